Context: an optimization exercise on an open-source flow, tuned for small area, a short achievable clock period and few clock cycles. The choices shown serve that exercise and are no tape-out recipe.
RTL that was checked went through simulation tests only; none was proved equivalent to the original.
The runs stand in the order in which they began. Some may have run side by side, so a run need not build on the results above it, and the first need not be the original design.
Some runs may be left out. An edit can pass the tests and still lose a function that they never use.
No functional check of the RTL was part of runs 2 to 6 and 14.
Power and IR drop assume default switching activity.

===== flow/run.sh =====
#!/bin/bash
# synth_recipe.tcl (not shown) runs the flow's synth.tcl, then flattens the netlist and writes it again
# the make line also repeats each setting of config.mk as NAME=value (left out here)
make -C /OpenROAD-flow-scripts/flow DESIGN_CONFIG=/design/flow/config.mk WORK_HOME=/design/flow/orfs CLKGATE_MAP_FILE= SYNTH_SCRIPT=/design/flow/synth_recipe.tcl finish

===== flow/config.mk =====
export PLATFORM = sky130hd
export DESIGN_NAME = engine
export DESIGN_NICKNAME = engine
export VERILOG_FILES = /design/flow/design.v
export SDC_FILE = /design/flow/constraint.sdc
export NUM_CORES = 4
export LEC_CHECK = 0
export CAP_MARGIN = 20
export CORE_MARGIN = 2
export CORE_UTILIZATION = 40
export SLEW_MARGIN = 20

===== flow/constraint.sdc =====
create_clock -name core_clock -period 11.0 [get_ports {clk}]
set_input_delay 2.2000 -clock core_clock [delete_from_list [all_inputs] [get_ports {clk}]]
set_output_delay 2.2000 -clock core_clock [all_outputs]
set_load 0.01 [all_outputs]

===== flow/design.v =====
`timescale 1 ns / 1 ps
module generic_register_chain #(
   parameter                  DATA_WIDTH     = 32,
   parameter                  CHAIN_LENGTH   = 1
) (
   input                      clk,
   input                      rst,
   input    [DATA_WIDTH-1:0]  data_in,
   output   [DATA_WIDTH-1:0]  data_out
);
   wire  [DATA_WIDTH-1:0]     chain [0:CHAIN_LENGTH];
   assign chain[CHAIN_LENGTH] = data_in;
   genvar i;
   generate
      for (i = CHAIN_LENGTH-1; i >= 0; i = i - 1) begin : REGS
         generic_register #(
            .DATA_WIDTH       (DATA_WIDTH)
         ) REG_I (
            .clk              (clk),
            .rst              (rst),
            .data_in          (chain[i+1]),
            .data_out         (chain[i])
         );
      end
   endgenerate
   assign data_out = chain[0];
endmodule
module generic_register #(
   parameter                  DATA_WIDTH     = 32
) (
   input                      clk,
   input                      rst,
   input    [DATA_WIDTH-1:0]  data_in,
   output   [DATA_WIDTH-1:0]  data_out
);
   reg   [DATA_WIDTH-1:0]     data_s;
   always @(posedge clk)
   begin
      if (rst == 1'd1)
         data_s <= {DATA_WIDTH{1'b0}};
      else
         data_s <= data_in;
   end
   assign data_out = data_s;
endmodule
`timescale 1 ns / 1 ps
module generic_fifo #(
   parameter                  DATA_WIDTH  = 8,
   parameter                  DATA_DEPTH  = 32,
   parameter                  AFULL_POS   = 24
) (
   input                      clk,
   input                      rst,
   output                     afull_out,
   input                      write_en_in,
   input    [DATA_WIDTH-1:0]  data_in,
   output                     empty_out,
   input                      read_en_in,
   output   [DATA_WIDTH-1:0]  data_out
);
   localparam                 PW = $clog2(DATA_DEPTH);
   reg   [DATA_WIDTH-1:0]     memory_s [0:DATA_DEPTH-1];
   reg   [PW-1:0]             push_pointer_s;
   reg   [PW-1:0]             pop_pointer_s;
   wire                       empty_s;
   wire                       afull_s;
   always @(posedge clk)
   begin
      if (rst == 1'd1) begin
         push_pointer_s <= {PW{1'b0}};
      end else if (write_en_in == 1'd1) begin
         memory_s[push_pointer_s] <= data_in;
         if (push_pointer_s >= DATA_DEPTH-1)
            push_pointer_s <= {PW{1'b0}};
         else
            push_pointer_s <= push_pointer_s + 1'd1;
      end
   end
   always @(posedge clk)
   begin
      if (rst == 1'd1) begin
         pop_pointer_s <= {PW{1'b0}};
      end else if (read_en_in == 1'd1 && empty_s == 1'd0) begin
         if (pop_pointer_s >= DATA_DEPTH-1)
            pop_pointer_s <= {PW{1'b0}};
         else
            pop_pointer_s <= pop_pointer_s + 1'd1;
      end
   end
   assign empty_s = (push_pointer_s == pop_pointer_s);
   assign afull_s = ((push_pointer_s > pop_pointer_s) &&
                     ({1'b0, push_pointer_s} - {1'b0, pop_pointer_s} > AFULL_POS)) ||
                    ((push_pointer_s < pop_pointer_s) &&
                     (DATA_DEPTH - 1 - pop_pointer_s + push_pointer_s > AFULL_POS));
   assign empty_out  = empty_s;
   assign afull_out  = afull_s;
   assign data_out   = memory_s[pop_pointer_s];
endmodule
`timescale 1 ns / 1 ps
module fifo_64x512 (
   input                      clk,
   input                      rst,
   input    [63:0]            din,
   input                      wr_en,
   input                      rd_en,
   output   [63:0]            dout,
   output                     full,
   output                     empty,
   output                     prog_full
);
   localparam                 DEPTH       = 8;
   localparam                 PROG_FULL   = 6;
   reg   [63:0]               memory_s [0:DEPTH-1];
   reg   [2:0]                push_pointer_s;
   reg   [2:0]                pop_pointer_s;
   reg   [3:0]                count_s;
   wire                       push_s = wr_en && !full;
   wire                       pop_s  = rd_en && !empty;
   always @(posedge clk)
   begin
      if (push_s)
         memory_s[push_pointer_s] <= din;
   end
   always @(posedge clk)
   begin
      if (rst == 1'd1) begin
         push_pointer_s <= 3'd0;
         pop_pointer_s  <= 3'd0;
         count_s        <= 4'd0;
      end else begin
         if (push_s)
            push_pointer_s <= push_pointer_s + 3'd1;
         if (pop_s)
            pop_pointer_s  <= pop_pointer_s + 3'd1;
         count_s <= count_s + {3'd0, push_s} - {3'd0, pop_s};
      end
   end
   assign dout       = memory_s[pop_pointer_s];
   assign full       = (count_s == DEPTH);
   assign empty      = (count_s == 4'd0);
   assign prog_full  = (count_s >= PROG_FULL);
endmodule
`timescale 1 ns / 1 ps
module mul_48 (
   input                      clk,
   input    [47:0]            a,
   input    [47:0]            b,
   output   [47:0]            p
);
   reg   [47:0]               p_s;
   always @(posedge clk)
   begin
      p_s <= a * b;
   end
   assign p = p_s;
endmodule
`timescale 1 ns / 1 ps
module generic_counter (
   input                      clk,
   input                      rst,
   output                     done,
   input    [63:0]            start_in,
   input    [63:0]            end_in,
   input    [63:0]            step_in,
   input                      read_in,
   output   [63:0]            count_out
);
   reg   [63:0]               counter_s;
   always @(posedge clk)
   begin
      if (rst == 1'd1)
         counter_s <= start_in;
      else if (read_in == 1'd1)
         counter_s <= counter_s + step_in;
   end
   assign count_out = counter_s;
   assign done = counter_s >= end_in;
endmodule
`timescale 1 ns / 1 ps
module outstanding_requests (
   input                      clk,
   input                      rst,
   output                     done,
   input                      rq_vld_in,
   input                      rs_vld_in
);
   reg   [63:0]               rq_count_s;
   reg   [63:0]               rs_count_s;
   always @(posedge clk)
   begin
      if (rst == 1)              rq_count_s <= 64'd0;
      else if (rq_vld_in == 1)   rq_count_s <= rq_count_s + 64'd1;
      if (rst == 1)              rs_count_s <= 64'd0;
      else if (rs_vld_in == 1)   rs_count_s <= rs_count_s + 64'd1;
   end
   assign done = (rq_count_s == rs_count_s);
endmodule
`timescale 1 ns / 1 ps
module hash_function (
   input                      clk,
   input                      rst,
   input                      valid_in,
   input    [63:0]            data_in,
   output                     valid_out,
   output   [63:0]            data_out
);
   wire  [47:0]               prime_0_s = 48'h00001E698F65;
   wire  [47:0]               prime_1_s = 48'h000024820C8D;
   wire  [47:0]               data_in_0_s;
   wire  [47:0]               data_in_1_s;
   wire  [47:0]               mul_0_s;
   wire  [47:0]               mul_1_s;
   wire  [47:0]               add_s;
   reg                        valid_out_s;
   assign data_in_0_s = {16'd0, data_in[63:32]};
   assign data_in_1_s = {16'd0, data_in[31:0]};
   mul_48 MUL_0 (
      .clk                    (clk),
      .a                      (prime_0_s),
      .b                      (data_in_0_s),
      .p                      (mul_0_s)
   );
   mul_48 MUL_1 (
      .clk                    (clk),
      .a                      (prime_1_s),
      .b                      (data_in_1_s),
      .p                      (mul_1_s)
   );
   assign add_s = mul_0_s + mul_1_s;
   always @(posedge clk)
   begin
      if (rst == 1'd1) begin
         valid_out_s <= 1'd0;
      end else begin
         valid_out_s <= valid_in;
      end
   end
   assign valid_out  = valid_out_s;
   assign data_out   = {33'd0, add_s[30:0]};
endmodule
`timescale 1 ns / 1 ps
module sync_2_fifo (
   input                      clk,
   input                      rst,
   output   [1:0]             afull_out,
   input    [1:0]             write_en_in,
   input    [63:0]            data_1_in,
   input    [63:0]            data_0_in,
   output                     empty_out,
   input                      read_en_in,
   output   [63:0]            data_1_out,
   output   [63:0]            data_0_out
);
   wire  [1:0]                fifo_empty_s;
   fifo_64x512 FIFO_0 (
      .clk                    (clk),
      .rst                    (rst),
      .din                    (data_0_in),
      .wr_en                  (write_en_in[0]),
      .rd_en                  (read_en_in),
      .dout                   (data_0_out),
      .full                   (),
      .empty                  (fifo_empty_s[0]),
      .prog_full              (afull_out[0])
   );
   fifo_64x512 FIFO_1 (
      .clk                    (clk),
      .rst                    (rst),
      .din                    (data_1_in),
      .wr_en                  (write_en_in[1]),
      .rd_en                  (read_en_in),
      .dout                   (data_1_out),
      .full                   (),
      .empty                  (fifo_empty_s[1]),
      .prog_full              (afull_out[1])
   );
   assign empty_out = (fifo_empty_s != 2'd0);
endmodule
`timescale 1 ns / 1 ps
module sync_3_fifo (
   input                      clk,
   input                      rst,
   output   [2:0]             afull_out,
   input    [2:0]             write_en_in,
   input    [63:0]            data_2_in,
   input    [63:0]            data_1_in,
   input    [63:0]            data_0_in,
   output                     empty_out,
   input                      read_en_in,
   output   [63:0]            data_2_out,
   output   [63:0]            data_1_out,
   output   [63:0]            data_0_out
);
   wire  [2:0]                fifo_empty_s;
   fifo_64x512 FIFO_0 (
      .clk                    (clk),
      .rst                    (rst),
      .din                    (data_0_in),
      .wr_en                  (write_en_in[0]),
      .rd_en                  (read_en_in),
      .dout                   (data_0_out),
      .full                   (),
      .empty                  (fifo_empty_s[0]),
      .prog_full              (afull_out[0])
   );
   fifo_64x512 FIFO_1 (
      .clk                    (clk),
      .rst                    (rst),
      .din                    (data_1_in),
      .wr_en                  (write_en_in[1]),
      .rd_en                  (read_en_in),
      .dout                   (data_1_out),
      .full                   (),
      .empty                  (fifo_empty_s[1]),
      .prog_full              (afull_out[1])
   );
   fifo_64x512 FIFO_2 (
      .clk                    (clk),
      .rst                    (rst),
      .din                    (data_2_in),
      .wr_en                  (write_en_in[2]),
      .rd_en                  (read_en_in),
      .dout                   (data_2_out),
      .full                   (),
      .empty                  (fifo_empty_s[2]),
      .prog_full              (afull_out[2])
   );
   assign empty_out = (fifo_empty_s != 3'd0);
endmodule
`timescale 1 ns / 1 ps
module stream_rows (
   input                clk,
   input                rst,
   output               done,
   input    [63:0]      num_rows_in,
   input    [63:0]      rows_size_in,   
   input    [63:0]      row_start_in,   
   input    [63:0]      row_skip_in,    
   output               output_empty_out,
   input                output_read_en_in,
   output   [63:0]      output_value_out,
   input                row_rq_stall_in,
   output               row_rq_vld_out,
   output   [47:0]      row_rq_vadr_out,
   output               row_rs_stall_out,
   input                row_rs_vld_in,
   input    [63:0]      row_rs_data_in
);
   wire                       curr_row_done_s;
   reg   [7:0]                curr_row_done_hold_s;
   wire                       curr_row_read_en_s;
   wire  [63:0]               curr_row_data_out_s;
   wire                       req_fifo_afull_s;
   wire                       req_fifo_empty_s;
   wire  [47:0]               row_base_address_s;
   wire                       mem_rq_vld_s;
   wire  [47:0]               mem_rq_addr_s;
   wire                       mem_rq_out_done_s;
   wire                       row_fifo_empty_s;
   generic_counter CURR_ROW (
      .clk                    (clk),
      .rst                    (rst),
      .done                   (curr_row_done_s),
      .start_in               (row_start_in),
      .end_in                 (num_rows_in),
      .step_in                (row_skip_in),
      .read_in                (curr_row_read_en_s),
      .count_out              (curr_row_data_out_s)
   );
   assign curr_row_read_en_s = !rst && !req_fifo_afull_s && !curr_row_done_s;
   always @(posedge clk)
   begin
      curr_row_done_hold_s <= {curr_row_done_hold_s[6:0], curr_row_done_s};
   end
   wire                       curr_row_read_en_reg;
   wire  [47:0]               curr_row_data_out_reg;
   wire  [47:0]               curr_row_size_out_reg;
   generic_register_chain #(
      .DATA_WIDTH             (1),
      .CHAIN_LENGTH           (6)
   ) RE_CHAIN (
      .clk                    (clk),
      .rst                    (rst),
      .data_in                (curr_row_read_en_s),
      .data_out               (curr_row_read_en_reg)
   );
   generic_register_chain #(
      .DATA_WIDTH             (48),
      .CHAIN_LENGTH           (5)
   ) DATA_CHAIN (
      .clk                    (clk),
      .rst                    (rst),
      .data_in                (curr_row_data_out_s[47:0]),
      .data_out               (curr_row_data_out_reg)
   );
   mul_48 ROW_BASE (
      .clk                    (clk),
      .a                      (curr_row_data_out_reg),
      .b                      (rows_size_in[47:0]),
      .p                      (row_base_address_s)
   );
   generic_fifo #(
      .DATA_WIDTH             (48),
      .DATA_DEPTH             (32),
      .AFULL_POS              (12)
   ) REQ_FIFO (
      .clk                    (clk),
      .rst                    (rst),
      .afull_out              (req_fifo_afull_s),
      .write_en_in            (curr_row_read_en_reg),
      .data_in                ({3'd0, row_base_address_s[47:3]}),
      .empty_out              (req_fifo_empty_s),
      .read_en_in             (mem_rq_vld_s),
      .data_out               (mem_rq_addr_s)
   );
   assign mem_rq_vld_s = !req_fifo_empty_s && !row_rq_stall_in;
   outstanding_requests MEM_RQ_OUT (
      .clk                    (clk),
      .rst                    (rst),
      .done                   (mem_rq_out_done_s),
      .rq_vld_in              (mem_rq_vld_s),
      .rs_vld_in              (row_rs_vld_in)
   );
   assign row_rq_vld_out      = mem_rq_vld_s;
   assign row_rq_vadr_out     = mem_rq_addr_s;
   generic_fifo #(
      .DATA_WIDTH             (64),
      .DATA_DEPTH             (32),
      .AFULL_POS              (24)
   ) ROW_FIFO (
      .clk                    (clk),
      .rst                    (rst),
      .afull_out              (row_rs_stall_out),
      .write_en_in            (row_rs_vld_in),
      .data_in                (row_rs_data_in),
      .empty_out              (row_fifo_empty_s),
      .read_en_in             (output_read_en_in),
      .data_out               (output_value_out)
   );
   assign output_empty_out = row_fifo_empty_s;
   assign done = (curr_row_done_hold_s == 8'hFF) && req_fifo_empty_s && 
                  mem_rq_out_done_s && row_fifo_empty_s;
endmodule
`timescale 1 ns / 1 ps
module hash_phase (
   input                      clk,
   input                      rst,
   output                     done,
   input    [63:0]            hash_mask_in,
   output                     afull_out,
   input                      write_en_in,
   input    [63:0]            value_in,
   output                     empty_out,
   input                      read_en_in,
   output   [63:0]            value_out,
   output   [63:0]            hash_out
);
   wire                       function_valid_out_s;
   wire  [63:0]               function_data_out_s;
   hash_function FUNCTION (
      .clk                    (clk),
      .rst                    (rst),
      .valid_in               (write_en_in),
      .data_in                ({32'd0, value_in[63:32]}),
      .valid_out              (function_valid_out_s),
      .data_out               (function_data_out_s)
   );
   wire  [1:0]                fifo_afull_s;
   wire                       fifo_empty_s;
   wire  [63:0]               hash_fifo_data_out_s;
   sync_2_fifo FIFO ( 
      .clk                    (clk),
      .rst                    (rst),
      .afull_out              (fifo_afull_s),
      .write_en_in            ({write_en_in, function_valid_out_s}),
      .data_1_in              (value_in),
      .data_0_in              (function_data_out_s),
      .empty_out              (fifo_empty_s),
      .read_en_in             (read_en_in),
      .data_1_out             (value_out),
      .data_0_out             (hash_fifo_data_out_s)
   );
   assign hash_out   = hash_fifo_data_out_s & hash_mask_in;
   assign afull_out  = (fifo_afull_s != 2'd0);
   assign empty_out  = fifo_empty_s;
   assign done       = fifo_empty_s && !function_valid_out_s;
endmodule
`timescale 1 ns / 1 ps
module filter_rows (
   input                clk,
   input                rst,
   output               done,
   input    [63:0]      num_rows_in,
   input    [63:0]      row_start_in,
   input    [63:0]      row_skip_in,
   input    [63:0]      rows_size_in,         
   input    [63:0]      hash_mask_in,
   output               output_empty_out,
   input                output_read_en_in,
   output   [63:0]      output_value_out,
   output   [63:0]      output_hash_out,
   input                row_rq_stall_in,
   output               row_rq_vld_out,
   output   [47:0]      row_rq_vadr_out,
   output               row_rs_stall_out,
   input                row_rs_vld_in,
   input    [63:0]      row_rs_data_in
);
   wire                          rows_done_s;
   wire                          rows_output_empty_s;
   wire  [63:0]                  rows_output_value_s;
   wire                          rows_read_en_s;
   wire                          hash_done_s;
   wire                          hash_afull_s;
   stream_rows ROWS_0 (
      .clk                       (clk),
      .rst                       (rst),
      .done                      (rows_done_s),
      .num_rows_in               (num_rows_in),
      .rows_size_in              (rows_size_in),             
      .row_start_in              (row_start_in),
      .row_skip_in               (row_skip_in),
      .output_empty_out          (rows_output_empty_s),
      .output_read_en_in         (rows_read_en_s),
      .output_value_out          (rows_output_value_s), 
      .row_rq_stall_in           (row_rq_stall_in),
      .row_rq_vld_out            (row_rq_vld_out),
      .row_rq_vadr_out           (row_rq_vadr_out),
      .row_rs_stall_out          (row_rs_stall_out),
      .row_rs_vld_in             (row_rs_vld_in),
      .row_rs_data_in            (row_rs_data_in)
   );
   assign rows_read_en_s = !hash_afull_s && !rows_output_empty_s;
   hash_phase HASH (
      .clk                       (clk),
      .rst                       (rst),
      .done                      (hash_done_s),
      .hash_mask_in              (hash_mask_in),
      .afull_out                 (hash_afull_s),
      .write_en_in               (rows_read_en_s),
      .value_in                  (rows_output_value_s),
      .empty_out                 (output_empty_out),
      .read_en_in                (output_read_en_in),
      .value_out                 (output_value_out),
      .hash_out                  (output_hash_out)
   );
   assign done = rows_done_s && hash_done_s;
endmodule
`timescale 1 ns / 1 ps
module search_list (
   input                      clk,
   input                      rst,
   output                     done,
   input                      new_job_empty_in,
   output                     new_job_read_en_out,
   input    [63:0]            new_job_value_in,
   input    [63:0]            new_job_pointer_in,
   input                      ll_rq_0_afull_in,
   output                     ll_rq_0_vld_out,
   output   [47:0]            ll_rq_0_address_out,
   output                     ll_rs_0_afull_out,
   input                      ll_rs_0_write_en_in,
   input    [63:0]            ll_rs_0_data_in,
   input                      ll_rq_1_afull_in,
   output                     ll_rq_1_vld_out,
   output   [47:0]            ll_rq_1_address_out,
   output                     ll_rs_1_afull_out,
   input                      ll_rs_1_write_en_in,
   input    [63:0]            ll_rs_1_data_in,
   output                     output_empty_out,
   input                      output_read_en_in,
   output   [63:0]            output_dim_table_out,
   output   [63:0]            output_fact_table_out
);
   localparam  LL_IDLE        = 3'd0,
               LL_READ_OLD    = 3'd1,
               LL_READ_NEW    = 3'd2;
   reg   [2:0]                ll_rq_curr_state;
   reg   [2:0]                ll_rq_next_state;
   wire                       new_job_valid_s;
   wire                       new_job_ready_s;
   wire                       ll_rq_read_en_s;
   wire  [47:0]               ll_rq_address_s;
   wire  [63:0]               ll_rq_value_s;
   wire                       rq_0_out_done_s;
   wire                       rq_1_out_done_s;
   wire  [2:0]                out_jobs_afull_s;
   wire                       out_jobs_empty_s;
   wire                       out_jobs_read_en_s;
   wire  [63:0]               out_jobs_dim_value_s;
   wire  [63:0]               out_jobs_ptr_s;
   wire  [63:0]               out_jobs_fact_value_s;
   wire                       decide_match_s;
   wire                       decide_last_element_s;
   wire  [1:0]                rec_jobs_afull_s;
   wire                       rec_jobs_write_en_s;
   wire                       rec_jobs_empty_s;
   wire  [63:0]               rec_jobs_value_s;
   wire  [63:0]               rec_jobs_ptr_s;
   wire                       rec_jobs_read_en_s;
   wire  [1:0]                match_jobs_afull_s;
   wire                       match_jobs_write_en_s;
   wire                       match_jobs_empty_s;
   wire                       done_s;
   reg   [3:0]                done_hold_s;
   assign new_job_valid_s     = (new_job_pointer_in != 64'hFFFF_FFFF_FFFF_FFFF);
   assign new_job_ready_s     = !new_job_empty_in && new_job_valid_s;
   assign new_job_read_en_out = (!new_job_empty_in && !new_job_valid_s) || (ll_rq_next_state == LL_READ_NEW);
   always @(posedge clk)
   begin
      if (rst == 1'd1)  ll_rq_curr_state <= LL_IDLE;
      else              ll_rq_curr_state <= ll_rq_next_state;
   end
   always @*
   begin
      if (ll_rq_0_afull_in || ll_rq_1_afull_in || out_jobs_afull_s[2])
         ll_rq_next_state <= LL_IDLE;
      else if  (!rec_jobs_empty_s)
         ll_rq_next_state <= LL_READ_OLD;
      else if  (new_job_ready_s)
         ll_rq_next_state <= LL_READ_NEW;
      else
         ll_rq_next_state <= LL_IDLE;
   end
   assign ll_rq_read_en_s  = (ll_rq_next_state != LL_IDLE);
   assign ll_rq_address_s  = (ll_rq_next_state == LL_READ_OLD)? rec_jobs_ptr_s[47:0] : new_job_pointer_in[47:0];
   assign ll_rq_value_s    = (ll_rq_next_state == LL_READ_OLD)? rec_jobs_value_s     : new_job_value_in;
   assign ll_rq_0_vld_out     = ll_rq_read_en_s;
   assign ll_rq_0_address_out = ll_rq_address_s * 'd2;
   outstanding_requests RQ_0_OUT (
      .clk                    (clk),
      .rst                    (rst),
      .done                   (rq_0_out_done_s),
      .rq_vld_in              (ll_rq_read_en_s),
      .rs_vld_in              (ll_rs_0_write_en_in)
   );
   assign ll_rq_1_vld_out     = ll_rq_read_en_s;
   assign ll_rq_1_address_out = (ll_rq_address_s * 'd2) + 48'd1;
   outstanding_requests RQ_1_OUT (
      .clk                    (clk),
      .rst                    (rst),
      .done                   (rq_1_out_done_s),
      .rq_vld_in              (ll_rq_read_en_s),
      .rs_vld_in              (ll_rs_1_write_en_in)
   );
   sync_3_fifo OUT_JOBS (
      .clk                    (clk),
      .rst                    (rst),
      .afull_out              (out_jobs_afull_s),
      .write_en_in            ({ll_rq_read_en_s, ll_rs_1_write_en_in, ll_rs_0_write_en_in}),
      .data_2_in              (ll_rq_value_s),
      .data_1_in              (ll_rs_1_data_in),
      .data_0_in              (ll_rs_0_data_in),
      .empty_out              (out_jobs_empty_s),
      .read_en_in             (out_jobs_read_en_s),
      .data_2_out             (out_jobs_fact_value_s),
      .data_1_out             (out_jobs_ptr_s),
      .data_0_out             (out_jobs_dim_value_s)
   );
   assign ll_rs_0_afull_out      = out_jobs_afull_s[0];
   assign ll_rs_1_afull_out      = out_jobs_afull_s[1];
   assign decide_match_s         = (out_jobs_dim_value_s[63:32] == out_jobs_fact_value_s[63:32]);
   assign decide_last_element_s  = (out_jobs_ptr_s == 64'hffff_ffff_ffff_ffff);
   assign out_jobs_read_en_s  = !out_jobs_empty_s && (rec_jobs_afull_s == 2'd0) &&
                                (match_jobs_afull_s == 2'd0);
   assign rec_jobs_write_en_s = out_jobs_read_en_s &&  
                                !decide_last_element_s;
   assign rec_jobs_read_en_s  = (ll_rq_next_state == LL_READ_OLD);
   sync_2_fifo REC_JOBS (
      .clk                    (clk),
      .rst                    (rst),
      .afull_out              (rec_jobs_afull_s),
      .write_en_in            ({rec_jobs_write_en_s, rec_jobs_write_en_s}),
      .data_1_in              (out_jobs_fact_value_s),
      .data_0_in              (out_jobs_ptr_s),
      .empty_out              (rec_jobs_empty_s),
      .read_en_in             (rec_jobs_read_en_s),
      .data_1_out             (rec_jobs_value_s),
      .data_0_out             (rec_jobs_ptr_s)
   );
   assign match_jobs_write_en_s = out_jobs_read_en_s && decide_match_s;
   sync_2_fifo MATCH_JOBS (
      .clk                    (clk),
      .rst                    (rst),
      .afull_out              (match_jobs_afull_s),
      .write_en_in            ({match_jobs_write_en_s, match_jobs_write_en_s}),
      .data_1_in              (out_jobs_dim_value_s),
      .data_0_in              (out_jobs_fact_value_s),
      .empty_out              (match_jobs_empty_s),
      .read_en_in             (output_read_en_in),
      .data_1_out             (output_dim_table_out),
      .data_0_out             (output_fact_table_out)
   );
   assign output_empty_out = match_jobs_empty_s;
   assign done_s = new_job_empty_in && rq_0_out_done_s      && rq_1_out_done_s &&
                   out_jobs_empty_s && match_jobs_empty_s && rec_jobs_empty_s;
   always @(posedge clk)
   begin
      done_hold_s <= {done_hold_s[2:0], done_s};
   end
   assign done = (done_hold_s == 4'hF);
endmodule
`timescale 1ns / 1ps
module probe_phase (
   input                      clk,
   input                      rst,
   output                     done,
   output                     row_afull_out,
   input                      row_write_en_in,
   input [63:0]               row_value_in,
   input [63:0]               row_hash_value_in,
   input                      ht_rq_afull_in,
   output                     ht_rq_vld_out,
   output   [47:0]            ht_rq_address_out,
   output                     ht_rs_afull_out,
   input                      ht_rs_write_en_in,
   input    [63:0]            ht_rs_data_in,
   input                      ll_rq_0_afull_in,
   output                     ll_rq_0_vld_out,
   output   [47:0]            ll_rq_0_address_out,
   output                     ll_rs_0_afull_out,
   input                      ll_rs_0_write_en_in,
   input    [63:0]            ll_rs_0_data_in,
   input                      ll_rq_1_afull_in,
   output                     ll_rq_1_vld_out,
   output   [47:0]            ll_rq_1_address_out,
   output                     ll_rs_1_afull_out,
   input                      ll_rs_1_write_en_in,
   input    [63:0]            ll_rs_1_data_in,
   output                     output_empty_out,
   input                      output_read_en_in,
   output   [63:0]            output_dim_table_out,
   output   [63:0]            output_fact_table_out
);
   wire  [1:0]                row_fifo_afull_s;
   wire                       row_fifo_empty_s;
   wire                       row_fifo_read_en_s;
   wire  [63:0]               row_fifo_value_s;
   wire  [63:0]               row_fifo_hash_value_s;
   wire  [1:0]                new_job_afull_s;
   wire                       new_job_empty_s;
   wire  [63:0]               new_job_row_value_s;
   wire  [63:0]               new_job_row_ptr_s;
   wire                       search_new_job_read_en_s;
   wire                       search_done_s;
   sync_2_fifo ROW_FIFO (
      .clk                    (clk),
      .rst                    (rst),
      .afull_out              (row_fifo_afull_s),
      .write_en_in            ({row_write_en_in, row_write_en_in}),
      .data_1_in              (row_value_in),
      .data_0_in              (row_hash_value_in),
      .empty_out              (row_fifo_empty_s),
      .read_en_in             (row_fifo_read_en_s),
      .data_1_out             (row_fifo_value_s),
      .data_0_out             (row_fifo_hash_value_s)
   );
   assign row_afull_out = (row_fifo_afull_s != 2'd0);
   assign row_fifo_read_en_s  = !row_fifo_empty_s && !ht_rq_afull_in && !new_job_afull_s[1];
   assign ht_rq_vld_out       = row_fifo_read_en_s;
   assign ht_rq_address_out   = row_fifo_hash_value_s[47:0];
   sync_2_fifo NEW_JOBS (
      .clk                    (clk),
      .rst                    (rst),
      .afull_out              (new_job_afull_s),
      .write_en_in            ({row_fifo_read_en_s,  ht_rs_write_en_in}),
      .data_1_in              (row_fifo_value_s),
      .data_0_in              (ht_rs_data_in),
      .empty_out              (new_job_empty_s),
      .read_en_in             (search_new_job_read_en_s),
      .data_1_out             (new_job_row_value_s),
      .data_0_out             (new_job_row_ptr_s)
   );
   assign ht_rs_afull_out  = new_job_afull_s[0];
   wire                       new_job_rq_out_done_s;
   outstanding_requests NEW_JOB_RQ_OUT (
      .clk                    (clk),
      .rst                    (rst),
      .done                   (new_job_rq_out_done_s),
      .rq_vld_in              (row_fifo_read_en_s),
      .rs_vld_in              (ht_rs_write_en_in)
   );
   search_list SEARCH (
      .clk                    (clk),
      .rst                    (rst),
      .done                   (search_done_s),
      .new_job_empty_in       (new_job_empty_s),
      .new_job_read_en_out    (search_new_job_read_en_s),
      .new_job_value_in       (new_job_row_value_s),
      .new_job_pointer_in     (new_job_row_ptr_s),
      .ll_rq_0_afull_in       (ll_rq_0_afull_in),
      .ll_rq_0_vld_out        (ll_rq_0_vld_out),
      .ll_rq_0_address_out    (ll_rq_0_address_out),
      .ll_rs_0_afull_out      (ll_rs_0_afull_out),
      .ll_rs_0_write_en_in    (ll_rs_0_write_en_in),
      .ll_rs_0_data_in        (ll_rs_0_data_in),
      .ll_rq_1_afull_in       (ll_rq_1_afull_in),
      .ll_rq_1_vld_out        (ll_rq_1_vld_out),
      .ll_rq_1_address_out    (ll_rq_1_address_out),
      .ll_rs_1_afull_out      (ll_rs_1_afull_out),
      .ll_rs_1_write_en_in    (ll_rs_1_write_en_in),
      .ll_rs_1_data_in        (ll_rs_1_data_in),
      .output_empty_out       (output_empty_out),
      .output_read_en_in      (output_read_en_in),
      .output_dim_table_out   (output_dim_table_out),
      .output_fact_table_out  (output_fact_table_out)
   );
   assign done = row_fifo_empty_s && new_job_empty_s && new_job_rq_out_done_s && search_done_s;
endmodule
`timescale 1 ns / 1 ps
module engine (
   input                      clk,
   input                      rst,
   output                     done,
   input    [63:0]            num_rows_in,
   input    [63:0]            row_start_in,
   input    [63:0]            row_skip_in,
   input    [63:0]            rows_size_in,            
   input    [63:0]            hash_mask_in,
   input                      row_rq_stall_in,
   output                     row_rq_vld_out,
   output   [47:0]            row_rq_vadr_out,
   output                     row_rs_stall_out,
   input                      row_rs_vld_in,
   input    [63:0]            row_rs_data_in,
   input                      ht_rq_afull_in,
   output                     ht_rq_vld_out,
   output   [47:0]            ht_rq_address_out,
   output                     ht_rs_afull_out,
   input                      ht_rs_write_en_in,
   input    [63:0]            ht_rs_data_in,
   input                      ll_rq_0_afull_in,
   output                     ll_rq_0_vld_out,
   output   [47:0]            ll_rq_0_address_out,
   output                     ll_rs_0_afull_out,
   input                      ll_rs_0_write_en_in,
   input    [63:0]            ll_rs_0_data_in,
   input                      ll_rq_1_afull_in,
   output                     ll_rq_1_vld_out,
   output   [47:0]            ll_rq_1_address_out,
   output                     ll_rs_1_afull_out,
   input                      ll_rs_1_write_en_in,
   input    [63:0]            ll_rs_1_data_in,
   output                     output_empty_out,
   input                      output_read_en_in,
   output   [63:0]            output_dim_table_out,
   output   [63:0]            output_fact_table_out
);
   wire                       stream_done_s;
   wire                       stream_empty_s;
   wire                       stream_read_en_s;
   wire  [63:0]               stream_value_s;
   wire  [63:0]               stream_hash_s;
   wire  [47:0]               stream_rq_vadr_s;
   wire                       probe_phase_done_s;
   wire                       probe_phase_afull_s;
   wire  [47:0]               probe_phase_ht_rq_addr_s;
   wire  [47:0]               probe_phase_ll_rq_addr_s;
   wire                       probe_phase_output_empty_s;
   wire                       probe_phase_output_read_en_s;
   wire  [63:0]               probe_phase_output_dim_table_s;
   wire  [63:0]               probe_phase_output_fact_table_s;
   filter_rows STREAM (
      .clk                    (clk),
      .rst                    (rst),
      .done                   (stream_done_s),
      .num_rows_in            (num_rows_in),
      .row_start_in           (row_start_in),
      .row_skip_in            (row_skip_in),
      .rows_size_in           (rows_size_in),
      .hash_mask_in           (hash_mask_in),
      .output_empty_out       (stream_empty_s),
      .output_read_en_in      (stream_read_en_s),
      .output_value_out       (stream_value_s),
      .output_hash_out        (stream_hash_s),
      .row_rq_stall_in        (row_rq_stall_in),
      .row_rq_vld_out         (row_rq_vld_out),
      .row_rq_vadr_out        (row_rq_vadr_out),
      .row_rs_stall_out       (row_rs_stall_out),
      .row_rs_vld_in          (row_rs_vld_in),
      .row_rs_data_in         (row_rs_data_in)
   );
   assign stream_read_en_s = !stream_empty_s && !probe_phase_afull_s;
   probe_phase PROBE_PHASE (
      .clk                    (clk),
      .rst                    (rst),
      .done                   (probe_phase_done_s),
      .row_afull_out          (probe_phase_afull_s),
      .row_write_en_in        (stream_read_en_s),
      .row_value_in           (stream_value_s),
      .row_hash_value_in      (stream_hash_s),
      .ht_rq_afull_in         (ht_rq_afull_in),
      .ht_rq_vld_out          (ht_rq_vld_out),
      .ht_rq_address_out      (ht_rq_address_out),
      .ht_rs_afull_out        (ht_rs_afull_out),
      .ht_rs_write_en_in      (ht_rs_write_en_in),
      .ht_rs_data_in          (ht_rs_data_in),
      .ll_rq_0_afull_in       (ll_rq_0_afull_in),
      .ll_rq_0_vld_out        (ll_rq_0_vld_out),
      .ll_rq_0_address_out    (ll_rq_0_address_out),
      .ll_rs_0_afull_out      (ll_rs_0_afull_out),
      .ll_rs_0_write_en_in    (ll_rs_0_write_en_in),
      .ll_rs_0_data_in        (ll_rs_0_data_in),
      .ll_rq_1_afull_in       (ll_rq_1_afull_in),
      .ll_rq_1_vld_out        (ll_rq_1_vld_out),
      .ll_rq_1_address_out    (ll_rq_1_address_out),
      .ll_rs_1_afull_out      (ll_rs_1_afull_out),
      .ll_rs_1_write_en_in    (ll_rs_1_write_en_in),
      .ll_rs_1_data_in        (ll_rs_1_data_in),
      .output_empty_out       (output_empty_out),
      .output_read_en_in      (output_read_en_in),
      .output_dim_table_out   (output_dim_table_out),
      .output_fact_table_out  (output_fact_table_out)
   );
   assign done = stream_done_s && probe_phase_done_s;
endmodule

==> qor.yml, run 1 <==
syn-instance-count: 24600
cp.arrival_ns: 11.01
yosysWarnings: 13
cts-root-buf: "clkbuf_16"
die_h_um: 1060
fin_crit_sh: 0.903
synth_cell_types: 87
ir_worst_vdd_v: 0.00102
cts_hold_buf: 0
cts.sinks: 10600
syn_to_final_growth_pct: 14.7
ant_nets: 0
async_flop_share: 0
io_pins: 917
slowest_stage: "clkdlybuf4s50_1"
max_slew.worst_pin.slew_ns: 1.18
synth_edf_count: 9544
hold_path.class: "reg -> reg"
regMostFlops: "STREAM.ROWS_0.ROW_FIFO.memory_s"
synthTopCellsByArea: "edfxtp_1 (64%), mux4_2 (13%), fa_1 (5.0%)"
firstDrtPassIters: 6
finalHoldViolCount: 0
critical_path_required_ns: 12.08
yosysTopAreaCellShare: 0.637
tns_ns: 0
crit_type: "in -> reg"
antenna_found_initial: 178
drc_errors: 0
core_sq_um: 1120000
setup_viol: 0
wirelength_um: 1170000
nNetsFinal: 28400
reg2reg_from: "STREAM.ROWS_0.DATA_CHAIN.REGS[0].REG_I.data_s[19]"
status: "complete, no violations"
grt_pass1_wl_um: 1680000
place_ws_ns: 0.0410
finalClockSkew_ns: 0.160
worst-path-max-fanout: 15
syn_area_sq_um: 450000
grt_use_total: 0.203
dpl_cell_area_sq_um: 478000
clk_pin_slew_ns: 0.06
layout-drive-gt1-share: 0.207
finalWeightedCongestion: 0.871
yosysMostFrequentCell: "edfxtp_1"
synthTopCellsByCount: "edfxtp_1 (9,544), mux4_2 (2,518), inv_1 (1,609)"
syn_avg_cell_area_sq_um: 18.3
rows: 389
place_hpwl_um: 718000
reg_top3: "STREAM.ROWS_0.ROW_FIFO.memory_s (2048), STREAM.ROWS_0.REQ_FIFO.memory_s (1440)"
synth_ff_type: "edfxtp_1"
cts_resized: 0
p_sw_mw: 35.6
timing.fmax_mhz: 101
internal_power_mw: 83.9
grt_max_degree: 123
dr_total_vias: 228000
cpPeakStageDelay_ns: 0.75
start_kind: "primary input"
grt_overflow: 0
crit_start: "rows_size_in[6]"
wl_per_cell_um: 27.9
hp-start: "STREAM.ROWS_0.curr_row_done_hold_s[6]"
p_sw_frac: 0.298
htreeDepth: 7
largest_reg_flops: 2048
die_x_um: 1060
ys_seq_area_frac: 0.684
power_frac_comb: 0.265
whs_ns: 0.316
crit_path_end_kind: "flip-flop"
portBuffers: 845
rsz0062_at_grt: "no"
clk_path_buf_depth: 6
pwr-share-clk: 0.321
numCtsBuffers: 1206
worst_skew_pair.late_latency_ns: 1.28
final_util: 0.460
final_area_sq_um: 516000
slew_headroom: 0.191
synth_seq_cells: 10600
synth_top_area_cell: "edfxtp_1"
p_leak_nw: 170
powerDensity_nw_per_um2: 232
drtIter0Drc: 21800
drv_cap: 0
seq_power_share: 0.414
start_util: 0.401
cts_tree: "done"
finalWorstPathRequiredPeriod_ns: 9.93
fin_ws_ns: 1.07
die-area_sq_um: 1130000
cts_setup_buffers: 0
finalMaxSlewViolations: 0
cp_common_cell: "fa_1"
vias_per_cell: 5.46
grt_pass1_vias: 235000
-- worst max-delay path, delay by kind of cell --
| kind | cells | cell delay, ns |
|---|---|---|
| buf+inv | 7 | 1.45 |
| simple gates | 1 | 0.19 |
| compound gates | 10 | 2.37 |
| fa+ha+maj | 10 | 4.63 |
| xor+xnor | 1 | 0.13 |
-- placed cells by master, fill, tap and decap left out, drive strengths merged, types with 232 or more instances in the layout --
master	instances
fa	1113
ha	644
clkdlybuf4s50	839
nor2	842
and2	745
clkinv	434
nor2b	428
a21oi	389
buf	587
nand2	1065
xor2	427
mux4	2518
edfxtp	9544
inv	1653
mux2	546
dfxtp	1046
clkbuf	1490
nand3	232
xnor2	529
-- power groups by stage --
| stage | combinational (mW) | sequential (mW) | clock [mW] |
|---|---|---|---|
| detailed placement | 32.0 | 50.3 | 0 |
| finish | 31.7 | 49.5 | 38.3 |
| global placement | 31.6 | 50.2 | 0 |
| CTS | 32.2 | 49.5 | 39.1 |
| floorplan | 21.2 | 49.6 | 0 |
| global route | 34.6 | 49.7 | 40.7 |
-- kinds of logic (layout without fill, tap and decap cells) --
logic type                 after synthesis  after routing  share of synthesized area
other                                    2             89                  0.0000167
adders and majority gates             1757           1757                     0.0675
muxes                                 3249           3249                      0.144
DFF                                  10600          10600                      0.684
AOI/OAI and AO/OA                     1068           1068                     0.0146
and+or+nand+nor                       4154           4154                     0.0470
xor gates and xnor gates               958            958                     0.0187
buffers and inverters                 2775           5111                     0.0242
-- worst paths after layout --
| path | depth (start not counted) | to | slack [ns] |
|---|---|---|---|
| setup reg to reg | 29 | STREAM.ROWS_0.ROW_BASE.p_s[47] | 1.75 |
| hold reg to reg | 0 | STREAM.ROWS_0.curr_row_done_hold_s[7] | 0.32 |
| setup / recovery | 29 | STREAM.ROWS_0.ROW_BASE.p_s[47] | 1.07 |
| hold / removal | 0 | STREAM.ROWS_0.curr_row_done_hold_s[7] | 0.32 |
-- routing by layer --
metal / share of wire / global-route usage / up-vias / wire length [um]
li1: - / - / 96900 / -
met2: 0.48 / 0.333 / 7430 / 566000
met4: 0.030 / 0.0587 / 54 / 35200
met1: 0.42 / 0.280 / 122000 / 490000
met5: 0.00030 / 0 / - / 351
met3: 0.066 / 0.0335 / 1750 / 76500
-- per-stage QoR --
stage	total power, mW	cells
after global placement	81.8	39700
after floorplan	70.9	24600
final	119	41800
after global routing	125	41800
after CTS	121	41800
after detailed placement	82.3	39700
-- layout make-up --
class                           count  area [sq um]
Antenna cell                       67           168
Clock buffer                     1490         32300
Clock inverter                    582          5050
Fill cell                       94700        606000
Inverter                         1613          6060
Multi-Input combinational cell  11200        133000
Sequential cell                 10600        308000
Tap cell                        14900         18600
Timing Repair Buffer             1426         13500
Testbench counts, summed over its fixed seeds: cycles 51,461.
==> run 2: changes to the inputs <==
==> flow/design.v (replaced) <==
`timescale 1 ns / 1 ps
module engine (
   input                      clk,
   input                      rst,
   output                     done,
   input    [63:0]            num_rows_in,
   input    [63:0]            row_start_in,
   input    [63:0]            row_skip_in,
   input    [63:0]            rows_size_in,            
   input    [63:0]            hash_mask_in,
   input                      row_rq_stall_in,
   output                     row_rq_vld_out,
   output   [47:0]            row_rq_vadr_out,
   output                     row_rs_stall_out,
   input                      row_rs_vld_in,
   input    [63:0]            row_rs_data_in,
   input                      ht_rq_afull_in,
   output                     ht_rq_vld_out,
   output   [47:0]            ht_rq_address_out,
   output                     ht_rs_afull_out,
   input                      ht_rs_write_en_in,
   input    [63:0]            ht_rs_data_in,
   input                      ll_rq_0_afull_in,
   output                     ll_rq_0_vld_out,
   output   [47:0]            ll_rq_0_address_out,
   output                     ll_rs_0_afull_out,
   input                      ll_rs_0_write_en_in,
   input    [63:0]            ll_rs_0_data_in,
   input                      ll_rq_1_afull_in,
   output                     ll_rq_1_vld_out,
   output   [47:0]            ll_rq_1_address_out,
   output                     ll_rs_1_afull_out,
   input                      ll_rs_1_write_en_in,
   input    [63:0]            ll_rs_1_data_in,
   output                     output_empty_out,
   input                      output_read_en_in,
   output   [63:0]            output_dim_table_out,
   output   [63:0]            output_fact_table_out
);
   localparam  K        = 16;           
   localparam  TW       = 4;            
   localparam  HTD      = 8;            
   localparam  HW       = 3;            
   localparam  ROW_CAP  = 8;            
   reg                        run_s;
   reg   [5:0]                icnt_s;
   reg   [47:0]               badr_s;      
   reg   [47:0]               bstep_s;     
   reg   [63:0]               idx_s;
   reg                        left_vld_s;
   reg                        left_s;
   reg   [3:0]                row_out_s;
   wire                       size_bit_s = rows_size_in[6'd47 - icnt_s];
   wire                       row_issue_s;
   always @(posedge clk)
   begin
      if (rst == 1'd1) begin
         run_s    <= 1'd0;
         icnt_s   <= 6'd0;
         badr_s   <= 48'd0;
         bstep_s  <= 48'd0;
      end else if (!run_s) begin
         badr_s   <= {badr_s[46:0], 1'b0}  + (size_bit_s ? row_start_in[47:0] : 48'd0);
         bstep_s  <= {bstep_s[46:0], 1'b0} + (size_bit_s ? row_skip_in[47:0]  : 48'd0);
         icnt_s   <= icnt_s + 6'd1;
         if (icnt_s == 6'd47)
            run_s <= 1'd1;
      end else if (row_issue_s) begin
         badr_s   <= badr_s + bstep_s;
      end
   end
   always @(posedge clk)
   begin
      if (rst == 1'd1)
         idx_s <= row_start_in;
      else if (row_issue_s)
         idx_s <= idx_s + row_skip_in;
      left_s <= (idx_s < num_rows_in);
      if (rst == 1'd1)
         left_vld_s <= 1'd0;
      else
         left_vld_s <= !row_issue_s;
   end
   assign row_issue_s      = run_s && left_vld_s && left_s && (row_out_s != ROW_CAP) &&
                             !row_rq_stall_in;
   assign row_rq_vld_out   = row_issue_s;
   assign row_rq_vadr_out  = {3'd0, badr_s[47:3]};
   always @(posedge clk)
   begin
      if (rst == 1'd1)
         row_out_s <= 4'd0;
      else
         row_out_s <= row_out_s + {3'd0, row_issue_s} - {3'd0, row_rs_vld_in};
   end
   reg   [63:0]               slot_v_s [0:K-1];
   reg   [K-1:0]              busy_s;
   reg   [TW-1:0]             alloc_s;
   integer                    i;
   always @*
   begin
      alloc_s = {TW{1'b0}};
      for (i = K-1; i >= 0; i = i - 1)
         if (!busy_s[i]) alloc_s = i;
   end
   always @(posedge clk)
   begin
      if (row_rs_vld_in)
         slot_v_s[alloc_s] <= row_rs_data_in;
   end
   reg                        a_vld_s;
   reg   [31:0]               a_key_s;
   reg   [TW-1:0]             a_tag_s;
   reg                        b_vld_s;
   reg   [30:0]               b_adr_s;
   reg   [TW-1:0]             b_tag_s;
   wire                       ht_issue_s;
   wire                       a_to_b_s = a_vld_s && (!b_vld_s || ht_issue_s);
   wire  [30:0]               k_s      = a_key_s[30:0];
   wire  [30:0]               hash_s   = k_s + (k_s << 2) + (k_s << 3) + (k_s << 7) +
                                         (k_s << 10) + (k_s << 11) + (k_s << 17) +
                                         (k_s << 23) + (k_s << 26) + (k_s << 29);
   assign row_rs_stall_out = (&busy_s) || (a_vld_s && b_vld_s);
   always @(posedge clk)
   begin
      if (rst == 1'd1)
         a_vld_s <= 1'd0;
      else if (row_rs_vld_in)
         a_vld_s <= 1'd1;
      else if (a_to_b_s)
         a_vld_s <= 1'd0;
      if (row_rs_vld_in) begin
         a_key_s <= row_rs_data_in[63:32];
         a_tag_s <= alloc_s;
      end
      if (rst == 1'd1)
         b_vld_s <= 1'd0;
      else if (a_to_b_s)
         b_vld_s <= 1'd1;
      else if (ht_issue_s)
         b_vld_s <= 1'd0;
      if (a_to_b_s) begin
         b_adr_s <= hash_s & hash_mask_in[30:0];
         b_tag_s <= a_tag_s;
      end
   end
   reg   [TW-1:0]             htf_s [0:HTD-1];
   reg   [HW-1:0]             htf_wr_s;
   reg   [HW-1:0]             htf_rd_s;
   reg   [HW:0]               htf_cnt_s;
   assign ht_issue_s          = b_vld_s && (htf_cnt_s != HTD) && !ht_rq_afull_in;
   assign ht_rq_vld_out       = ht_issue_s;
   assign ht_rq_address_out   = {17'd0, b_adr_s};
   always @(posedge clk)
   begin
      if (ht_issue_s)
         htf_s[htf_wr_s] <= b_tag_s;
      if (rst == 1'd1) begin
         htf_wr_s  <= {HW{1'b0}};
         htf_rd_s  <= {HW{1'b0}};
         htf_cnt_s <= {(HW+1){1'b0}};
      end else begin
         if (ht_issue_s)
            htf_wr_s <= htf_wr_s + 1'd1;
         if (ht_rs_write_en_in)
            htf_rd_s <= htf_rd_s + 1'd1;
         htf_cnt_s <= htf_cnt_s + {{HW{1'b0}}, ht_issue_s} - {{HW{1'b0}}, ht_rs_write_en_in};
      end
   end
   wire  [TW-1:0]             ht_tag_s = htf_s[htf_rd_s];
   wire                       ht_nil_s = (ht_rs_data_in == 64'hFFFF_FFFF_FFFF_FFFF);
   reg                        q_vld_s;
   reg   [47:0]               q_ptr_s;
   reg   [TW-1:0]             q_tag_s;
   assign ht_rs_afull_out = q_vld_s;
   reg                        p0_s;
   reg                        p1_s;
   reg   [47:0]               rptr_s;
   wire                       ll_iss_0_s = p0_s && !ll_rq_0_afull_in;
   wire                       ll_iss_1_s = p1_s && !ll_rq_1_afull_in;
   wire                       rq_free_s  = (!p0_s || !ll_rq_0_afull_in) &&
                                           (!p1_s || !ll_rq_1_afull_in);
   assign ll_rq_0_vld_out     = ll_iss_0_s;
   assign ll_rq_1_vld_out     = ll_iss_1_s;
   assign ll_rq_0_address_out = {rptr_s[46:0], 1'b0};
   assign ll_rq_1_address_out = {rptr_s[46:0], 1'b1};
   localparam  LD       = 2*K;
   localparam  LW       = TW+1;
   reg   [TW-1:0]             llf_tag_s [0:LD-1];
   reg   [LD-1:0]             llf_half_s;     
   reg   [LD-1:0]             llf_nil_s;      
   reg   [LW-1:0]             llf_wr_s;
   reg   [LW-1:0]             llf_rd0_s;
   reg   [LW-1:0]             llf_rd1_s;
   reg   [LW:0]               llf_cnt0_s;
   reg   [LW:0]               llf_cnt1_s;
   wire  [TW-1:0]             tag0_s   = llf_tag_s[llf_rd0_s];
   wire  [TW-1:0]             tag1_s   = llf_tag_s[llf_rd1_s];
   wire  [63:0]               v0_s     = slot_v_s[tag0_s];
   wire                       llf_room_s = (llf_cnt0_s != LD) && (llf_cnt1_s != LD);
   reg                        c0_vld_s;
   reg                        c0_match_s;
   reg   [31:0]               c0_dlo_s;
   reg                        c1_vld_s;
   reg                        c1_nil_s;
   reg   [47:0]               c1_ptr_s;
   wire                       m_in_s   = (ll_rs_0_data_in[63:32] == v0_s[63:32]);
   wire                       c0_av_s  = c0_vld_s || ll_rs_0_write_en_in;
   wire                       c0_m_s   = c0_vld_s ? c0_match_s : m_in_s;
   wire  [31:0]               c0_d_s   = c0_vld_s ? c0_dlo_s   : ll_rs_0_data_in[31:0];
   wire                       c1_av_s  = c1_vld_s || ll_rs_1_write_en_in;
   wire                       c1_n_s   = c1_vld_s ? c1_nil_s   : (ll_rs_1_data_in == 64'hFFFF_FFFF_FFFF_FFFF);
   wire  [47:0]               c1_p_s   = c1_vld_s ? c1_ptr_s   : ll_rs_1_data_in[47:0];
   reg                        r_vld_s;
   reg   [31:0]               r_key_s;
   reg   [31:0]               r_vlo_s;
   reg   [31:0]               r_dlo_s;
   wire                       res_free_s  = !r_vld_s || output_read_en_in;
   wire                       proc0_s     = c0_av_s && (!c0_m_s || res_free_s);
   wire                       proc1_s     = c1_av_s && (c1_n_s || (rq_free_s && llf_room_s));
   wire                       recirc_s    = proc1_s && !c1_n_s;
   wire                       same_s      = (llf_rd0_s == llf_rd1_s);
   wire                       free0_s     = proc0_s && ((llf_half_s[llf_rd0_s] && llf_nil_s[llf_rd0_s]) ||
                                                        (same_s && proc1_s && c1_n_s));
   wire                       free1_s     = proc1_s && c1_n_s && llf_half_s[llf_rd1_s] && !(same_s && proc0_s);
   wire                       load_q_s    = q_vld_s && rq_free_s && llf_room_s && !recirc_s;
   wire                       rq_load_s   = recirc_s || load_q_s;
   always @(posedge clk)
   begin
      if (rst == 1'd1) begin
         q_vld_s <= 1'd0;
      end else if (ht_rs_write_en_in && !ht_nil_s) begin
         q_vld_s <= 1'd1;
      end else if (load_q_s) begin
         q_vld_s <= 1'd0;
      end
      if (ht_rs_write_en_in) begin
         q_ptr_s <= ht_rs_data_in[47:0];
         q_tag_s <= ht_tag_s;
      end
      if (rst == 1'd1) begin
         p0_s <= 1'd0;
         p1_s <= 1'd0;
      end else if (rq_load_s) begin
         p0_s <= 1'd1;
         p1_s <= 1'd1;
      end else begin
         p0_s <= p0_s && !ll_iss_0_s;
         p1_s <= p1_s && !ll_iss_1_s;
      end
      if (rq_load_s)
         rptr_s <= recirc_s ? c1_p_s : q_ptr_s;
      if (rq_load_s)
         llf_tag_s[llf_wr_s] <= recirc_s ? tag1_s : q_tag_s;
      if (rst == 1'd1) begin
         llf_wr_s   <= {LW{1'b0}};
         llf_rd0_s  <= {LW{1'b0}};
         llf_rd1_s  <= {LW{1'b0}};
         llf_cnt0_s <= {(LW+1){1'b0}};
         llf_cnt1_s <= {(LW+1){1'b0}};
      end else begin
         if (rq_load_s)
            llf_wr_s <= llf_wr_s + 1'd1;
         if (proc0_s)
            llf_rd0_s <= llf_rd0_s + 1'd1;
         if (proc1_s)
            llf_rd1_s <= llf_rd1_s + 1'd1;
         llf_cnt0_s <= llf_cnt0_s + {{LW{1'b0}}, rq_load_s} - {{LW{1'b0}}, proc0_s};
         llf_cnt1_s <= llf_cnt1_s + {{LW{1'b0}}, rq_load_s} - {{LW{1'b0}}, proc1_s};
      end
      llf_half_s <= (llf_half_s | ({{(LD-1){1'b0}}, proc0_s} << llf_rd0_s)
                                | ({{(LD-1){1'b0}}, proc1_s} << llf_rd1_s))
                    & ~({{(LD-1){1'b0}}, rq_load_s} << llf_wr_s);
      llf_nil_s  <= (llf_nil_s | ({{(LD-1){1'b0}}, proc1_s && c1_n_s} << llf_rd1_s))
                    & ~({{(LD-1){1'b0}}, rq_load_s} << llf_wr_s);
      if (rst == 1'd1) begin
         c0_vld_s <= 1'd0;
         c1_vld_s <= 1'd0;
      end else begin
         c0_vld_s <= c0_av_s && !proc0_s;
         c1_vld_s <= c1_av_s && !proc1_s;
      end
      if (!c0_vld_s) begin
         c0_match_s <= m_in_s;
         c0_dlo_s   <= ll_rs_0_data_in[31:0];
      end
      if (!c1_vld_s) begin
         c1_nil_s   <= (ll_rs_1_data_in == 64'hFFFF_FFFF_FFFF_FFFF);
         c1_ptr_s   <= ll_rs_1_data_in[47:0];
      end
      if (rst == 1'd1)
         r_vld_s <= 1'd0;
      else if (proc0_s && c0_m_s)
         r_vld_s <= 1'd1;
      else if (output_read_en_in)
         r_vld_s <= 1'd0;
      if (proc0_s && c0_m_s) begin
         r_key_s <= v0_s[63:32];
         r_vlo_s <= v0_s[31:0];
         r_dlo_s <= c0_d_s;
      end
      if (rst == 1'd1)
         busy_s <= {K{1'b0}};
      else
         busy_s <= (busy_s | ({{(K-1){1'b0}}, row_rs_vld_in} << alloc_s))
                   & ~({{(K-1){1'b0}}, ht_rs_write_en_in && ht_nil_s} << ht_tag_s)
                   & ~({{(K-1){1'b0}}, free0_s} << tag0_s)
                   & ~({{(K-1){1'b0}}, free1_s} << tag1_s);
   end
   assign ll_rs_0_afull_out      = c0_vld_s;
   assign ll_rs_1_afull_out      = c1_vld_s;
   assign output_empty_out       = !r_vld_s;
   assign output_dim_table_out   = {r_key_s, r_dlo_s};
   assign output_fact_table_out  = {r_key_s, r_vlo_s};
   assign done = run_s && left_vld_s && !left_s && (row_out_s == 4'd0) && !a_vld_s &&
                 !b_vld_s && (busy_s == {K{1'b0}}) && !r_vld_s;
endmodule
==> run 2 against run 1 <==
Compared with the run above: sequential share of layout area decreased by 13 points; first-iteration DRC count fell by 75%; still clean; clock power decreased by 82%; final cell count down 72%; die area decreased by 79%; highest routed layer unchanged; global-route usage grew 2.3 points; worst hold slack improved by 0.11 ns.
==> qor.yml, run 2 <==
syn_avg_cell_area_sq_um: 12.0
cts_resized: 0
layout_common_cells: "edfxtp_1 (1,512), nand2_1 (956), clkdlybuf4s50_1 (858), a21oi_1 (416), ha_1 (389)"
fin_cells: 11600
setup_viol: 0
hold_path.class: "reg -> reg"
yosysWarnings: 1
wl_per_cell_um: 23.4
place_ws_ns: 1.39
p_leak_nw: 41.4
ant_nets: 0
place_hpwl_um: 179000
slew_headroom: 0.221
fin_crit_sh: 0.808
clk_path_buf_depth: 3
cts.sinks: 1840
cts_tree: "done"
syn-instance-count: 7735
drv_cap: 0
start_util: 0.402
start_kind: "primary input"
reg_top3: "slot_v_s (1024), llf_tag_s (128), idx_s (64)"
synth_cell_types: 86
power_mw: 25.3
grt_pass1_vias: 63400
powerDensity_nw_per_um2: 229
yosysTopAreaCellShare: 0.491
io_pins: 917
regMostFlops: "slot_v_s"
cts_hold_buf: 0
core_sq_um: 230000
drtIter0Drc: 5442
status: "complete, no violations"
die-area_sq_um: 235000
crit_path_end_kind: "flip-flop"
clk_pin_slew_ns: 0.06
rsz0062_at_grt: "no"
drc_errors: 0
synthTopCellsByArea: "edfxtp_1 (49%), dfxtp_1 (7.1%), ha_1 (5.3%)"
cp.arrival_ns: 9.60
die_x_um: 485
finalWorstPathRequiredPeriod_ns: 8.88
final_util: 0.480
numCtsBuffers: 201
timing.fmax_mhz: 113
grt_overflow: 0
htreeDepth: 4
antenna_found_initial: 41
synth_ff_type: "edfxtp_1"
tns_ns: 0
dpl_cell_area_sq_um: 103000
vias_per_cell: 5.56
finalHoldViolCount: 0
crit_type: "in -> reg"
grt_max_degree: 191
nNetsFinal: 9503
cts_setup_buffers: 0
dpl.cell_count: 11200
dr_total_vias: 64600
syn_area_sq_um: 92500
portBuffers: 861
largest_reg_flops: 1024
timing.reg2reg.setup_slack_ns: 2.25
wirelength_um: 272000
ir_worst_vdd_v: 0.000237
finalClockSkew_ns: 0.0792
synth_seq_cells: 1840
final_common_cell: "edfxtp_1"
whs_ns: 0.421
grt_use_total: 0.225
layout-drive-gt1-share: 0.0868
final_area_sq_um: 110000
finalWeightedCongestion: 0.916
rows: 176
synthTopCellsByCount: "edfxtp_1 (1,512), nand2_1 (958), a21oi_1 (419)"
grt_pass1_wl_um: 404000
critical_path_required_ns: 11.71
synth_top_area_cell: "edfxtp_1"
finalMaxSlewViolations: 0
worst_skew_pair.late_latency_ns: 0.88
max_slew.worst_pin.slew_ns: 1.17
synth_edf_count: 1512
die_h_um: 485
yosysMostFrequentCell: "edfxtp_1"
syn_to_final_growth_pct: 19.3
firstDrtPassIters: 6
ys_seq_area_frac: 0.562
cts-root-buf: "clkbuf_16"
worst-path-max-fanout: 53
async_flop_share: 0
fin_ws_ns: 2.12
==> run 2: changes by cell type in the layout (fill, tap and decap cells not counted), moves of 364 or more <==
cell	previous run	this run
dfxtp_1	985	322
clkbuf_16	1237	205
buf_4	525	88
mux4_2	2518	113
mux2_2	546	154
nor2b_1	428	64
fa_1	1113	120
inv_1	1607	311
edfxtp_1	9544	1512
and2_1	744	134
xnor2_1	528	146
==> run 2: where the power goes <==
part	leakage, nW	total [mW]	switching, mW	internal (mW)
Sequential	16.5	8.64	0.381	8.26
Combinational	21.5	9.76	5.72	4.04
Clock	3.31	6.92	2.95	3.96
Total	41.4	25.3	9.06	16.3
==> run 2: layout make-up <==
class | count | area (sq um)
well taps | 3026 | 3790
flip-flops and latches | 1840 | 52000
fillers | 20600 | 120000
diodes | 15 | 37.5
repair buffers | 954 | 9370
clock inverters | 128 | 1400
inverters | 316 | 1190
multi-input cells | 5094 | 37100
clock buffers | 254 | 5480
==> run 2: logic make-up after synthesis <==
group / after synthesis / share of synthesized area
mux: 584 / 0.0805
buf+inv: 821 / 0.0406
xor+xnor: 252 / 0.0239
fa+ha+maj: 509 / 0.0786
other cells: 2 / 0.0000812
compound gates: 1388 / 0.0973
flops: 1840 / 0.562
simple gates: 2339 / 0.117
==> run 2: path summary, 6_finish.rpt <==
kind | start | endpoint | cells after the start
hold / removal | a_tag_s[2] | b_tag_s[2] | 0
setup reg to reg | flip-flop | llf_cnt0_s[4] | 26
setup / recovery | rows_size_in[12] | badr_s[46] | 19
hold reg to reg | a_tag_s[2] | b_tag_s[2] | 0
==> run 2: per-layer routing <==
layer / global-route usage / vias up / routed length [um]
met2: 0.365 / 2211 / 128000
met3: 0.0370 / 433 / 18100
met1: 0.309 / 32100 / 118000
met5: 0 / - / 205
met4: 0.0717 / 30 / 8230
li1: - / 29900 / -
==> run 2: critical path: stages <==
cell and delay [ns]:
clkdlybuf4s50_1 0.48, mux4_2 0.50, mux4_2 0.46, mux4_2 0.83
and2_1 0.32, ha_1 0.20, or3_1 0.46, a211oi_1 0.53
nor4_1 0.22, nor4_1 0.60, o31ai_1 0.33, a211o_1 0.34
a21oi_1 0.30, o21ai_0 0.25, a41o_1 0.37, a221o_1 0.38
a221oi_1 0.36, mux2i_1 0.12, a2111oi_0 0.35
==> run 3: changes to the inputs <==
--- a/flow/design.v
+++ b/flow/design.v
@@ -47,26 +47,42 @@
    reg   [47:0]               badr_s;      
    reg   [47:0]               bstep_s;     
    reg   [63:0]               idx_s;
+   reg   [63:0]               skip_s;      
    reg                        left_vld_s;
    reg                        left_s;
    reg   [3:0]                row_out_s;
-   wire                       size_bit_s = rows_size_in[6'd47 - icnt_s];
+   reg                        sbit_s;      
+   reg   [5:0]                lz_s;        
+   integer                    j;
+   always @*
+   begin
+      lz_s = 6'd48;
+      for (j = 0; j < 48; j = j + 1)
+         if (rows_size_in[j]) lz_s = 6'd47 - j;
+   end
    wire                       row_issue_s;
+   wire                       init_step_s = !run_s && (icnt_s != 6'd48);
+   wire  [5:0]                nbit_s      = 6'd46 - icnt_s;
+   wire  [47:0]               badd_a_s = run_s ? badr_s  : {badr_s[46:0], 1'b0};
+   wire  [47:0]               badd_b_s = run_s ? bstep_s : (sbit_s ? idx_s[47:0] : 48'd0);
    always @(posedge clk)
    begin
       if (rst == 1'd1) begin
          run_s    <= 1'd0;
-         icnt_s   <= 6'd0;
+         icnt_s   <= lz_s;
+         sbit_s   <= (rows_size_in[47:0] != 48'd0);
          badr_s   <= 48'd0;
          bstep_s  <= 48'd0;
-      end else if (!run_s) begin
-         badr_s   <= {badr_s[46:0], 1'b0}  + (size_bit_s ? row_start_in[47:0] : 48'd0);
-         bstep_s  <= {bstep_s[46:0], 1'b0} + (size_bit_s ? row_skip_in[47:0]  : 48'd0);
-         icnt_s   <= icnt_s + 6'd1;
-         if (icnt_s == 6'd47)
+      end else begin
+         if (!run_s && icnt_s == 6'd48)
             run_s <= 1'd1;
-      end else if (row_issue_s) begin
-         badr_s   <= badr_s + bstep_s;
+         if (init_step_s) begin
+            bstep_s  <= {bstep_s[46:0], 1'b0} + (sbit_s ? skip_s[47:0] : 48'd0);
+            icnt_s   <= icnt_s + 6'd1;
+            sbit_s   <= (icnt_s != 6'd47) && rows_size_in[nbit_s];
+         end
+         if (init_step_s || row_issue_s)
+            badr_s   <= badd_a_s + badd_b_s;
       end
    end
    always @(posedge clk)
@@ -74,7 +90,8 @@
       if (rst == 1'd1)
          idx_s <= row_start_in;
       else if (row_issue_s)
-         idx_s <= idx_s + row_skip_in;
+         idx_s <= idx_s + skip_s;
+      skip_s <= row_skip_in;
       left_s <= (idx_s < num_rows_in);
       if (rst == 1'd1)
          left_vld_s <= 1'd0;
@@ -172,19 +189,24 @@
    reg   [47:0]               q_ptr_s;
    reg   [TW-1:0]             q_tag_s;
    assign ht_rs_afull_out = q_vld_s;
-   reg                        p0_s;
-   reg                        p1_s;
-   reg   [47:0]               rptr_s;
-   wire                       ll_iss_0_s = p0_s && !ll_rq_0_afull_in;
-   wire                       ll_iss_1_s = p1_s && !ll_rq_1_afull_in;
-   wire                       rq_free_s  = (!p0_s || !ll_rq_0_afull_in) &&
-                                           (!p1_s || !ll_rq_1_afull_in);
+   reg   [47:0]               rq_ptr_s [0:1];
+   reg                        rq_wr_s;
+   reg                        rq_rd0_s;
+   reg                        rq_rd1_s;
+   reg   [1:0]                rq_cnt0_s;
+   reg   [1:0]                rq_cnt1_s;
+   wire                       ll_iss_0_s = (rq_cnt0_s != 2'd0) && !ll_rq_0_afull_in;
+   wire                       ll_iss_1_s = (rq_cnt1_s != 2'd0) && !ll_rq_1_afull_in;
+   wire                       rq_free_s  = (rq_cnt0_s != 2'd2 || !ll_rq_0_afull_in) &&
+                                           (rq_cnt1_s != 2'd2 || !ll_rq_1_afull_in);
+   wire  [47:0]               rq_a0_s    = rq_ptr_s[rq_rd0_s];
+   wire  [47:0]               rq_a1_s    = rq_ptr_s[rq_rd1_s];
    assign ll_rq_0_vld_out     = ll_iss_0_s;
    assign ll_rq_1_vld_out     = ll_iss_1_s;
-   assign ll_rq_0_address_out = {rptr_s[46:0], 1'b0};
-   assign ll_rq_1_address_out = {rptr_s[46:0], 1'b1};
-   localparam  LD       = 2*K;
-   localparam  LW       = TW+1;
+   assign ll_rq_0_address_out = {rq_a0_s[46:0], 1'b0};
+   assign ll_rq_1_address_out = {rq_a1_s[46:0], 1'b1};
+   localparam  LW       = TW;         
+   localparam  LD       = 2**LW;
    reg   [TW-1:0]             llf_tag_s [0:LD-1];
    reg   [LD-1:0]             llf_half_s;     
    reg   [LD-1:0]             llf_nil_s;      
@@ -193,10 +215,11 @@
    reg   [LW-1:0]             llf_rd1_s;
    reg   [LW:0]               llf_cnt0_s;
    reg   [LW:0]               llf_cnt1_s;
-   wire  [TW-1:0]             tag0_s   = llf_tag_s[llf_rd0_s];
-   wire  [TW-1:0]             tag1_s   = llf_tag_s[llf_rd1_s];
+   reg   [TW-1:0]             tag0_s;
+   reg   [TW-1:0]             tag1_s;
    wire  [63:0]               v0_s     = slot_v_s[tag0_s];
-   wire                       llf_room_s = (llf_cnt0_s != LD) && (llf_cnt1_s != LD);
+   wire                       llf_room0_s = (llf_cnt0_s != LD);
+   wire                       llf_room_s  = llf_room0_s && (llf_cnt1_s != LD);
    reg                        c0_vld_s;
    reg                        c0_match_s;
    reg   [31:0]               c0_dlo_s;
@@ -215,15 +238,19 @@
    reg   [31:0]               r_vlo_s;
    reg   [31:0]               r_dlo_s;
    wire                       res_free_s  = !r_vld_s || output_read_en_in;
-   wire                       proc0_s     = c0_av_s && (!c0_m_s || res_free_s);
-   wire                       proc1_s     = c1_av_s && (c1_n_s || (rq_free_s && llf_room_s));
+   wire                       proc0_s     = c0_av_s && res_free_s;
+   wire                       proc1_s     = c1_av_s && rq_free_s && llf_room0_s;
    wire                       recirc_s    = proc1_s && !c1_n_s;
    wire                       same_s      = (llf_rd0_s == llf_rd1_s);
    wire                       free0_s     = proc0_s && ((llf_half_s[llf_rd0_s] && llf_nil_s[llf_rd0_s]) ||
                                                         (same_s && proc1_s && c1_n_s));
    wire                       free1_s     = proc1_s && c1_n_s && llf_half_s[llf_rd1_s] && !(same_s && proc0_s);
    wire                       load_q_s    = q_vld_s && rq_free_s && llf_room_s && !recirc_s;
-   wire                       rq_load_s   = recirc_s || load_q_s;
+   wire                       rq_load_s   = recirc_s || load_q_s;     
+   wire                       rq_write_s  = proc1_s || load_q_s;      
+   wire  [TW-1:0]             wtag_s      = recirc_s ? tag1_s : q_tag_s;
+   wire  [LW-1:0]             rd0_nx_s    = rst ? {LW{1'b0}} : llf_rd0_s + {{(LW-1){1'b0}}, proc0_s};
+   wire  [LW-1:0]             rd1_nx_s    = rst ? {LW{1'b0}} : llf_rd1_s + {{(LW-1){1'b0}}, proc1_s};
    always @(posedge clk)
    begin
       if (rst == 1'd1) begin
@@ -238,19 +265,24 @@
          q_tag_s <= ht_tag_s;
       end
       if (rst == 1'd1) begin
-         p0_s <= 1'd0;
-         p1_s <= 1'd0;
-      end else if (rq_load_s) begin
-         p0_s <= 1'd1;
-         p1_s <= 1'd1;
+         rq_wr_s   <= 1'd0;
+         rq_rd0_s  <= 1'd0;
+         rq_rd1_s  <= 1'd0;
+         rq_cnt0_s <= 2'd0;
+         rq_cnt1_s <= 2'd0;
       end else begin
-         p0_s <= p0_s && !ll_iss_0_s;
-         p1_s <= p1_s && !ll_iss_1_s;
-      end
-      if (rq_load_s)
-         rptr_s <= recirc_s ? c1_p_s : q_ptr_s;
-      if (rq_load_s)
-         llf_tag_s[llf_wr_s] <= recirc_s ? tag1_s : q_tag_s;
+         if (rq_load_s)  rq_wr_s  <= !rq_wr_s;
+         if (ll_iss_0_s) rq_rd0_s <= !rq_rd0_s;
+         if (ll_iss_1_s) rq_rd1_s <= !rq_rd1_s;
+         rq_cnt0_s <= rq_cnt0_s + {1'd0, rq_load_s} - {1'd0, ll_iss_0_s};
+         rq_cnt1_s <= rq_cnt1_s + {1'd0, rq_load_s} - {1'd0, ll_iss_1_s};
+      end
+      if (rq_write_s)
+         rq_ptr_s[rq_wr_s] <= recirc_s ? c1_p_s : q_ptr_s;
+      if (rq_write_s)
+         llf_tag_s[llf_wr_s] <= wtag_s;
+      tag0_s <= (rq_write_s && llf_wr_s == rd0_nx_s) ? wtag_s : llf_tag_s[rd0_nx_s];
+      tag1_s <= (rq_write_s && llf_wr_s == rd1_nx_s) ? wtag_s : llf_tag_s[rd1_nx_s];
       if (rst == 1'd1) begin
          llf_wr_s   <= {LW{1'b0}};
          llf_rd0_s  <= {LW{1'b0}};
@@ -289,11 +321,11 @@
       end
       if (rst == 1'd1)
          r_vld_s <= 1'd0;
-      else if (proc0_s && c0_m_s)
-         r_vld_s <= 1'd1;
+      else if (proc0_s)
+         r_vld_s <= c0_m_s;
       else if (output_read_en_in)
          r_vld_s <= 1'd0;
-      if (proc0_s && c0_m_s) begin
+      if (proc0_s) begin
          r_key_s <= v0_s[63:32];
          r_vlo_s <= v0_s[31:0];
          r_dlo_s <= c0_d_s;
--- a/flow/config.mk
+++ b/flow/config.mk
@@ -7,5 +7,7 @@
 export LEC_CHECK = 0
 export CAP_MARGIN = 20
 export CORE_MARGIN = 2
-export CORE_UTILIZATION = 40
+export CORE_UTILIZATION = 50
+export SETUP_SLACK_MARGIN = 5
 export SLEW_MARGIN = 20
+export TNS_END_PERCENT = 100
==> run 3 against run 2 <==
Compared with the run above: critical endpoint is now r_vld_s; via count shrank 1.3%; final cell count decreased by 8.5%; sequential share of layout area up 1.4 points; critical path type is now reg -> reg; worst setup slack gained 2.8 ns.
==> qor.yml, run 3 <==
die_h_um: 429
syn_area_sq_um: 90200
dr_total_vias: 63800
ys_seq_area_frac: 0.579
ant_nets: 0
layout_common_cells: "edfxtp_1 (1,502), nand2_1 (973), clkdlybuf4s50_1 (858), nand3_1 (358), ha_1 (351)"
firstDrtPassIters: 8
die_x_um: 429
start_kind: "flip-flop"
crit_type: "reg -> reg"
ir_worst_vdd_v: 0.000344
fin_cells: 10600
status: "complete, no violations"
rsz0062_at_grt: "yes"
yosysTopAreaCellShare: 0.500
drc_errors: 0
drv_cap: 0
synth_top_area_cell: "edfxtp_1"
antenna_found_initial: 35
fin_crit_sh: 0.550
yosysMostFrequentCell: "edfxtp_1"
regMostFlops: "slot_v_s"
clk_path_buf_depth: 3
io_pins: 917
place_ws_ns: 3.90
final_area_sq_um: 108000
rows: 155
portBuffers: 861
cts-root-buf: "clkbuf_16"
dpl.cell_count: 10200
timing.reg2reg.setup_slack_ns: 4.95
powerDensity_nw_per_um2: 249
cp.arrival_ns: 6.83
crit_path_end_kind: "flip-flop"
seq_power_share: 0.339
grt_pass1_vias: 61700
timing.fmax_mhz: 165
synth_ff_type: "edfxtp_1"
p_sw_mw: 9.82
yosysWarnings: 1
synthTopCellsByCount: "edfxtp_1 (1,502), nand2_1 (977), nor2_1 (360)"
synth_seq_cells: 1856
p_leak_nw: 39.7
critical_path.cell_chain: "mux4_2 -> mux2i_2 -> buf_4 -> and2_2 -> nor2_4 -> buf_4 -> mux2i_1 -> a221oi_1 -> mux2_2 -> a2bb2oi_1 -> nand4bb_1 -> nor4_2 -> nand4_1 -> a31oi_1"
finalMaxSlewViolations: 0
hold_path.class: "reg -> reg"
p_sw_frac: 0.367
slew_headroom: 0.190
htreeDepth: 4
power_mw: 26.8
slowest_stage: "a221oi_1"
final_util: 0.602
synth_edf_count: 1502
setup_viol: 0
syn_avg_cell_area_sq_um: 12.3
grt_max_degree: 178
syn-instance-count: 7328
wirelength_um: 287000
largest_reg_flops: 1024
internal_power_mw: 17.0
finalClockSkew_ns: 0.0663
whs_ns: 0.385
async_flop_share: 0
grt_use_total: 0.303
worst_skew_pair.late_latency_ns: 0.89
place_hpwl_um: 191000
synthTopCellsByArea: "edfxtp_1 (50%), dfxtp_1 (7.9%), ha_1 (4.9%)"
max_slew.worst_pin.slew_ns: 1.21
cp_common_cell: "buf_4"
cts.sinks: 1856
cpPeakStageDelay_ns: 0.93
die-area_sq_um: 184000
power_frac_comb: 0.415
reg_top3: "slot_v_s (1024), rq_ptr_s (94)"
pwr-share-clk: 0.247
grt_overflow: 0
clk_pin_slew_ns: 0.06
grt_pass1_wl_um: 416000
tns_ns: 0
core_sq_um: 179000
vias_per_cell: 5.99
final_common_cell: "edfxtp_1"
finalHoldViolCount: 0
nNetsFinal: 9156
worst-path-max-fanout: 54
numCtsBuffers: 197
cts_tree: "done"
finalWorstPathRequiredPeriod_ns: 6.05
wl_per_cell_um: 27.0
start_util: 0.504
layout-drive-gt1-share: 0.113
synth_cell_types: 100
critical_path_required_ns: 11.78
fin_ws_ns: 4.95
finalWeightedCongestion: 0.944
syn_to_final_growth_pct: 19.4
drtIter0Drc: 6042
dpl_cell_area_sq_um: 101000
[run 3: changes by cell type in the layout (fill, tap and decap cells not counted), moves of 25 or more]
cell      before  now
a22o_1        16   56
a211oi_1      46   74
mux4_2       113   86
and2_1       134   75
buf_4         88  118
inv_1        311  215
ha_1         389  351
a22oi_1       13   39
a21o_1       149  114
dfxtp_1      322  347
mux2i_1      317   87
mux2_2       154  329
a21oi_1      416  316
[run 3: critical path, delay by kind of cell, from the launching register on]
kind,cells,cell delay [ns]
buffers and inverters,2,0.70
AOI/OAI and AO/OA,3,1.45
and+or+nand+nor,5,1.78
DFF,1,0.60
muxes,4,1.38
[run 3: final cells by class]
type	count	area, sq um
clock inverters	111	1160
flip-flops and latches	1856	52200
well taps	2355	2950
diodes	20	50.0
multi-input cells	4828	35400
clock buffers	254	5240
repair buffers	994	9770
fillers	14500	71200
inverters	222	833
[run 3: what timing repair did]
action / CTS / global route
setup endpoints to repair: 9 / 7
hold buffers: 0 / 0
gates resized for setup: 14 / 19
pin swaps: 1 / 5
gates cloned: 1 / 3
setup buffers: 24 / 6
[run 3: logic make-up (layout without fill, tap and decap cells)]
kind of cell | Yosys count | in the layout | share of synthesized area
simple gates | 2247 | 2250 | 0.115
flops | 1856 | 1856 | 0.579
compound gates | 1366 | 1366 | 0.104
buf+inv | 667 | 1581 | 0.0335
mux | 505 | 505 | 0.0728
fa+ha+maj | 470 | 470 | 0.0751
xor+xnor | 215 | 215 | 0.0209
other cells | 2 | 42 | 0.0000833
[run 3: worst paths after layout]
path,cells past startpoint,to,start
worst min-delay path,0,b_tag_s[1],a_tag_s[1]
worst max register to register,14,r_vld_s,flip-flop
worst max-delay path,14,r_vld_s,flip-flop
worst min register to register,0,b_tag_s[1],a_tag_s[1]
[run 3: power by group through the flow]
stage	clock network [mW]	logic, mW	registers, mW
6_report	6.61	11.1	9.07
4_1_cts	6.70	11.0	9.07
2_1_floorplan	0	7.17	9.08
3_3_place_gp	0	10.8	9.20
3_5_place_dp	0	10.8	9.22
5_1_grt	6.97	12.1	9.14
[run 3: per-layer routing]
| layer | vias up | GRT usage | part of all wire |
|---|---|---|---|
| met2 | 2421 | 0.500 | 0.48 |
| li1 | 28900 | - | - |
| met3 | 497 | 0.0485 | 0.066 |
| met4 | 10 | 0.120 | 0.042 |
| met1 | 31900 | 0.402 | 0.41 |
| met5 | - | 0 | 0.00027 |
==> run 4: changes to the inputs <==
--- a/flow/config.mk
+++ b/flow/config.mk
@@ -5,6 +5,7 @@
 export SDC_FILE = /design/flow/constraint.sdc
 export NUM_CORES = 4
 export LEC_CHECK = 0
+export ABC_AREA = 1
 export CAP_MARGIN = 20
 export CORE_MARGIN = 2
 export CORE_UTILIZATION = 50
==> run 4 against run 3 <==
Compared with the run above: core utilization about the same; first-iteration DRC count down 7.8%; flip-flop and latch count unchanged; critical path depth is 10 lower; sequential share of layout area rose by 0.59 points.
==> qor.yml, run 4 <==
max_slew.worst_pin.slew_ns: 1.11
finalMaxSlewViolations: 0
grt_pass1_vias: 63200
worst_skew_pair.late_latency_ns: 0.86
crit_path_end_kind: "output pin"
core_sq_um: 177000
crit_type: "in -> out"
grt_overflow: 0
cts.sinks: 1856
synth_ff_type: "edfxtp_1"
synth_seq_cells: 1856
drc_errors: 0
synth_edf_count: 1502
cts-root-buf: "clkbuf_16"
grt_pass1_wl_um: 398000
fill_cells: 14700
regMostFlops: "slot_v_s"
clk_pin_slew_ns: 0.06
yosysWarnings: 1
fin_crit_sh: 0.526
drv_cap: 0
finalHoldViolCount: 0
critical_path_required_ns: 8.80
htreeDepth: 4
timing.fmax_mhz: 173
hold_path.class: "reg -> reg"
vias_per_cell: 5.59
io_pins: 917
tns_ns: 0
synth_top_family_by_area: "simple AND/OR/NAND/NOR gates"
rsz0062_at_grt: "yes"
seq_area_sq_um: 52200
grt_max_degree: 195
dpl.cell_count: 11400
rows: 154
numCtsBuffers: 195
start_util: 0.504
ys_seq_area_frac: 0.586
status: "complete, no violations"
final_common_cell: "edfxtp_1"
firstDrtPassIters: 8
p_leak_nw: 41.7
place_hpwl_um: 182000
dr_total_vias: 66000
layout-drive-gt1-share: 0.0627
start_kind: "primary input"
whs_ns: 0.409
largest_reg_flops: 1024
syn_avg_cell_area_sq_um: 10.4
fin_ws_ns: 5.22
reg_top3: "slot_v_s (1024), rq_ptr_s (94)"
syn_area_sq_um: 89100
nNetsFinal: 10300
synth_cell_types: 64
ant_nets: 0
wl_per_cell_um: 23.1
synthAdderAreaFrac: 0.0760
finalWorstPathRequiredPeriod_ns: 5.78
finalWeightedCongestion: 0.935
fin_cells: 11800
die_h_um: 426
die_x_um: 426
antenna_found_initial: 44
yosysTopAreaCellShare: 0.506
async_flop_share: 0
finalClockSkew_ns: 0.0561
syn_to_final_growth_pct: 19.3
die-area_sq_um: 182000
layout_common_cells: "edfxtp_1 (1,502), nand2_1 (1,485), nor2_1 (881), clkdlybuf4s50_1 (857), o21ai_0 (761)"
clk_path_buf_depth: 3
synthMuxAreaShare: 0.0145
drtIter0Drc: 5568
powerDensity_nw_per_um2: 240
grt_use_total: 0.291
wirelength_um: 273000
portBuffers: 861
synth-simple-area-share: 0.132
worst-path-max-fanout: 3
synthXorXnorAreaFrac: 0.0108
synthTopCellsByArea: "edfxtp_1 (51%), dfxtp_1 (8.0%), nand2_1 (6.3%)"
cts_tree: "done"
cp.arrival_ns: 3.58
slew_headroom: 0.258
setup_viol: 0
synth_compound_area_frac: 0.122
multi_input_comb_area_sq_um: 32200
cts_hold_buf: 0
yosysMostFrequentCell: "edfxtp_1"
final_util: 0.602
syn-instance-count: 8551
synthTopCellsByCount: "edfxtp_1 (1,502), nand2_1 (1,488), nor2_1 (903)"
synth_top_area_cell: "edfxtp_1"
place_ws_ns: 4.30
ir_worst_vdd_v: 0.000190
-- run 4: layout make-up --
class | instances | share of cell area
sequential | 1856 | 0.491
multi-input combinational | 5457 | 0.303
timing repair buffer | 992 | 0.0912
clock buffer | 258 | 0.0500
inverter | 779 | 0.0279
tap | 2340 | 0.0275
clock inverter | 105 | 0.00902
antenna | 26 | 0.000612
-- run 4: worst paths after layout --
check | startpoint | endpoint | slack (ns) | cells past startpoint
worst max-delay path | row_rq_stall_in | row_rq_vld_out | 5.22 | 4
worst min-delay path | a_tag_s[3] | b_tag_s[3] | 0.41 | 0
worst max register to register | a_key_s[4] | b_adr_s[30] | 5.23 | 31
worst min register to register | a_tag_s[3] | b_tag_s[3] | 0.41 | 0
-- run 4: per-stage QoR --
stage | instance area (sq um) | total power, mW
floorplan | 89200 | 15.4
global placement | 99300 | 18.8
detailed placement | 99300 | 18.9
CTS | 106000 | 25.4
global route | 106000 | 27.1
finish | 106000 | 25.6
-- run 4: power breakdown --
part	internal [mW]	switching (mW)
Combinational	3.87	6.19
Sequential	8.58	0.467
Clock	3.64	2.82
-- run 4: worst max-delay path, stage by stage --
cell and delay [ns]:
clkdlybuf4s50_1 0.55, nor2_1 0.14, and3_1 0.20, dlygate4sd2_1 0.47
-- run 4: cell families (layout without fill, tap and decap cells) --
group / after synthesis / in the layout
other: 2 / 48
AO/OA/AOI/OAI: 1825 / 1825
AND/OR/NAND/NOR: 2901 / 2901
XOR/XNOR: 110 / 110
flip-flops: 1856 / 1856
adder cells (fa/ha/maj): 470 / 470
buffers and inverters: 1258 / 2134
multiplexers: 129 / 129
-- run 4: what timing repair did --
item | in CTS | in global routing
setup endpoints to repair | 8 | 22
setup buffers | 17 | 29
resized for setup | 6 | 58
pin swaps | 1 | 20
-- run 4: routing by layer --
| metal | share of wire | global-route usage | routed length [um] | vias up |
|---|---|---|---|---|
| li1 | - | - | - | 31400 |
| met1 | 0.42 | 0.379 | 113000 | 32000 |
| met2 | 0.49 | 0.490 | 132000 | 2183 |
| met3 | 0.059 | 0.0458 | 16200 | 434 |
| met4 | 0.039 | 0.112 | 10700 | 30 |
| met5 | 0.00070 | 0 | 191 | - |
==> run 5: changes to the inputs <==
==> flow/flow/run.sh (new file) <==
#!/bin/bash
# Layout: the standard flow (standard.sh, unchanged synthesis), with the
# port buffers made from the smallest buffer cell instead of a delay cell.
set -euo pipefail
export BUFFER_PORTS_ARGS="-buffer_cell sky130_fd_sc_hd__buf_1"
bash standard.sh > standard_flow.log 2>&1
==> flow/standard.sh (new file) <==
#!/bin/bash
# synth_recipe.tcl (not shown) runs the flow's synth.tcl, then flattens the netlist and writes it again
# the make line also repeats each setting of config.mk as NAME=value (left out here)
make -C /OpenROAD-flow-scripts/flow DESIGN_CONFIG=/design/flow/config.mk WORK_HOME=/design/flow/orfs CLKGATE_MAP_FILE= SYNTH_SCRIPT=/design/flow/synth_recipe.tcl "${@:-finish}"
removed: flow/run.sh
==> run 5 against run 4 <==
Compared with the run above: highest routed layer unchanged; critical path type is now reg -> reg; synthesized cell count is the same; clock power is 2% lower; first-iteration DRC count fell by 0.84%; die area unchanged; worst setup slack improved by 0.056 ns.
==> qor.yml, run 5 <==
status: "complete, no violations"
p_leak_nw: 39.3
grt_pass1_wl_um: 388000
dpl_cell_area_sq_um: 94000
final_util: 0.572
finalWorstPathRequiredPeriod_ns: 5.73
slew_headroom: 0.169
p_sw_mw: 9.42
yosysTopAreaCellShare: 0.506
die-area_sq_um: 182000
synth_seq_cells: 1856
htreeDepth: 4
wl_per_cell_um: 22.5
ys_seq_area_frac: 0.586
grt_overflow: 0
cp_top_family: "adder cells"
final_common_cell: "edfxtp_1"
synthTopCellsByArea: "edfxtp_1 (51%), dfxtp_1 (8.0%), nand2_1 (6.3%)"
dr_total_vias: 66200
power_frac_comb: 0.377
start_util: 0.504
grt_use_total: 0.283
vias_per_cell: 5.60
finalWeightedCongestion: 0.948
timing.fmax_mhz: 175
ir_worst_vdd_v: 0.000256
tns_ns: 0
critical_path_required_ns: 11.59
synth_ff_type: "edfxtp_1"
syn_avg_cell_area_sq_um: 10.4
setup_viol: 0
internal_power_mw: 15.3
largest_reg_flops: 1024
max_slew.worst_pin.slew_ns: 1.25
syn_to_final_growth_pct: 13.3
finalHoldViolCount: 0
ant_nets: 0
fin_crit_sh: 0.521
die_h_um: 426
yosysMostFrequentCell: "edfxtp_1"
rsz0062_at_grt: "yes"
cp_common_cell: "nand2_1"
cts-root-buf: "clkbuf_16"
clk_pin_slew_ns: 0.06
worst_skew_pair.late_latency_ns: 0.84
slowest_stage: "fa_2"
core_sq_um: 177000
drtIter0Drc: 5521
regMostFlops: "slot_v_s"
syn-instance-count: 8551
whs_ns: 0.419
clk_path_buf_depth: 3
finalClockSkew_ns: 0.0432
hold_path.class: "reg -> reg"
synth_cell_types: 64
syn_area_sq_um: 89100
p_sw_frac: 0.381
synth_top_area_cell: "edfxtp_1"
io_pins: 917
die_x_um: 426
reg_top3: "slot_v_s (1024), rq_ptr_s (94)"
antenna_found_initial: 56
cp.arrival_ns: 6.32
finalMaxSlewViolations: 0
wirelength_um: 267000
layout_common_cells: "edfxtp_1 (1,502), nand2_1 (1,481), nor2_1 (879), buf_1 (858), o21ai_0 (759)"
synthTopCellsByCount: "edfxtp_1 (1,502), nand2_1 (1,488), nor2_1 (903)"
power_mw: 24.7
layout-drive-gt1-share: 0.0646
crit_path_end_kind: "flip-flop"
portBuffers: 861
crit_type: "reg -> reg"
place_hpwl_um: 175000
cp_num_buf_inv: 3
rows: 154
pwr-share-clk: 0.257
cts.sinks: 1856
cts_tree: "done"
powerDensity_nw_per_um2: 245
start_kind: "flip-flop"
grt_max_degree: 197
final_area_sq_um: 101000
drv_cap: 0
seq_power_share: 0.366
async_flop_share: 0
drc_errors: 0
nNetsFinal: 10400
worst-path-max-fanout: 4
synth_edf_count: 1502
cpPeakStageDelay_ns: 0.58
grt_pass1_vias: 62900
yosysWarnings: 1
numCtsBuffers: 194
firstDrtPassIters: 6
==> run 5: cell counts after synthesis <==
No cell type changed its count.
==> run 5: stage by stage <==
stage / std cells / setup WS [ns]
2_1_floorplan: 8571 / 5.15
3_3_place_gp: 11400 / 4.42
3_5_place_dp: 11400 / 4.31
4_1_cts: 11700 / 5.01
5_1_grt: 11800 / 4.85
6_report: 11800 / 5.27
==> run 5: final timing paths <==
kind	startpoint	end	slack [ns]	cells past startpoint
max	a_key_s[7]	b_adr_s[30]	5.27	33
max reg2reg	a_key_s[7]	b_adr_s[30]	5.27	33
min reg2reg	a_tag_s[3]	b_tag_s[3]	0.42	0
min	a_tag_s[3]	b_tag_s[3]	0.42	0
==> run 5: timing repair <==
item	in CTS	in global routing
endpoints found under the setup margin	7	10
gates cloned	1	3
hold buffers	0	0
pin swaps	2	38
buffers inserted	15	48
resized for setup	10	60
==> run 5: kinds of logic after synthesis <==
group,Yosys count,share of synthesized area
and+or+nand+nor,2901,0.132
DFF,1856,0.586
AOI/OAI and AO/OA,1825,0.122
buffers and inverters,1258,0.0588
adders and majority gates,470,0.0760
muxes,129,0.0145
xor gates and xnor gates,110,0.0108
other,2,0.0000843
==> run 5: worst reg2reg max path: cells and delay by family (launching register included) <==
kind | cells | cell delay [ns]
adder cells (fa/ha/maj) | 6 | 2.14
AO/OA/AOI/OAI | 11 | 1.45
buffers and inverters | 3 | 0.29
flip-flops | 1 | 0.51
AND/OR/NAND/NOR | 13 | 1.11
==> run 5: layout make-up <==
cell class / instances / area, sq um
clock inverter: 100 / 981
tap: 2340 / 2930
fill: 15000 / 75700
clock buffer: 254 / 5160
timing repair buffer: 1008 / 4450
multi-input combinational: 5460 / 32200
antenna: 33 / 82.6
timing repair inverter: 1 / 8.76
sequential: 1856 / 52200
inverter: 779 / 2980
==> run 5: layer usage <==
metal  track usage  vias to the layer above  routed length (um)
li1              -                    31400                   -
met1         0.364                    32100              108000
met2         0.471                     2186              130000
met3        0.0471                      472               16800
met4         0.131                       38               12000
met5             0                        -                 240
==> run 5: power by group through the flow <==
stage,Combinational (mW),Sequential [mW],Clock (mW)
after CTS,9.01,9.05,6.47
after global routing,10.5,9.11,6.75
after global placement,8.79,9.18,0
after floorplan,6.34,9.09,0
after detailed placement,8.89,9.20,0
final,9.33,9.05,6.36
==> run 6: changes to the inputs <==
--- a/flow/design.v
+++ b/flow/design.v
@@ -44,8 +44,10 @@
    localparam  ROW_CAP  = 8;            
    reg                        run_s;
    reg   [5:0]                icnt_s;
-   reg   [47:0]               badr_s;      
-   reg   [47:0]               bstep_s;     
+   reg   [23:0]               bh_s, bl_s;  
+   reg                        bc_s;
+   reg   [23:0]               dh_s, dl_s;  
+   reg                        dc_s;
    reg   [63:0]               idx_s;
    reg   [63:0]               skip_s;      
    reg                        left_vld_s;
@@ -63,26 +65,51 @@
    wire                       row_issue_s;
    wire                       init_step_s = !run_s && (icnt_s != 6'd48);
    wire  [5:0]                nbit_s      = 6'd46 - icnt_s;
-   wire  [47:0]               badd_a_s = run_s ? badr_s  : {badr_s[46:0], 1'b0};
-   wire  [47:0]               badd_b_s = run_s ? bstep_s : (sbit_s ? idx_s[47:0] : 48'd0);
+   wire  [23:0]               bl_a_s   = init_step_s ? {bl_s[22:0], 1'b0} : bl_s;
+   wire  [23:0]               bl_b_s   = init_step_s ? (sbit_s ? idx_s[23:0] : 24'd0) : dl_s;
+   wire  [24:0]               bl_sum_s = {1'b0, bl_a_s} + {1'b0, bl_b_s};
+   wire  [23:0]               bh_a_s   = init_step_s ? {bh_s[22:0], bl_s[23]} : bh_s;
+   wire  [23:0]               bh_b_s   = init_step_s ? (sbit_s ? idx_s[47:24] : 24'd0) :
+                                         (bc_s ? 24'd0 : dh_s);
+   wire  [23:0]               bh_sum_s = bh_a_s + bh_b_s +
+                                         (init_step_s ? {22'd0, bc_s, 1'b0} : {23'd0, bc_s});
+   wire  [24:0]               dl_sum_s = {1'b0, dl_s[22:0], 1'b0} + {1'b0, (sbit_s ? skip_s[23:0] : 24'd0)};
+   wire  [23:0]               dh_sum_s = (init_step_s ? {dh_s[22:0], dl_s[23]} : dh_s) +
+                                         ((init_step_s && sbit_s) ? skip_s[47:24] : 24'd0) +
+                                         (init_step_s ? {22'd0, dc_s, 1'b0} : {23'd0, dc_s});
    always @(posedge clk)
    begin
       if (rst == 1'd1) begin
          run_s    <= 1'd0;
          icnt_s   <= lz_s;
          sbit_s   <= (rows_size_in[47:0] != 48'd0);
-         badr_s   <= 48'd0;
-         bstep_s  <= 48'd0;
+         bh_s     <= 24'd0;
+         bl_s     <= 24'd0;
+         bc_s     <= 1'd0;
+         dh_s     <= 24'd0;
+         dl_s     <= 24'd0;
+         dc_s     <= 1'd0;
+      end else if (init_step_s) begin
+         icnt_s   <= icnt_s + 6'd1;
+         sbit_s   <= (icnt_s != 6'd47) && rows_size_in[nbit_s];
+         bl_s     <= bl_sum_s[23:0];
+         bh_s     <= bh_sum_s;
+         bc_s     <= bl_sum_s[24];
+         dl_s     <= dl_sum_s[23:0];
+         dh_s     <= dh_sum_s;
+         dc_s     <= dl_sum_s[24];
       end else begin
-         if (!run_s && icnt_s == 6'd48)
+         if (!run_s)
             run_s <= 1'd1;
-         if (init_step_s) begin
-            bstep_s  <= {bstep_s[46:0], 1'b0} + (sbit_s ? skip_s[47:0] : 48'd0);
-            icnt_s   <= icnt_s + 6'd1;
-            sbit_s   <= (icnt_s != 6'd47) && rows_size_in[nbit_s];
+         if (dc_s) begin
+            dh_s  <= dh_sum_s;
+            dc_s  <= 1'd0;
          end
-         if (init_step_s || row_issue_s)
-            badr_s   <= badd_a_s + badd_b_s;
+         if (row_issue_s)
+            bl_s  <= bl_sum_s[23:0];
+         if (row_issue_s || bc_s)
+            bh_s  <= bh_sum_s;
+         bc_s     <= row_issue_s && bl_sum_s[24];
       end
    end
    always @(posedge clk)
@@ -101,7 +128,7 @@
    assign row_issue_s      = run_s && left_vld_s && left_s && (row_out_s != ROW_CAP) &&
                              !row_rq_stall_in;
    assign row_rq_vld_out   = row_issue_s;
-   assign row_rq_vadr_out  = {3'd0, badr_s[47:3]};
+   assign row_rq_vadr_out  = {3'd0, bh_s, bl_s[23:3]};
    always @(posedge clk)
    begin
       if (rst == 1'd1)
@@ -125,17 +152,19 @@
          slot_v_s[alloc_s] <= row_rs_data_in;
    end
    reg                        a_vld_s;
-   reg   [31:0]               a_key_s;
+   reg   [30:0]               a_s1_s;      
+   reg   [30:0]               a_s2_s;
    reg   [TW-1:0]             a_tag_s;
    reg                        b_vld_s;
    reg   [30:0]               b_adr_s;
    reg   [TW-1:0]             b_tag_s;
    wire                       ht_issue_s;
    wire                       a_to_b_s = a_vld_s && (!b_vld_s || ht_issue_s);
-   wire  [30:0]               k_s      = a_key_s[30:0];
-   wire  [30:0]               hash_s   = k_s + (k_s << 2) + (k_s << 3) + (k_s << 7) +
-                                         (k_s << 10) + (k_s << 11) + (k_s << 17) +
-                                         (k_s << 23) + (k_s << 26) + (k_s << 29);
+   wire  [30:0]               k_s      = row_rs_data_in[62:32];
+   wire  [30:0]               s1_s     = k_s + (k_s << 2) + (k_s << 3) + (k_s << 7) + (k_s << 10);
+   wire  [30:0]               s2_s     = (k_s << 11) + (k_s << 17) + (k_s << 23) + (k_s << 26) +
+                                         (k_s << 29);
+   wire  [30:0]               hash_s   = a_s1_s + a_s2_s;
    assign row_rs_stall_out = (&busy_s) || (a_vld_s && b_vld_s);
    always @(posedge clk)
    begin
@@ -146,7 +175,8 @@
       else if (a_to_b_s)
          a_vld_s <= 1'd0;
       if (row_rs_vld_in) begin
-         a_key_s <= row_rs_data_in[63:32];
+         a_s1_s  <= s1_s;
+         a_s2_s  <= s2_s;
          a_tag_s <= alloc_s;
       end
       if (rst == 1'd1)
@@ -210,16 +240,26 @@
    reg   [TW-1:0]             llf_tag_s [0:LD-1];
    reg   [LD-1:0]             llf_half_s;     
    reg   [LD-1:0]             llf_nil_s;      
-   reg   [LW-1:0]             llf_wr_s;
-   reg   [LW-1:0]             llf_rd0_s;
-   reg   [LW-1:0]             llf_rd1_s;
-   reg   [LW:0]               llf_cnt0_s;
-   reg   [LW:0]               llf_cnt1_s;
+   reg   [LW:0]               llf_wp_s;       
+   reg   [LW:0]               llf_rp0_s;
+   reg   [LW:0]               llf_rp1_s;
+   wire  [LW-1:0]             llf_wr_s  = llf_wp_s[LW-1:0];
+   wire  [LW-1:0]             llf_rd0_s = llf_rp0_s[LW-1:0];
+   wire  [LW-1:0]             llf_rd1_s = llf_rp1_s[LW-1:0];
    reg   [TW-1:0]             tag0_s;
    reg   [TW-1:0]             tag1_s;
-   wire  [63:0]               v0_s     = slot_v_s[tag0_s];
-   wire                       llf_room0_s = (llf_cnt0_s != LD);
-   wire                       llf_room_s  = llf_room0_s && (llf_cnt1_s != LD);
+   reg   [K-1:0]              tag0_oh_s;      
+   reg   [63:0]               v0_s;
+   integer                    m;
+   always @*
+   begin
+      v0_s = 64'd0;
+      for (m = 0; m < K; m = m + 1)
+         v0_s = v0_s | ({64{tag0_oh_s[m]}} & slot_v_s[m]);
+   end
+   wire                       llf_room0_s = (llf_wp_s != {~llf_rp0_s[LW], llf_rp0_s[LW-1:0]});
+   wire                       llf_room_s  = llf_room0_s &&
+                                            (llf_wp_s != {~llf_rp1_s[LW], llf_rp1_s[LW-1:0]});
    reg                        c0_vld_s;
    reg                        c0_match_s;
    reg   [31:0]               c0_dlo_s;
@@ -250,7 +290,9 @@
    wire                       rq_write_s  = proc1_s || load_q_s;      
    wire  [TW-1:0]             wtag_s      = recirc_s ? tag1_s : q_tag_s;
    wire  [LW-1:0]             rd0_nx_s    = rst ? {LW{1'b0}} : llf_rd0_s + {{(LW-1){1'b0}}, proc0_s};
+   wire  [TW-1:0]             tag0_nx_s;
    wire  [LW-1:0]             rd1_nx_s    = rst ? {LW{1'b0}} : llf_rd1_s + {{(LW-1){1'b0}}, proc1_s};
+   assign tag0_nx_s = (rq_write_s && llf_wr_s == rd0_nx_s) ? wtag_s : llf_tag_s[rd0_nx_s];
    always @(posedge clk)
    begin
       if (rst == 1'd1) begin
@@ -281,23 +323,20 @@
          rq_ptr_s[rq_wr_s] <= recirc_s ? c1_p_s : q_ptr_s;
       if (rq_write_s)
          llf_tag_s[llf_wr_s] <= wtag_s;
-      tag0_s <= (rq_write_s && llf_wr_s == rd0_nx_s) ? wtag_s : llf_tag_s[rd0_nx_s];
+      tag0_s <= tag0_nx_s;
+      tag0_oh_s <= {{(K-1){1'b0}}, 1'b1} << tag0_nx_s;
       tag1_s <= (rq_write_s && llf_wr_s == rd1_nx_s) ? wtag_s : llf_tag_s[rd1_nx_s];
       if (rst == 1'd1) begin
-         llf_wr_s   <= {LW{1'b0}};
-         llf_rd0_s  <= {LW{1'b0}};
-         llf_rd1_s  <= {LW{1'b0}};
-         llf_cnt0_s <= {(LW+1){1'b0}};
-         llf_cnt1_s <= {(LW+1){1'b0}};
+         llf_wp_s   <= {(LW+1){1'b0}};
+         llf_rp0_s  <= {(LW+1){1'b0}};
+         llf_rp1_s  <= {(LW+1){1'b0}};
       end else begin
          if (rq_load_s)
-            llf_wr_s <= llf_wr_s + 1'd1;
+            llf_wp_s <= llf_wp_s + 1'd1;
          if (proc0_s)
-            llf_rd0_s <= llf_rd0_s + 1'd1;
+            llf_rp0_s <= llf_rp0_s + 1'd1;
          if (proc1_s)
-            llf_rd1_s <= llf_rd1_s + 1'd1;
-         llf_cnt0_s <= llf_cnt0_s + {{LW{1'b0}}, rq_load_s} - {{LW{1'b0}}, proc0_s};
-         llf_cnt1_s <= llf_cnt1_s + {{LW{1'b0}}, rq_load_s} - {{LW{1'b0}}, proc1_s};
+            llf_rp1_s <= llf_rp1_s + 1'd1;
       end
       llf_half_s <= (llf_half_s | ({{(LD-1){1'b0}}, proc0_s} << llf_rd0_s)
                                 | ({{(LD-1){1'b0}}, proc1_s} << llf_rd1_s))
@@ -335,7 +374,7 @@
       else
          busy_s <= (busy_s | ({{(K-1){1'b0}}, row_rs_vld_in} << alloc_s))
                    & ~({{(K-1){1'b0}}, ht_rs_write_en_in && ht_nil_s} << ht_tag_s)
-                   & ~({{(K-1){1'b0}}, free0_s} << tag0_s)
+                   & ~({K{free0_s}} & tag0_oh_s)
                    & ~({{(K-1){1'b0}}, free1_s} << tag1_s);
    end
    assign ll_rs_0_afull_out      = c0_vld_s;
==> run 6 against run 5 <==
Compared with the run above: sequential share of layout area is 1.1 points higher; still clean; critical path type is now in -> reg; non-clock buffer count is 28 higher; via count is 4.3% lower; global-route usage is 0.32 points lower; area after synthesis is 2.5% lower; design area is 0.71% lower; first-iteration DRC count is 6.0% lower; clock power is 4.7% higher; final cell count is 3.7% lower; core utilization is 0.72 points higher; combinational power is 18% lower.
==> qor.yml, run 6 <==
top_layer: "met5"
finalWeightedCongestion: 0.950
grt_pass1_vias: 61300
yosysTopAreaCellShare: 0.525
crit_start: "row_rs_data_in[34]"
dr_wl_met2_um: 125000
dpl.cell_count: 11000
die_x_um: 421
synth_ff_type: "edfxtp_1"
core_sq_um: 173000
cpPeakStageDelay_ns: 0.56
slew_headroom: 0.271
synth_compound_area_frac: 0.105
finalMaxSlewViolations: 0
fin_crit_sh: 0.536
syn-instance-count: 7997
final_common_cell: "nand2_1"
endpoint: "a_s1_s[30]"
grt_max_degree: 95
timing.fmax_mhz: 170
synthTopCellsByArea: "edfxtp_1 (53%), dfxtp_1 (8.3%), nand2_1 (8.1%)"
drv_cap: 0
synth_top_area_cell: "edfxtp_1"
worst-path-max-fanout: 8
nNetsFinal: 9955
fill_cells: 14700
synth_top_family_by_area: "simple AND/OR/NAND/NOR gates"
yosysWarnings: 1
p_leak_nw: 39.3
synth_cell_types: 71
cp_common_cell: "a21oi_2"
whs_ns: 0.418
clk_path_buf_depth: 3
synthMuxAreaShare: 0.00138
cts-root-buf: "clkbuf_16"
rr_worst_depth: 34
io_pins: 917
synthAdderAreaFrac: 0.0777
yosysMostFrequentCell: "nand2_1"
dpl_cell_area_sq_um: 92800
wl_per_cell_um: 22.6
final_area_sq_um: 100000
start_util: 0.502
layout-drive-gt1-share: 0.0794
synth-simple-area-share: 0.138
firstDrtPassIters: 6
ir_worst_vdd_v: 0.000182
async_flop_share: 0
drtIter0Drc: 5187
rows: 153
start_kind: "primary input"
die_h_um: 421
drc_errors: 0
wl_met3_um: 16500
multi_input_comb_area_sq_um: 30100
syn_avg_cell_area_sq_um: 10.9
tns_ns: 0
largest_reg_flops: 1024
clk_pin_slew_ns: 0.06
synth_seq_cells: 1881
grt_pass1_wl_um: 378000
finalClockSkew_ns: 0.0513
die-area_sq_um: 177000
dr_total_vias: 63400
crit_path_end_kind: "flip-flop"
worst_skew_pair.late_latency_ns: 0.86
finalHoldViolCount: 0
seq_area_sq_um: 52900
synthXorXnorAreaFrac: 0.0168
rsz0062_at_grt: "yes"
syn_area_sq_um: 86900
layout_common_cells: "nand2_1 (1,867), edfxtp_1 (1,520), buf_1 (850), inv_1 (746), o21ai_0 (413)"
portBuffers: 861
hold_path.class: "reg -> reg"
powerDensity_nw_per_um2: 235
ant_nets: 0
crit_type: "in -> reg"
met1Wirelength_um: 107000
r2r_end: "bh_s[23]"
grt_overflow: 0
ys_seq_area_frac: 0.608
slowest_stage: "fa_1"
wirelength_um: 257000
setup_viol: 0
grt_use_total: 0.280
htreeDepth: 4
cp.arrival_ns: 6.49
max_slew.worst_pin.slew_ns: 1.09
power_mw: 23.6
status: "complete, no violations"
reg2reg_from: "icnt_s[0]"
timing.reg2reg.setup_slack_ns: 5.42
cts.sinks: 1881
antenna_found_initial: 15
reg_top3: "slot_v_s (1024), rq_ptr_s (94)"
critical_path_required_ns: 11.59
synthTopCellsByCount: "nand2_1 (1,874), edfxtp_1 (1,520), inv_1 (752)"
numCtsBuffers: 194
synth_edf_count: 1520
regMostFlops: "slot_v_s"
cts_tree: "done"
place_hpwl_um: 164000
syn_to_final_growth_pct: 15.4
vias_per_cell: 5.56
fin_cells: 11400
finalWorstPathRequiredPeriod_ns: 5.90
==> run 6: cells by family after synthesis <==
| logic type | count (synthesis) |
|---|---|
| AOI/OAI and AO/OA | 1431 |
| xor gates and xnor gates | 167 |
| adders and majority gates | 482 |
| buffers and inverters | 1135 |
| DFF | 1881 |
| muxes | 12 |
| other | 2 |
| and+or+nand+nor | 2887 |
==> run 6: report_power, final <==
| group | switching, mW | internal (mW) |
|---|---|---|
| sequential | 0.571 | 8.71 |
| clock | 2.85 | 3.81 |
| combinational | 4.96 | 2.66 |
| total | 8.37 | 15.2 |
==> run 6: layout make-up <==
type | count | area share
Antenna cell | 13 | 0.000324
Clock buffer | 261 | 0.0537
Clock inverter | 105 | 0.0112
Inverter | 770 | 0.0290
Multi-Input combinational cell | 5003 | 0.300
Sequential cell | 1881 | 0.527
Tap cell | 2325 | 0.0290
Timing Repair Buffer | 1036 | 0.0492
==> run 6: critical path, delay by kind of cell <==
family | cells | cell delay (ns)
xor+xnor | 1 | 0.13
compound gates | 13 | 1.65
fa+ha+maj | 4 | 1.57
simple gates | 7 | 0.54
buf+inv | 3 | 0.38
==> run 6: stage by stage <==
| step | util | setup slack (ns) |
|---|---|---|
| 2_1_floorplan | - | 4.77 |
| 3_5_place_dp | 0.535 | 3.58 |
| 4_1_cts | 0.574 | 4.97 |
| 6_report | 0.579 | 5.10 |
| 5_1_grt | 0.579 | 4.85 |
| 3_3_place_gp | 0.535 | 3.60 |
==> run 6: timing repair <==
| action | 4_1_cts | 5_1_grt |
|---|---|---|
| cloned | 1 | 11 |
| endpoints found under the setup margin | 45 | 23 |
| pin swaps | 3 | 41 |
| hold buffers | 0 | 0 |
| resized for setup | 34 | 76 |
| buffers inserted | 3 | 42 |
==> run 6: worst min path at each step <==
stage / from / to / slack [ns] / depth (start not counted)
after CTS: a_tag_s[0] / b_tag_s[0] / 0.42 / 0
after floorplan: a_tag_s[0] / b_tag_s[0] / 0.40 / 0
final: a_tag_s[0] / b_tag_s[0] / 0.42 / 0
after global placement: a_tag_s[1] / b_tag_s[1] / 0.40 / 0
after detailed placement: a_tag_s[0] / b_tag_s[0] / 0.40 / 0
after global routing: a_tag_s[3] / b_tag_s[3] / 0.43 / 0
==> run 6: routing by layer <==
| layer | global-route usage | vias to the layer above |
|---|---|---|
| met5 | 0 | - |
| met1 | 0.368 | 30900 |
| met2 | 0.470 | 2270 |
| li1 | - | 29800 |
| met3 | 0.0459 | 419 |
| met4 | 0.0990 | 8 |
==> run 7: changes to the inputs <==
--- a/flow/design.v
+++ b/flow/design.v
@@ -161,9 +161,26 @@
    wire                       ht_issue_s;
    wire                       a_to_b_s = a_vld_s && (!b_vld_s || ht_issue_s);
    wire  [30:0]               k_s      = row_rs_data_in[62:32];
-   wire  [30:0]               s1_s     = k_s + (k_s << 2) + (k_s << 3) + (k_s << 7) + (k_s << 10);
-   wire  [30:0]               s2_s     = (k_s << 11) + (k_s << 17) + (k_s << 23) + (k_s << 26) +
-                                         (k_s << 29);
+   wire  [30:0]               t0_s = k_s,         t1_s = k_s << 2,  t2_s = k_s << 3;
+   wire  [30:0]               t3_s = k_s << 7,    t4_s = k_s << 10, t5_s = k_s << 11;
+   wire  [30:0]               t6_s = k_s << 17,   t7_s = k_s << 23, t8_s = k_s << 26;
+   wire  [30:0]               t9_s = k_s << 29;
+   wire  [30:0]               sa_s = t0_s ^ t1_s ^ t2_s;
+   wire  [30:0]               ca_s = ((t0_s & t1_s) | (t0_s & t2_s) | (t1_s & t2_s)) << 1;
+   wire  [30:0]               sb_s = t3_s ^ t4_s ^ t5_s;
+   wire  [30:0]               cb_s = ((t3_s & t4_s) | (t3_s & t5_s) | (t4_s & t5_s)) << 1;
+   wire  [30:0]               sc_s = t6_s ^ t7_s ^ t8_s;
+   wire  [30:0]               cc_s = ((t6_s & t7_s) | (t6_s & t8_s) | (t7_s & t8_s)) << 1;
+   wire  [30:0]               sd_s = sa_s ^ ca_s ^ sb_s;
+   wire  [30:0]               cd_s = ((sa_s & ca_s) | (sa_s & sb_s) | (ca_s & sb_s)) << 1;
+   wire  [30:0]               se_s = cb_s ^ sc_s ^ cc_s;
+   wire  [30:0]               ce_s = ((cb_s & sc_s) | (cb_s & cc_s) | (sc_s & cc_s)) << 1;
+   wire  [30:0]               sf_s = sd_s ^ cd_s ^ se_s;
+   wire  [30:0]               cf_s = ((sd_s & cd_s) | (sd_s & se_s) | (cd_s & se_s)) << 1;
+   wire  [30:0]               sg_s = sf_s ^ cf_s ^ ce_s;
+   wire  [30:0]               cg_s = ((sf_s & cf_s) | (sf_s & ce_s) | (cf_s & ce_s)) << 1;
+   wire  [30:0]               s1_s = sg_s ^ cg_s ^ t9_s;
+   wire  [30:0]               s2_s = ((sg_s & cg_s) | (sg_s & t9_s) | (cg_s & t9_s)) << 1;
    wire  [30:0]               hash_s   = a_s1_s + a_s2_s;
    assign row_rs_stall_out = (&busy_s) || (a_vld_s && b_vld_s);
    always @(posedge clk)
==> flow/flow/run.sh (replaced) <==
#!/bin/bash
set -euo pipefail
export BUFFER_PORTS_ARGS="-buffer_cell sky130_fd_sc_hd__buf_1"
export SETUP_SLACK_MARGIN=6.3
bash standard.sh > standard_flow.log 2>&1
--- a/flow/config.mk
+++ b/flow/config.mk
@@ -9,6 +9,5 @@
 export CAP_MARGIN = 20
 export CORE_MARGIN = 2
 export CORE_UTILIZATION = 50
-export SETUP_SLACK_MARGIN = 5
 export SLEW_MARGIN = 20
 export TNS_END_PERCENT = 100
==> run 7 against run 6 <==
Compared with the run above: maximum frequency is 18% higher; first-iteration DRC count is 3.2% higher; final cell count is 0.90% higher; synthesized cell count is 0.71% higher; critical path type is now reg -> reg; clock skew is 0.0011 ns lower; die area is 0.51% higher; worst setup slack better by 0.90 ns; flip-flop and latch count is 6 higher.
==> qor.yml, run 7 <==
core_sq_um: 174000
cpPeakStageDelay_ns: 0.49
layout-drive-gt1-share: 0.0929
reg_top3: "slot_v_s (1024), rq_ptr_s (94)"
wl_per_cell_um: 22.8
status: "complete, no violations"
slowest_stage: "edfxtp_1"
multi_input_comb_area_sq_um: 30400
regMostFlops: "slot_v_s"
synth_top_area_cell: "edfxtp_1"
async_flop_share: 0
synthTopCellsByArea: "edfxtp_1 (52%), dfxtp_1 (8.3%), nand2_1 (7.8%)"
die_h_um: 422
synth_edf_count: 1526
rows: 153
fill_cells: 14700
critical_path_required_ns: 11.80
wirelength_um: 262000
synth_cell_types: 68
setup_viol: 0
htreeDepth: 4
clk_pin_slew_ns: 0.06
synthXorXnorAreaFrac: 0.0144
crit_type: "reg -> reg"
syn_avg_cell_area_sq_um: 10.8
grt_pass1_vias: 61500
synthTopCellsByCount: "nand2_1 (1,819), edfxtp_1 (1,526), inv_1 (872)"
slew_headroom: 0.286
synth_seq_cells: 1887
seq_area_sq_um: 53100
cts_tree: "done"
portBuffers: 861
cts.sinks: 1887
final_common_cell: "nand2_1"
timing.fmax_mhz: 200
firstDrtPassIters: 6
hold_path.class: "reg -> reg"
ys_seq_area_frac: 0.607
finalMaxSlewViolations: 0
max_slew.worst_pin.slew_ns: 1.07
vias_per_cell: 5.58
finalClockSkew_ns: 0.0501
finalWeightedCongestion: 0.947
tns_ns: 0
cp.arrival_ns: 5.80
antenna_found_initial: 29
endpoint: "bh_s[23]"
rsz0062_at_grt: "yes"
finalWorstPathRequiredPeriod_ns: 5.00
powerDensity_nw_per_um2: 230
r2r_end: "bh_s[23]"
crit_path_end_kind: "flip-flop"
syn_area_sq_um: 87400
die_x_um: 422
dr_total_vias: 64100
ir_worst_vdd_v: 0.000167
start_util: 0.503
layout_common_cells: "nand2_1 (1,790), edfxtp_1 (1,526), inv_1 (844), buf_1 (830), nor2_1 (418)"
dpl_cell_area_sq_um: 93100
synth_ff_type: "edfxtp_1"
drc_errors: 0
place_hpwl_um: 168000
start_kind: "flip-flop"
final_area_sq_um: 102000
syn_to_final_growth_pct: 16.3
drtIter0Drc: 5352
timing.reg2reg.setup_slack_ns: 6.00
cts-root-buf: "clkbuf_16"
grt_overflow: 0
synthAdderAreaFrac: 0.0825
io_pins: 917
worst_skew_pair.late_latency_ns: 0.85
yosysMostFrequentCell: "nand2_1"
finalHoldViolCount: 0
cts_hold_buf: 0
drv_cap: 0
clk_path_buf_depth: 3
die-area_sq_um: 178000
grt_max_degree: 95
synthMuxAreaShare: 0.00115
rr_worst_depth: 37
numCtsBuffers: 195
reg2reg_from: "icnt_s[0]"
synth-simple-area-share: 0.133
yosysTopAreaCellShare: 0.525
synth_top_family_by_area: "simple AND/OR/NAND/NOR gates"
crit_start: "icnt_s[0]"
syn-instance-count: 8054
p_leak_nw: 39.9
grt_use_total: 0.285
largest_reg_flops: 1024
synth_compound_area_frac: 0.105
ant_nets: 0
nNetsFinal: 10100
fin_crit_sh: 0.454
grt_pass1_wl_um: 384000
yosysWarnings: 1
worst-path-max-fanout: 5
run 7: cell count changes in the layout (fill, tap and decap cells not counted), sizes merged, moves of 17 or more:
cell	change
a21oi	+17
fa	+27
nand2	-71
nor2	+24
a31oi	-18
buf	+35
o21bai	-19
inv	+118
or2	-19
run 7: routing by layer:
| layer | wire, um | global-route usage | up-vias |
|---|---|---|---|
| li1 | - | - | 29900 |
| met2 | 130000 | 0.487 | 2260 |
| met5 | 113 | 0 | - |
| met4 | 9110 | 0.0993 | 20 |
| met1 | 106000 | 0.368 | 31500 |
| met3 | 17400 | 0.0440 | 461 |
run 7: power breakdown:
part / switching [mW] / internal (mW) / leakage (nW)
clock network: 2.86 / 3.70 / 3.07
logic: 4.71 / 2.66 / 19.7
registers: 0.691 / 8.73 / 17.1
run 7: critical path, delay by kind of cell (launching register included):
family | cells | cell delay (ns)
AOI/OAI and AO/OA | 11 | 1.37
xor gates and xnor gates | 1 | 0.16
adders and majority gates | 4 | 1.01
buffers and inverters | 9 | 0.69
DFF | 1 | 0.49
and+or+nand+nor | 12 | 1.25
run 7: how the worst min path moves through the flow:
stage | start | slack (ns) | cells after the start | endpoint
floorplan | a_tag_s[0] | 0.40 | 0 | b_tag_s[0]
global placement | a_tag_s[3] | 0.40 | 0 | b_tag_s[3]
detailed placement | a_tag_s[0] | 0.41 | 0 | b_tag_s[0]
CTS | a_tag_s[0] | 0.42 | 0 | b_tag_s[0]
global route | a_tag_s[0] | 0.43 | 0 | b_tag_s[0]
finish | a_tag_s[0] | 0.42 | 0 | b_tag_s[0]
run 7: layout make-up:
| cell class | instances | share of cell area |
|---|---|---|
| Tap cell | 2325 | 0.0286 |
| Multi-Input combinational cell | 4938 | 0.300 |
| Clock buffer | 255 | 0.0514 |
| Timing Repair Buffer | 1073 | 0.0516 |
| Antenna cell | 15 | 0.000369 |
| Timing Repair inverter | 6 | 0.000800 |
| Inverter | 893 | 0.0340 |
| Clock inverter | 104 | 0.0109 |
| Sequential cell | 1887 | 0.523 |
run 7: repair_timing:
item                       4_1_cts  5_1_grt
gates resized for setup        136      177
cloned                           9        4
setup endpoints to repair      194      114
setup buffers                   63       50
pin swaps                       27       76
run 7: cell families after synthesis:
| logic type | Yosys count |
|---|---|
| fa+ha+maj | 502 |
| compound gates | 1441 |
| simple gates | 2814 |
| buf+inv | 1254 |
| other cells | 2 |
| mux | 10 |
| xor+xnor | 144 |
| flops | 1887 |
run 7: through the flow:
stage,instances,setup slack (ns),total power [mW],hold slack (ns),utilization
detailed placement,11000,3.80,16.5,0.411,0.536
global route,11500,5.77,24.6,0.433,0.585
global placement,11000,3.78,16.4,0.400,0.535
floorplan,8074,5.17,13.9,0.400,-
finish,11500,6.00,23.4,0.422,0.585
CTS,11400,6.06,23.2,0.425,0.578
Testbench counts for the RTL of run 7, summed over its fixed seeds: cycles 29,088.
==> run 8: changes to the inputs <==
--- a/flow/config.mk
+++ b/flow/config.mk
@@ -5,7 +5,6 @@
 export SDC_FILE = /design/flow/constraint.sdc
 export NUM_CORES = 4
 export LEC_CHECK = 0
-export ABC_AREA = 1
 export CAP_MARGIN = 20
 export CORE_MARGIN = 2
 export CORE_UTILIZATION = 50
==> run 8 against run 7 <==
Compared with the run above: worst hold slack lost 0.0043 ns; routed wire length grew 1.7%; core utilization shrank 0.50 points; worst setup slack lost 0.067 ns; largest cell class unchanged; still clean on timing, DRC and antenna; sequential share of layout area grew 0.98 points; sequential power grew 0.8%; clock power shrank 2%; first-iteration DRC count grew 6.1%; largest power group unchanged.
==> qor.yml, run 8 <==
yosysWarnings: 1
synth_seq_cells: 1887
rows: 152
cpPeakStageDelay_ns: 0.17
regMostFlops: "slot_v_s"
slowest_stage: "nand4b_1"
drv_cap: 0
crit_path_end_kind: "output pin"
clk_path_buf_depth: 3
synth_ff_type: "edfxtp_1"
finalWeightedCongestion: 0.964
die_h_um: 421
synthTopCellsByCount: "edfxtp_1 (1,526), nand2_1 (545), ha_1 (379)"
place_ws_ns: 4.18
grt_max_degree: 180
ant_nets: 0
grt_pass1_wl_um: 380000
reg_top3: "slot_v_s (1024), rq_ptr_s (94)"
wl_per_cell_um: 27.0
fill_cells: 14100
cp_top_family: "buffers and inverters"
p_sw_mw: 8.19
dr_total_vias: 59300
tns_ns: 0
cts.sinks: 1887
multi_input_comb_area_sq_um: 31600
seq_area_sq_um: 53100
syn_area_sq_um: 86800
clk_pin_slew_ns: 0.06
p_leak_nw: 36.2
final_common_cell: "edfxtp_1"
r2r_end: "bh_s[22]"
async_flop_share: 0
syn-instance-count: 6503
io_pins: 917
syn_to_final_growth_pct: 14.9
max_slew.worst_pin.slew_ns: 1.09
fin_crit_sh: 0.461
portBuffers: 861
drtIter0Drc: 5680
fin_ws_ns: 5.93
reg2reg_from: "icnt_s[5]"
worst_skew_pair.late_latency_ns: 0.85
setup_viol: 0
critical_path_required_ns: 8.80
slew_headroom: 0.272
pwr-share-clk: 0.272
start_util: 0.504
die-area_sq_um: 177000
cp.arrival_ns: 2.87
critical_path.cell_chain: "buf_1 -> nand4b_1 -> a21oi_2 -> buf_6 -> buf_6"
start_kind: "primary input"
cts_tree: "done"
finalWorstPathRequiredPeriod_ns: 5.07
grt_pass1_vias: 57000
power_mw: 23.6
antenna_found_initial: 40
rr_worst_depth: 19
synth_top_area_cell: "edfxtp_1"
worst-path-max-fanout: 2
internal_power_mw: 15.4
cts_hold_buf: 0
rsz0062_at_grt: "yes"
grt_overflow: 0
cp_common_cell: "buf_6"
final_area_sq_um: 99800
htreeDepth: 4
drc_errors: 0
firstDrtPassIters: 6
synth_cell_types: 89
core_sq_um: 172000
finalMaxSlewViolations: 0
crit_start: "row_rq_stall_in"
ir_worst_vdd_v: 0.000197
vias_per_cell: 6.00
dpl_cell_area_sq_um: 92500
synth_edf_count: 1526
hold_path.class: "reg -> reg"
nNetsFinal: 8461
largest_reg_flops: 1024
finalClockSkew_ns: 0.0549
layout-drive-gt1-share: 0.116
p_sw_frac: 0.347
place_hpwl_um: 171000
wirelength_um: 267000
die_x_um: 421
timing.reg2reg.setup_slack_ns: 6.37
seq_power_share: 0.403
yosysTopAreaCellShare: 0.528
syn_avg_cell_area_sq_um: 13.3
grt_use_total: 0.294
synthTopCellsByArea: "edfxtp_1 (53%), dfxtp_1 (8.3%), ha_1 (5.5%)"
cp_num_buf_inv: 3
numCtsBuffers: 195
cp.depth: 5
ys_seq_area_frac: 0.611
yosysMostFrequentCell: "edfxtp_1"
powerDensity_nw_per_um2: 236
status: "complete, no violations"
finalHoldViolCount: 0
crit_type: "in -> out"
layout_common_cells: "edfxtp_1 (1,526), buf_1 (837), nand2_1 (543), ha_1 (367), dfxtp_1 (341)"
endpoint: "row_rq_vld_out"
timing.fmax_mhz: 197
cts-root-buf: "clkbuf_16"
power_frac_comb: 0.324
## run 8: cell count changes after synthesis, moves of 105 or more
cell     before  now
mux2_2        0  233
nand2_1    1819  545
o21ai_0     425  180
a21oi_1     411  281
a22oi_1       4  137
nor2_1      456  270
nand3_1     222   84
a21o_1        3  108
inv_1       872  302
## run 8: repair_timing
item	4_1_cts	5_1_grt
resized for setup	78	52
pin swaps	10	27
buffers inserted	28	19
gates cloned	5	3
setup endpoints to repair	287	51
## run 8: worst min path at each step
stage / start / to / slack [ns] / cells past startpoint
6_report: a_tag_s[0] / b_tag_s[0] / 0.42 / 0
5_1_grt: a_tag_s[0] / b_tag_s[0] / 0.43 / 0
4_1_cts: a_tag_s[0] / b_tag_s[0] / 0.42 / 0
3_5_place_dp: a_tag_s[0] / b_tag_s[0] / 0.40 / 0
3_3_place_gp: a_tag_s[1] / b_tag_s[1] / 0.41 / 0
2_1_floorplan: a_tag_s[0] / b_tag_s[0] / 0.40 / 0
## run 8: area by class of cell
cell class	instances	share of cell area
inverter	306	0.0120
multi-input combinational	3980	0.316
clock buffer	275	0.0534
antenna	26	0.000652
tap	2310	0.0290
timing repair buffer	1002	0.0478
sequential	1887	0.532
clock inverter	84	0.00824
## run 8: kinds of logic after synthesis
| family | Yosys count | synth area share |
|---|---|---|
| DFF | 1887 | 0.611 |
| and+or+nand+nor | 1450 | 0.0799 |
| AOI/OAI and AO/OA | 1436 | 0.119 |
| buffers and inverters | 658 | 0.0320 |
| adders and majority gates | 502 | 0.0830 |
| muxes | 344 | 0.0520 |
| xor gates and xnor gates | 224 | 0.0226 |
| other | 2 | 0.0000865 |
## run 8: per-layer routing
| metal | wire [um] | share of wire | track usage |
|---|---|---|---|
| met3 | 18100 | 0.068 | 0.0448 |
| met5 | 138 | 0.00052 | 0 |
| met4 | 10100 | 0.038 | 0.118 |
| met1 | 109000 | 0.41 | 0.392 |
| met2 | 129000 | 0.48 | 0.482 |
## run 8: stage by stage
stage	util	cells	hold WS [ns]
2_1_floorplan	-	6523	0.400
3_3_place_gp	0.537	9429	0.407
3_5_place_dp	0.537	9430	0.405
4_1_cts	0.577	9822	0.418
5_1_grt	0.579	9863	0.428
6_report	0.580	9870	0.417
## run 8: power by group through the flow
| stage | sequential, mW | combinational, mW | clock (mW) |
|---|---|---|---|
| 4_1_cts | 9.48 | 7.59 | 6.51 |
| 3_3_place_gp | 9.60 | 7.40 | 0 |
| 2_1_floorplan | 9.22 | 5.19 | 0 |
| 3_5_place_dp | 9.62 | 7.47 | 0 |
| 5_1_grt | 9.57 | 8.37 | 6.78 |
| 6_report | 9.50 | 7.65 | 6.42 |
==> run 9: changes to the inputs <==
==> flow/flow/run.sh (replaced) <==
#!/bin/bash
set -euo pipefail
export BUFFER_PORTS_ARGS="-buffer_cell sky130_fd_sc_hd__buf_1"
export SETUP_SLACK_MARGIN=6.6
bash standard.sh > standard_flow.log 2>&1
==> run 9 against run 8 <==
Compared with the run above: core utilization increased by 0.87 points; die area unchanged; area after synthesis stayed put; register-to-register slack about the same; via count increased by 0.72%; worst setup slack worse by 0.0058 ns; critical path type unchanged; highest routed layer unchanged.
==> qor.yml, run 9 <==
start_util: 0.504
setup_viol: 0
tns_ns: 0
regMostFlops: "slot_v_s"
htreeDepth: 4
synth_top_area_cell: "edfxtp_1"
critical_path_required_ns: 8.80
dpl.cell_count: 9433
grt_pass1_vias: 57800
wl_per_cell_um: 27.4
yosysTopAreaCellShare: 0.528
powerDensity_nw_per_um2: 237
synthTopCellsByArea: "edfxtp_1 (53%), dfxtp_1 (8.3%), ha_1 (5.5%)"
synth_ff_type: "edfxtp_1"
max_slew.worst_pin.slew_ns: 1.14
core_sq_um: 172000
clk_pin_slew_ns: 0.06
multi_input_comb_area_sq_um: 31900
synth_seq_cells: 1887
p_sw_frac: 0.344
fin_cells: 9921
yosysMostFrequentCell: "edfxtp_1"
async_flop_share: 0
final_common_cell: "edfxtp_1"
cts.sinks: 1887
crit_start: "row_rq_stall_in"
grt_overflow: 0
finalMaxSlewViolations: 0
cpPeakStageDelay_ns: 0.17
die_h_um: 421
dr_total_vias: 59700
reg2reg_from: "icnt_s[1]"
numCtsBuffers: 197
slew_headroom: 0.233
p_leak_nw: 36.9
cp_common_cell: "buf_6"
finalClockSkew_ns: 0.0614
layout-drive-gt1-share: 0.138
rows: 152
clk_path_buf_depth: 3
portBuffers: 861
synth_edf_count: 1526
ant_nets: 0
place_hpwl_um: 172000
die_x_um: 421
grt_pass1_wl_um: 387000
cp_num_buf_inv: 3
start_kind: "primary input"
grt_max_degree: 80
pwr-share-clk: 0.277
status: "complete, no violations"
antenna_found_initial: 33
synth_cell_types: 89
seq_power_share: 0.399
cts_tree: "done"
cp.arrival_ns: 2.87
cts_hold_buf: 0
finalWeightedCongestion: 0.938
worst-path-max-fanout: 5
internal_power_mw: 15.7
drv_cap: 0
ys_seq_area_frac: 0.611
vias_per_cell: 6.02
cp_top_family: "buffers and inverters"
power_mw: 24.0
p_sw_mw: 8.24
rsz0062_at_grt: "yes"
seq_area_sq_um: 53100
syn_to_final_growth_pct: 16.7
largest_reg_flops: 1024
cts-root-buf: "clkbuf_16"
yosysWarnings: 1
whs_ns: 0.421
fin_crit_sh: 0.461
finalWorstPathRequiredPeriod_ns: 5.07
drc_errors: 0
syn-instance-count: 6503
wirelength_um: 272000
syn_avg_cell_area_sq_um: 13.3
nNetsFinal: 8524
hp-start: "a_tag_s[3]"
die-area_sq_um: 177000
reg_top3: "slot_v_s (1024), rq_ptr_s (94)"
synthTopCellsByCount: "edfxtp_1 (1,526), nand2_1 (545), ha_1 (379)"
crit_type: "in -> out"
timing.fmax_mhz: 197
worst_skew_pair.late_latency_ns: 0.84
firstDrtPassIters: 6
ir_worst_vdd_v: 0.000173
io_pins: 917
critical_path.cell_chain: "buf_1 -> nand4b_1 -> a21oi_2 -> buf_6 -> buf_6"
hold_path.class: "reg -> reg"
fill_cells: 13900
crit_path_end_kind: "output pin"
layout_common_cells: "edfxtp_1 (1,526), buf_1 (828), nand2_1 (539), ha_1 (349), dfxtp_1 (330)"
syn_area_sq_um: 86800
power_frac_comb: 0.323
grt_use_total: 0.298
slowest_stage: "nand4b_1"
drtIter0Drc: 5623
finalHoldViolCount: 0
## run 9: stage by stage
step           setup WS [ns]  utilization  instance area (sq um)
2_1_floorplan           6.08            -                  87400
3_3_place_gp            4.95        0.538                  92600
3_5_place_dp            4.87        0.538                  92600
4_1_cts                 5.93        0.583                 100000
5_1_grt                 5.88        0.588                 101000
6_report                5.93        0.588                 101000
## run 9: final timing paths
kind	to	slack (ns)	depth (start not counted)
hold reg to reg	b_tag_s[3]	0.42	0
setup / recovery	row_rq_vld_out	5.93	5
hold / removal	b_tag_s[3]	0.42	0
setup reg to reg	bh_s[22]	6.38	19
## run 9: final cells by class
class / instances / share of cell area
Clock inverter: 89 / 0.00960
Sequential cell: 1887 / 0.525
Timing Repair Buffer: 1063 / 0.0550
Inverter: 306 / 0.0120
Antenna cell: 17 / 0.000420
Tap cell: 2310 / 0.0285
Clock buffer: 269 / 0.0542
Multi-Input combinational cell: 3980 / 0.316
## run 9: logic make-up after synthesis
logic type | share of synthesized area
DFF | 0.611
and+or+nand+nor | 0.0799
AOI/OAI and AO/OA | 0.119
buffers and inverters | 0.0320
adders and majority gates | 0.0830
muxes | 0.0520
xor gates and xnor gates | 0.0226
other | 0.0000865
## run 9: metal layers
| layer | global-route usage | wire length [um] | share of wire | vias to the layer above |
|---|---|---|---|---|
| met5 | 0 | 115 | 0.00042 | - |
| met4 | 0.0993 | 9300 | 0.034 | 16 |
| met3 | 0.0520 | 19200 | 0.071 | 455 |
| met2 | 0.500 | 133000 | 0.49 | 2349 |
| met1 | 0.393 | 111000 | 0.41 | 30200 |
| li1 | - | - | - | 26700 |
## run 9: what timing repair did
item                       in CTS  in global routing
pin swaps                      29                 58
cloned                         10                  5
resized for setup             153                128
buffers inserted               58                 40
setup endpoints to repair     315                100
## run 9: power groups by stage
stage	combinational [mW]	sequential, mW	clock, mW
after floorplan	5.23	9.22	0
after global placement	7.34	9.68	0
after detailed placement	7.39	9.70	0
after CTS	7.61	9.56	6.75
after global routing	8.46	9.63	7.02
final	7.75	9.57	6.65
==> run 10: changes to the inputs <==
--- a/flow/design.v
+++ b/flow/design.v
@@ -125,8 +125,17 @@
       else
          left_vld_s <= !row_issue_s;
    end
-   assign row_issue_s      = run_s && left_vld_s && left_s && (row_out_s != ROW_CAP) &&
-                             !row_rq_stall_in;
+   reg                        row_ok_s;
+   wire  [3:0]                row_out_nx_s = row_out_s + {3'd0, row_issue_s} - {3'd0, row_rs_vld_in};
+   always @(posedge clk)
+   begin
+      if (rst == 1'd1)
+         row_ok_s <= 1'd0;
+      else
+         row_ok_s <= !row_issue_s && (run_s || icnt_s == 6'd48) && (idx_s < num_rows_in) &&
+                     (row_out_nx_s != ROW_CAP);
+   end
+   assign row_issue_s      = row_ok_s && !row_rq_stall_in;
    assign row_rq_vld_out   = row_issue_s;
    assign row_rq_vadr_out  = {3'd0, bh_s, bl_s[23:3]};
    always @(posedge clk)
@@ -134,7 +143,7 @@
       if (rst == 1'd1)
          row_out_s <= 4'd0;
       else
-         row_out_s <= row_out_s + {3'd0, row_issue_s} - {3'd0, row_rs_vld_in};
+         row_out_s <= row_out_nx_s;
    end
    reg   [63:0]               slot_v_s [0:K-1];
    reg   [K-1:0]              busy_s;
@@ -211,7 +220,17 @@
    reg   [HW-1:0]             htf_wr_s;
    reg   [HW-1:0]             htf_rd_s;
    reg   [HW:0]               htf_cnt_s;
-   assign ht_issue_s          = b_vld_s && (htf_cnt_s != HTD) && !ht_rq_afull_in;
+   reg                        ht_ok_s;
+   wire  [HW:0]               htf_cnt_nx_s = htf_cnt_s + {{HW{1'b0}}, ht_issue_s} -
+                                             {{HW{1'b0}}, ht_rs_write_en_in};
+   always @(posedge clk)
+   begin
+      if (rst == 1'd1)
+         ht_ok_s <= 1'd0;
+      else
+         ht_ok_s <= (a_to_b_s || (b_vld_s && !ht_issue_s)) && (htf_cnt_nx_s != HTD);
+   end
+   assign ht_issue_s          = ht_ok_s && !ht_rq_afull_in;
    assign ht_rq_vld_out       = ht_issue_s;
    assign ht_rq_address_out   = {17'd0, b_adr_s};
    always @(posedge clk)
@@ -227,7 +246,7 @@
             htf_wr_s <= htf_wr_s + 1'd1;
          if (ht_rs_write_en_in)
             htf_rd_s <= htf_rd_s + 1'd1;
-         htf_cnt_s <= htf_cnt_s + {{HW{1'b0}}, ht_issue_s} - {{HW{1'b0}}, ht_rs_write_en_in};
+         htf_cnt_s <= htf_cnt_nx_s;
       end
    end
    wire  [TW-1:0]             ht_tag_s = htf_s[htf_rd_s];
==> flow/flow/run.sh (replaced) <==
#!/bin/bash
set -euo pipefail
export BUFFER_PORTS_ARGS="-buffer_cell sky130_fd_sc_hd__buf_1"
export SETUP_SLACK_MARGIN=6.3
bash standard.sh > standard_flow.log 2>&1
==> run 10 against run 9 <==
Compared with the run above: clock-buffer cell count decreased by 15; highest routed layer unchanged; via count decreased by 0.91%; first-iteration DRC count decreased by 0.16%; worst setup slack improved by 0.25 ns; global-route usage decreased by 0.60 points; final cell count decreased by 0.52%; synthesized cell count decreased by 0.28%; register-to-register slack got worse by 0.04 ns; area after synthesis about the same; design area decreased by 0.94%; largest cell class unchanged.
==> qor.yml, run 10 <==
worst_skew_pair.late_latency_ns: 0.84
synth_ff_type: "edfxtp_1"
dr_total_vias: 59100
synth_top_area_cell: "edfxtp_1"
place_hpwl_um: 171000
finalClockSkew_ns: 0.0506
endpoint: "row_rq_vld_out"
fin_crit_sh: 0.438
ys_seq_area_frac: 0.612
dpl_cell_area_sq_um: 92500
io_pins: 917
fin_cells: 9869
drtIter0Drc: 5614
synth_cell_types: 96
yosysTopAreaCellShare: 0.528
htreeDepth: 4
grt_pass1_vias: 57300
critical_path_required_ns: 8.80
syn_avg_cell_area_sq_um: 13.4
reg_top3: "slot_v_s (1024), rq_ptr_s (94)"
cts.sinks: 1889
synthMuxAreaShare: 0.0519
synth_top_family_by_area: "compound AO/OA/AOI/OAI gates"
tns_ns: 0
powerDensity_nw_per_um2: 236
cts_hold_buf: 0
final_area_sq_um: 100000
reg2reg_from: "icnt_s[1]"
synth-simple-area-share: 0.0797
synthXorXnorAreaFrac: 0.0236
synthTopCellsByCount: "edfxtp_1 (1,526), nand2_1 (571), ha_1 (377)"
ant_nets: 0
syn_area_sq_um: 86700
slew_headroom: 0.235
portBuffers: 861
status: "complete, no violations"
crit_path_end_kind: "output pin"
grt_use_total: 0.292
r2r_end: "dh_s[23]"
finalWeightedCongestion: 0.967
finalWorstPathRequiredPeriod_ns: 4.82
cts-root-buf: "clkbuf_16"
layout_common_cells: "edfxtp_1 (1,526), buf_1 (837), nand2_1 (563), ha_1 (364), dfxtp_1 (341)"
crit_start: "row_rq_stall_in"
fill_cells: 14000
finalHoldViolCount: 0
rsz0062_at_grt: "yes"
max_slew.worst_pin.slew_ns: 1.15
vias_per_cell: 5.99
async_flop_share: 0
largest_reg_flops: 1024
drv_cap: 0
numCtsBuffers: 194
synth_seq_cells: 1889
grt_overflow: 0
cts_tree: "done"
syn-instance-count: 6485
firstDrtPassIters: 5
clk_pin_slew_ns: 0.06
ir_worst_vdd_v: 0.000203
die_h_um: 420
wl_per_cell_um: 27.1
synth_edf_count: 1526
cp.arrival_ns: 2.62
drc_errors: 0
yosysWarnings: 1
die-area_sq_um: 177000
die_x_um: 420
core_sq_um: 172000
synthTopCellsByArea: "edfxtp_1 (53%), dfxtp_1 (8.4%), ha_1 (5.4%)"
antenna_found_initial: 30
nNetsFinal: 8465
setup_viol: 0
syn_to_final_growth_pct: 15.7
timing.fmax_mhz: 207
finalMaxSlewViolations: 0
regMostFlops: "slot_v_s"
hold_path.class: "reg -> reg"
grt_pass1_wl_um: 379000
seq_area_sq_um: 53200
start_util: 0.504
wirelength_um: 267000
clk_path_buf_depth: 3
synthAdderAreaFrac: 0.0828
yosysMostFrequentCell: "edfxtp_1"
final_common_cell: "edfxtp_1"
start_kind: "primary input"
synth_compound_area_frac: 0.118
dpl.cell_count: 9424
rows: 152
worst-path-max-fanout: 2
rr_worst_depth: 21
layout-drive-gt1-share: 0.117
multi_input_comb_area_sq_um: 31800
grt_max_degree: 73
crit_type: "in -> out"
p_leak_nw: 36.3
power_mw: 23.6
final_util: 0.583
timing.reg2reg.setup_slack_ns: 6.34
[run 10: cell types whose count changed in the layout (fill, tap and decap cells not counted), moves of 15 or more]
| cell | before | now |
|---|---|---|
| clkinv_1 | 33 | 49 |
| a21oi_1 | 270 | 295 |
| mux2_2 | 225 | 180 |
| ha_1 | 349 | 364 |
| nand2_1 | 539 | 563 |
| mux2_1 | 0 | 47 |
| o21ai_0 | 175 | 81 |
| a21o_1 | 107 | 88 |
| o21ai_1 | 6 | 91 |
[run 10: repair_timing]
item | 4_1_cts | 5_1_grt
gates resized for setup | 87 | 79
buffers inserted | 28 | 30
setup endpoints to repair | 331 | 148
pin swaps | 12 | 44
gates cloned | 5 | 5
[run 10: final cells by class]
type | count | area share
Antenna cell | 13 | 0.000324
Clock buffer | 254 | 0.0520
Clock inverter | 110 | 0.0122
Inverter | 279 | 0.0108
Multi-Input combinational cell | 3983 | 0.317
Sequential cell | 1889 | 0.530
Tap cell | 2310 | 0.0288
Timing Repair Buffer | 1031 | 0.0493
[run 10: report_power, final]
group / total, mW / internal (mW) / switching, mW
Sequential: 9.48 / 8.74 / 0.745
Clock: 6.69 / 3.86 / 2.82
Combinational: 7.48 / 2.97 / 4.51
Total: 23.6 / 15.6 / 8.07
[run 10: logic make-up (layout without fill, tap and decap cells)]
logic type,count (synthesis),in the layout
buffers and inverters,636,1674
adder cells (fa/ha/maj),500,500
XOR/XNOR,234,234
multiplexers,342,342
AND/OR/NAND/NOR,1451,1452
AO/OA/AOI/OAI,1431,1433
other,2,35
flip-flops,1889,1889
[run 10: critical path, cell delays in order]
cell and delay, ns:
buf_1 0.07, nand2b_4 0.16, inv_6 0.09, buf_6 0.10
[run 10: metrics by stage]
stage | hold slack (ns) | setup WS [ns]
4_1_cts | 0.416 | 6.18
5_1_grt | 0.426 | 6.17
3_3_place_gp | 0.405 | 4.20
6_report | 0.416 | 6.18
2_1_floorplan | 0.400 | 5.40
3_5_place_dp | 0.405 | 4.18
[run 10: layer usage]
| layer | routed length (um) | GRT usage |
|---|---|---|
| met5 | 69 | 0 |
| met4 | 11900 | 0.123 |
| met3 | 18100 | 0.0382 |
| met2 | 128000 | 0.481 |
| met1 | 109000 | 0.391 |
[run 10: how the worst min path moves through the flow]
| stage | startpoint | endpoint | slack (ns) | cells after the start |
|---|---|---|---|---|
| finish | a_tag_s[1] | b_tag_s[1] | 0.42 | 0 |
| global route | a_tag_s[1] | b_tag_s[1] | 0.43 | 0 |
| CTS | a_tag_s[1] | b_tag_s[1] | 0.42 | 0 |
| detailed placement | a_tag_s[2] | b_tag_s[2] | 0.40 | 0 |
| global placement | a_tag_s[3] | b_tag_s[3] | 0.41 | 0 |
| floorplan | a_tag_s[0] | b_tag_s[0] | 0.40 | 0 |
Testbench counts for the RTL of run 10, summed over its fixed seeds: cycles 29,088.
==> run 11: changes to the inputs <==
==> flow/flow/run.sh (replaced) <==
#!/bin/bash
set -euo pipefail
export BUFFER_PORTS_ARGS="-buffer_cell sky130_fd_sc_hd__buf_1"
export SETUP_SLACK_MARGIN=6.5
bash standard.sh > standard_flow.log 2>&1
==> run 11 against run 10 <==
Compared with the run above: worst setup slack worse by 0.019 ns; die area unchanged; still clean; clock-buffer cell count down 1; sequential power up 0.7%; critical endpoint unchanged; largest cell class unchanged.
==> qor.yml, run 11 <==
status: "complete, no violations"
final_common_cell: "edfxtp_1"
largest_reg_flops: 1024
wirelength_um: 266000
drc_errors: 0
grt_overflow: 0
grt_use_met3: 0.0391
yosysWarnings: 1
grt_use_total: 0.291
tns_ns: 0
worst_skew_pair.late_latency_ns: 0.84
timing.fmax_mhz: 207
syn_to_final_growth_pct: 16.5
die-area_sq_um: 177000
grt_pass1_vias: 56900
final_util: 0.588
cts_tree: "done"
cts-root-buf: "clkbuf_16"
ys_seq_area_frac: 0.612
whs_ns: 0.415
synth_edf_count: 1526
regMostFlops: "slot_v_s"
cts_hold_buf: 0
dr_total_vias: 59300
top_usage_layer: "met2"
nNetsFinal: 8494
rsz0062_at_grt: "yes"
cts.sinks: 1889
synth_ff_type: "edfxtp_1"
synth_seq_cells: 1889
syn-instance-count: 6485
finalWeightedCongestion: 0.958
ir_worst_vdd_v: 0.000178
hold_path.class: "reg -> reg"
cp.arrival_ns: 2.64
numCtsBuffers: 193
worst-path-max-fanout: 2
rows: 152
vias_per_cell: 5.99
io_pins: 917
die_x_um: 420
place_hpwl_um: 169000
power_mw: 23.7
layout_common_cells: "edfxtp_1 (1,526), buf_1 (834), nand2_1 (565), ha_1 (347), dfxtp_1 (338)"
core_sq_um: 172000
synthTopCellsByArea: "edfxtp_1 (53%), dfxtp_1 (8.4%), ha_1 (5.4%)"
htreeDepth: 4
met2_usage: 0.485
ant_nets: 0
yosysTopAreaCellShare: 0.528
die_h_um: 420
synthTopCellsByCount: "edfxtp_1 (1,526), nand2_1 (571), ha_1 (377)"
wl_per_cell_um: 26.8
antenna_found_initial: 30
dpl.cell_count: 9413
synth_top_area_cell: "edfxtp_1"
reg_top3: "slot_v_s (1024), rq_ptr_s (94)"
finalHoldViolCount: 0
clk_pin_slew_ns: 0.06
slew_headroom: 0.229
start_kind: "primary input"
finalWorstPathRequiredPeriod_ns: 4.84
async_flop_share: 0
start_util: 0.504
yosysMostFrequentCell: "edfxtp_1"
critical_path_required_ns: 8.80
powerDensity_nw_per_um2: 235
fin_cells: 9900
slowest_stage: "nand2b_4"
layout-drive-gt1-share: 0.131
syn_avg_cell_area_sq_um: 13.4
crit_type: "in -> out"
synth_cell_types: 96
firstDrtPassIters: 6
grt_pass1_wl_um: 377000
drv_cap: 0
cpPeakStageDelay_ns: 0.16
p_leak_nw: 36.6
fill_cells: 14000
fin_crit_sh: 0.440
portBuffers: 861
critical_path.cell_chain: "buf_1 -> nand2b_4 -> inv_6 -> buf_6"
syn_area_sq_um: 86700
crit_path_end_kind: "output pin"
drtIter0Drc: 5669
clk_path_buf_depth: 3
setup_viol: 0
max_slew.worst_pin.slew_ns: 1.16
met1_usage: 0.388
finalClockSkew_ns: 0.0634
grt_max_degree: 167
finalMaxSlewViolations: 0
==> run 11: cell counts after synthesis <==
No cell type changed its count.
==> run 11: stage by stage <==
step | cell area, sq um | setup WS, ns
floorplan | 87400 | 5.48
global placement | 92600 | 4.57
detailed placement | 92600 | 4.72
CTS | 100000 | 6.16
global route | 101000 | 6.06
finish | 101000 | 6.16
==> run 11: power breakdown <==
part | internal, mW | switching [mW] | total (mW)
Clock | 3.87 | 2.83 | 6.70
Sequential | 8.74 | 0.806 | 9.55
Combinational | 3.02 | 4.43 | 7.45
==> run 11: final cells by class <==
class | instances | area (sq um) | share of cell area
flip-flops and latches | 1889 | 53200 | 0.526
multi-input cells | 3984 | 32000 | 0.317
clock buffers | 253 | 5330 | 0.0528
repair buffers | 1060 | 5330 | 0.0528
well taps | 2310 | 2890 | 0.0286
clock inverters | 109 | 1180 | 0.0117
inverters | 279 | 1100 | 0.0109
diodes | 16 | 40.0 | 0.000396
==> run 11: metal layers <==
layer / vias up / wire length, um / part of all wire
met3: 422 / 18100 / 0.068
met1: 29900 / 108000 / 0.41
met5: - / 79 / 0.00030
li1: 26600 / - / -
met2: 2386 / 130000 / 0.49
met4: 12 / 9540 / 0.036
==> run 11: logic make-up (layout without fill, tap and decap cells) <==
| group | count (synthesis) | after routing | share of synthesized area |
|---|---|---|---|
| fa+ha+maj | 500 | 500 | 0.0828 |
| other cells | 2 | 38 | 0.0000866 |
| compound gates | 1431 | 1431 | 0.118 |
| simple gates | 1451 | 1455 | 0.0797 |
| buf+inv | 636 | 1701 | 0.0312 |
| flops | 1889 | 1889 | 0.612 |
| mux | 342 | 342 | 0.0519 |
| xor+xnor | 234 | 234 | 0.0236 |
==> run 11: timing repair <==
item,in CTS,in global routing
gates cloned,7,3
pin swaps,45,51
endpoints found under the setup margin,413,175
gates resized for setup,161,91
setup buffers,58,40
==> run 11: worst paths after layout <==
check	endpoint	start	slack [ns]	depth (start not counted)
worst max-delay path	row_rq_vld_out	row_rq_stall_in	6.16	4
worst min-delay path	b_tag_s[2]	a_tag_s[2]	0.41	0
worst max register to register	bh_s[21]	icnt_s[0]	6.23	24
worst min register to register	b_tag_s[2]	a_tag_s[2]	0.41	0
==> run 11: worst max-delay path: cells and delay by family <==
family,cells,cell delay (ns)
AND/OR/NAND/NOR,1,0.16
buffers and inverters,3,0.28
==> run 12: changes to the inputs <==
==> flow/flow/run.sh (replaced) <==
#!/bin/bash
set -euo pipefail
export BUFFER_PORTS_ARGS="-buffer_cell sky130_fd_sc_hd__buf_1"
export SETUP_SLACK_MARGIN=6.3
bash standard.sh > standard_flow.log 2>&1
--- a/flow/config.mk
+++ b/flow/config.mk
@@ -8,5 +8,6 @@
 export CAP_MARGIN = 20
 export CORE_MARGIN = 2
 export CORE_UTILIZATION = 50
+export CTS_BUF_LIST = sky130_fd_sc_hd__clkbuf_4 sky130_fd_sc_hd__clkbuf_8
 export SLEW_MARGIN = 20
 export TNS_END_PERCENT = 100
==> run 12 against run 11 <==
Compared with the run above: die area unchanged; routed wire length increased by 1.1%; sequential share of layout area increased by 0.35 points; critical path depth unchanged; design area decreased by 0.66%; register-to-register slack improved by 0.11 ns; flip-flop and latch count is the same; non-clock buffer count down 35; core utilization down 0.39 points; area after synthesis unchanged.
==> qor.yml, run 12 <==
status: "complete, no violations"
tns_ns: 0
finalHoldViolCount: 0
drv_cap: 0
grt_pass1_vias: 58300
fin_crit_sh: 0.438
regMostFlops: "slot_v_s"
die-area_sq_um: 177000
ir_worst_vdd_v: 0.000195
whs_ns: 0.419
synth_top_area_cell: "edfxtp_1"
firstDrtPassIters: 6
clk_pin_slew_ns: 0.06
wl_per_cell_um: 26.6
antenna_found_initial: 32
async_flop_share: 0
final_area_sq_um: 100000
cts_tree: "done"
place_hpwl_um: 171000
largest_reg_flops: 1024
yosysTopAreaCellShare: 0.528
die_x_um: 420
finalWorstPathRequiredPeriod_ns: 4.82
hp-start: "a_tag_s[2]"
layout-drive-gt1-share: 0.149
yosysMostFrequentCell: "edfxtp_1"
worst_skew_pair.late_latency_ns: 1.06
drtIter0Drc: 5572
timing.fmax_mhz: 208
cts.sinks: 1889
start_util: 0.504
cts_hold_buf: 0
slew_headroom: 0.222
rr_worst_depth: 21
grt_use_total: 0.293
portBuffers: 861
yosysWarnings: 1
synthTopCellsByArea: "edfxtp_1 (53%), dfxtp_1 (8.4%), ha_1 (5.4%)"
timing.reg2reg.setup_slack_ns: 6.34
vias_per_cell: 5.95
powerDensity_nw_per_um2: 234
fill_cells: 14200
die_h_um: 420
syn_area_sq_um: 86700
cts-root-buf: "clkbuf_8"
synthTopCellsByCount: "edfxtp_1 (1,526), nand2_1 (571), ha_1 (377)"
core_sq_um: 172000
r2r_end: "bh_s[23]"
setup_viol: 0
cp.arrival_ns: 2.62
rows: 152
layout_common_cells: "edfxtp_1 (1,526), buf_1 (839), nand2_1 (564), clkbuf_8 (366), ha_1 (363)"
hold_depth: 0
finalMaxSlewViolations: 0
finalWeightedCongestion: 0.967
rsz0062_at_grt: "yes"
synth_ff_type: "edfxtp_1"
start_kind: "primary input"
ant_nets: 0
max_slew.worst_pin.slew_ns: 1.16
place_ws_ns: 4.18
nNetsFinal: 8596
io_pins: 917
grt_max_degree: 73
synth_edf_count: 1526
synth_cell_types: 96
wirelength_um: 268000
htreeDepth: 5
fin_ws_ns: 6.18
grt_overflow: 0
hold_path.class: "reg -> reg"
reg_top3: "slot_v_s (1024), rq_ptr_s (94)"
clk_path_buf_depth: 4
dpl_cell_area_sq_um: 92500
grt_pass1_wl_um: 380000
numCtsBuffers: 331
worst-path-max-fanout: 2
synth_seq_cells: 1889
drc_errors: 0
p_leak_nw: 36.6
crit_type: "in -> out"
dr_total_vias: 60000
crit_path_end_kind: "output pin"
syn_to_final_growth_pct: 15.7
hold_end: "b_tag_s[2]"
ys_seq_area_frac: 0.612
critical_path_required_ns: 8.80
syn_avg_cell_area_sq_um: 13.4
reg2reg_from: "icnt_s[1]"
syn-instance-count: 6485
finalClockSkew_ns: 0.0831
final_common_cell: "edfxtp_1"
run 12: cell counts after synthesis:
No cell type changed its count.
run 12: layer usage:
| layer | GRT usage | vias to the layer above | wire length, um |
|---|---|---|---|
| met5 | 0 | - | 45 |
| met4 | 0.134 | 8 | 11300 |
| met3 | 0.0427 | 529 | 18600 |
| met2 | 0.481 | 2430 | 129000 |
| met1 | 0.386 | 30200 | 109000 |
| li1 | - | 26800 | - |
run 12: cell type report:
class	instances	area, sq um	share of cell area
Sequential cell	1889	53200	0.530
Multi-Input combinational cell	3983	31800	0.317
Clock buffer	497	6020	0.0600
Timing Repair Buffer	1025	4780	0.0477
Tap cell	2310	2890	0.0288
Inverter	279	1080	0.0108
Clock inverter	87	551	0.00549
Antenna cell	21	52.6	0.000524
run 12: report_power, final:
part / switching [mW] / internal [mW] / leakage [nW]
Sequential: 0.748 / 8.74 / 17.1
Combinational: 4.51 / 2.96 / 16.0
Clock: 2.85 / 3.63 / 3.52
Total: 8.12 / 15.3 / 36.6
run 12: cell families after synthesis:
logic type	count (synthesis)	share of synthesized area
adders and majority gates	500	0.0828
muxes	342	0.0519
DFF	1889	0.612
xor gates and xnor gates	234	0.0236
other	2	0.0000866
and+or+nand+nor	1451	0.0797
buffers and inverters	636	0.0312
AOI/OAI and AO/OA	1431	0.118
run 12: per-stage QoR:
stage	util	cells	power [mW]
6_report	0.584	10100	23.4
5_1_grt	0.584	10100	24.6
4_1_cts	0.579	10000	23.5
3_5_place_dp	0.538	9424	16.9
3_3_place_gp	0.538	9423	16.8
2_1_floorplan	-	6505	14.3
run 12: timing repair:
| item | 4_1_cts | 5_1_grt |
|---|---|---|
| setup buffers | 16 | 39 |
| resized for setup | 71 | 81 |
| gates cloned | 3 | 4 |
| pin swaps | 10 | 47 |
| endpoints found under the setup margin | 312 | 50 |
run 12: how the worst max path moves through the flow:
stage          slack (ns)                 from              end
2_1_floorplan        5.40        row_rs_vld_in  slot_v_s[13][0]
3_3_place_gp         4.20  ll_rs_1_data_in[24]     rq_cnt0_s[1]
3_5_place_dp         4.18  ll_rs_1_data_in[19]     rq_cnt0_s[1]
4_1_cts              6.08            icnt_s[2]         dh_s[23]
5_1_grt              6.17      row_rq_stall_in   row_rq_vld_out
6_report             6.18      row_rq_stall_in   row_rq_vld_out
run 12: worst max-delay path, cell delays in order:
cell	delay (ns)
buf_1	0.07
nand2b_4	0.15
inv_6	0.09
buf_6	0.10
==> run 13: changes to the inputs <==
--- a/flow/config.mk
+++ b/flow/config.mk
@@ -7,7 +7,6 @@
 export LEC_CHECK = 0
 export CAP_MARGIN = 20
 export CORE_MARGIN = 2
-export CORE_UTILIZATION = 50
-export CTS_BUF_LIST = sky130_fd_sc_hd__clkbuf_4 sky130_fd_sc_hd__clkbuf_8
+export CORE_UTILIZATION = 55
 export SLEW_MARGIN = 20
 export TNS_END_PERCENT = 100
==> run 13 against run 12 <==
Compared with the run above: sequential share of layout area up 0.28 points; die area down 9.0%; critical path depth did not move; clock power about the same; non-clock buffer count grew 9; clock-buffer cell count fell by 243; global-route usage is 3.3 points higher; routed wire length is essentially flat.
==> qor.yml, run 13 <==
portBuffers: 861
die_x_um: 401
rsz0062_at_grt: "yes"
synth-simple-area-share: 0.0797
grt_pass1_wl_um: 386000
layout-drive-gt1-share: 0.120
clk_pin_slew_ns: 0.06
dr_total_vias: 59500
synthMuxAreaShare: 0.0519
finalWeightedCongestion: 0.950
finalHoldViolCount: 0
ys_seq_area_frac: 0.612
cts-root-buf: "clkbuf_16"
vias_per_cell: 6.19
synth_edf_count: 1526
place_hpwl_um: 172000
synthXorXnorAreaFrac: 0.0236
timing.fmax_mhz: 205
core_sq_um: 156000
start_util: 0.554
fin_crit_sh: 0.444
clk_path_buf_depth: 3
hp-start: "a_tag_s[2]"
cts_tree: "done"
syn-instance-count: 6485
synth_compound_area_frac: 0.118
syn_to_final_growth_pct: 15.1
tns_ns: 0
max_slew.worst_pin.slew_ns: 1.13
numCtsBuffers: 194
nNetsFinal: 8471
crit_path_end_kind: "output pin"
die-area_sq_um: 161000
grt_use_total: 0.326
grt_pass1_vias: 57800
layout_common_cells: "edfxtp_1 (1,526), buf_1 (834), nand2_1 (566), ha_1 (361), dfxtp_1 (340)"
timing.reg2reg.setup_slack_ns: 6.23
finalClockSkew_ns: 0.0590
powerDensity_nw_per_um2: 235
drv_cap: 0
synthTopCellsByCount: "edfxtp_1 (1,526), nand2_1 (571), ha_1 (377)"
reg2reg_from: "icnt_s[0]"
synthTopCellsByArea: "edfxtp_1 (53%), dfxtp_1 (8.4%), ha_1 (5.4%)"
dpl_cell_area_sq_um: 92200
wl_per_cell_um: 27.9
setup_viol: 0
htreeDepth: 4
synth_seq_cells: 1889
largest_reg_flops: 1024
crit_start: "row_rq_stall_in"
yosysWarnings: 1
cp.arrival_ns: 2.69
ir_worst_vdd_v: 0.000185
worst_skew_pair.late_latency_ns: 0.85
yosysMostFrequentCell: "edfxtp_1"
reg_top3: "slot_v_s (1024), rq_ptr_s (94)"
grt_overflow: 0
async_flop_share: 0
hold_path.class: "reg -> reg"
die_h_um: 401
cts.sinks: 1889
ant_nets: 0
synth_ff_type: "edfxtp_1"
finalWorstPathRequiredPeriod_ns: 4.89
regMostFlops: "slot_v_s"
critical_path_required_ns: 8.80
synthAdderAreaFrac: 0.0828
synth_top_area_cell: "edfxtp_1"
yosysTopAreaCellShare: 0.528
rows: 145
p_leak_nw: 36.2
firstDrtPassIters: 6
status: "complete, no violations"
drtIter0Drc: 5807
slew_headroom: 0.242
synth_top_family_by_area: "compound AO/OA/AOI/OAI gates"
final_common_cell: "edfxtp_1"
drc_errors: 0
fill_cells: 12000
whs_ns: 0.418
worst-path-max-fanout: 2
final_area_sq_um: 99800
synth_cell_types: 96
io_pins: 917
start_kind: "primary input"
grt_max_degree: 122
syn_avg_cell_area_sq_um: 13.4
antenna_found_initial: 29
finalMaxSlewViolations: 0
wirelength_um: 268000
syn_area_sq_um: 86700
crit_type: "in -> out"
-- run 13: worst max-delay path: stages --
cell,delay (ns)
buf_1,0.08
nand2b_4,0.18
inv_6,0.11
buf_6,0.11
-- run 13: timing repair --
| item | in CTS | in global routing |
|---|---|---|
| buffers inserted | 29 | 37 |
| hold buffers | 0 | 0 |
| pin swaps | 20 | 48 |
| cloned | 9 | 2 |
| setup endpoints to repair | 263 | 69 |
| gates resized for setup | 91 | 61 |
-- run 13: where the power goes --
group          switching [mW]  internal (mW)
Clock                    2.84           3.64
Combinational            4.48           2.97
Sequential              0.779           8.74
-- run 13: stage by stage --
stage | total power, mW | utilization | std cells | worst slack (ns)
after floorplan | 14.3 | - | 6505 | 5.40
after global placement | 16.8 | 0.589 | 9166 | 4.58
after detailed placement | 16.9 | 0.590 | 9169 | 4.61
after CTS | 23.4 | 0.634 | 9571 | 6.12
after global routing | 24.6 | 0.638 | 9614 | 6.06
final | 23.5 | 0.638 | 9622 | 6.11
-- run 13: final cells by class --
class	instances	area [sq um]	share of cell area
sequential	1889	53200	0.533
antenna	12	30.0	0.000301
clock inverter	110	1130	0.0113
timing repair buffer	1034	4870	0.0488
tap	2058	2570	0.0258
clock buffer	254	5130	0.0514
inverter	279	1090	0.0109
multi-input combinational	3986	31800	0.319
-- run 13: final timing paths --
path / endpoint / depth (start not counted)
worst max-delay path: row_rq_vld_out / 4
worst min-delay path: b_tag_s[2] / 0
worst max register to register: bh_s[23] / 21
worst min register to register: b_tag_s[2] / 0
-- run 13: cells by family (layout without fill, tap and decap cells) --
| family | Yosys count | after routing |
|---|---|---|
| xor+xnor | 234 | 234 |
| simple gates | 1451 | 1454 |
| mux | 342 | 342 |
| compound gates | 1431 | 1434 |
| flops | 1889 | 1889 |
| fa+ha+maj | 500 | 500 |
| buf+inv | 636 | 1677 |
| other cells | 2 | 34 |
-- run 13: routing by layer --
layer	part of all wire	wire [um]	vias up	GRT usage
met5	0.00046	124	-	0
met4	0.031	8230	18	0.0994
met3	0.091	24500	417	0.0727
met2	0.47	126000	2619	0.523
met1	0.41	109000	29900	0.446
li1	-	-	26500	-
==> run 14: changes to the inputs <==
--- a/flow/design.v
+++ b/flow/design.v
@@ -37,7 +37,7 @@
    output   [63:0]            output_dim_table_out,
    output   [63:0]            output_fact_table_out
 );
-   localparam  K        = 16;           
+   localparam  K        = 14;           
    localparam  TW       = 4;            
    localparam  HTD      = 8;            
    localparam  HW       = 3;            
--- a/flow/config.mk
+++ b/flow/config.mk
@@ -7,6 +7,6 @@
 export LEC_CHECK = 0
 export CAP_MARGIN = 20
 export CORE_MARGIN = 2
-export CORE_UTILIZATION = 55
+export CORE_UTILIZATION = 50
 export SLEW_MARGIN = 20
 export TNS_END_PERCENT = 100
==> run 14 against run 13 <==
Compared with the run above: still clean on timing, DRC and antenna; global-route usage is 2.9 points lower; power is 3.1% lower; first-iteration DRC count is 5.2% higher; routed wire length is 5.0% lower; flip-flop and latch count is 132 lower; design area is 4.7% lower; synthesized cell count is 3.2% lower; maximum frequency is 0.60% higher.
==> qor.yml, run 14 <==
status: "complete, no violations"
grt_max_degree: 152
yosysTopAreaCellShare: 0.513
grt_use_total: 0.297
async_flop_share: 0
rows: 148
cp_top_family: "buffers and inverters"
drtIter0Drc: 6107
clk_path_buf_depth: 3
numCtsBuffers: 189
nNetsFinal: 8265
powerDensity_nw_per_um2: 239
syn-instance-count: 6276
synth_edf_count: 1398
timing.reg2reg.setup_slack_ns: 6.46
ant_nets: 0
largest_reg_flops: 896
synth_seq_cells: 1757
ys_seq_area_frac: 0.601
reg_top3: "slot_v_s (896), rq_ptr_s (94)"
die-area_sq_um: 167000
timing.fmax_mhz: 206
power_mw: 22.7
finalWorstPathRequiredPeriod_ns: 4.86
die_h_um: 408
hold_end: "b_tag_s[3]"
io_pins: 917
clk_pin_slew_ns: 0.06
cp_num_buf_inv: 3
final_common_cell: "edfxtp_1"
hold_path.class: "reg -> reg"
rsz0062_at_grt: "yes"
core_sq_um: 163000
slowest_stage: "nand2b_4"
syn_area_sq_um: 81800
portBuffers: 861
critical_path.cell_chain: "buf_1 -> nand2b_4 -> inv_6 -> buf_6"
grt_pass1_wl_um: 366000
drc_errors: 0
firstDrtPassIters: 6
cts_tree: "done"
worst-path-max-fanout: 2
critical_path_required_ns: 8.80
cpPeakStageDelay_ns: 0.19
antenna_found_initial: 42
setup_viol: 0
crit_type: "in -> out"
grt_pass1_vias: 55100
cts-root-buf: "clkbuf_16"
dr_total_vias: 56900
start_util: 0.503
die_x_um: 408
reg2reg_from: "icnt_s[1]"
synth_ff_type: "edfxtp_1"
yosysMostFrequentCell: "edfxtp_1"
fin_crit_sh: 0.442
tns_ns: 0
finalWeightedCongestion: 0.971
synthTopCellsByCount: "edfxtp_1 (1,398), nand2_1 (617), ha_1 (377)"
slew_headroom: 0.275
synth_cell_types: 90
ir_worst_vdd_v: 0.000171
crit_path_end_kind: "output pin"
finalHoldViolCount: 0
whs_ns: 0.417
drv_cap: 0
finalClockSkew_ns: 0.0325
regMostFlops: "slot_v_s"
vias_per_cell: 5.96
layout-drive-gt1-share: 0.126
cts_hold_buf: 0
max_slew.worst_pin.slew_ns: 1.07
place_hpwl_um: 166000
p_leak_nw: 35.4
syn_avg_cell_area_sq_um: 13.0
synth_top_area_cell: "edfxtp_1"
finalMaxSlewViolations: 0
syn_to_final_growth_pct: 16.3
r2r_end: "dh_s[23]"
hp-start: "a_tag_s[3]"
cp.arrival_ns: 2.66
synthTopCellsByArea: "edfxtp_1 (51%), dfxtp_1 (8.8%), ha_1 (5.8%)"
start_kind: "primary input"
wirelength_um: 255000
yosysWarnings: 1
hold_depth: 0
cts.sinks: 1757
grt_overflow: 0
layout_common_cells: "edfxtp_1 (1,398), buf_1 (838), nand2_1 (613), ha_1 (366), dfxtp_1 (339)"
htreeDepth: 4
rr_worst_depth: 20
worst_skew_pair.late_latency_ns: 0.84
wl_per_cell_um: 26.7
-- run 14: final cells by class --
class / instances / area, sq um
fill: 13300 / 67500
sequential: 1757 / 49200
multi-input combinational: 3920 / 30600
clock buffer: 266 / 5430
timing repair buffer: 1015 / 4810
tap: 2175 / 2720
inverter: 295 / 1150
clock inverter: 91 / 1080
antenna: 20 / 50.0
-- run 14: worst max path at each step --
| stage | startpoint | end | slack, ns | cells after the start |
|---|---|---|---|---|
| floorplan | row_rs_vld_in | slot_v_s[4][0] | 5.45 | 2 |
| global placement | ll_rs_1_data_in[19] | rq_cnt0_s[1] | 4.00 | 16 |
| detailed placement | ll_rs_1_data_in[14] | rq_cnt0_s[1] | 4.05 | 16 |
| CTS | row_rq_stall_in | row_rq_vld_out | 6.13 | 4 |
| global route | row_rq_stall_in | row_rq_vld_out | 6.12 | 4 |
| finish | row_rq_stall_in | row_rq_vld_out | 6.14 | 4 |
-- run 14: metrics by stage --
step	area, sq um	setup WS [ns]	std cells	util
after floorplan	82200	5.45	6296	-
final	95100	6.14	9539	0.585
after detailed placement	87400	4.05	9099	0.538
after global routing	95100	6.12	9527	0.585
after CTS	94600	6.13	9488	0.582
after global placement	87400	4.00	9099	0.538
-- run 14: logic make-up after synthesis --
kind of cell | count (synthesis) | synth area share
AND/OR/NAND/NOR | 1499 | 0.0852
other | 2 | 0.0000919
flip-flops | 1757 | 0.601
buffers and inverters | 621 | 0.0324
XOR/XNOR | 230 | 0.0246
AO/OA/AOI/OAI | 1326 | 0.114
adder cells (fa/ha/maj) | 500 | 0.0878
multiplexers | 341 | 0.0549
-- run 14: metal layers --
metal / up-vias / wire (um) / global-route usage
met2: 2440 / 119000 / 0.471
met3: 384 / 21400 / 0.0597
met5: - / 125 / 0
li1: 25500 / - / -
met4: 16 / 7530 / 0.0893
met1: 28600 / 107000 / 0.413
-- run 14: repair_timing --
item,4_1_cts,5_1_grt
setup endpoints to repair,432,276
gates resized for setup,99,52
pin swaps,12,14
buffers inserted,25,28
cloned,7,3
-- run 14: worst register-to-register path, delay by kind of cell (launching register included) --
kind | cells | cell delay [ns]
AO/OA/AOI/OAI | 7 | 1.41
buffers and inverters | 4 | 0.36
multiplexers | 2 | 0.42
adder cells (fa/ha/maj) | 4 | 1.22
flip-flops | 1 | 0.42
AND/OR/NAND/NOR | 3 | 0.60
-- run 14: power breakdown --
| group | switching [mW] | internal, mW |
|---|---|---|
| clock network | 2.72 | 3.85 |
| logic | 4.34 | 2.94 |
| registers | 0.738 | 8.17 |

==> what the ideal ports hide <==
In the flow no input, the clock included, has a driving cell. The finished layouts below were timed again as built, in two steps. Step 1 (the two cells are an assumption about what drives the block):
set clk [get_ports {clk}]
set_driving_cell -lib_cell sky130_fd_sc_hd__clkbuf_16 $clk
set_driving_cell -lib_cell sky130_fd_sc_hd__buf_2 [delete_from_list [all_inputs] $clk]
Step 2, shift: input delay + t, output delay - t, t = (earliest + latest rising clock arrival at the registers) / 2. This alone moves slack from input paths to output paths. Three values: ideal, step 1, step 2; two values: the first two.
run | shift t [ns] | setup WS [ns] | worst hold slack (ns) | worst setup path after step 2 | worst slew at a driven data input, ns
run 1 | 1.362 | 1.066 / 1.089 / -0.273 | 0.316 / 0.316 / 0.316 | input to register | 0.43
run 2 | 0.940 | 2.115 / 2.182 / 1.242 | 0.421 / 0.421 / 0.421 | input to register | 0.24
run 3 | 0.940 | 4.952 / 4.945 / 4.478 | 0.385 / 0.385 / 0.385 | input to register | 0.23
run 4 | 0.921 | 5.216 / 5.174 / 4.492 | 0.409 / 0.409 / 0.409 | input to register | 0.23
run 5 | 0.915 | 5.273 / 5.273 / 4.689 | 0.419 / 0.419 / 0.419 | input to register | 0.21
run 6 | 0.922 | 5.102 / 5.148 / 4.226 | 0.418 / 0.418 / 0.418 | input to register | 0.15
run 7 | 0.919 | 6.001 / 5.959 / 5.342 | 0.422 / 0.422 / 0.422 | input to register | 0.15
run 8 | 0.911 | 5.934 / 5.823 / 5.531 | 0.417 / 0.417 / 0.417 | input to register | 0.25
run 9 | 0.910 | 5.928 / 5.827 / 5.685 | 0.421 / 0.421 / 0.421 | input to register | 0.16
run 10 | 0.895 | 6.179 / 6.090 / 5.502 | 0.416 / 0.416 / 0.416 | input to register | 0.29
run 11 | 0.893 | 6.160 / 6.080 / 5.588 | 0.415 / 0.415 / 0.415 | input to register | 0.24
run 12 | 1.099 | 6.184 / 6.091 / 5.328 | 0.419 / 0.419 / 0.419 | input to register | 0.28
run 13 | 0.912 | 6.112 / 6.067 / 5.436 | 0.418 / 0.418 / 0.418 | input to register | 0.17
run 14 | 0.915 | 6.141 / 6.058 / 5.407 | 0.417 / 0.417 / 0.417 | input to register | 0.46
Met with ideal ports but missed after step 2: setup timing in run 1. The setup slack of run 1, which loses most, moves by +0.023 ns with the drivers and by -1.339 ns with both steps.
